Source: an optimization exercise on an open RTL-to-GDS flow (aim: a short achievable clock period). Production flows keep margins and buffers that such runs may drop.
RTL that was checked went through simulation tests only; none was proved equivalent to the original.
Order is by start time. A run may have started before the one above it ended, and the first run may already hold edits.
The series may have gaps, and a smaller design here may also do less where the tests do not look.
The RTL of runs 1 to 3 was laid out without a check of its function.
In runs 4 and 6 to 14 the design's own scripts or RTL, not TritonCTS, make the clock network.
The clock port is modelled as an ideal driver, which makes a skipped or thinned clock tree look cheaper than it is; a real chip needs a root buffer or a tree.
No activity file was given, so power comes from the tool's default toggle rates.

`design/flow/design.v`:
```
module FIFO
  #(
    parameter ADDR_W=5,      
    parameter DATA_W=8,      
    parameter DEPTH=32)      
   (
    input               clk,     
    input               rst,     
    input               we,      
    input               re,      
    input  [DATA_W-1:0] datai,   
    output [DATA_W-1:0] datao,   
    output              full,    
    output              avail,   
    output              empty,   
    output [ADDR_W:0]   used);   
localparam [ADDR_W-1:0] ADDR_LIMIT=DEPTH-1;
reg  [ADDR_W-1:0] addr_re;  
reg  [ADDR_W-1:0] addr_wr;  
reg  [ADDR_W:0]   diff;       
wire avail_now;
reg  avail_ff;
reg [DATA_W-1:0] ram[DEPTH-1:0];
reg [ADDR_W-1:0] read_addr_r;
always @(posedge clk)
begin : the_ram
  if (we)
     ram[addr_wr] <= datai;
  read_addr_r <= addr_re;
end  
assign datao=ram[read_addr_r];
always @(posedge clk or posedge rst)
begin : avail_ff_proc
   if (rst)
      avail_ff <= 1'b0;
   else
      avail_ff <= avail_now;
end  
assign avail_now=diff!=0;
assign avail=avail_now & avail_ff;
assign full=diff==DEPTH;
assign used=diff;
always @(posedge clk or posedge rst)
begin : FIFO_work
  if (rst)
     begin
     addr_wr <= 0;
     addr_re <= 0;
     diff    <= 0;
     end
  else
     begin
     if (we)  
        begin
        if (addr_wr==ADDR_LIMIT)
           addr_wr <= 0;
        else
           addr_wr <= addr_wr+1;
        diff <= diff+1;
        end
     if (re)  
        begin
        if (addr_re==ADDR_LIMIT)
           addr_re <= 0;
        else
           addr_re <= addr_re+1;
        diff <= diff-1;
        end
     if (re && we)
        diff <= diff;
     end
end  
assign empty=~avail_now;
endmodule  
module LA_1_Base
  #(
    parameter N_CH=8,
    parameter N_FIFO=9,
    parameter N_TX=10,
    parameter C_TX=1000,
    parameter CLK_DIV=1,
    parameter F_CLK=60)
   (
    input             clk_i,
    input             rst_i,
    output [N_CH-1:0] tx_data_o, 
    output            tx_wr_o,
    input             tx_full_i,     
    input             tx_ft_full_i,  
    input             rx_rd_i,
    input [7:0]       rx_data_i,
    input [N_CH-1:0]  chn_i,
    output            wr_o,
    output [3:0]      dbg_o);
reg             start_r;
reg             start_acq_r;
reg             was_full;
wire            next_data;
wire            tx_wr;
wire [N_CH-1:0] acq_data;
reg  [N_CH-1:0] acq_data_r;
reg  [N_CH-1:0] trg_mask;
reg  [N_CH-1:0] trg_value;
reg  [N_CH-1:0] trg_edge;
wire [N_CH-1:0] acq_edge;
wire            trigger;
reg  [1:0]      cnt_rx;
reg  [N_TX-1:0] cnt_tx;
wire [1:0]      cnt_tx_sel;
reg  [7:0]      cnt_cdiv;
reg             cfg_src_r;  
wire [N_CH-1:0] cfg_data;  
assign tx_data_o=cfg_src_r ? cfg_data : acq_data_r;
assign acq_data=chn_i;
generate
if (N_CH==8)
   begin : cfg_8
   assign cnt_tx_sel=cnt_tx[1:0];
   assign cfg_data=cnt_tx_sel==2'd0 ? 8'h08 : (   
                   cnt_tx_sel==2'd1 ? N_FIFO[7:0] : (  
                   cnt_tx_sel==2'd2 ? CLK_DIV[7:0] : ( 
                                      F_CLK[7:0])));   
   end  
else if (N_CH==16)
   begin : cfg_16
   assign cfg_data=cnt_tx[0]==1'b0 ? {N_FIFO[7:0], 8'h10} :       
                                     {F_CLK[7:0], CLK_DIV[7:0]};  
   end  
else if (N_CH==32)
   begin : cfg_32
   assign cfg_data={F_CLK[7:0], CLK_DIV[7:0], N_FIFO[7:0], 8'h20};
   end  
endgenerate
assign tx_wr=!tx_full_i && (start_acq_r || (start_r && trigger)) && cnt_cdiv==0;
assign tx_wr_o=tx_wr;
assign next_data=!tx_full_i && start_r && cnt_cdiv==0 && !cfg_src_r;
assign wr_o=next_data;
always @(posedge clk_i)
begin : do_clk_div
  if (rst_i || (rx_rd_i && rx_data_i[0]))
     cnt_cdiv <= 0;
  else
     begin
     cnt_cdiv <= cnt_cdiv+1;
     if (cnt_cdiv==CLK_DIV-1)
        cnt_cdiv <= 0;
     end
end  
always @(posedge clk_i)
begin : do_regs
  if (rst_i)
     begin
     start_r     <= 1'b0;
     start_acq_r <= 1'b0;
     cfg_src_r   <= 1'b0;
     was_full    <= 1'b0;
     cnt_tx      <= {N_TX{1'b0}};
     cnt_rx      <= 2'b0;
     trg_mask    <= 8'b0;
     trg_value   <= 8'b0;
     trg_edge    <= 8'b0;
     end
  else
     begin
     if (tx_ft_full_i && start_r)
         was_full <= 1'b1;
     if (start_r && (trigger || cfg_src_r))
        start_acq_r <= 1'b1;
     if (tx_wr)
        begin
        cnt_tx <= cnt_tx+1;
        if (cnt_tx==C_TX-1 ||
           (cfg_src_r && cnt_tx[1:0]==2'b11 && N_CH==8)  ||
           (cfg_src_r && cnt_tx[0:0]==1'b1  && N_CH==16) ||
           (cfg_src_r && N_CH==32))
           begin
           start_r     <= 1'b0;
           start_acq_r <= 1'b0;
           end
        end
     if (rx_rd_i)
        begin
        cnt_rx <= cnt_rx+1;
        case (cnt_rx)
             2'd0: trg_mask  <= rx_data_i;
             2'd1: trg_value <= rx_data_i;
             2'd2: trg_edge  <= rx_data_i;
             2'd3:
                begin
                start_r   <= rx_data_i[0];
                cfg_src_r <= rx_data_i[1];
                if (!start_r && rx_data_i[0])
                   begin
                   was_full <= 1'b0;
                   cnt_tx <= {N_TX{1'b0}};
                   if (trg_mask==8'b0)
                      start_acq_r <= 1'b1;
                   end
                if (!rx_data_i[0])
                   start_acq_r <= 1'b0;
                end
        endcase
        end
     if (!rx_rd_i)
        cnt_rx <= 2'b0;
     end
end  
assign dbg_o=4'b0;
always @(posedge clk_i)
begin : do_acq_data_r
  if (rst_i)
     acq_data_r <= {N_CH{1'b0}};
  else if (next_data)
     acq_data_r <= acq_data;
end  
assign acq_edge=(acq_data_r ^ acq_data) &&
                trg_edge;  
assign trigger=trg_mask==8'b0 ||  
               ((trg_value ~^ acq_data_r) &  
                (trg_edge  ~^ acq_edge) &    
                 trg_mask)==trg_mask;  
endmodule  
module Reducer_32_8
   (
    input         clk,
    input         rst,
    input  [31:0] in_d,
    input         in_wr,
    input         out_empty,
    output        in_full,
    output [7:0]  out_d,
    output        out_wr);
localparam N_IN=32;
localparam N_OUT=8;
localparam integer STEPS=N_IN/N_OUT;
localparam integer CNT_BITS=$clog2(STEPS);
reg busy_r;
reg [CNT_BITS-1:0] cnt_r;
reg [N_IN-1:0] in_d_r;
wire last;
wire in_full_aux;
always @(posedge clk)
begin : do_fsm
  if (rst)
     begin
     cnt_r  <= 0;
     busy_r <= 0;
     end
  else  
     begin
     if (busy_r && out_empty)
        begin
        if (last)
           begin
           busy_r <= 0;
           cnt_r  <= 0;
           end
        else
           cnt_r  <= cnt_r+1;
        end
     if (in_wr)
        begin
        in_d_r <= in_d;
        busy_r <= 1;
        cnt_r  <= 0;
        end
     end
end  
assign last=cnt_r==STEPS-1 && out_empty;
assign in_full_aux=busy_r && !last;
assign out_wr=out_empty && busy_r;
assign in_full=in_full_aux;
integer i;
reg [N_OUT-1:0] out_d_aux;
always @ (*)
begin : do_mux
  for (i=0; i<N_OUT; i=i+1)
      out_d_aux[i]=in_d_r[cnt_r*N_OUT+i];
end  
assign out_d=out_d_aux;
endmodule  
module ft245_sync_if
  #(
    parameter DEBUG=0,             
    parameter EXTRA_READ_GUARD=0,  
    parameter FAST_WRITE_OLD=0,    
    parameter USE_STATE_RESET=0)   
   (
    input  [7:0] adbus_i,
    output [7:0] adbus_o,
    output adbus_oe,
    input  rxf_n_i,
    input  txe_n_i,
    output rd_n_o,
    output wr_n_o,
    input  clk_i,
    output oe_n_o,
    output siwu_o, 
    input rst_i, 
    input [7:0] tx_data_i, 
    input tx_empty_i, 
    output tx_read_o, 
    output [7:0] rx_data_o, 
    output rx_valid_o, 
    input rx_full_i);
localparam  
  ST_RESET=0,
  ST_IDLE=1,
  ST_WAIT_READ1=2,
  ST_WAIT_READ2=3,
  ST_READ=4,
  ST_READ_OLD=5,
  ST_AFTER_READ1=6,
  ST_AFTER_READ2=7,
  ST_WRITE=8,
  ST_WRITE_OLD=9;
reg  [3:0] state_r;
reg  [3:0] next_state;  
wire ft_oe;
wire ft_wr;
wire ft_rd;
reg  ft_txe_r;
reg  ft_rxf_r;
reg  [7:0] rx_data_old_0;
reg  [7:0] rx_data_old_1;
reg  [1:0] rx_valid_old;
reg  [7:0] rx_data_r;
wire oe;
wire rx_valid;
wire ft_read_ok;
wire fpga_read_ok;
reg  [1:0] ft_rd_old;
wire rx_pending;
reg  [7:0] tx_data_old_0;
reg  [7:0] tx_data_old_1;
reg  [7:0] tx_data_old_2;
reg  [2:0] tx_valid_old;
reg  [1:0] ft_wr_old;
reg  write_failed;
reg  [1:0] old_counter;
wire tx_read_int;
reg  tx_read_old;
reg  [7:0] tx_data_r;
reg rd_n;
reg wr_n;
reg oe_n;
assign rd_n_o=rd_n;
assign wr_n_o=wr_n;
assign oe_n_o=oe_n;
assign siwu_o=1'b1;
assign adbus_o=tx_data_r;
assign adbus_oe=oe;
wire [7:0] adbus_io=oe ? tx_data_r : adbus_i;
always @(posedge clk_i or posedge rst_i)
begin : in_sync
  if (rst_i)
     begin
     rx_data_r <= 8'b0;
     ft_txe_r  <= 1'b0;
     ft_rxf_r  <= 1'b0;
     end
  else
     begin
     rx_data_r <= adbus_io;
     ft_txe_r  <= ~txe_n_i;
     ft_rxf_r  <= ~rxf_n_i;
     end
end  
always @(posedge clk_i or posedge rst_i)
begin : out_sync
  if (rst_i)
     begin
     tx_data_r <= 8'b0;
     rd_n      <= 1'b1;
     wr_n      <= 1'b1;
     oe_n      <= 1'b1;
     end
  else
     begin
     rd_n    <= ~ft_rd;
     wr_n    <= ~ft_wr;
     oe_n    <= ~ft_oe;
     if (state_r==ST_WRITE_OLD)
        tx_data_r <= tx_data_old_2;
     else
        tx_data_r <= tx_data_i;
     end
end  
always @(posedge clk_i or posedge rst_i)
begin : state_machine
  if (rst_i)
     begin
     if (USE_STATE_RESET)
        state_r <= ST_RESET;
     else
        state_r <= ST_IDLE;
     end
  else
     state_r <= next_state;
end  
always @*
begin : state_machine_next
  next_state <= state_r;
  case (state_r)
       ST_RESET: next_state <= ST_IDLE;
       ST_IDLE:
         begin
         if (ft_txe_r)
            begin
            if (write_failed)
               next_state <= ST_WRITE_OLD;
            else if (!tx_empty_i)
               next_state <= ST_WRITE;
            end
         if (!rx_full_i)
            begin
            if (rx_pending)
               next_state <= ST_READ_OLD;
            else if (ft_rxf_r)
               next_state <= ST_WAIT_READ1;
            end
         end  
       ST_WAIT_READ1:
         next_state <= ST_WAIT_READ2;
       ST_WAIT_READ2:
         next_state <= ST_READ;
       ST_READ:
         if (!ft_rxf_r || rx_full_i)
            next_state <= ST_AFTER_READ1;
       ST_AFTER_READ1:
         if (EXTRA_READ_GUARD)
            next_state <= ST_AFTER_READ2;
         else
            next_state <= ST_IDLE;
       ST_AFTER_READ2: next_state <= ST_IDLE;
       ST_WRITE:
         if (!ft_txe_r || tx_empty_i)
            next_state <= ST_IDLE;
       ST_WRITE_OLD:
         if (old_counter==2)
            begin
            next_state <= ST_IDLE;
            if (FAST_WRITE_OLD && ft_txe_r && !tx_empty_i)
               next_state <= ST_WRITE;
            end
       ST_READ_OLD:
         if (!rx_pending || rx_full_i)
            next_state <= ST_IDLE;
  endcase
end  
assign ft_oe=state_r==ST_WAIT_READ1 || state_r==ST_WAIT_READ2 || state_r==ST_READ;
assign oe=~(state_r==ST_WAIT_READ1  || state_r==ST_WAIT_READ2 || state_r==ST_READ ||
            state_r==ST_AFTER_READ1 || state_r==ST_AFTER_READ2);
assign ft_rd=state_r==ST_WAIT_READ2 || state_r==ST_READ ? ~rx_full_i : 1'b0;
always @(posedge clk_i or posedge rst_i)
begin : old_rx
  if (rst_i)
     ft_rd_old <= 2'b0;
  else
     ft_rd_old <= { ft_rd_old[0], ft_rd };
end  
assign ft_read_ok=ft_rd_old[1] & ft_rxf_r;
always @(posedge clk_i or posedge rst_i)
begin : do_rx_pipe
  if (rst_i)
     begin
     {rx_data_old_1, rx_data_old_0} <= {2{8'b0}};
     rx_valid_old   <= {2{1'b0}};
     end
  else
     if ((ft_read_ok && !fpga_read_ok) ||  
         (state_r==ST_READ_OLD && !rx_full_i))  
        begin
        {rx_data_old_1, rx_data_old_0} <= { rx_data_old_0, rx_data_r };
        rx_valid_old   <= { rx_valid_old[0], ft_read_ok };
        end
end  
assign rx_pending=rx_valid_old!=0;
assign rx_valid= state_r==ST_READ ? ft_read_ok :   
                (state_r==ST_READ_OLD ? rx_valid_old[1] : 1'b0);  
assign fpga_read_ok=rx_valid & ~rx_full_i;
assign rx_valid_o=fpga_read_ok;
assign rx_data_o=state_r==ST_READ_OLD ? rx_data_old_1 : rx_data_r;
assign tx_read_int=next_state==ST_WRITE ? ft_txe_r : 1'b0;
assign tx_read_o=tx_read_int;
always @(posedge clk_i or posedge rst_i)
begin : old_tx
  if (rst_i)
     ft_wr_old <= 2'b0;
  else
     ft_wr_old <= { ft_wr_old[0], ft_wr };
end  
always @(posedge clk_i or posedge rst_i)
begin : tx_read_old_proc
  if (rst_i)
     tx_read_old <= 1'b0;
  else
     tx_read_old <= tx_read_int;
end  
always @(posedge clk_i or posedge rst_i)
begin : do_tx_fifo
  if (rst_i)
     begin
     {tx_data_old_2, tx_data_old_1, tx_data_old_0} <= {2{8'b0}};
     tx_valid_old   <= {2{1'b0}};
     old_counter    <= 2'b0;
     write_failed   <= 1'b0;
     end
  else
     begin
     if (!write_failed)
        begin
        {tx_data_old_2, tx_data_old_1, tx_data_old_0} <= { tx_data_old_1, tx_data_old_0, tx_data_i };
        tx_valid_old   <= { tx_valid_old[1:0], tx_read_old };
        end
     if (ft_wr_old[1] && !ft_txe_r)
        write_failed <= 1'b1;
     if (tx_read_old && !ft_txe_r)
        write_failed <= 1'b1;
     if (state_r==ST_WRITE_OLD)
        begin
        old_counter  <= old_counter+1;
        tx_valid_old <= { tx_valid_old[1:0], 1'b0 };
        {tx_data_old_2, tx_data_old_1, tx_data_old_0} <= { tx_data_old_1, tx_data_old_0, 8'b0 };
        if (old_counter==2)
           begin
           old_counter  <= 2'b0;
           write_failed <= 1'b0;
           end
        end  
     end  
end  
assign ft_wr= state_r==ST_WRITE     ? ft_txe_r :
             (state_r==ST_WRITE_OLD ? tx_valid_old[2] : 0);
endmodule  
module la_1_32_sync_ft245
   (
    input         clk,
    input         rst,
    input  [7:0]  ft_data_i,
    output [7:0]  ft_data_o,
    output        ft_data_oe,
    input         ft_rxf_n,
    input         ft_txe_n,
    output        ft_rd_n,
    output        ft_wr_n,
    output        ft_oe_n,
    output        ft_siwu,
    input  [31:0] chn,
    output        wr,
    output [3:0]  dbg);
localparam CLK_DIV=2;
localparam N_FIFO=7;    
localparam N_TX=8;
localparam C_TX=250;
localparam F_CLK=60;
wire [31:0] la_tx_data;
wire        la_tx_wr;
wire        red_in_full;
wire [7:0]  red_out_d;
wire        red_out_wr;
wire [7:0]  fifo_datao;
wire        fifo_full;
wire        fifo_avail;
wire        fifo_empty;
wire [N_FIFO:0] fifo_used;
wire        ft_tx_read;
wire [7:0]  ft_rx_data;
wire        ft_rx_valid;
LA_1_Base
  #(.N_CH(32), .N_FIFO(N_FIFO), .N_TX(N_TX), .C_TX(C_TX), .CLK_DIV(CLK_DIV),
    .F_CLK(F_CLK))
  la
   (.clk_i(clk), .rst_i(rst),
    .tx_data_o(la_tx_data), .tx_wr_o(la_tx_wr), .tx_full_i(red_in_full),
    .tx_ft_full_i(fifo_full),
    .rx_rd_i(ft_rx_valid), .rx_data_i(ft_rx_data),
    .chn_i(chn), .wr_o(wr), .dbg_o(dbg));
Reducer_32_8 red
   (.clk(clk), .rst(rst),
    .in_d(la_tx_data), .in_wr(la_tx_wr), .out_empty(~fifo_full),
    .in_full(red_in_full), .out_d(red_out_d), .out_wr(red_out_wr));
FIFO #(.ADDR_W(N_FIFO), .DATA_W(8), .DEPTH(2**N_FIFO)) fifo
   (.clk(clk), .rst(rst), .we(red_out_wr), .re(ft_tx_read),
    .datai(red_out_d), .datao(fifo_datao), .full(fifo_full),
    .avail(fifo_avail), .empty(fifo_empty), .used(fifo_used));
ft245_sync_if ft
   (.adbus_i(ft_data_i), .adbus_o(ft_data_o), .adbus_oe(ft_data_oe),
    .rxf_n_i(ft_rxf_n), .txe_n_i(ft_txe_n), .rd_n_o(ft_rd_n),
    .wr_n_o(ft_wr_n), .clk_i(clk), .oe_n_o(ft_oe_n), .siwu_o(ft_siwu),
    .rst_i(rst),
    .tx_data_i(fifo_datao), .tx_empty_i(fifo_empty), .tx_read_o(ft_tx_read),
    .rx_data_o(ft_rx_data), .rx_valid_o(ft_rx_valid), .rx_full_i(1'b0));
endmodule  
```
`design/flow/run.sh`:
```
#!/bin/bash
# synth_recipe.tcl (not shown) runs the flow's synth.tcl, then flattens the netlist and writes it again
# the make line also repeats each setting of config.mk as NAME=value (left out here)
make -C /OpenROAD-flow-scripts/flow DESIGN_CONFIG=/design/flow/config.mk WORK_HOME=/design/flow/orfs CLKGATE_MAP_FILE= SYNTH_SCRIPT=/design/flow/synth_recipe.tcl finish
```
`design/flow/config.mk`:
```
export PLATFORM = sky130hd
export DESIGN_NAME = la_1_32_sync_ft245
export DESIGN_NICKNAME = la_1_32_sync_ft245
export VERILOG_FILES = /design/flow/design.v
export SDC_FILE = /design/flow/constraint.sdc
export NUM_CORES = 4
export LEC_CHECK = 0
export CAP_MARGIN = 20
export CORE_MARGIN = 2
export CORE_UTILIZATION = 40
export SLEW_MARGIN = 20
```
`design/flow/constraint.sdc`:
```
create_clock -name core_clock -period 4.0 [get_ports {clk}]
set_input_delay 0.8000 -clock core_clock [delete_from_list [all_inputs] [get_ports {clk}]]
set_output_delay 0.8000 -clock core_clock [all_outputs]
set_load 0.01 [all_outputs]
```
==> results of run 1 <==
path summary, 6_finish.rpt:
kind	depth (start not counted)	from	to	slack [ps]
worst max-delay path	5	la.cnt_cdiv[3]	wr	210
worst min-delay path	2	rst	ft.rx_data_old_1[5]	300
worst max register to register	14	ft.state_r[0]	fifo.diff[7]	330
worst min register to register	0	ft.ft_rd_old[0]	ft.ft_rd_old[1]	350
max in group asynchronous	3	rst	ft.wr_n	2880
min in group core_clock	0	ft.ft_rd_old[0]	ft.ft_rd_old[1]	350
Yosys cell counts, drive strengths merged (8+ instances only):
cell type	instances
clkbuf	66
nor3	10
ha	18
xor2	54
a211oi	44
xnor2	10
buf	86
o21ai	50
mux4	234
mux2i	126
o41ai	9
mux2	80
a31oi	11
nand3	52
nand4	14
nor2	254
inv	21
and2	10
a22oi	45
nor4	11
and3	12
o2bb2ai	8
o211ai	25
or2	12
nand2	84
dfxtp	87
a22o	8
dfrtp	96
nor2b	48
edfxtp	1056
a21oi	40
area by class of cell:
| cell class | instances | area, um2 | area share |
|---|---|---|---|
| Inverter | 21 | 86.3 | 0.00154 |
| Timing Repair Buffer | 142 | 1400 | 0.0250 |
| Sequential cell | 1243 | 36000 | 0.640 |
| Multi-Input combinational cell | 1333 | 12700 | 0.226 |
| Tap cell | 1637 | 2050 | 0.0365 |
| Clock buffer | 156 | 3270 | 0.0582 |
| Clock inverter | 69 | 719 | 0.0128 |
per-layer routing:
metal / global-route usage / vias to the layer above
met3: 0.0279 / 162
li1: - / 11082
met2: 0.290 / 768
met5: 0 / -
met4: 0.0565 / 0
met1: 0.250 / 13243
metrics by stage:
stage	util	cell area, um2	total power, mW
final	0.456	56200	31.8
after global routing	0.456	56200	33.0
after CTS	0.455	56100	32.1
after detailed placement	0.423	52100	20.7
after global placement	0.423	52100	20.5
after floorplan	-	49500	19.1
placed cells by master (no fill, tap or decap), types with 18 or more instances in the layout:
master and instances:
o21ai_0 43, clkinv_1 18, mux2i_1 126, inv_1 19
mux4_2 226, buf_4 71, a22oi_1 45, clkinv_2 24
o211ai_1 25, xor2_1 54, nor2b_1 48, clkbuf_1 26
edfxtp_1 1056, nor2_1 250, mux2_2 68, clkdlybuf4s50_1 55
nand2_1 84, dfrtp_1 96, nand3_1 51, dfxtp_1 83
ha_1 18, a21oi_1 39, a211oi_1 43, clkbuf_16 124
what timing repair did:
action,4_1_cts,5_1_grt
setup buffers,0,0
gates resized for setup,0,5
hold endpoints to repair,0,0
endpoints found under the setup margin,0,1
power groups by stage:
stage	clock (mW)	combinational, mW	sequential [mW]
2_1_floorplan	0	4.33	14.8
3_3_place_gp	0	5.49	15.1
3_5_place_dp	0	5.58	15.1
4_1_cts	11.7	5.59	14.8
5_1_grt	12.2	5.94	14.9
6_report	11.4	5.54	14.8
worst register-to-register path: cells and delay by family (launching register included):
family / cells / cell delay, ps
adders and majority gates: 1 / 250
and+or+nand+nor: 4 / 840
DFF: 1 / 680
buffers and inverters: 1 / 190
AOI/OAI and AO/OA: 7 / 1480
xor gates and xnor gates: 1 / 160
cell families (layout without fill, tap and decap cells):
group | Yosys count | count (layout) | share of synthesized area
AOI/OAI and AO/OA | 264 | 264 | 0.0368
xor gates and xnor gates | 64 | 64 | 0.0117
adders and majority gates | 19 | 19 | 0.00495
buffers and inverters | 173 | 388 | 0.0189
DFF | 1243 | 1243 | 0.726
muxes | 440 | 440 | 0.150
other | 2 | 5 | 0.000152
and+or+nand+nor | 541 | 541 | 0.0507
==> impl_metrics.ini, run 1 <==
[cts]
cts_buffers = 121
clkLatencyLatePin_ps = 700
cts.sinks = 1243
h-tree-depth = 3
clock_path_buffers = 3
postCtsHoldBufs = 0
clk_pin_slew_worst_paths_ps = 60
root_buffer = clkbuf_16
cts_tree = built

[floorplan]
die_h_um = 356
die_area_um2 = 127000
pin_count = 62
rows = 129
die_x_um = 356
core_um2 = 123000
initial_core_util = 0.401

[power]
p_clk_frac = 0.360
swShare = 0.251
power_frac_comb = 0.174
cellPowerDensity_nw_per_um2 = 566
internal_power_mw = 23.8
vdd_drop_max_mv = 0.399
p_switching_mw = 7.98
power_leakage_nw = 18.3
p_seq_frac = 0.466

[logic_synthesis]
synth_seq_area_share = 0.726
synth_top_cell_area_share = 0.641
yosys_most_used_dff = edfxtp_1
avgSynthCellArea_um2 = 18.0
async_flop_share = 0.0805
syn-cell-area_um2 = 49500
yosys_warnings = 4
synth_edf_count = 1056
ys_ff_latch = 1243
syn_inst = 2746
synth_cell_type_count = 74
synth_top_area_cell = edfxtp_1
netlist_top_cells_area = edfxtp_1 (64%), mux4_2 (11%), dfrtp_1 (4.9%), dfxtp_1 (3.5%), mux2i_1 (2.5%)

[cells_and_area]
fin_cells = 4601
drive_above_1_share = 0.208
top_regs = fifo.ram x1024, la.acq_data_r x32, red.in_d_r x32
syn_to_final_growth_pct = 13.5
largest_reg_flops = 1024
top_register = fifo.ram
n_fill_cell = 10402
nNetsFinal = 2925
diodes = 0

[critical_path]
end_kind = output pin
cp.arrival_ps = 2990
path_class = flop to output pin
crit_fanout = 4
cp.required_ps = 3200
cpPeakStageDelay_ps = 570
cp_top_family = simple AND/OR/NAND/NOR gates
cp-start-kind = flop
path_cells = or4_1 -> nor3_1 -> and3_1 -> and3b_2 -> clkdlybuf4s50_1
path_buf_inv = 1
critPathSlowestCell = clkdlybuf4s50_1

[timing]
grt_setup_unrepaired = false
fin_skew_ps = 24.1
setup_viol = 0
holdWs_ps = 303
slew_violations = 0
tightest_slew_ps = 1110
finalCritPeriodShare = 0.948
fin_ws_ps = 208
slew_headroom = 0.262
final.setup.tns_ps = 0
hold_violations = 0
timing.fmax_mhz = 264
fin_crit_ps = 3790

[global_route]
grt_max_degree = 98
grt_pass1_vias = 26274
antenna_found_initial = 1
grt_pass1_wl_um = 171000
overflow = 0
grt_use_total = 0.179

[route]
firstDrtPassIters = 5
route.met3.wl_um = 6560
antenna_left = 0
vias = 25255
drc = 0
top_layer = met4
viasPerCell = 5.49
drtIter0Drc = 2432
wl_per_cell_um = 24.6
routedLengthMet1_um = 48800
met2_length_um = 55000
drt_wl_total_um = 113000

[job]
max_cap_violations = 0

[place]
gp_congestion = 0.845
place_inst = 4375
hpwl_um = 70800
numPortBuffers = 56
dpl_worst_slack_ps = 197

[min_path]
min_path_type = primary input to asynchronous set/reset pin

[outcome]
status = timing/DRC/antenna clean
==> run 2, diff against run 1 <==
==> design/flow/design.v (replaced) <==
module la_1_32_sync_ft245
   (
    input         clk,
    input         rst,
    input  [7:0]  ft_data_i,
    output [7:0]  ft_data_o,
    output        ft_data_oe,
    input         ft_rxf_n,
    input         ft_txe_n,
    output        ft_rd_n,
    output        ft_wr_n,
    output        ft_oe_n,
    output        ft_siwu,
    input  [31:0] chn,
    output        wr,
    output [3:0]  dbg);
localparam [31:0] CFG_WORD=32'h3C020720;  
localparam [7:0]  C_TX_LAST=8'd249;       
integer i;
reg  s_nidle, s_wr1, s_wr2, s_read, s_rold, s_ar1, s_write, s_wold;
wire s_idle=~s_nidle;
reg        ft_txe_r, ft_rxf_r;
reg  [7:0] rx_data_r;
reg  [7:0] rx_old0, rx_old1;
reg  [1:0] rx_valid_old;
reg  [1:0] ft_rd_old;
reg  [7:0] tx_old0, tx_old1, tx_old2;
reg  [2:0] tx_valid_old;
reg  [1:0] ft_wr_old;
reg        write_failed;
reg  [1:0] old_counter;
reg        tx_read_old;
reg  [7:0] tx_data_r;
reg        rd_n_r, wr_n_r, oe_n_r, oe_r, wr_r;
reg  [127:0] oh_wr, oh_re, oh_rd;
reg  [7:0]   ram[0:127];
reg  [7:0]   diff;
reg          avail_r, full_r;
reg          busy_r;
reg  [1:0]   cnt_r;
reg  [31:0]  in_d_r;
reg          start_r, start_acq_r, cfg_src_r;
reg  [7:0]   cnt_tx;
reg  [1:0]   cnt_rx;
reg  [7:0]   trg_mask, trg_value, trg_edge;
reg  [31:0]  acq_data_r;
reg          cdiv;
wire rx_pending=|rx_valid_old;
wire ft_read_ok=ft_rd_old[1] & ft_rxf_r;
wire rx_valid=(s_read & ft_read_ok) | (s_rold & rx_valid_old[1]);
wire [7:0] rx_data=s_rold ? rx_old1 : rx_data_r;
wire rx_shift=(ft_read_ok & ~rx_valid) | s_rold;
wire old_end=old_counter==2'd2;
wire idle_tx=s_idle & ~rx_pending & ~ft_rxf_r & ft_txe_r;
wire go_rold=s_idle & rx_pending;
wire go_wr1=s_idle & ~rx_pending & ft_rxf_r;
wire go_wold=idle_tx & write_failed;
wire go_write=idle_tx & ~write_failed & avail_r;
wire n_wr1=go_wr1;
wire n_wr2=s_wr1;
wire n_read=s_wr2 | (s_read & ft_rxf_r);
wire n_ar1=s_read & ~ft_rxf_r;
wire n_write=go_write | (s_write & ft_txe_r & avail_r);
wire n_wold=go_wold | (s_wold & ~old_end);
wire n_rold=go_rold | (s_rold & rx_pending);
wire n_nidle=n_wr1 | n_wr2 | n_read | n_ar1 | n_write | n_wold | n_rold;
wire ft_rd=s_wr2 | s_read;
wire ft_oe=s_wr1 | s_wr2 | s_read;
wire ft_wr=(s_write & ft_txe_r) | (s_wold & tx_valid_old[2]);
wire tx_read=n_write;  
wire we=busy_r & ~full_r;
wire re=tx_read;
wire inc=we & ~re;
wire dec=re & ~we;
reg  [7:0] datai;
always @*
begin
  case (cnt_r)
    2'd0: datai=in_d_r[7:0];
    2'd1: datai=in_d_r[15:8];
    2'd2: datai=in_d_r[23:16];
    default: datai=in_d_r[31:24];
  endcase
end
reg [7:0] dout;
always @*
begin
  dout=8'b0;
  for (i=0; i<128; i=i+1)
      dout=dout | (ram[i] & {8{oh_rd[i]}});
end
always @(posedge clk)
begin
  for (i=0; i<128; i=i+1)
      if (we && oh_wr[i])
         ram[i] <= datai;
  oh_rd <= oh_re;
end
always @(posedge clk or posedge rst)
begin
  if (rst)
     begin
     oh_wr   <= 128'b1;
     oh_re   <= 128'b1;
     diff    <= 8'b0;
     avail_r <= 1'b0;
     full_r  <= 1'b0;
     end
  else
     begin
     if (we)
        oh_wr <= {oh_wr[126:0], oh_wr[127]};
     if (re)
        oh_re <= {oh_re[126:0], oh_re[127]};
     if (inc)
        begin
        diff    <= diff+8'd1;
        avail_r <= 1'b1;
        full_r  <= diff==8'd127;
        end
     else if (dec)
        begin
        diff    <= diff-8'd1;
        avail_r <= diff!=8'd1;
        full_r  <= 1'b0;
        end
     end
end
wire last=(cnt_r==2'd3) & ~full_r;
wire tx_full=busy_r & ~last;
wire cdiv0=~cdiv;
wire [31:0] tx_data_o=cfg_src_r ? CFG_WORD : acq_data_r;
wire any_edge=|trg_edge;
wire any_change=|(acq_data_r ^ chn);
wire edge0=any_change & any_edge;
wire [7:0] trg_ok;
assign trg_ok[0]=~trg_mask[0] | ((trg_value[0] ~^ acq_data_r[0]) & (trg_edge[0] ~^ edge0));
genvar g;
generate
for (g=1; g<8; g=g+1)
   begin : trg_bits
   assign trg_ok[g]=~trg_mask[g] | ((trg_value[g] ~^ acq_data_r[g]) & ~trg_edge[g]);
   end
endgenerate
wire trigger=(trg_mask==8'b0) | (&trg_ok);
wire tx_wr=~tx_full & cdiv0 & (start_acq_r | (start_r & trigger));
wire next_data=~tx_full & start_r & cdiv0 & ~cfg_src_r;
wire rx_cmd=rx_valid & (cnt_rx==2'd3);
reg       nx_start, nx_start_acq, nx_cfg_src, nx_busy, nx_cdiv;
reg [1:0] nx_cnt;
reg [7:0] nx_cnt_tx;
always @*
begin
  nx_start=start_r;
  nx_start_acq=start_acq_r;
  nx_cfg_src=cfg_src_r;
  nx_cnt_tx=cnt_tx;
  if (start_r && (trigger || cfg_src_r))
     nx_start_acq=1'b1;
  if (tx_wr)
     begin
     nx_cnt_tx=cnt_tx+8'd1;
     if (cnt_tx==C_TX_LAST || cfg_src_r)
        begin
        nx_start=1'b0;
        nx_start_acq=1'b0;
        end
     end
  if (rx_cmd)
     begin
     nx_start=rx_data[0];
     nx_cfg_src=rx_data[1];
     if (!start_r && rx_data[0])
        begin
        nx_cnt_tx=8'b0;
        if (trg_mask==8'b0)
           nx_start_acq=1'b1;
        end
     if (!rx_data[0])
        nx_start_acq=1'b0;
     end
  nx_cdiv=(rx_valid && rx_data[0]) ? 1'b0 : ~cdiv;
  nx_busy=busy_r;
  nx_cnt=cnt_r;
  if (busy_r && !full_r)
     begin
     if (last)
        begin
        nx_busy=1'b0;
        nx_cnt=2'd0;
        end
     else
        nx_cnt=cnt_r+2'd1;
     end
  if (tx_wr)
     begin
     nx_busy=1'b1;
     nx_cnt=2'd0;
     end
end
wire nx_full=inc ? diff==8'd127 : (dec ? 1'b0 : full_r);
wire nx_tx_full=nx_busy & ~((nx_cnt==2'd3) & ~nx_full);
wire nx_next_data=~nx_tx_full & nx_start & ~nx_cdiv & ~nx_cfg_src;
always @(posedge clk or posedge rst)
begin
  if (rst)
     begin
     start_r     <= 1'b0;
     start_acq_r <= 1'b0;
     cfg_src_r   <= 1'b0;
     cnt_tx      <= 8'b0;
     cnt_rx      <= 2'b0;
     trg_mask    <= 8'b0;
     trg_value   <= 8'b0;
     trg_edge    <= 8'b0;
     cdiv        <= 1'b0;
     busy_r      <= 1'b0;
     cnt_r       <= 2'b0;
     acq_data_r  <= 32'b0;
     end
  else
     begin
     start_r     <= nx_start;
     start_acq_r <= nx_start_acq;
     cfg_src_r   <= nx_cfg_src;
     cnt_tx      <= nx_cnt_tx;
     cdiv        <= nx_cdiv;
     busy_r      <= nx_busy;
     cnt_r       <= nx_cnt;
     if (rx_valid)
        begin
        cnt_rx <= cnt_rx+2'd1;
        case (cnt_rx)
          2'd0: trg_mask  <= rx_data;
          2'd1: trg_value <= rx_data;
          2'd2: trg_edge  <= rx_data;
          default: ;
        endcase
        end
     else
        cnt_rx <= 2'b0;
     if (next_data)
        acq_data_r <= chn;
     end
end
always @(posedge clk)
begin
  if (tx_wr)
     in_d_r <= tx_data_o;
end
always @(posedge clk or posedge rst)
begin
  if (rst)
     begin
     s_nidle      <= 1'b0;
     s_wr1        <= 1'b0;
     s_wr2        <= 1'b0;
     s_read       <= 1'b0;
     s_rold       <= 1'b0;
     s_ar1        <= 1'b0;
     s_write      <= 1'b0;
     s_wold       <= 1'b0;
     ft_txe_r     <= 1'b0;
     ft_rxf_r     <= 1'b0;
     rx_data_r    <= 8'b0;
     rx_old0      <= 8'b0;
     rx_old1      <= 8'b0;
     rx_valid_old <= 2'b0;
     ft_rd_old    <= 2'b0;
     ft_wr_old    <= 2'b0;
     tx_read_old  <= 1'b0;
     tx_old0      <= 8'b0;
     tx_old1      <= 8'b0;
     tx_old2      <= 8'b0;
     tx_valid_old <= 3'b0;
     old_counter  <= 2'b0;
     write_failed <= 1'b0;
     end
  else
     begin
     s_nidle <= n_nidle;
     s_wr1   <= n_wr1;
     s_wr2   <= n_wr2;
     s_read  <= n_read;
     s_rold  <= n_rold;
     s_ar1   <= n_ar1;
     s_write <= n_write;
     s_wold  <= n_wold;
     ft_txe_r  <= ~ft_txe_n;
     ft_rxf_r  <= ~ft_rxf_n;
     rx_data_r <= oe_r ? tx_data_r : ft_data_i;
     if (rx_shift)
        begin
        rx_old1      <= rx_old0;
        rx_old0      <= rx_data_r;
        rx_valid_old <= {rx_valid_old[0], ft_read_ok};
        end
     ft_rd_old   <= {ft_rd_old[0], ft_rd};
     ft_wr_old   <= {ft_wr_old[0], ft_wr};
     tx_read_old <= tx_read;
     if (!write_failed)
        begin
        tx_old2      <= tx_old1;
        tx_old1      <= tx_old0;
        tx_old0      <= dout;
        tx_valid_old <= {tx_valid_old[1:0], tx_read_old};
        end
     if (ft_wr_old[1] && !ft_txe_r)
        write_failed <= 1'b1;
     if (tx_read_old && !ft_txe_r)
        write_failed <= 1'b1;
     if (s_wold)
        begin
        old_counter  <= old_counter+2'd1;
        tx_valid_old <= {tx_valid_old[1:0], 1'b0};
        tx_old2      <= tx_old1;
        tx_old1      <= tx_old0;
        tx_old0      <= 8'b0;
        if (old_end)
           begin
           old_counter  <= 2'b0;
           write_failed <= 1'b0;
           end
        end
     end
end
always @(posedge clk)
begin
  if (rst)
     begin
     rd_n_r <= 1'b1;
     wr_n_r <= 1'b1;
     oe_n_r <= 1'b1;
     oe_r   <= 1'b1;
     wr_r   <= 1'b0;
     end
  else
     begin
     rd_n_r <= ~ft_rd;
     wr_n_r <= ~ft_wr;
     oe_n_r <= ~ft_oe;
     oe_r   <= ~(n_wr1 | n_wr2 | n_read | n_ar1);
     wr_r   <= nx_next_data;
     end
  tx_data_r <= s_wold ? tx_old2 : dout;
end
assign ft_data_o=tx_data_r;
assign ft_data_oe=oe_r;
assign ft_rd_n=rd_n_r;
assign ft_wr_n=wr_n_r;
assign ft_oe_n=oe_n_r;
assign ft_siwu=1'b1;
assign wr=wr_r;
assign dbg=4'b0;
endmodule  
==> run 2 against run 1 <==
  * Core utilization grew 1.0 points
  * Highest routed layer is now met5
  * Still clean
  * Synthesized cell count grew 31%
  * Largest cell class unchanged
  * Critical path type is now flop to flop
  * Synthesized area grew 16%
==> impl_metrics.ini, run 2 <==
[power]
internal_power_mw = 31.2
p_clk_frac = 0.341
p_seq_frac = 0.511
swShare = 0.278
power_frac_comb = 0.148
power_mw = 43.2
power_leakage_nw = 25.5
p_switching_mw = 12.0
cellPowerDensity_nw_per_um2 = 655
vdd_drop_max_mv = 0.579

[cells_and_area]
final_cell_mix = edfxtp_1 (1056), nand2_1 (446), dfrtp_1 (406)
syn_to_final_growth_pct = 15.5
design_area_um2 = 66000
top_register = ram
largest_reg_flops = 1024
fin_cells = 5789
nNetsFinal = 3821
drive_above_1_share = 0.130
final_common_cell = edfxtp_1
n_fill_cell = 12119

[floorplan]
pin_count = 62
die_h_um = 382
die_area_um2 = 146000
rows = 138
initial_core_util = 0.404
die_x_um = 382
core_um2 = 142000

[cts]
cts_setup_buffers = 0
cts_buffers = 156
post_cts_resized = 0
postCtsHoldBufs = 0
root_buffer = clkbuf_16
cts.sinks = 1605
clock_path_buffers = 3
h-tree-depth = 4
clk_pin_slew_worst_paths_ps = 60
clkLatencyLatePin_ps = 810
cts_tree = built

[timing]
hold_violations = 0
grt_setup_unrepaired = false
setup_viol = 0
fin_skew_ps = 32.6
slew_headroom = 0.144
slew_violations = 0
tightest_slew_ps = 1280
fin_ws_ps = 498
fin_crit_ps = 3500
timing.fmax_mhz = 286
finalCritPeriodShare = 0.875

[critical_path]
path_cells = a22o_1 -> a221oi_1 -> nand3_1 -> nor4_1 -> buf_4 -> and3_1 -> o21a_1 -> nor2_1
critPathLaunch = oh_rd[0]
cp-start-kind = flop
path_class = flop to flop
end_kind = flop
r2r_slack_ps = 500
crit_fanout = 6
cpPeakStageDelay_ps = 800
cp.required_ps = 4660
critPathSlowestCell = a221oi_1
r2r_end = tx_old0[3]
rr_worst_depth = 8
r2r_start = oh_rd[0]
cp.arrival_ps = 4160

[logic_synthesis]
avgSynthCellArea_um2 = 16.0
async_flop_share = 0.254
synth_cell_type_count = 53
synth_edf_count = 1056
synth_most_common_cell = edfxtp_1
syn-cell-area_um2 = 57200
synth_seq_area_share = 0.782
synth-simple-area-share = 0.0684
yosys-top-cells-count = edfxtp_1 (1056), nand2_1 (446), dfrtp_1 (406)
syn_inst = 3584
yosys_warnings = 2
synth_adder_area_share = 0.00328
netlist_top_cells_area = edfxtp_1 (55%), dfrtp_1 (18%), dfxtp_1 (4.9%), nand2_1 (2.9%), a221oi_1 (2.7%)
synth_top_area_cell = edfxtp_1
synthMuxAreaShare = 0.0178
ys_ff_latch = 1605
synth_top_cell_area_share = 0.554
synth_top_family_by_area = compound AO/OA/AOI/OAI gates
synth_xor_area_frac = 0.00766
yosys_most_used_dff = edfxtp_1
synth_compound_area_frac = 0.104

[global_route]
grt_use_total = 0.294
grt_pass1_wl_um = 291000
antenna_found_initial = 8
overflow = 0
grt_pass1_vias = 33631
grt_max_degree = 129

[route]
drt_wl_total_um = 217000
drtIter0Drc = 6538
viasPerCell = 6.25
drc = 0
wl_per_cell_um = 37.4
vias = 36165
firstDrtPassIters = 5
antenna_left = 0

[outcome]
status = timing/DRC/antenna clean

[place]
postPlaceCellArea_um2 = 60900
hpwl_um = 143000
gp_congestion = 1.03
dpl_worst_slack_ps = 410
numPortBuffers = 56
place_inst = 5493

[job]
max_cap_violations = 0

[min_path]
whs_endpoint = ft_wr_old[1]
hold_depth = 0
hold_start = ft_wr_old[0]
min_path_type = flop to flop
[run 2: worst max path at each step]
stage                 endpoint  slack (ps)
global route        tx_old0[3]         670
floorplan               oe_n_r       -2950
detailed placement   cnt_tx[1]         410
global placement     cnt_tx[5]         430
finish              tx_old0[3]         500
CTS                 tx_old0[3]         900
[run 2: power groups by stage]
stage,clock network (mW),logic [mW],registers [mW]
finish,14.7,6.41,22.1
global route,15.5,6.78,22.2
CTS,14.8,6.34,22.1
detailed placement,0,6.31,22.4
global placement,0,6.20,22.4
floorplan,0,3.37,22.3
[run 2: cell families (layout without fill, tap and decap cells)]
family	Yosys count	count (layout)
other cells	2	11
compound gates	748	748
simple gates	820	820
buf+inv	251	557
mux	93	93
flops	1605	1605
xor+xnor	50	50
fa+ha+maj	15	15
[run 2: layout make-up]
class                   instances  area [um2]  share of cell area
flip-flops and latches       1605       44700               0.677
multi-input cells            1731       11600               0.176
clock buffers                 221        4370              0.0662
well taps                    1890        2360              0.0358
repair buffers                235        2100              0.0318
clock inverters                68         702              0.0106
inverters                      33         133             0.00201
diodes                          6        15.0            0.000227
[run 2: metrics by stage]
step	setup TNS, ps	hold slack, ps	util
after floorplan	-952790	331	-
after global placement	0	333	0.430
after detailed placement	0	335	0.430
after CTS	0	347	0.466
after global routing	0	361	0.466
final	0	347	0.466
[run 2: routing by layer]
metal / global-route usage / part of all wire / vias up
li1: - / - / 14068
met4: 0.172 / 0.071 / 6
met3: 0.105 / 0.15 / 600
met1: 0.387 / 0.36 / 18518
met2: 0.419 / 0.42 / 2973
met5: 0.000331 / 0.00070 / -
[run 2: worst max-delay path, delay by kind of cell, from the launching register on]
kind	cells	cell delay (ps)
buffers and inverters	1	250
AOI/OAI and AO/OA	3	1270
and+or+nand+nor	4	1300
DFF	1	550
==> run 3, diff against run 2 <==
--- a/design/flow/config.mk
+++ b/design/flow/config.mk
@@ -6,6 +6,10 @@
 export NUM_CORES = 4
 export LEC_CHECK = 0
+export ABC_CLOCK_PERIOD_IN_PS = 1500
 export CAP_MARGIN = 20
 export CORE_MARGIN = 2
-export CORE_UTILIZATION = 40
+export CORE_UTILIZATION = 60
+export PLACE_DENSITY = 0.75
+export SETUP_SLACK_MARGIN = 2.3
 export SLEW_MARGIN = 20
+export TNS_END_PERCENT = 100
==> run 3 against run 2 <==
  * The flow now stops in 5_1_grt
  * Synthesized area unchanged
  * Synthesized cell count unchanged
==> impl_metrics.ini, run 3 <==
[outcome]
status = did not finish
lastStage = 5_1_grt
tool.error = [ERROR GRT-0232] Routing congestion too high. Check the congestion heatmap in the GUI.

[cts]
cts.sinks = 1605
h-tree-depth = 4
cts_buffers = 153
root_buffer = clkbuf_16
postCtsHoldBufs = 0
clock_path_buffers = 3

[logic_synthesis]
yosys-top-cells-count = edfxtp_1 (1056), nand2_1 (446), dfrtp_1 (406)
synth_cell_type_count = 53
syn_inst = 3584
ys_ff_latch = 1605
synthMuxAreaShare = 0.0178
synth_top_area_cell = edfxtp_1
yosys_warnings = 2
syn-cell-area_um2 = 57200
synth_seq_area_share = 0.782
synth_top_cell_area_share = 0.554
synth_edf_count = 1056
synth_top_family_by_area = compound AO/OA/AOI/OAI gates
netlist_top_cells_area = edfxtp_1 (55%), dfrtp_1 (18%), dfxtp_1 (4.9%), nand2_1 (2.9%), a221oi_1 (2.7%)
avgSynthCellArea_um2 = 16.0
synth_most_common_cell = edfxtp_1
synth_xor_area_frac = 0.00766
synth_adder_area_share = 0.00328
async_flop_share = 0.254
synth-simple-area-share = 0.0684
yosys_most_used_dff = edfxtp_1
synth_compound_area_frac = 0.104

[floorplan]
pin_count = 62
initial_core_util = 0.604
die_h_um = 313
die_x_um = 313
rows = 113

[global_route]
grt_max_degree = 103
overflow = 364
grt_use_total = 0.776

[place]
numPortBuffers = 56
dpl_worst_slack_ps = 496
postPlaceCellArea_um2 = 59600
gp_congestion = 1.08
hpwl_um = 128000
==> run 3: cell counts after synthesis <==
No cell type changed its count.
==> run 3: worst max path at each step <==
stage                    from  slack (ps)  cells after the start         to
3_3_place_gp          chn[26]         470                      9  cnt_tx[7]
3_5_place_dp          chn[26]         500                      8  cnt_tx[1]
4_1_cts        acq_data_r[21]        1610                     10  cnt_tx[0]
2_1_floorplan             rst       -2950                      2     oe_n_r
==> run 3: cells by family after synthesis <==
| group | Yosys count |
|---|---|
| buffers and inverters | 251 |
| AND/OR/NAND/NOR | 820 |
| XOR/XNOR | 50 |
| flip-flops | 1605 |
| AO/OA/AOI/OAI | 748 |
| adder cells (fa/ha/maj) | 15 |
| other | 2 |
| multiplexers | 93 |
==> run 3: repair_timing <==
action,4_1_cts
cloned,194
resized for setup,1271
pin swaps,306
buffers inserted,206
endpoints found under the setup margin,2466
==> run 3: stage by stage <==
stage | instances | power (mW)
floorplan | 3587 | 25.7
global placement | 4795 | 28.2
detailed placement | 4797 | 28.4
CTS | 5480 | 57.8
==> run 3: routing by layer <==
metal / GRT overflow / GRT usage
met1: 21 / 0.776
met2: 158 / 0.887
met3: 22 / 0.705
met4: 159 / 0.730
met5: 4 / 0.440
==> run 3: power by group through the flow <==
stage / clock network [mW] / registers, mW / logic, mW
after CTS: 14.8 / 21.9 / 21.0
after detailed placement: 0 / 22.4 / 5.99
after global placement: 0 / 22.4 / 5.80
after floorplan: 0 / 22.3 / 3.39
==> run 4, diff against run 3 <==
--- a/design/flow/design.v
+++ b/design/flow/design.v
@@ -17,4 +17,5 @@
 localparam [31:0] CFG_WORD=32'h3C020720;  
 localparam [7:0]  C_TX_LAST=8'd249;       
+localparam        DEPTH=128;
 integer i;
 reg  s_nidle, s_wr1, s_wr2, s_read, s_rold, s_ar1, s_write, s_wold;
@@ -33,8 +34,15 @@
 reg  [7:0] tx_data_r;
 reg        rd_n_r, wr_n_r, oe_n_r, oe_r, wr_r;
-reg  [127:0] oh_wr, oh_re, oh_rd;
-reg  [7:0]   ram[0:127];
-reg  [7:0]   diff;
-reg          avail_r, full_r;
+reg        oe_i;
+reg  [7:0] tx_data_i;
+reg  [7:0]       fifo[0:DEPTH-1];
+reg  [7:0]       diff;      
+reg              avail_r;   
+reg              full_r;    
+reg  [DEPTH/8-1:0] shift_g;  
+reg              re_r;      
+reg              we_r;      
+reg  [7:0]       datai_r;   
+reg  [7:0]       dpop;      
 reg          busy_r;
 reg  [1:0]   cnt_r;
@@ -46,4 +54,5 @@
 reg  [31:0]  acq_data_r;
 reg          cdiv;
+reg          np_r;      
 wire rx_pending=|rx_valid_old;
 wire ft_read_ok=ft_rd_old[1] & ft_rxf_r;
@@ -68,32 +77,38 @@
 wire ft_oe=s_wr1 | s_wr2 | s_read;
 wire ft_wr=(s_write & ft_txe_r) | (s_wold & tx_valid_old[2]);
-wire tx_read=n_write;  
-wire we=busy_r & ~full_r;
-wire re=tx_read;
+wire [1:0] nx_rx_valid_old=rx_shift ? {rx_valid_old[0], ft_read_ok} : rx_valid_old;
+wire nx_write_failed=(s_wold & old_end) ? 1'b0 :
+                     (write_failed | (ft_wr_old[1] & ~ft_txe_r) | (tx_read_old & ~ft_txe_r));
+wire re=re_r;
+wire we=we_r;
 wire inc=we & ~re;
 wire dec=re & ~we;
-reg  [7:0] datai;
+wire nx_avail=inc ? 1'b1 : (dec ? diff!=8'd1 : avail_r);
+wire nx_re=~ft_txe_n & nx_avail &
+           (n_write | (~n_nidle & ~(|nx_rx_valid_old) & ft_rxf_n & ~nx_write_failed));
+wire nx_full=inc ? diff==DEPTH-1 : (dec ? 1'b0 : full_r);
+wire [7:0] nx_diff=inc ? diff+8'd1 : (dec ? diff-8'd1 : diff);
+reg [DEPTH/8-1:0] nx_gt;
 always @*
 begin
-  case (cnt_r)
-    2'd0: datai=in_d_r[7:0];
-    2'd1: datai=in_d_r[15:8];
-    2'd2: datai=in_d_r[23:16];
-    default: datai=in_d_r[31:24];
-  endcase
-end
-reg [7:0] dout;
-always @*
-begin
-  dout=8'b0;
-  for (i=0; i<128; i=i+1)
-      dout=dout | (ram[i] & {8{oh_rd[i]}});
+  for (i=0; i<DEPTH/8; i=i+1)
+      nx_gt[i]=inc ? diff>=8*i : (dec ? diff>=8*i+2 : diff>=8*i+1);
 end
 always @(posedge clk)
 begin
-  for (i=0; i<128; i=i+1)
-      if (we && oh_wr[i])
-         ram[i] <= datai;
-  oh_rd <= oh_re;
+  for (i=0; i<DEPTH; i=i+1)
+      if (shift_g[i/8])
+         begin
+         if (diff==i+1)
+            fifo[i] <= datai_r;
+         else if (i<DEPTH-1)
+            fifo[i] <= fifo[(i+1)%DEPTH];
+         end
+      else
+         begin
+         if (diff==i)
+            fifo[i] <= datai_r;
+         end
+  dpop <= fifo[0];
 end
 always @(posedge clk or posedge rst)
@@ -101,7 +116,5 @@
   if (rst)
      begin
-     oh_wr   <= 128'b1;
-     oh_re   <= 128'b1;
-     diff    <= 8'b0;
+     diff    <= 8'd0;
      avail_r <= 1'b0;
      full_r  <= 1'b0;
@@ -109,97 +122,116 @@
   else
      begin
-     if (we)
-        oh_wr <= {oh_wr[126:0], oh_wr[127]};
-     if (re)
-        oh_re <= {oh_re[126:0], oh_re[127]};
-     if (inc)
-        begin
-        diff    <= diff+8'd1;
-        avail_r <= 1'b1;
-        full_r  <= diff==8'd127;
-        end
-     else if (dec)
-        begin
-        diff    <= diff-8'd1;
-        avail_r <= diff!=8'd1;
-        full_r  <= 1'b0;
-        end
+     diff    <= nx_diff;
+     avail_r <= nx_avail;
+     full_r  <= nx_full;
      end
 end
 wire last=(cnt_r==2'd3) & ~full_r;
-wire tx_full=busy_r & ~last;
-wire cdiv0=~cdiv;
 wire [31:0] tx_data_o=cfg_src_r ? CFG_WORD : acq_data_r;
 wire any_edge=|trg_edge;
 wire any_change=|(acq_data_r ^ chn);
-wire edge0=any_change & any_edge;
-wire [7:0] trg_ok;
-assign trg_ok[0]=~trg_mask[0] | ((trg_value[0] ~^ acq_data_r[0]) & (trg_edge[0] ~^ edge0));
+wire [7:0] lvl_ok;
+assign lvl_ok[0]=~trg_mask[0] | (trg_value[0] ~^ acq_data_r[0]);
 genvar g;
 generate
 for (g=1; g<8; g=g+1)
    begin : trg_bits
-   assign trg_ok[g]=~trg_mask[g] | ((trg_value[g] ~^ acq_data_r[g]) & ~trg_edge[g]);
+   assign lvl_ok[g]=~trg_mask[g] | ((trg_value[g] ~^ acq_data_r[g]) & ~trg_edge[g]);
    end
 endgenerate
-wire trigger=(trg_mask==8'b0) | (&trg_ok);
-wire tx_wr=~tx_full & cdiv0 & (start_acq_r | (start_r & trigger));
-wire next_data=~tx_full & start_r & cdiv0 & ~cfg_src_r;
+wire mask0=trg_mask==8'b0;
+wire trig_nochg=mask0 | ((&lvl_ok) & (~trg_mask[0] | ~trg_edge[0]));
+wire trig_chg  =mask0 | ((&lvl_ok) & (~trg_mask[0] | (trg_edge[0] ~^ any_edge)));
+wire p_r=~np_r;
+wire next_data=p_r & start_r & ~cfg_src_r;
 wire rx_cmd=rx_valid & (cnt_rx==2'd3);
-reg       nx_start, nx_start_acq, nx_cfg_src, nx_busy, nx_cdiv;
-reg [1:0] nx_cnt;
-reg [7:0] nx_cnt_tx;
+wire cnt_tx_last=cnt_tx==C_TX_LAST;
+wire nx_cdiv=(rx_valid && rx_data[0]) ? 1'b0 : ~cdiv;
+wire nx_cfg_src=rx_cmd ? rx_data[1] : cfg_src_r;
+reg       busy0;
+reg [1:0] cnt0;
 always @*
 begin
-  nx_start=start_r;
-  nx_start_acq=start_acq_r;
-  nx_cfg_src=cfg_src_r;
-  nx_cnt_tx=cnt_tx;
-  if (start_r && (trigger || cfg_src_r))
-     nx_start_acq=1'b1;
-  if (tx_wr)
+  busy0=busy_r;
+  cnt0=cnt_r;
+  if (busy_r && !full_r)
      begin
-     nx_cnt_tx=cnt_tx+8'd1;
-     if (cnt_tx==C_TX_LAST || cfg_src_r)
+     if (last)
         begin
-        nx_start=1'b0;
-        nx_start_acq=1'b0;
+        busy0=1'b0;
+        cnt0=2'd0;
         end
+     else
+        cnt0=cnt_r+2'd1;
      end
-  if (rx_cmd)
+end
+wire tx_full0=busy0 & ~((cnt0==2'd3) & ~nx_full);
+wire start0=rx_cmd ? rx_data[0] : start_r;
+wire p0=~tx_full0 & ~nx_cdiv;
+wire wr0=p0 & start0 & ~nx_cfg_src;
+reg [7:0] byte0;
+always @*
+begin
+  case (cnt0)
+    2'd0: byte0=in_d_r[7:0];
+    2'd1: byte0=in_d_r[15:8];
+    2'd2: byte0=in_d_r[23:16];
+    default: byte0=in_d_r[31:24];
+  endcase
+end
+function [24:0] la_next;
+  input trg;
+  reg       t_wr, n_start, n_start_acq, n_busy;
+  reg [7:0] n_cnt_tx;
+  begin
+  t_wr=p_r & (start_acq_r | (start_r & trg));
+  n_start=start_r;
+  n_start_acq=start_acq_r;
+  n_cnt_tx=cnt_tx;
+  if (start_r && (trg || cfg_src_r))
+     n_start_acq=1'b1;
+  if (t_wr)
      begin
-     nx_start=rx_data[0];
-     nx_cfg_src=rx_data[1];
-     if (!start_r && rx_data[0])
+     n_cnt_tx=cnt_tx+8'd1;
+     if (cnt_tx_last || cfg_src_r)
         begin
-        nx_cnt_tx=8'b0;
-        if (trg_mask==8'b0)
-           nx_start_acq=1'b1;
+        n_start=1'b0;
+        n_start_acq=1'b0;
         end
-     if (!rx_data[0])
-        nx_start_acq=1'b0;
      end
-  nx_cdiv=(rx_valid && rx_data[0]) ? 1'b0 : ~cdiv;
-  nx_busy=busy_r;
-  nx_cnt=cnt_r;
-  if (busy_r && !full_r)
+  if (rx_cmd)
      begin
-     if (last)
+     n_start=rx_data[0];
+     if (!start_r && rx_data[0])
         begin
-        nx_busy=1'b0;
-        nx_cnt=2'd0;
+        n_cnt_tx=8'b0;
+        if (mask0)
+           n_start_acq=1'b1;
         end
-     else
-        nx_cnt=cnt_r+2'd1;
-     end
-  if (tx_wr)
-     begin
-     nx_busy=1'b1;
-     nx_cnt=2'd0;
+     if (!rx_data[0])
+        n_start_acq=1'b0;
      end
-end
-wire nx_full=inc ? diff==8'd127 : (dec ? 1'b0 : full_r);
-wire nx_tx_full=nx_busy & ~((nx_cnt==2'd3) & ~nx_full);
-wire nx_next_data=~nx_tx_full & nx_start & ~nx_cdiv & ~nx_cfg_src;
+  n_busy=t_wr | busy0;
+  la_next={t_wr, n_start, n_start_acq, n_cnt_tx, n_busy,
+           t_wr ? 2'd0 : cnt0,
+           t_wr | ~p0,
+           n_busy & ~nx_full,
+           ~t_wr & wr0,
+           t_wr ? tx_data_o[7:0] : byte0};
+  end
+endfunction
+wire [24:0] la_nx_c1=la_next(trig_chg);
+wire [24:0] la_nx_c0=la_next(trig_nochg);
+wire [24:0] la_nx=any_change ? la_nx_c1 : la_nx_c0;
+wire       tx_wr=la_nx[24];
+wire       nx_start=la_nx[23];
+wire       nx_start_acq=la_nx[22];
+wire [7:0] nx_cnt_tx=la_nx[21:14];
+wire       nx_busy=la_nx[13];
+wire [1:0] nx_cnt=la_nx[12:11];
+wire       nx_np=la_nx[10];
+wire       nx_we=la_nx[9];
+wire       nx_wr=la_nx[8];
+wire [7:0] nx_datai=la_nx[7:0];
 always @(posedge clk or posedge rst)
 begin
@@ -215,7 +247,9 @@
      trg_edge    <= 8'b0;
      cdiv        <= 1'b0;
+     np_r        <= 1'b0;
      busy_r      <= 1'b0;
      cnt_r       <= 2'b0;
      acq_data_r  <= 32'b0;
+     we_r        <= 1'b0;
      end
   else
@@ -226,6 +260,8 @@
      cnt_tx      <= nx_cnt_tx;
      cdiv        <= nx_cdiv;
+     np_r        <= nx_np;
      busy_r      <= nx_busy;
      cnt_r       <= nx_cnt;
+     we_r        <= nx_we;
      if (rx_valid)
         begin
@@ -248,4 +284,5 @@
   if (tx_wr)
      in_d_r <= tx_data_o;
+  datai_r <= nx_datai;
 end
 always @(posedge clk or posedge rst)
@@ -262,4 +299,6 @@
      s_wold       <= 1'b0;
      ft_txe_r     <= 1'b0;
+     oe_i         <= 1'b1;
+     tx_data_i    <= 8'b0;
      ft_rxf_r     <= 1'b0;
      rx_data_r    <= 8'b0;
@@ -270,4 +309,6 @@
      ft_wr_old    <= 2'b0;
      tx_read_old  <= 1'b0;
+     re_r         <= 1'b0;
+     shift_g      <= {DEPTH/8{1'b0}};
      tx_old0      <= 8'b0;
      tx_old1      <= 8'b0;
@@ -288,6 +329,8 @@
      s_wold  <= n_wold;
      ft_txe_r  <= ~ft_txe_n;
+     oe_i      <= ~(n_wr1 | n_wr2 | n_read | n_ar1);
+     tx_data_i <= s_wold ? tx_old2 : dpop;
      ft_rxf_r  <= ~ft_rxf_n;
-     rx_data_r <= oe_r ? tx_data_r : ft_data_i;
+     rx_data_r <= oe_i ? tx_data_i : ft_data_i;
      if (rx_shift)
         begin
@@ -298,10 +341,12 @@
      ft_rd_old   <= {ft_rd_old[0], ft_rd};
      ft_wr_old   <= {ft_wr_old[0], ft_wr};
-     tx_read_old <= tx_read;
+     tx_read_old <= re;
+     re_r    <= nx_re;
+     shift_g <= {DEPTH/8{nx_re}} & nx_gt;
      if (!write_failed)
         begin
         tx_old2      <= tx_old1;
         tx_old1      <= tx_old0;
-        tx_old0      <= dout;
+        tx_old0      <= dpop;
         tx_valid_old <= {tx_valid_old[1:0], tx_read_old};
         end
@@ -341,7 +386,7 @@
      oe_n_r <= ~ft_oe;
      oe_r   <= ~(n_wr1 | n_wr2 | n_read | n_ar1);
-     wr_r   <= nx_next_data;
+     wr_r   <= nx_wr;
      end
-  tx_data_r <= s_wold ? tx_old2 : dout;
+  tx_data_r <= s_wold ? tx_old2 : dpop;
 end
 assign ft_data_o=tx_data_r;
==> design/flow/flow/run.sh (new file) <==
#!/bin/bash
# Standard layout (standard.sh), with two changes:
#  * the port buffers that placement inserts are buf_4 cells (ORFS picks a
#    slow delay buffer, clkdlybuf4s50_1, by default);
#  * the clock tree: ORFS's cts.tcl sources flow/pre_cts.tcl (PRE_CTS_TCL),
#    which replaces clock_tree_synthesis by a two-level balanced tree.
# standard.sh's output is in standard.log; each ORFS step keeps its own log
# under orfs/logs.
set -euo pipefail
export PRE_CTS_TCL="$(pwd)/flow/pre_cts.tcl"
export BUFFER_PORTS_ARGS="-buffer_cell sky130_fd_sc_hd__buf_4"
bash standard.sh > standard.log 2>&1
==> design/flow/flow/pre_cts.tcl (new file) <==
# Own clock tree for the CTS step of the standard flow (sourced through
# PRE_CTS_TCL by ORFS's cts.tcl, just before it calls clock_tree_synthesis).
# TritonCTS builds a three-buffer-deep H-tree here; this builds a two-level
# balanced tree instead: the clock port drives 4 root buffers (one per
# quadrant), each root drives the leaf buffers of its quadrant, and each
# leaf buffer drives a cluster of nearby flip-flops (the sinks split into
# equal-count columns by x, then equal-count rows by y). All flip-flops are
# two buffers from the port, with the same buffer type at each level.
proc manual_cts_build {ncol nrow nroot} {
  set db [ord::get_db]
  set block [ord::get_db_block]
  set bufm [$db findMaster sky130_fd_sc_hd__clkbuf_16]
  set clk_net [$block findNet clk]
  set sinks {}
  foreach it [$clk_net getITerms] {
    set inst [$it getInst]
    set bb [$inst getBBox]
    set x [expr {([$bb xMin] + [$bb xMax]) / 2}]
    set y [expr {([$bb yMin] + [$bb yMax]) / 2}]
    lappend sinks [list $x $y $it]
  }
  set n [llength $sinks]
  puts "manual_cts: $n sinks, $ncol x $nrow leaf clusters, $nroot roots"
  # columns of equal count by x, then rows of equal count by y
  set sinks [lsort -integer -index 0 $sinks]
  set leaves {}
  for {set c 0} {$c < $ncol} {incr c} {
    set a [expr {$c * $n / $ncol}]
    set b [expr {($c + 1) * $n / $ncol - 1}]
    set col [lsort -integer -index 1 [lrange $sinks $a $b]]
    set m [llength $col]
    for {set r 0} {$r < $nrow} {incr r} {
      set a2 [expr {$r * $m / $nrow}]
      set b2 [expr {($r + 1) * $m / $nrow - 1}]
      lappend leaves [list $c $r [lrange $col $a2 $b2]]
    }
  }
  # root buffers: split the columns among the roots
  set roots {}
  set rootnets {}
  for {set k 0} {$k < $nroot} {incr k} {
    set rinst [odb::dbInst_create $block $bufm "cts_root_$k"]
    set rnet [odb::dbNet_create $block "clknet_root_$k"]
    $rnet setSigType CLOCK
    [$rinst findITerm X] connect $rnet
    lappend roots $rinst
    lappend rootnets $rnet
    set rsx($k) 0; set rsy($k) 0; set rcnt($k) 0
  }
  set li 0
  foreach leaf $leaves {
    lassign $leaf c r members
    set sx 0; set sy 0
    foreach s $members { incr sx [lindex $s 0]; incr sy [lindex $s 1] }
    set cnt [llength $members]
    set cx [expr {$sx / $cnt}]
    set cy [expr {$sy / $cnt}]
    set linst [odb::dbInst_create $block $bufm "cts_leaf_$li"]
    set lnet [odb::dbNet_create $block "clknet_leaf_$li"]
    $lnet setSigType CLOCK
    foreach s $members {
      set it [lindex $s 2]
      $it disconnect
      $it connect $lnet
    }
    [$linst findITerm X] connect $lnet
    # root index: by quadrant of columns/rows
    if {$nroot == 1} {
      set k 0
    } elseif {$nroot == 2} {
      set k [expr {$c < $ncol / 2 ? 0 : 1}]
    } else {
      set k [expr {($c < $ncol / 2 ? 0 : 1) + ($r < $nrow / 2 ? 0 : 2)}]
    }
    [$linst findITerm A] connect [lindex $rootnets $k]
    $linst setLocation [expr {$cx - 2000}] [expr {$cy - 1360}]
    $linst setPlacementStatus PLACED
    incr rsx($k) $cx; incr rsy($k) $cy; incr rcnt($k)
    incr li
  }
  for {set k 0} {$k < $nroot} {incr k} {
    set rinst [lindex $roots $k]
    [$rinst findITerm A] connect $clk_net
    $rinst setLocation [expr {$rsx($k) / $rcnt($k) - 2000}] [expr {$rsy($k) / $rcnt($k) - 1360}]
    $rinst setPlacementStatus PLACED
  }
  $clk_net setSigType CLOCK
  puts "manual_cts: $li leaf buffers"
}

rename clock_tree_synthesis orfs_clock_tree_synthesis
proc clock_tree_synthesis {args} {
  manual_cts_build 8 8 4
  set_propagated_clock [all_clocks]
}
==> design/flow/standard.sh (new file) <==
#!/bin/bash
# synth_recipe.tcl (not shown) runs the flow's synth.tcl, then flattens the netlist and writes it again
# the make line also repeats each setting of config.mk as NAME=value (left out here)
make -C /OpenROAD-flow-scripts/flow DESIGN_CONFIG=/design/flow/config.mk WORK_HOME=/design/flow/orfs CLKGATE_MAP_FILE= SYNTH_SCRIPT=/design/flow/synth_recipe.tcl "${@:-finish}"
--- a/design/flow/config.mk
+++ b/design/flow/config.mk
@@ -9,6 +9,5 @@
 export CAP_MARGIN = 20
 export CORE_MARGIN = 2
-export CORE_UTILIZATION = 60
-export PLACE_DENSITY = 0.75
+export CORE_UTILIZATION = 40
 export SETUP_SLACK_MARGIN = 2.3
 export SLEW_MARGIN = 20
removed: design/flow/run.sh
==> run 4 against run 3 <==
  * The run now finishes clean
  * Synthesized area down 5.2%
  * Synthesized cell count up 71%
==> impl_metrics.ini, run 4 <==
[outcome]
status = timing/DRC/antenna clean

[cts]
postCtsHoldBufs = 0
clk_pin_slew_worst_paths_ps = 100
clkLatencyLatePin_ps = 520

[route]
antenna_left = 0
viasPerCell = 6.02
vias = 51906
drc = 0
drt_wl_total_um = 198000
drtIter0Drc = 5006
wl_per_cell_um = 23.0
firstDrtPassIters = 8

[floorplan]
core_um2 = 135000
die_h_um = 372
die_area_um2 = 138000
initial_core_util = 0.402
rows = 135
die_x_um = 372
pin_count = 62

[timing]
setup_viol = 0
fin_ws_ps = 1040
fin_skew_ps = 43.8
slew_headroom = 0.216
finalCritPeriodShare = 0.740
hold_violations = 0
tightest_slew_ps = 1180
holdWs_ps = 345
grt_setup_unrepaired = true
slew_violations = 0
timing.fmax_mhz = 338
final.setup.tns_ps = 0
fin_crit_ps = 2960

[critical_path]
r2r_start = diff[7]
critPathSlowestCell = a211oi_1
r2r_end = fifo[49][3]
end_kind = flop
cpPeakStageDelay_ps = 710
cp.required_ps = 4340
path_class = flop to flop
cp_top_family = compound AO/OA/AOI/OAI gates
path_cells = buf_6 -> nor2_4 -> buf_12 -> buf_12 -> nand3_4 -> buf_6 -> buf_6 -> nor2_4 -> buf_12 -> a21oi_4 -> nor2_1 -> a211oi_1
path_buf_inv = 6
cp.arrival_ps = 3300
rr_worst_depth = 12
crit_fanout = 7
r2r_slack_ps = 1040
cp-start-kind = flop

[logic_synthesis]
async_flop_share = 0.143
syn-cell-area_um2 = 54200
ys_ff_latch = 1266
avgSynthCellArea_um2 = 8.82
synth_seq_area_share = 0.493
synth_edf_count = 48
yosys-top-cells-count = nor2_1 (1211), dfxtp_1 (1037), nor3_1 (587)
yosys_most_used_dff = dfxtp_1
yosys_warnings = 2
netlist_top_cells_area = dfxtp_1 (38%), nor2_1 (8.4%), dfrtp_1 (8.3%), mux2i_1 (7.1%), a211oi_1 (6.8%)
syn_inst = 6146
synth_cell_type_count = 68
synth_most_common_cell = nor2_1
synth_top_area_cell = dfxtp_1
synth_top_cell_area_share = 0.383

[place]
hpwl_um = 86900
numPortBuffers = 56
dpl_worst_slack_ps = 819
postPlaceCellArea_um2 = 57100
gp_congestion = 0.827

[power]
cellPowerDensity_nw_per_um2 = 733
p_seq_frac = 0.398
power_leakage_nw = 28.8
swShare = 0.406
p_switching_mw = 24.2
p_clk_frac = 0.120
power_frac_comb = 0.482
vdd_drop_max_mv = 0.442
internal_power_mw = 35.4

[cells_and_area]
diodes = 0
final_cell_mix = dfxtp_1 (1016), nor2_1 (612), buf_6 (485)
largest_reg_flops = 1024
top_register = fifo
n_fill_cell = 9916
ff_latch_area_um2 = 26900
drive_above_1_share = 0.457
syn_to_final_growth_pct = 50.0
final_common_cell = dfxtp_1
top_regs = fifo x1024, acq_data_r x32, in_d_r x32
multi_input_area_um2 = 36600
design_area_um2 = 81300
nNetsFinal = 6908

[global_route]
grt_use_total = 0.240
grt_max_degree = 79
overflow = 0
grt_pass1_wl_um = 272000
grt_pass1_vias = 47919
antenna_found_initial = 4

[min_path]
hold_depth = 0
min_path_type = flop to flop
hold_start = fifo[0][4]
whs_endpoint = dpop[4]

[job]
max_cap_violations = 0
## run 4: cell types whose count changed after synthesis, moves of 233 or more
cell	before	now
dfxtp_1	141	1037
nor2_1	30	1211
nand2_1	446	213
o21a_1	10	252
clkbuf_1	204	458
edfxtp_1	1056	48
mux2i_1	25	384
a211oi_1	0	488
o21ai_0	50	585
nor3_1	17	587
## run 4: timing repair
action	in CTS	in global routing
gates resized for setup	1967	1530
endpoints found under the hold margin	0	0
pin swaps	542	594
endpoints found under the setup margin	1203	1199
gates cloned	73	15
setup buffers	626	219
## run 4: worst reg2reg max path, delay by kind of cell (launching register included)
kind / cells / cell delay, ps
simple gates: 4 / 330
buf+inv: 6 / 910
flops: 1 / 580
compound gates: 2 / 970
## run 4: area by class of cell
type / instances / share of cell area
plain buffers: 68 / 0.0209
inverters: 29 / 0.00181
multi-input cells: 4359 / 0.450
flip-flops and latches: 1266 / 0.330
well taps: 1781 / 0.0274
repair buffers: 1125 / 0.170
repair inverters: 1 / 0.0000615
## run 4: power groups by stage
stage	Sequential (mW)	Clock (mW)	Combinational, mW
2_1_floorplan	20.5	0	13.3
5_1_grt	24.3	7.65	30.3
3_5_place_dp	22.7	0	15.7
4_1_cts	22.7	7.19	22.8
6_report	23.7	7.15	28.7
3_3_place_gp	22.6	0	15.3
## run 4: metrics by stage
stage,utilization,cells,power [mW]
final,0.603,8629,59.6
after CTS,0.542,8395,52.7
after global placement,0.423,7628,37.9
after detailed placement,0.423,7628,38.4
after floorplan,-,6149,33.8
after global routing,0.603,8629,62.2
## run 4: worst max path at each step
stage | from | endpoint | slack [ps] | cells after the start
after global routing | diff[2] | fifo[49][3] | 1120 | 9
after global placement | chn[29] | cnt_tx[0] | 860 | 10
after detailed placement | chn[29] | cnt_tx[5] | 820 | 8
after CTS | acq_data_r[8] | cnt_tx[5] | 1460 | 7
after floorplan | rst | oe_n_r | 290 | 2
final | diff[7] | fifo[49][3] | 1040 | 12
## run 4: cell families after synthesis
group           synth area share
compound gates             0.190
xor+xnor                 0.00792
fa+ha+maj                0.00323
buf+inv                   0.0382
flops                      0.493
mux                       0.0929
other cells             0.000139
simple gates               0.175
## run 4: routing by layer
metal	up-vias	global-route usage	routed length, um
met3	884	0.0295	15600
met4	6	0.0886	13000
met1	25366	0.314	76900
met5	-	0	35
li1	23246	-	-
met2	2404	0.403	93000
==> run 5, diff against run 4 <==
--- a/design/flow/design.v
+++ b/design/flow/design.v
@@ -37,8 +37,5 @@
 reg  [7:0] tx_data_i;
 reg  [7:0]       fifo[0:DEPTH-1];
-reg  [7:0]       diff;      
-reg              avail_r;   
-reg              full_r;    
-reg  [DEPTH/8-1:0] shift_g;  
+reg  [DEPTH-1:0] occ;       
 reg              re_r;      
 reg              we_r;      
@@ -55,4 +52,6 @@
 reg          cdiv;
 reg          np_r;      
+wire avail_r=occ[0];
+wire full_r=occ[DEPTH-1];
 wire rx_pending=|rx_valid_old;
 wire ft_read_ok=ft_rd_old[1] & ft_rxf_r;
@@ -84,21 +83,12 @@
 wire inc=we & ~re;
 wire dec=re & ~we;
-wire nx_avail=inc ? 1'b1 : (dec ? diff!=8'd1 : avail_r);
-wire nx_re=~ft_txe_n & nx_avail &
-           (n_write | (~n_nidle & ~(|nx_rx_valid_old) & ft_rxf_n & ~nx_write_failed));
-wire nx_full=inc ? diff==DEPTH-1 : (dec ? 1'b0 : full_r);
-wire [7:0] nx_diff=inc ? diff+8'd1 : (dec ? diff-8'd1 : diff);
-reg [DEPTH/8-1:0] nx_gt;
-always @*
-begin
-  for (i=0; i<DEPTH/8; i=i+1)
-      nx_gt[i]=inc ? diff>=8*i : (dec ? diff>=8*i+2 : diff>=8*i+1);
-end
+wire nx_avail=inc ? 1'b1 : (dec ? occ[1] : occ[0]);
+wire nx_full=inc ? occ[DEPTH-2] : (dec ? 1'b0 : occ[DEPTH-1]);
 always @(posedge clk)
 begin
   for (i=0; i<DEPTH; i=i+1)
-      if (shift_g[i/8])
+      if (re)
          begin
-         if (diff==i+1)
+         if (we && occ[i] && (i==DEPTH-1 || !occ[(i+1)%DEPTH]))
             fifo[i] <= datai_r;
          else if (i<DEPTH-1)
@@ -107,5 +97,5 @@
       else
          begin
-         if (diff==i)
+         if (we && (i==0 || occ[(i+DEPTH-1)%DEPTH]) && !occ[i])
             fifo[i] <= datai_r;
          end
@@ -115,15 +105,9 @@
 begin
   if (rst)
-     begin
-     diff    <= 8'd0;
-     avail_r <= 1'b0;
-     full_r  <= 1'b0;
-     end
-  else
-     begin
-     diff    <= nx_diff;
-     avail_r <= nx_avail;
-     full_r  <= nx_full;
-     end
+     occ <= {DEPTH{1'b0}};
+  else if (inc)
+     occ <= {occ[DEPTH-2:0], 1'b1};
+  else if (dec)
+     occ <= {1'b0, occ[DEPTH-1:1]};
 end
 wire last=(cnt_r==2'd3) & ~full_r;
@@ -310,5 +294,4 @@
      tx_read_old  <= 1'b0;
      re_r         <= 1'b0;
-     shift_g      <= {DEPTH/8{1'b0}};
      tx_old0      <= 8'b0;
      tx_old1      <= 8'b0;
@@ -342,6 +325,6 @@
      ft_wr_old   <= {ft_wr_old[0], ft_wr};
      tx_read_old <= re;
-     re_r    <= nx_re;
-     shift_g <= {DEPTH/8{nx_re}} & nx_gt;
+     re_r <= ~ft_txe_n & nx_avail &
+             (n_write | (~n_nidle & ~(|nx_rx_valid_old) & ft_rxf_n & ~nx_write_failed));
      if (!write_failed)
         begin
==> design/flow/run.sh (new file) <==
#!/bin/bash
# synth_recipe.tcl (not shown) runs the flow's synth.tcl, then flattens the netlist and writes it again
# the make line also repeats each setting of config.mk as NAME=value (left out here)
make -C /OpenROAD-flow-scripts/flow DESIGN_CONFIG=/design/flow/config.mk WORK_HOME=/design/flow/orfs CLKGATE_MAP_FILE= SYNTH_SCRIPT=/design/flow/synth_recipe.tcl finish
removed: design/flow/flow/run.sh
removed: design/flow/flow/pre_cts.tcl
removed: design/flow/standard.sh
==> run 5 against run 4 <==
  * Still clean
  * Maximum frequency up 24%
  * Total power down 11%
  * Die area rose by 8.9%
  * Combinational power decreased by 28%
  * Clock skew shrank 18 ps
  * Critical path depth shrank 5
  * Critical path type unchanged
  * Largest cell class unchanged
  * Largest power group unchanged
  * Highest routed layer is now met4
==> impl_metrics.ini, run 5 <==
[outcome]
status = timing/DRC/antenna clean

[logic_synthesis]
async_flop_share = 0.207
syn-cell-area_um2 = 59100
synth_top_cell_area_share = 0.351
synth_seq_area_share = 0.496
avgSynthCellArea_um2 = 11.0
synth_most_common_cell = mux2i_1
yosys_most_used_dff = dfxtp_1
ys_ff_latch = 1368
yosys-top-cells-count = mux2i_1 (1909), dfxtp_1 (1037), nand3_1 (384)
synth_cell_type_count = 49
synth_edf_count = 48
syn_inst = 5349
synth_top_area_cell = dfxtp_1
netlist_top_cells_area = dfxtp_1 (35%), mux2i_1 (32%), dfrtp_1 (12%), nand3_1 (3.3%), o21ai_0 (2.6%)
yosys_warnings = 2

[floorplan]
core_um2 = 147000
die_x_um = 388
pin_count = 62
initial_core_util = 0.402
die_area_um2 = 151000
rows = 141
die_h_um = 388

[cells_and_area]
largest_reg_flops = 1024
final_cell_mix = mux2i_1 (1172), dfxtp_1 (1026), mux2i_4 (559)
final_common_cell = mux2i_1
drive_above_1_share = 0.326
diodes = 0
fin_cells = 7713
n_fill_cell = 11520
nNetsFinal = 5712
top_register = fifo
top_regs = fifo x1024, occ x128
syn_to_final_growth_pct = 41.0
fin_util = 0.566

[cts]
clk_pin_slew_worst_paths_ps = 60
cts.sinks = 1368
clock_path_buffers = 3
h-tree-depth = 4
clkLatencyLatePin_ps = 770
cts_tree = built
cts_buffers = 151
root_buffer = clkbuf_16

[timing]
slew_violations = 0
tightest_slew_ps = 901
final.setup.tns_ps = 0
timing.fmax_mhz = 418
fin_skew_ps = 26.1
setup_viol = 0
finalCritPeriodShare = 0.598
slew_headroom = 0.400
hold_violations = 0
grt_setup_unrepaired = true
fin_crit_ps = 2390

[global_route]
grt_max_degree = 106
overflow = 0
grt_use_total = 0.202
antenna_found_initial = 0
grt_pass1_wl_um = 244000
grt_pass1_vias = 42673

[critical_path]
cp.required_ps = 4680
r2r_end = cnt_tx[6]
crit_fanout = 5
cp-start-kind = flop
r2r_slack_ps = 1610
cpPeakStageDelay_ps = 510
critPathSlowestCell = or4_4
critPathLaunch = acq_data_r[15]
path_cells = xnor2_2 -> nand4_1 -> nor4_4 -> a221o_2 -> nand4b_4 -> or4_4 -> a21oi_2
rr_worst_depth = 7
end_kind = flop
cp.arrival_ps = 3070
path_class = flop to flop
r2r_start = acq_data_r[15]

[power]
cellPowerDensity_nw_per_um2 = 639
power_leakage_nw = 32.6
vdd_drop_max_mv = 0.541

[place]
hpwl_um = 69300
place_inst = 6900
gp_congestion = 0.744
numPortBuffers = 56

[route]
viasPerCell = 5.46
firstDrtPassIters = 7
antenna_left = 0
drtIter0Drc = 2467
wl_per_cell_um = 21.0
vias = 42120
drc = 0
drt_wl_total_um = 162000

[min_path]
min_path_type = primary input to flop
hold_depth = 2
whs_endpoint = acq_data_r[29]
hold_start = chn[29]

[job]
max_cap_violations = 0
## run 5: timing repair
item                       4_1_cts  5_1_grt
pin swaps                       99      140
hold buffers                     0        0
buffers inserted               325       81
setup endpoints to repair     1333     1388
gates resized for setup       1059     1022
gates cloned                    93       37
## run 5: where the power goes
| part | switching [mW] | internal [mW] |
|---|---|---|
| clock network | 5.76 | 8.35 |
| logic | 11.1 | 9.61 |
| registers | 2.04 | 16.3 |
## run 5: how the worst max path moves through the flow
stage / to / slack (ps) / depth (start not counted)
after global placement: cnt_tx[4] / 470 / 8
after CTS: cnt_tx[6] / 1610 / 7
after floorplan: oe_n_r / -1170 / 2
after detailed placement: cnt_tx[6] / 470 / 8
final: cnt_tx[6] / 1610 / 7
after global routing: cnt_tx[6] / 1500 / 7
## run 5: area by class of cell
class                           count  area (um2)  area share
Clock inverter                     34         362     0.00434
Inverter                           20        98.8     0.00119
Sequential cell                  1368       29300       0.352
Tap cell                         1930        2410      0.0290
Clock buffer                      243        4680      0.0562
Multi-Input combinational cell   3485       36600       0.439
Timing Repair inverter              5        50.0    0.000601
Timing Repair Buffer              628        9780       0.117
## run 5: metal layers
metal	track usage	share of wire	up-vias
li1	-	-	19808
met1	0.264	0.44	21206
met2	0.341	0.49	804
met3	0.0318	0.042	302
met4	0.0656	0.031	0
met5	0	0	-
## run 5: cell families (layout without fill, tap and decap cells)
logic type | count (synthesis) | count (layout) | share of synthesized area
other cells | 2 | 5 | 0.000127
flops | 1368 | 1368 | 0.496
mux | 2024 | 2025 | 0.345
simple gates | 1053 | 1055 | 0.0873
fa+ha+maj | 9 | 9 | 0.00191
buf+inv | 502 | 930 | 0.0325
compound gates | 350 | 350 | 0.0310
xor+xnor | 41 | 41 | 0.00608
## run 5: critical path, delay by kind of cell (launching register included)
kind             cells  cell delay, ps
flip-flops           1             410
AO/OA/AOI/OAI        2             460
XOR/XNOR             1             160
AND/OR/NAND/NOR      4            1270
## run 5: metrics by stage
stage               total power, mW  instance area (um2)  hold WS, ps  setup slack, ps
CTS                            50.6                76800          339             1610
floorplan                      26.9                59700          323            -1170
detailed placement             29.4                61000          327              468
finish                         53.2                83300          336             1610
global placement               29.2                61000          325              467
global route                   55.4                83300          326             1500
==> run 6, diff against run 5 <==
--- a/design/flow/design.v
+++ b/design/flow/design.v
@@ -1,2 +1,16 @@
+module LA_Trigger_Select
+  #(parameter N=1)
+   (
+    input  [31:0]  chn_i,        
+    input  [31:0]  acq_i,        
+    input          trg_chg_i,    
+    input          trg_nochg_i,  
+    input  [N-1:0] nx_t1_i,      
+    input  [N-1:0] nx_t0_i,      
+    output [N-1:0] nx_o);
+wire any_change=|(acq_i ^ chn_i);
+wire trigger=any_change ? trg_chg_i : trg_nochg_i;
+assign nx_o=trigger ? nx_t1_i : nx_t0_i;
+endmodule  
 module la_1_32_sync_ft245
    (
@@ -37,5 +51,9 @@
 reg  [7:0] tx_data_i;
 reg  [7:0]       fifo[0:DEPTH-1];
-reg  [DEPTH-1:0] occ;       
+reg  [7:0]       diff;      
+reg  [DEPTH:0]   pos;       
+reg              avail_r;   
+reg              full_r;    
+reg  [DEPTH/8-1:0] shift_g;  
 reg              re_r;      
 reg              we_r;      
@@ -44,14 +62,16 @@
 reg          busy_r;
 reg  [1:0]   cnt_r;
-reg  [31:0]  in_d_r;
+reg          tw_r;
+reg  [31:0]  txd_r, in_d_hold;
+wire [31:0]  in_d_r=tw_r ? txd_r : in_d_hold;
 reg          start_r, start_acq_r, cfg_src_r;
 reg  [7:0]   cnt_tx;
 reg  [1:0]   cnt_rx;
 reg  [7:0]   trg_mask, trg_value, trg_edge;
+reg  [7:0]   n_okif1, n_okif0;
+reg          n_mask0, n_k_nochg, n_k_chg;
 reg  [31:0]  acq_data_r;
 reg          cdiv;
 reg          np_r;      
-wire avail_r=occ[0];
-wire full_r=occ[DEPTH-1];
 wire rx_pending=|rx_valid_old;
 wire ft_read_ok=ft_rd_old[1] & ft_rxf_r;
@@ -83,12 +103,21 @@
 wire inc=we & ~re;
 wire dec=re & ~we;
-wire nx_avail=inc ? 1'b1 : (dec ? occ[1] : occ[0]);
-wire nx_full=inc ? occ[DEPTH-2] : (dec ? 1'b0 : occ[DEPTH-1]);
+wire nx_avail=inc ? 1'b1 : (dec ? ~pos[1] : avail_r);
+wire nx_re=~ft_txe_n & nx_avail &
+           (n_write | (~n_nidle & ~(|nx_rx_valid_old) & ft_rxf_n & ~nx_write_failed));
+wire nx_full=inc ? pos[DEPTH-1] : (dec ? 1'b0 : full_r);
+wire [7:0] nx_diff=inc ? diff+8'd1 : (dec ? diff-8'd1 : diff);
+reg [DEPTH/8-1:0] nx_gt;
+always @*
+begin
+  for (i=0; i<DEPTH/8; i=i+1)
+      nx_gt[i]=inc ? diff>=8*i : (dec ? diff>=8*i+2 : diff>=8*i+1);
+end
 always @(posedge clk)
 begin
   for (i=0; i<DEPTH; i=i+1)
-      if (re)
+      if (shift_g[i/8])
          begin
-         if (we && occ[i] && (i==DEPTH-1 || !occ[(i+1)%DEPTH]))
+         if (pos[i+1])
             fifo[i] <= datai_r;
          else if (i<DEPTH-1)
@@ -97,5 +126,5 @@
       else
          begin
-         if (we && (i==0 || occ[(i+DEPTH-1)%DEPTH]) && !occ[i])
+         if (pos[i])
             fifo[i] <= datai_r;
          end
@@ -105,26 +134,37 @@
 begin
   if (rst)
-     occ <= {DEPTH{1'b0}};
-  else if (inc)
-     occ <= {occ[DEPTH-2:0], 1'b1};
-  else if (dec)
-     occ <= {1'b0, occ[DEPTH-1:1]};
+     begin
+     diff    <= 8'd0;
+     pos     <= {{DEPTH{1'b0}}, 1'b1};
+     avail_r <= 1'b0;
+     full_r  <= 1'b0;
+     end
+  else
+     begin
+     diff    <= nx_diff;
+     if (inc)
+        pos <= {pos[DEPTH-1:0], 1'b0};
+     else if (dec)
+        pos <= {1'b0, pos[DEPTH:1]};
+     avail_r <= nx_avail;
+     full_r  <= nx_full;
+     end
 end
 wire last=(cnt_r==2'd3) & ~full_r;
 wire [31:0] tx_data_o=cfg_src_r ? CFG_WORD : acq_data_r;
-wire any_edge=|trg_edge;
-wire any_change=|(acq_data_r ^ chn);
 wire [7:0] lvl_ok;
-assign lvl_ok[0]=~trg_mask[0] | (trg_value[0] ~^ acq_data_r[0]);
 genvar g;
 generate
-for (g=1; g<8; g=g+1)
+for (g=0; g<8; g=g+1)
    begin : trg_bits
-   assign lvl_ok[g]=~trg_mask[g] | ((trg_value[g] ~^ acq_data_r[g]) & ~trg_edge[g]);
+   assign lvl_ok[g]=~(acq_data_r[g] ? n_okif1[g] : n_okif0[g]);
    end
 endgenerate
-wire mask0=trg_mask==8'b0;
-wire trig_nochg=mask0 | ((&lvl_ok) & (~trg_mask[0] | ~trg_edge[0]));
-wire trig_chg  =mask0 | ((&lvl_ok) & (~trg_mask[0] | (trg_edge[0] ~^ any_edge)));
+wire mask0=~n_mask0;
+wire trig_nochg=mask0 | ((&lvl_ok) & ~n_k_nochg);
+wire trig_chg  =mask0 | ((&lvl_ok) & ~n_k_chg);
+wire [7:0] nx_mask =(rx_valid && cnt_rx==2'd0) ? rx_data : trg_mask;
+wire [7:0] nx_value=(rx_valid && cnt_rx==2'd1) ? rx_data : trg_value;
+wire [7:0] nx_edge =(rx_valid && cnt_rx==2'd2) ? rx_data : trg_edge;
 wire p_r=~np_r;
 wire next_data=p_r & start_r & ~cfg_src_r;
@@ -205,7 +245,11 @@
   end
 endfunction
-wire [24:0] la_nx_c1=la_next(trig_chg);
-wire [24:0] la_nx_c0=la_next(trig_nochg);
-wire [24:0] la_nx=any_change ? la_nx_c1 : la_nx_c0;
+wire [24:0] la_nx_t1=la_next(1'b1);
+wire [24:0] la_nx_t0=la_next(1'b0);
+wire [24:0] la_nx;
+LA_Trigger_Select #(.N(25)) trg_sel
+   (.chn_i(chn), .acq_i(acq_data_r), .trg_chg_i(trig_chg),
+    .trg_nochg_i(trig_nochg), .nx_t1_i(la_nx_t1), .nx_t0_i(la_nx_t0),
+    .nx_o(la_nx));
 wire       tx_wr=la_nx[24];
 wire       nx_start=la_nx[23];
@@ -230,4 +274,10 @@
      trg_value   <= 8'b0;
      trg_edge    <= 8'b0;
+     n_okif1     <= 8'h00;
+     n_okif0     <= 8'h00;
+     n_mask0     <= 1'b0;
+     n_k_nochg   <= 1'b0;
+     n_k_chg     <= 1'b0;
+     tw_r        <= 1'b0;
      cdiv        <= 1'b0;
      np_r        <= 1'b0;
@@ -248,16 +298,14 @@
      cnt_r       <= nx_cnt;
      we_r        <= nx_we;
-     if (rx_valid)
-        begin
-        cnt_rx <= cnt_rx+2'd1;
-        case (cnt_rx)
-          2'd0: trg_mask  <= rx_data;
-          2'd1: trg_value <= rx_data;
-          2'd2: trg_edge  <= rx_data;
-          default: ;
-        endcase
-        end
-     else
-        cnt_rx <= 2'b0;
+     cnt_rx    <= rx_valid ? cnt_rx+2'd1 : 2'b0;
+     trg_mask  <= nx_mask;
+     trg_value <= nx_value;
+     trg_edge  <= nx_edge;
+     n_okif1   <= nx_mask & ~{nx_value[7:1] & ~nx_edge[7:1], nx_value[0]};
+     n_okif0   <= nx_mask & ~{~nx_value[7:1] & ~nx_edge[7:1], ~nx_value[0]};
+     n_mask0   <= nx_mask!=8'b0;
+     n_k_nochg <= nx_mask[0] & nx_edge[0];
+     n_k_chg   <= nx_mask[0] & (nx_edge[0] ^ (|nx_edge));
+     tw_r      <= tx_wr;
      if (next_data)
         acq_data_r <= chn;
@@ -266,6 +314,6 @@
 always @(posedge clk)
 begin
-  if (tx_wr)
-     in_d_r <= tx_data_o;
+  txd_r     <= tx_data_o;
+  in_d_hold <= in_d_r;
   datai_r <= nx_datai;
 end
@@ -294,4 +342,5 @@
      tx_read_old  <= 1'b0;
      re_r         <= 1'b0;
+     shift_g      <= {DEPTH/8{1'b0}};
      tx_old0      <= 8'b0;
      tx_old1      <= 8'b0;
@@ -325,6 +374,6 @@
      ft_wr_old   <= {ft_wr_old[0], ft_wr};
      tx_read_old <= re;
-     re_r <= ~ft_txe_n & nx_avail &
-             (n_write | (~n_nidle & ~(|nx_rx_valid_old) & ft_rxf_n & ~nx_write_failed));
+     re_r    <= nx_re;
+     shift_g <= {DEPTH/8{nx_re}} & nx_gt;
      if (!write_failed)
         begin
==> design/flow/flow/run.sh (new file) <==
#!/bin/bash
# Standard layout (standard.sh), with two changes:
#  * the port buffers that placement inserts are buf_4 cells (ORFS picks a
#    slow delay buffer, clkdlybuf4s50_1, by default);
#  * the clock tree: ORFS's cts.tcl sources flow/pre_cts.tcl (PRE_CTS_TCL),
#    which replaces clock_tree_synthesis by a two-level balanced tree.
# standard.sh's output is in standard.log; each ORFS step keeps its own log
# under orfs/logs.
set -euo pipefail
export PRE_CTS_TCL="$(pwd)/flow/pre_cts.tcl"
export BUFFER_PORTS_ARGS="-buffer_cell sky130_fd_sc_hd__buf_4"
bash standard.sh > standard.log 2>&1
==> design/flow/flow/pre_cts.tcl: back to that of run 4 <==
==> design/flow/standard.sh (new file) <==
#!/bin/bash
# synth_recipe.tcl (not shown) runs the flow's synth.tcl, then flattens the netlist and writes it again
# the make line also repeats each setting of config.mk as NAME=value (left out here)
make -C /OpenROAD-flow-scripts/flow DESIGN_CONFIG=/design/flow/config.mk WORK_HOME=/design/flow/orfs CLKGATE_MAP_FILE= SYNTH_SCRIPT=/design/flow/synth_recipe.tcl "${@:-finish}"
--- a/design/flow/config.mk
+++ b/design/flow/config.mk
@@ -12,3 +12,4 @@
 export SETUP_SLACK_MARGIN = 2.3
 export SLEW_MARGIN = 20
+export SYNTH_HIERARCHICAL = 1
 export TNS_END_PERCENT = 100
removed: design/flow/run.sh
==> run 6 against run 5 <==
  * Total power shrank 1.9%
  * Core utilization shrank 12 points
  * Critical endpoint is now datai_r[4]
  * Global-route usage shrank 0.83 points
==> impl_metrics.ini, run 6 <==
[outcome]
status = timing/DRC/antenna clean

[place]
place_inst = 8137
hpwl_um = 85800
numPortBuffers = 56
gp_congestion = 0.754

[timing]
holdWs_ps = 348
tightest_slew_ps = 1100
setup_viol = 0
hold_violations = 0
final.setup.tns_ps = 0
timing.fmax_mhz = 417
finalCritPeriodShare = 0.599
slew_violations = 0
slew_headroom = 0.268
grt_setup_unrepaired = true
fin_crit_ps = 2400
fin_skew_ps = 27.8

[critical_path]
path_class = flop to flop
r2r_slack_ps = 1600
r2r_end = datai_r[4]
rr_worst_depth = 10
end_kind = flop
cp.required_ps = 4450
cpPeakStageDelay_ps = 440
critPathSlowestCell = dfrtp_1
path_cells = nor2b_4 -> buf_4 -> mux2i_1 -> buf_6 -> clkbuf_4 -> mux2_4 -> a21oi_2 -> or2b_1 -> a211oi_2 -> or2_1
crit_fanout = 4
cp_top_family = simple AND/OR/NAND/NOR gates
path_buf_inv = 3
cp-start-kind = flop
cp.arrival_ps = 2850
r2r_start = full_r

[route]
vias = 46793
antenna_left = 0
drc = 0
viasPerCell = 5.58
firstDrtPassIters = 6
drt_wl_total_um = 163000
wl_per_cell_um = 19.5
drtIter0Drc = 3720

[job]
max_cap_violations = 0

[min_path]
hold_depth = 0
min_path_type = flop to flop
hold_start = fifo[0][6]
whs_endpoint = dpop[6]

[floorplan]
initial_core_util = 0.402
core_um2 = 154000
rows = 144
pin_count = 62
die_h_um = 397
die_area_um2 = 158000
die_x_um = 397

[global_route]
grt_max_degree = 113
overflow = 0
antenna_found_initial = 5
grt_pass1_vias = 45488
grt_use_total = 0.194
grt_pass1_wl_um = 255000

[logic_synthesis]
synth_top_cell_area_share = 0.356
yosys_most_used_dff = dfxtp_1
synth_seq_area_share = 0.497
synth_most_common_cell = dfxtp_1
yosys_warnings = 8
yosys-top-cells-count = dfxtp_1 (1101), nor2_1 (1030), mux2i_1 (610)
synth_cell_type_count = 75
ys_ff_latch = 1447
syn_inst = 6571
netlist_top_cells_area = dfxtp_1 (36%), dfrtp_1 (13%), mux2i_1 (9.9%), nor2_1 (6.2%), o21ai_0 (4.7%)
avgSynthCellArea_um2 = 9.42
syn-cell-area_um2 = 61900
async_flop_share = 0.228
synth_top_area_cell = dfxtp_1
synth_edf_count = 16

[cells_and_area]
final_common_cell = dfxtp_1
final_cell_mix = dfxtp_1 (1080), nor2_1 (1022), o21ai_0 (563)
fin_util = 0.449
ff_latch_area_um2 = 30900
diodes = 0
drive_above_1_share = 0.154
top_regs = fifo x1024, pos x129
syn_to_final_growth_pct = 11.6
largest_reg_flops = 1024
n_fill_cell = 14544
fin_cells = 8384
multi_input_area_um2 = 29800
nNetsFinal = 6399
top_register = fifo

[cts]
postCtsHoldBufs = 0
clk_pin_slew_worst_paths_ps = 100
clkLatencyLatePin_ps = 520

[power]
power_leakage_nw = 25.8
cellPowerDensity_nw_per_um2 = 756
power_mw = 52.2
vdd_drop_max_mv = 0.694
## run 6: worst max path at each step
stage            start          to  slack, ps  cells after the start
5_1_grt         full_r  datai_r[5]       1580                      9
2_1_floorplan      rst      oe_n_r      -1850                      2
6_report        full_r  datai_r[4]       1600                     10
3_5_place_dp   chn[20]  datai_r[3]        950                      7
3_3_place_gp   chn[20]  datai_r[2]        980                      7
4_1_cts         full_r  datai_r[5]       1740                      9
## run 6: stage by stage
step / setup WS, ps / cell area [um2]
final: 1600 / 69100
after floorplan: -1850 / 62100
after CTS: 1740 / 68000
after global routing: 1580 / 69100
after detailed placement: 945 / 63400
after global placement: 978 / 63400
## run 6: power by group
part | internal (mW) | switching (mW)
clock | 3.01 | 4.46
sequential | 19.9 | 3.35
combinational | 10.0 | 11.4
total | 33.0 | 19.3
## run 6: layout make-up
cell class | count | share of cell area
Timing Repair Buffer | 301 | 0.0562
Sequential cell | 1447 | 0.448
Buffer | 68 | 0.0246
Timing Repair inverter | 1 | 0.0000725
Inverter | 48 | 0.00284
Multi-Input combinational cell | 4475 | 0.431
Tap cell | 2044 | 0.0370
## run 6: kinds of logic after synthesis
family	share of synthesized area
compound gates	0.175
xor+xnor	0.00708
fa+ha+maj	0.00263
buf+inv	0.0423
flops	0.497
mux	0.128
other cells	0.000121
simple gates	0.147
## run 6: layer usage
layer,routed length (um),track usage,up-vias
met2,77000,0.325,756
met4,3410,0.0390,2
met3,5540,0.0169,182
met5,19,0,-
met1,77500,0.272,23131
li1,-,-,22722
## run 6: repair_timing
| action | CTS | global route |
|---|---|---|
| resized for setup | 259 | 135 |
| buffers inserted | 111 | 41 |
| hold endpoints to repair | 0 | 0 |
| gates cloned | 18 | 9 |
| setup endpoints to repair | 1239 | 580 |
| pin swaps | 53 | 28 |
==> run 7, diff against run 6 <==
--- a/design/flow/design.v
+++ b/design/flow/design.v
@@ -53,4 +53,5 @@
 reg  [7:0]       diff;      
 reg  [DEPTH:0]   pos;       
+reg  [DEPTH/8-1:0] grp;     
 reg              avail_r;   
 reg              full_r;    
@@ -112,5 +113,5 @@
 begin
   for (i=0; i<DEPTH/8; i=i+1)
-      nx_gt[i]=inc ? diff>=8*i : (dec ? diff>=8*i+2 : diff>=8*i+1);
+      nx_gt[i]=inc ? grp[i] | pos[8*i] : (dec ? grp[i] & ~pos[8*i+1] : grp[i]);
 end
 always @(posedge clk)
@@ -137,4 +138,5 @@
      diff    <= 8'd0;
      pos     <= {{DEPTH{1'b0}}, 1'b1};
+     grp     <= {DEPTH/8{1'b0}};
      avail_r <= 1'b0;
      full_r  <= 1'b0;
@@ -143,4 +145,5 @@
      begin
      diff    <= nx_diff;
+     grp     <= nx_gt;
      if (inc)
         pos <= {pos[DEPTH-1:0], 1'b0};
@@ -190,18 +193,25 @@
      end
 end
-wire tx_full0=busy0 & ~((cnt0==2'd3) & ~nx_full);
+wire tx_full0=busy_r & (full_r ? ~((cnt_r==2'd3) & re) :
+                                 ((cnt_r!=2'd3) & ((cnt_r!=2'd2) | (~re & pos[DEPTH-1]))));
 wire start0=rx_cmd ? rx_data[0] : start_r;
 wire p0=~tx_full0 & ~nx_cdiv;
 wire wr0=p0 & start0 & ~nx_cfg_src;
-reg [7:0] byte0;
+reg [7:0] byte_hold, byte_adv;
 always @*
 begin
-  case (cnt0)
-    2'd0: byte0=in_d_r[7:0];
-    2'd1: byte0=in_d_r[15:8];
-    2'd2: byte0=in_d_r[23:16];
-    default: byte0=in_d_r[31:24];
+  case (cnt_r)
+    2'd0: begin byte_hold=in_d_hold[7:0];   byte_adv=in_d_hold[15:8];  end
+    2'd1: begin byte_hold=in_d_hold[15:8];  byte_adv=in_d_hold[23:16]; end
+    2'd2: begin byte_hold=in_d_hold[23:16]; byte_adv=in_d_hold[31:24]; end
+    default: begin byte_hold=in_d_hold[31:24]; byte_adv=in_d_hold[7:0]; end
   endcase
+  if (tw_r)
+     begin
+     byte_hold=txd_r[7:0];
+     byte_adv=txd_r[15:8];
+     end
 end
+wire [7:0] byte0=(busy_r & ~full_r) ? byte_adv : byte_hold;
 function [24:0] la_next;
   input trg;
@@ -410,5 +420,4 @@
      oe_n_r <= 1'b1;
      oe_r   <= 1'b1;
-     wr_r   <= 1'b0;
      end
   else
@@ -418,7 +427,7 @@
      oe_n_r <= ~ft_oe;
      oe_r   <= ~(n_wr1 | n_wr2 | n_read | n_ar1);
-     wr_r   <= nx_wr;
      end
   tx_data_r <= s_wold ? tx_old2 : dpop;
+  wr_r      <= nx_wr;
 end
 assign ft_data_o=tx_data_r;
--- a/design/flow/flow/pre_cts.tcl
+++ b/design/flow/flow/pre_cts.tcl
@@ -91,5 +91,5 @@
 rename clock_tree_synthesis orfs_clock_tree_synthesis
 proc clock_tree_synthesis {args} {
-  manual_cts_build 8 8 4
+  manual_cts_build 8 10 4
   set_propagated_clock [all_clocks]
 }
==> run 7 against run 6 <==
  * Critical path type unchanged
  * Worst setup slack better by 75 ps
  * Critical path depth up 2
  * Total power decreased by 26%
  * Clock skew up 22 ps
  * Hold slack worse by 58 ps
==> impl_metrics.ini, run 7 <==
[outcome]
status = timing/DRC/antenna clean

[logic_synthesis]
synth_edf_count = 48
async_flop_share = 0.232
synth_most_common_cell = dfxtp_1
synth_top_cell_area_share = 0.344
synth_cell_type_count = 70
yosys-top-cells-count = dfxtp_1 (1069), nor2_1 (1008), o21ai_0 (600)
avgSynthCellArea_um2 = 9.43
ys_ff_latch = 1455
synth_top_area_cell = dfxtp_1
syn-cell-area_um2 = 62300
yosys_warnings = 8
netlist_top_cells_area = dfxtp_1 (34%), dfrtp_1 (14%), mux2i_1 (9.5%), nor2_1 (6.1%), o21ai_0 (4.8%)
synth_seq_area_share = 0.503
yosys_most_used_dff = dfxtp_1
syn_inst = 6604

[global_route]
overflow = 0
antenna_found_initial = 3
grt_max_degree = 130
grt_pass1_vias = 44839
grt_pass1_wl_um = 249000
grt_use_total = 0.186

[cells_and_area]
final_cell_mix = dfxtp_1 (1049), nor2_1 (1004), mux2i_1 (527)
design_area_um2 = 70000
syn_to_final_growth_pct = 12.5
drive_above_1_share = 0.147
n_fill_cell = 14501
multi_input_area_um2 = 29300
top_regs = fifo x1024, pos x129
largest_reg_flops = 1024
final_common_cell = dfxtp_1
ff_latch_area_um2 = 31400
nNetsFinal = 6468
top_register = fifo

[critical_path]
cp.required_ps = 4500
cp-start-kind = flop
path_class = flop to flop
r2r_start = cnt_r[1]
end_kind = flop
rr_worst_depth = 12
crit_fanout = 7
r2r_slack_ps = 1680
r2r_end = datai_r[1]
cp.arrival_ps = 2820

[timing]
fin_crit_ps = 2320
setup_viol = 0
slew_violations = 0
fin_ws_ps = 1680
fin_skew_ps = 49.4
slew_headroom = 0.432
tightest_slew_ps = 851
timing.fmax_mhz = 431
finalCritPeriodShare = 0.580
grt_setup_unrepaired = true
final.setup.tns_ps = 0
hold_violations = 0

[route]
wl_per_cell_um = 18.6
vias = 46701
drtIter0Drc = 3590
firstDrtPassIters = 5
antenna_left = 0
viasPerCell = 5.52
drc = 0
drt_wl_total_um = 157000

[power]
power_mw = 38.5
power_leakage_nw = 25.6
p_clk_frac = 0.215
vdd_drop_max_mv = 0.568
p_seq_frac = 0.444
cellPowerDensity_nw_per_um2 = 550
swShare = 0.346
p_switching_mw = 13.3
power_frac_comb = 0.342
internal_power_mw = 25.2

[floorplan]
initial_core_util = 0.403
die_x_um = 399
rows = 144
die_h_um = 399
core_um2 = 154000
pin_count = 62
die_area_um2 = 159000

[place]
gp_congestion = 0.776
postPlaceCellArea_um2 = 63800
hpwl_um = 84500
numPortBuffers = 56
dpl_worst_slack_ps = 1100

[job]
max_cap_violations = 0

[cts]
clk_pin_slew_worst_paths_ps = 90
clkLatencyLatePin_ps = 560

[min_path]
min_path_type = primary input to asynchronous set/reset pin
[run 7: what timing repair did]
item,4_1_cts,5_1_grt
hold buffers,0,0
setup buffers,98,48
endpoints found under the setup margin,1185,545
pin swaps,35,54
resized for setup,242,238
gates cloned,19,20
[run 7: worst max-delay path by stage]
stage | startpoint | endpoint | cells past startpoint
3_3_place_gp | cnt_r[0] | wr_r | 10
4_1_cts | cnt_r[1] | datai_r[5] | 11
3_5_place_dp | cnt_r[0] | wr_r | 10
2_1_floorplan | rst | oe_n_r | 2
5_1_grt | cnt_r[1] | datai_r[4] | 11
6_report | cnt_r[1] | datai_r[1] | 12
[run 7: area by class of cell]
cell class	instances	share of cell area
inverters	62	0.00365
diodes	1	0.0000357
plain buffers	84	0.0300
well taps	2044	0.0365
repair inverters	2	0.000214
multi-input cells	4479	0.419
repair buffers	328	0.0617
flip-flops and latches	1455	0.449
[run 7: cell families after synthesis]
family | synth area share
compound gates | 0.179
xor+xnor | 0.00605
fa+ha+maj | 0.00241
buf+inv | 0.0439
flops | 0.503
mux | 0.117
other cells | 0.000121
simple gates | 0.149
[run 7: per-layer routing]
layer	track usage	vias to the layer above	routed length, um
li1	-	22917	-
met1	0.269	22831	76100
met2	0.308	760	72300
met3	0.0104	191	5100
met5	0	-	12
met4	0.0365	2	3560
[run 7: critical path, cell delays in order, from the launching register on]
cell	delay, ps
dfrtp_2	470
inv_4	100
ha_4	200
buf_6	150
buf_4	110
a22oi_1	50
a221oi_1	270
a21oi_1	70
a22o_1	280
o21ai_2	160
nand2b_1	80
a211oi_1	180
or2_2	130
[run 7: metrics by stage]
stage	std cells	hold slack, ps	util
after CTS	8386	273	0.443
after global routing	8455	308	0.453
after global placement	8185	326	0.413
final	8455	290	0.453
after detailed placement	8185	327	0.413
after floorplan	6607	323	-
[run 7: power groups by stage]
stage | clock network [mW] | registers (mW) | logic, mW
finish | 8.26 | 17.1 | 13.2
global route | 9.00 | 17.2 | 13.8
CTS | 8.50 | 17.1 | 11.2
detailed placement | 0 | 17.5 | 7.92
global placement | 0 | 17.5 | 7.77
floorplan | 0 | 16.5 | 6.02
==> run 8, diff against run 7 <==
--- a/design/flow/design.v
+++ b/design/flow/design.v
@@ -1,15 +1,17 @@
-module LA_Trigger_Select
-  #(parameter N=1)
+module LA_Change
    (
     input  [31:0]  chn_i,        
     input  [31:0]  acq_i,        
-    input          trg_chg_i,    
-    input          trg_nochg_i,  
-    input  [N-1:0] nx_t1_i,      
-    input  [N-1:0] nx_t0_i,      
+    output         change_o);    
+assign change_o=|(acq_i ^ chn_i);
+endmodule  
+module LA_Select
+  #(parameter N=1)
+   (
+    input          change_i,
+    input  [N-1:0] nx_chg_i,     
+    input  [N-1:0] nx_nochg_i,   
     output [N-1:0] nx_o);
-wire any_change=|(acq_i ^ chn_i);
-wire trigger=any_change ? trg_chg_i : trg_nochg_i;
-assign nx_o=trigger ? nx_t1_i : nx_t0_i;
+assign nx_o=change_i ? nx_chg_i : nx_nochg_i;
 endmodule  
 module la_1_32_sync_ft245
@@ -62,5 +64,7 @@
 reg  [7:0]       dpop;      
 reg          busy_r;
-reg  [1:0]   cnt_r;
+reg  [3:1]   cnt_oh;    
+reg          cnt_nz;    
+wire [3:0]   cnt_c={cnt_oh, ~cnt_nz};
 reg          tw_r;
 reg  [31:0]  txd_r, in_d_hold;
@@ -154,5 +158,5 @@
      end
 end
-wire last=(cnt_r==2'd3) & ~full_r;
+wire last=cnt_c[3] & ~full_r;
 wire [31:0] tx_data_o=cfg_src_r ? CFG_WORD : acq_data_r;
 wire [7:0] lvl_ok;
@@ -176,23 +180,9 @@
 wire nx_cdiv=(rx_valid && rx_data[0]) ? 1'b0 : ~cdiv;
 wire nx_cfg_src=rx_cmd ? rx_data[1] : cfg_src_r;
-reg       busy0;
-reg [1:0] cnt0;
-always @*
-begin
-  busy0=busy_r;
-  cnt0=cnt_r;
-  if (busy_r && !full_r)
-     begin
-     if (last)
-        begin
-        busy0=1'b0;
-        cnt0=2'd0;
-        end
-     else
-        cnt0=cnt_r+2'd1;
-     end
-end
-wire tx_full0=busy_r & (full_r ? ~((cnt_r==2'd3) & re) :
-                                 ((cnt_r!=2'd3) & ((cnt_r!=2'd2) | (~re & pos[DEPTH-1]))));
+wire       adv=busy_r & ~full_r;
+wire       busy0=busy_r & ~last;
+wire [3:0] cnt0=adv ? {cnt_c[2:0], cnt_c[3]} : cnt_c;
+wire tx_full0=busy_r & (full_r ? ~(cnt_c[3] & re) :
+                                 (~cnt_c[3] & (~cnt_c[2] | (~re & pos[DEPTH-1]))));
 wire start0=rx_cmd ? rx_data[0] : start_r;
 wire p0=~tx_full0 & ~nx_cdiv;
@@ -201,10 +191,8 @@
 always @*
 begin
-  case (cnt_r)
-    2'd0: begin byte_hold=in_d_hold[7:0];   byte_adv=in_d_hold[15:8];  end
-    2'd1: begin byte_hold=in_d_hold[15:8];  byte_adv=in_d_hold[23:16]; end
-    2'd2: begin byte_hold=in_d_hold[23:16]; byte_adv=in_d_hold[31:24]; end
-    default: begin byte_hold=in_d_hold[31:24]; byte_adv=in_d_hold[7:0]; end
-  endcase
+  byte_hold=({8{cnt_c[0]}} & in_d_hold[7:0])   | ({8{cnt_c[1]}} & in_d_hold[15:8]) |
+            ({8{cnt_c[2]}} & in_d_hold[23:16]) | ({8{cnt_c[3]}} & in_d_hold[31:24]);
+  byte_adv =({8{cnt_c[3]}} & in_d_hold[7:0])   | ({8{cnt_c[0]}} & in_d_hold[15:8]) |
+            ({8{cnt_c[1]}} & in_d_hold[23:16]) | ({8{cnt_c[2]}} & in_d_hold[31:24]);
   if (tw_r)
      begin
@@ -214,5 +202,5 @@
 end
 wire [7:0] byte0=(busy_r & ~full_r) ? byte_adv : byte_hold;
-function [24:0] la_next;
+function [26:0] la_next;
   input trg;
   reg       t_wr, n_start, n_start_acq, n_busy;
@@ -248,5 +236,5 @@
   n_busy=t_wr | busy0;
   la_next={t_wr, n_start, n_start_acq, n_cnt_tx, n_busy,
-           t_wr ? 2'd0 : cnt0,
+           t_wr ? 4'b0001 : cnt0,
            t_wr | ~p0,
            n_busy & ~nx_full,
@@ -255,17 +243,21 @@
   end
 endfunction
-wire [24:0] la_nx_t1=la_next(1'b1);
-wire [24:0] la_nx_t0=la_next(1'b0);
-wire [24:0] la_nx;
-LA_Trigger_Select #(.N(25)) trg_sel
-   (.chn_i(chn), .acq_i(acq_data_r), .trg_chg_i(trig_chg),
-    .trg_nochg_i(trig_nochg), .nx_t1_i(la_nx_t1), .nx_t0_i(la_nx_t0),
+wire [26:0] la_nx_t1=la_next(1'b1);
+wire [26:0] la_nx_t0=la_next(1'b0);
+wire [26:0] la_nx;
+wire any_change;
+LA_Change chg
+   (.chn_i(chn), .acq_i(acq_data_r), .change_o(any_change));
+wire [26:0] la_nx_chg=trig_chg ? la_nx_t1 : la_nx_t0;
+wire [26:0] la_nx_nochg=trig_nochg ? la_nx_t1 : la_nx_t0;
+LA_Select #(.N(27)) trg_sel
+   (.change_i(any_change), .nx_chg_i(la_nx_chg), .nx_nochg_i(la_nx_nochg),
     .nx_o(la_nx));
-wire       tx_wr=la_nx[24];
-wire       nx_start=la_nx[23];
-wire       nx_start_acq=la_nx[22];
-wire [7:0] nx_cnt_tx=la_nx[21:14];
-wire       nx_busy=la_nx[13];
-wire [1:0] nx_cnt=la_nx[12:11];
+wire       tx_wr=la_nx[26];
+wire       nx_start=la_nx[25];
+wire       nx_start_acq=la_nx[24];
+wire [7:0] nx_cnt_tx=la_nx[23:16];
+wire       nx_busy=la_nx[15];
+wire [3:0] nx_cnt=la_nx[14:11];
 wire       nx_np=la_nx[10];
 wire       nx_we=la_nx[9];
@@ -293,5 +285,6 @@
      np_r        <= 1'b0;
      busy_r      <= 1'b0;
-     cnt_r       <= 2'b0;
+     cnt_oh      <= 3'b0;
+     cnt_nz      <= 1'b0;
      acq_data_r  <= 32'b0;
      we_r        <= 1'b0;
@@ -306,5 +299,6 @@
      np_r        <= nx_np;
      busy_r      <= nx_busy;
-     cnt_r       <= nx_cnt;
+     cnt_oh      <= nx_cnt[3:1];
+     cnt_nz      <= ~nx_cnt[0];
      we_r        <= nx_we;
      cnt_rx    <= rx_valid ? cnt_rx+2'd1 : 2'b0;
==> run 8 against run 7 <==
  * Highest routed layer unchanged
  * Sequential share of layout area grew 1.3 points
  * Critical path depth shrank 4
  * Synthesized area shrank 1.8%
  * Global-route usage shrank 0.37 points
  * Core utilization shrank 0.54 points
  * Critical endpoint is now cnt_tx[7]
==> impl_metrics.ini, run 8 <==
[global_route]
antenna_found_initial = 2
grt_pass1_vias = 43899
grt_pass1_wl_um = 240000
grt_use_total = 0.182
grt_max_degree = 117
overflow = 0

[route]
drc = 0
firstDrtPassIters = 7
antenna_left = 0
drtIter0Drc = 3388
drt_wl_total_um = 152000
wl_per_cell_um = 18.5
vias = 45184
viasPerCell = 5.50

[floorplan]
core_um2 = 152000
die_h_um = 395
die_x_um = 395
rows = 143
initial_core_util = 0.402
pin_count = 62
die_area_um2 = 156000

[logic_synthesis]
synth_adder_area_share = 0.00164
synth_top_area_cell = dfxtp_1
yosys_most_used_dff = dfxtp_1
async_flop_share = 0.233
synth_edf_count = 48
yosys_warnings = 8
synth_seq_area_share = 0.513
synth_top_family_by_area = compound AO/OA/AOI/OAI gates
synth_top_cell_area_share = 0.350
synth_xor_area_frac = 0.00516
ys_ff_latch = 1457
synth_most_common_cell = nor2_1
synth_compound_area_frac = 0.162
yosys-top-cells-count = nor2_1 (1181), dfxtp_1 (1069), mux2i_1 (611)
synth_cell_type_count = 72
synthMuxAreaShare = 0.131
synth-simple-area-share = 0.146
syn_inst = 6437
avgSynthCellArea_um2 = 9.50
syn-cell-area_um2 = 61100
netlist_top_cells_area = dfxtp_1 (35%), dfrtp_1 (14%), mux2i_1 (10%), nor2_1 (7.3%), o21ai_0 (4.0%)

[critical_path]
critPathLaunch = acq_data_r[4]
cp.arrival_ps = 2800
critPathSlowestCell = or4_4
end_kind = flop
r2r_slack_ps = 1680
cp-start-kind = flop
r2r_end = cnt_tx[7]
path_cells = mux2i_1 -> nand2_1 -> or4_4 -> buf_12 -> o31a_1 -> o32ai_2 -> a21o_1 -> mux2_4
r2r_start = acq_data_r[4]
crit_fanout = 7
crit_end = cnt_tx[7]
path_class = flop to flop
cp.required_ps = 4480
cpPeakStageDelay_ps = 610
rr_worst_depth = 8

[place]
gp_congestion = 0.777
dpl_worst_slack_ps = 993
numPortBuffers = 56
hpwl_um = 82500

[cells_and_area]
nNetsFinal = 6242
final_common_cell = nor2_1
drive_above_1_share = 0.148
diodes = 0
fin_util = 0.448
top_register = fifo
final_cell_mix = nor2_1 (1165), dfxtp_1 (1048), mux2i_1 (551)
largest_reg_flops = 1024
syn_to_final_growth_pct = 11.3
top_regs = fifo x1024, pos x129

[timing]
holdWs_ps = 342
fin_skew_ps = 18.5
fin_ws_ps = 1680
grt_setup_unrepaired = true
fin_crit_ps = 2320
final.setup.tns_ps = 0
slew_violations = 0
setup_viol = 0
hold_violations = 0
finalCritPeriodShare = 0.580
slew_headroom = 0.495
tightest_slew_ps = 758
timing.fmax_mhz = 431

[power]
vdd_drop_max_mv = 0.443
cellPowerDensity_nw_per_um2 = 519
power_leakage_nw = 26.0

[cts]
clkLatencyLatePin_ps = 540
postCtsHoldBufs = 0
clk_pin_slew_worst_paths_ps = 80

[outcome]
status = timing/DRC/antenna clean

[min_path]
min_path_type = flop to flop

[job]
max_cap_violations = 0
## run 8: cell types whose count changed after synthesis, sizes merged, moves of 49 or more
cell	previous run	this run
o22ai	107	266
buf	155	100
o21ai	603	496
nor3	330	260
nor2	1008	1181
clkbuf	453	502
nand2	393	316
a211oi	336	250
## run 8: worst min-delay path by stage
stage / from / endpoint / slack (ps) / depth (start not counted)
final: fifo[0][0] / dpop[0] / 340 / 0
after global routing: fifo[0][1] / dpop[1] / 350 / 0
after CTS: rst / pos[3] / 350 / 2
after detailed placement: fifo[0][6] / dpop[6] / 330 / 0
after global placement: fifo[0][6] / dpop[6] / 330 / 0
after floorplan: fifo[0][0] / dpop[0] / 320 / 0
## run 8: per-stage QoR
step,cells,power (mW),instance area [um2]
2_1_floorplan,6440,21.9,61400
3_3_place_gp,7993,24.4,62800
3_5_place_dp,7993,24.5,62800
4_1_cts,8169,34.7,66800
5_1_grt,8218,36.7,68100
6_report,8218,35.3,68100
## run 8: final cells by class
type	count	area [um2]
Buffer	84	2100
Fill cell	14220	83800
Inverter	38	180
Multi-Input combinational cell	4347	28600
Sequential cell	1457	31500
Tap cell	2030	2540
Timing Repair Buffer	262	3220
## run 8: cells by family after synthesis
kind of cell,after synthesis
AO/OA/AOI/OAI,1472
multiplexers,771
flip-flops,1457
adder cells (fa/ha/maj),8
XOR/XNOR,36
other,2
AND/OR/NAND/NOR,2051
buffers and inverters,640
## run 8: per-module statistics from Yosys, one instance, submodules excluded, a selection
module	cells inside	times used	flops+latches	area [um2]
la_1_32_sync_ft245	6364	1	1457	60400
LA_Change	43	1	0	347
## run 8: power by group
group / internal (mW) / switching [mW]
logic: 4.01 / 5.89
registers: 15.7 / 1.40
clock network: 3.67 / 4.60
total: 23.4 / 11.9
## run 8: worst max-delay path: cells and delay by family, from the launching register on
kind                   cells  cell delay (ps)
muxes                      2              300
AOI/OAI and AO/OA          3              670
DFF                        1              420
and+or+nand+nor            2              680
buffers and inverters      1              180
## run 8: per-layer routing
layer,routed length [um],vias up,GRT usage,share of wire
li1,-,22117,-,-
met1,73300,22227,0.261,0.48
met3,4030,175,0.00853,0.027
met2,71000,661,0.304,0.47
met4,3400,4,0.0400,0.022
met5,27,-,0,0.00018
## run 8: what timing repair did
action,in CTS,in global routing
cloned,11,9
setup endpoints to repair,1119,522
pin swaps,32,28
resized for setup,212,151
endpoints found under the hold margin,0,0
setup buffers,81,40
==> run 9, diff against run 8 <==
--- a/design/flow/design.v
+++ b/design/flow/design.v
@@ -74,5 +74,5 @@
 reg  [1:0]   cnt_rx;
 reg  [7:0]   trg_mask, trg_value, trg_edge;
-reg  [7:0]   n_okif1, n_okif0;
+reg          n_lvl;
 reg          n_mask0, n_k_nochg, n_k_chg;
 reg  [31:0]  acq_data_r;
@@ -160,15 +160,7 @@
 wire last=cnt_c[3] & ~full_r;
 wire [31:0] tx_data_o=cfg_src_r ? CFG_WORD : acq_data_r;
-wire [7:0] lvl_ok;
-genvar g;
-generate
-for (g=0; g<8; g=g+1)
-   begin : trg_bits
-   assign lvl_ok[g]=~(acq_data_r[g] ? n_okif1[g] : n_okif0[g]);
-   end
-endgenerate
 wire mask0=~n_mask0;
-wire trig_nochg=mask0 | ((&lvl_ok) & ~n_k_nochg);
-wire trig_chg  =mask0 | ((&lvl_ok) & ~n_k_chg);
+wire trig_nochg=mask0 | (~n_lvl & ~n_k_nochg);
+wire trig_chg  =mask0 | (~n_lvl & ~n_k_chg);
 wire [7:0] nx_mask =(rx_valid && cnt_rx==2'd0) ? rx_data : trg_mask;
 wire [7:0] nx_value=(rx_valid && cnt_rx==2'd1) ? rx_data : trg_value;
@@ -177,4 +169,10 @@
 wire next_data=p_r & start_r & ~cfg_src_r;
 wire rx_cmd=rx_valid & (cnt_rx==2'd3);
+wire [7:0] nx_lvl_new=~nx_mask |
+                      ({nx_value[7:1] ~^ chn[7:1], nx_value[0] ~^ chn[0]} &
+                       ~{nx_edge[7:1], 1'b0});
+wire [7:0] nx_lvl_old=~nx_mask |
+                      ({nx_value[7:1] ~^ acq_data_r[7:1], nx_value[0] ~^ acq_data_r[0]} &
+                       ~{nx_edge[7:1], 1'b0});
 wire cnt_tx_last=cnt_tx==C_TX_LAST;
 wire nx_cdiv=(rx_valid && rx_data[0]) ? 1'b0 : ~cdiv;
@@ -276,6 +274,5 @@
      trg_value   <= 8'b0;
      trg_edge    <= 8'b0;
-     n_okif1     <= 8'h00;
-     n_okif0     <= 8'h00;
+     n_lvl       <= 1'b0;
      n_mask0     <= 1'b0;
      n_k_nochg   <= 1'b0;
@@ -306,6 +303,5 @@
      trg_value <= nx_value;
      trg_edge  <= nx_edge;
-     n_okif1   <= nx_mask & ~{nx_value[7:1] & ~nx_edge[7:1], nx_value[0]};
-     n_okif0   <= nx_mask & ~{~nx_value[7:1] & ~nx_edge[7:1], ~nx_value[0]};
+     n_lvl     <= next_data ? ~(&nx_lvl_new) : ~(&nx_lvl_old);
      n_mask0   <= nx_mask!=8'b0;
      n_k_nochg <= nx_mask[0] & nx_edge[0];
==> run 9 against run 8 <==
  * Cell count about the same
  * Die area decreased by 1.1%
  * Sequential power decreased by 3%
  * Routed wire length decreased by 2.0%
  * Clock power decreased by 0.8%
  * Global-route usage increased by 0.091 points
  * Critical path type unchanged
  * Highest routed layer unchanged
==> impl_metrics.ini, run 9 <==
[logic_synthesis]
synth_top_cell_area_share = 0.354
yosys_warnings = 8
async_flop_share = 0.225
synth_xor_area_frac = 0.00565
synth_compound_area_frac = 0.157
synth_top_family_by_area = compound AO/OA/AOI/OAI gates
synth-simple-area-share = 0.149
synth_adder_area_share = 0.00166
synth_seq_area_share = 0.512
netlist_top_cells_area = dfxtp_1 (35%), dfrtp_1 (13%), mux2i_1 (9.9%), nor2_1 (7.7%), o21ai_0 (4.1%)
synth_cell_type_count = 64
syn_inst = 6433
yosys_most_used_dff = dfxtp_1
synthMuxAreaShare = 0.132
avgSynthCellArea_um2 = 9.40
synth_edf_count = 48
ys_ff_latch = 1442
synth_top_area_cell = dfxtp_1
synth_most_common_cell = nor2_1
syn-cell-area_um2 = 60500
yosys-top-cells-count = nor2_1 (1234), dfxtp_1 (1069), mux2i_1 (599)

[timing]
timing.fmax_mhz = 449
hold_violations = 0
finalCritPeriodShare = 0.557
final.setup.tns_ps = 0
slew_violations = 0
setup_viol = 0
slew_headroom = 0.378
grt_setup_unrepaired = true
fin_ws_ps = 1770
fin_crit_ps = 2230
fin_skew_ps = 27.8
holdWs_ps = 204
tightest_slew_ps = 932

[power]
vdd_drop_max_mv = 0.465
cellPowerDensity_nw_per_um2 = 492
power_mw = 33.3
power_leakage_nw = 25.6

[cts]
clkLatencyLatePin_ps = 540
postCtsHoldBufs = 0
clk_pin_slew_worst_paths_ps = 80

[critical_path]
rr_worst_depth = 7
cp.required_ps = 4420
critPathSlowestCell = or4_1
crit_fanout = 6
cpPeakStageDelay_ps = 480
critPathLaunch = s_read
crit_end = n_mask0
path_common_cell = buf_12
end_kind = flop
path_buf_inv = 2
path_depth = 7
path_cells = buf_12 -> a32o_4 -> nand2_8 -> buf_12 -> mux2i_4 -> nand2_1 -> or4_1
cp_top_family = simple AND/OR/NAND/NOR gates
cp.arrival_ps = 2640
r2r_slack_ps = 1770
cp-start-kind = flop
path_class = flop to flop
r2r_start = s_read
r2r_end = n_mask0

[cells_and_area]
fin_cells = 8211
design_area_um2 = 67600
fin_util = 0.451
final_common_cell = nor2_1
syn_to_final_growth_pct = 11.7
top_regs = fifo x1024, pos x129
drive_above_1_share = 0.150
final_cell_mix = nor2_1 (1226), dfxtp_1 (1048), mux2i_1 (520)
n_fill_cell = 14157
largest_reg_flops = 1024
top_register = fifo
nNetsFinal = 6247

[place]
gp_congestion = 0.777
postPlaceCellArea_um2 = 62000
dpl_worst_slack_ps = 939
place_inst = 7978
hpwl_um = 83100
numPortBuffers = 56

[floorplan]
die_area_um2 = 154000
die_h_um = 393
die_x_um = 393
pin_count = 62
rows = 142
initial_core_util = 0.403
core_um2 = 150000

[global_route]
grt_pass1_wl_um = 237000
antenna_found_initial = 7
grt_pass1_vias = 43376
grt_max_degree = 147
overflow = 0
grt_use_total = 0.183

[route]
antenna_left = 0
drc = 0
wl_per_cell_um = 18.1
vias = 44583
viasPerCell = 5.43
drtIter0Drc = 3265
firstDrtPassIters = 5
drt_wl_total_um = 149000

[min_path]
min_path_type = primary input to asynchronous set/reset pin

[job]
max_cap_violations = 0

[outcome]
status = timing/DRC/antenna clean
## run 9: report_power, final
part	leakage, nW	internal [mW]	switching (mW)
Combinational	11.2	3.41	5.05
Clock	1.04	3.67	4.53
Sequential	13.3	15.4	1.21
## run 9: layer usage
layer	GRT usage	part of all wire
met5	0	0.00010
met3	0.0153	0.031
met2	0.307	0.47
met4	0.0403	0.026
met1	0.256	0.48
## run 9: final cells by class
class	instances	area, um2	share of cell area
diodes	2	5.00	0.0000741
repair inverters	1	7.51	0.000111
multi-input cells	4334	28300	0.419
inverters	64	259	0.00383
repair buffers	268	3230	0.0477
plain buffers	84	2100	0.0311
flip-flops and latches	1442	31100	0.460
well taps	2016	2520	0.0373
## run 9: logic make-up after synthesis
group,count (synthesis)
compound gates,1429
xor+xnor,39
fa+ha+maj,8
buf+inv,662
flops,1442
mux,758
other cells,2
simple gates,2093
## run 9: Yosys stat by module (local to each module, per instance), a selection
module              cells inside  cell area [um2]
LA_Change                     43              347
la_1_32_sync_ft245          6360            59700
## run 9: how the worst min path moves through the flow
stage	to	from	slack (ps)	depth (start not counted)
floorplan	dpop[0]	fifo[0][0]	320	0
global placement	dpop[3]	fifo[0][3]	330	0
detailed placement	dpop[6]	fifo[0][6]	330	0
CTS	s_wold	rst	180	2
global route	s_wold	rst	180	2
finish	s_wold	rst	200	2
## run 9: timing repair
item                                    in CTS  in global routing
gates cloned                                15                  4
gates resized for setup                    281                147
endpoints found under the setup margin    1098                528
pin swaps                                   29                 35
buffers inserted                            90                 38
==> run 10, diff against run 9 <==
--- a/design/flow/design.v
+++ b/design/flow/design.v
@@ -3,15 +3,52 @@
     input  [31:0]  chn_i,        
     input  [31:0]  acq_i,        
-    output         change_o);    
-assign change_o=|(acq_i ^ chn_i);
+    output         nochange_o);  
+wire [31:0] d;
+wire [15:0] n1;
+wire [7:0]  o2;
+wire [3:0]  n3;
+wire [1:0]  o4;
+genvar i;
+generate
+for (i=0; i<32; i=i+1)
+   begin : l1
+   LA_Xor2 g (.a_i(chn_i[i]), .b_i(acq_i[i]), .y_o(d[i]));
+   end
+for (i=0; i<16; i=i+1)
+   begin : l2
+   LA_Nor2 g (.a_i(d[2*i]), .b_i(d[2*i+1]), .y_o(n1[i]));
+   end
+for (i=0; i<8; i=i+1)
+   begin : l3
+   LA_Nand2 g (.a_i(n1[2*i]), .b_i(n1[2*i+1]), .y_o(o2[i]));
+   end
+for (i=0; i<4; i=i+1)
+   begin : l4
+   LA_Nor2 g (.a_i(o2[2*i]), .b_i(o2[2*i+1]), .y_o(n3[i]));
+   end
+for (i=0; i<2; i=i+1)
+   begin : l5
+   LA_Nand2 g (.a_i(n3[2*i]), .b_i(n3[2*i+1]), .y_o(o4[i]));
+   end
+endgenerate
+LA_Nor2 l6 (.a_i(o4[0]), .b_i(o4[1]), .y_o(nochange_o));
+endmodule  
+module LA_Xor2 (input a_i, input b_i, output y_o);
+assign y_o=a_i ^ b_i;
+endmodule  
+module LA_Nor2 (input a_i, input b_i, output y_o);
+assign y_o=~(a_i | b_i);
+endmodule  
+module LA_Nand2 (input a_i, input b_i, output y_o);
+assign y_o=~(a_i & b_i);
 endmodule  
 module LA_Select
   #(parameter N=1)
    (
-    input          change_i,
+    input          nochange_i,
     input  [N-1:0] nx_chg_i,     
     input  [N-1:0] nx_nochg_i,   
     output [N-1:0] nx_o);
-assign nx_o=change_i ? nx_chg_i : nx_nochg_i;
+assign nx_o=nochange_i ? nx_nochg_i : nx_chg_i;
 endmodule  
 module la_1_32_sync_ft245
@@ -41,4 +78,7 @@
 reg  [7:0] rx_old0, rx_old1;
 reg  [1:0] rx_valid_old;
+reg        rx_valid;
+reg  [7:0] rx_data;
+reg        ld_mask, ld_value, ld_edge, rx_cmd;
 reg  [1:0] ft_rd_old;
 reg  [7:0] tx_old0, tx_old1, tx_old2;
@@ -81,7 +121,6 @@
 wire rx_pending=|rx_valid_old;
 wire ft_read_ok=ft_rd_old[1] & ft_rxf_r;
-wire rx_valid=(s_read & ft_read_ok) | (s_rold & rx_valid_old[1]);
-wire [7:0] rx_data=s_rold ? rx_old1 : rx_data_r;
-wire rx_shift=(ft_read_ok & ~rx_valid) | s_rold;
+wire rx_valid_c=(s_read & ft_read_ok) | (s_rold & rx_valid_old[1]);
+wire rx_shift=(ft_read_ok & ~rx_valid_c) | s_rold;
 wire old_end=old_counter==2'd2;
 wire idle_tx=s_idle & ~rx_pending & ~ft_rxf_r & ft_txe_r;
@@ -102,4 +141,5 @@
 wire ft_wr=(s_write & ft_txe_r) | (s_wold & tx_valid_old[2]);
 wire [1:0] nx_rx_valid_old=rx_shift ? {rx_valid_old[0], ft_read_ok} : rx_valid_old;
+wire       nx_rx_valid=(n_read & ft_rd_old[0] & ~ft_rxf_n) | (n_rold & nx_rx_valid_old[1]);
 wire nx_write_failed=(s_wold & old_end) ? 1'b0 :
                      (write_failed | (ft_wr_old[1] & ~ft_txe_r) | (tx_read_old & ~ft_txe_r));
@@ -163,10 +203,9 @@
 wire trig_nochg=mask0 | (~n_lvl & ~n_k_nochg);
 wire trig_chg  =mask0 | (~n_lvl & ~n_k_chg);
-wire [7:0] nx_mask =(rx_valid && cnt_rx==2'd0) ? rx_data : trg_mask;
-wire [7:0] nx_value=(rx_valid && cnt_rx==2'd1) ? rx_data : trg_value;
-wire [7:0] nx_edge =(rx_valid && cnt_rx==2'd2) ? rx_data : trg_edge;
+wire [7:0] nx_mask =ld_mask  ? rx_data : trg_mask;
+wire [7:0] nx_value=ld_value ? rx_data : trg_value;
+wire [7:0] nx_edge =ld_edge  ? rx_data : trg_edge;
 wire p_r=~np_r;
 wire next_data=p_r & start_r & ~cfg_src_r;
-wire rx_cmd=rx_valid & (cnt_rx==2'd3);
 wire [7:0] nx_lvl_new=~nx_mask |
                       ({nx_value[7:1] ~^ chn[7:1], nx_value[0] ~^ chn[0]} &
@@ -244,11 +283,11 @@
 wire [26:0] la_nx_t0=la_next(1'b0);
 wire [26:0] la_nx;
-wire any_change;
+wire no_change;
 LA_Change chg
-   (.chn_i(chn), .acq_i(acq_data_r), .change_o(any_change));
+   (.chn_i(chn), .acq_i(acq_data_r), .nochange_o(no_change));
 wire [26:0] la_nx_chg=trig_chg ? la_nx_t1 : la_nx_t0;
 wire [26:0] la_nx_nochg=trig_nochg ? la_nx_t1 : la_nx_t0;
 LA_Select #(.N(27)) trg_sel
-   (.change_i(any_change), .nx_chg_i(la_nx_chg), .nx_nochg_i(la_nx_nochg),
+   (.nochange_i(no_change), .nx_chg_i(la_nx_chg), .nx_nochg_i(la_nx_nochg),
     .nx_o(la_nx));
 wire       tx_wr=la_nx[26];
@@ -284,5 +323,4 @@
      cnt_oh      <= 3'b0;
      cnt_nz      <= 1'b0;
-     acq_data_r  <= 32'b0;
      we_r        <= 1'b0;
      end
@@ -308,10 +346,15 @@
      n_k_chg   <= nx_mask[0] & (nx_edge[0] ^ (|nx_edge));
      tw_r      <= tx_wr;
-     if (next_data)
-        acq_data_r <= chn;
      end
 end
 always @(posedge clk)
 begin
+  if (rst)
+     acq_data_r <= 32'b0;
+  else if (next_data)
+     acq_data_r <= chn;
+end
+always @(posedge clk)
+begin
   txd_r     <= tx_data_o;
   in_d_hold <= in_d_r;
@@ -338,4 +381,10 @@
      rx_old1      <= 8'b0;
      rx_valid_old <= 2'b0;
+     rx_valid     <= 1'b0;
+     rx_data      <= 8'b0;
+     ld_mask      <= 1'b0;
+     ld_value     <= 1'b0;
+     ld_edge      <= 1'b0;
+     rx_cmd       <= 1'b0;
      ft_rd_old    <= 2'b0;
      ft_wr_old    <= 2'b0;
@@ -365,4 +414,11 @@
      ft_rxf_r  <= ~ft_rxf_n;
      rx_data_r <= oe_i ? tx_data_i : ft_data_i;
+     rx_valid  <= nx_rx_valid;
+     rx_data   <= n_rold ? (rx_shift ? rx_old0 : rx_old1) :
+                           (oe_i ? tx_data_i : ft_data_i);
+     ld_mask   <= nx_rx_valid & (~rx_valid | cnt_rx==2'd3);
+     ld_value  <= nx_rx_valid & rx_valid & cnt_rx==2'd0;
+     ld_edge   <= nx_rx_valid & rx_valid & cnt_rx==2'd1;
+     rx_cmd    <= nx_rx_valid & rx_valid & cnt_rx==2'd2;
      if (rx_shift)
         begin
==> run 10 against run 9 <==
  * Still clean on timing, DRC and antenna
  * Clock power rose by 0.6%
  * Clock skew down 4.1 ps
  * Critical path depth unchanged
  * Die area rose by 0.10%
  * Synthesized area up 0.10%
  * Register-to-register slack improved by 70 ps
  * Worst setup slack improved by 68 ps
  * Global-route usage decreased by 0.31 points
  * Sequential share of layout area rose by 0.84 points
  * First-iteration DRC count shrank 5.6%
  * Maximum frequency increased by 3.1%
  * Largest power group unchanged
==> impl_metrics.ini, run 10 <==
[logic_synthesis]
yosys_most_used_dff = dfxtp_1
netlist_top_cells_area = dfxtp_1 (36%), dfrtp_1 (13%), mux2i_1 (9.9%), nor2_1 (8.2%), o22ai_1 (4.1%)
async_flop_share = 0.210
synth_top_area_cell = dfxtp_1
synth_cell_type_count = 70
syn_inst = 6471
syn-cell-area_um2 = 60500
ys_ff_latch = 1455
yosys-top-cells-count = nor2_1 (1322), dfxtp_1 (1101), mux2i_1 (596)
yosys_warnings = 8
avgSynthCellArea_um2 = 9.36
synth_seq_area_share = 0.514
synth_top_cell_area_share = 0.364
synth_most_common_cell = nor2_1
synth_edf_count = 48

[route]
viasPerCell = 5.41
drt_wl_total_um = 147000
antenna_left = 0
wl_per_cell_um = 17.8
vias = 44519
drtIter0Drc = 3081
drc = 0
firstDrtPassIters = 5

[floorplan]
die_area_um2 = 154000
pin_count = 62
core_um2 = 150000
initial_core_util = 0.403
die_h_um = 393
die_x_um = 393
rows = 142

[power]
p_switching_mw = 10.8
swShare = 0.323
cellPowerDensity_nw_per_um2 = 502
internal_power_mw = 22.7
p_clk_frac = 0.246
power_leakage_nw = 25.9
power_mw = 33.5
p_seq_frac = 0.497
power_frac_comb = 0.257
vdd_drop_max_mv = 0.539

[global_route]
grt_pass1_wl_um = 233000
grt_pass1_vias = 42630
grt_use_total = 0.180
antenna_found_initial = 3
overflow = 0
grt_max_degree = 123

[critical_path]
path_class = flop to flop
r2r_end = datai_r[0]
r2r_start = cnt_oh[1]
critPathLaunch = cnt_oh[1]
cp-start-kind = flop
cp.arrival_ps = 2590
r2r_slack_ps = 1840
cpPeakStageDelay_ps = 520
crit_fanout = 6
rr_worst_depth = 7
cp.required_ps = 4430
critPathSlowestCell = dfrtp_4
end_kind = flop
path_cells = buf_6 -> a22o_1 -> a221o_1 -> mux4_2 -> nand2_1 -> o21ai_1 -> mux2_2

[cells_and_area]
fin_util = 0.445
fin_cells = 8233
top_regs = fifo x1024, pos x129
syn_to_final_growth_pct = 10.3
largest_reg_flops = 1024
design_area_um2 = 66700
nNetsFinal = 6268
final_common_cell = nor2_1
drive_above_1_share = 0.135
top_register = fifo
final_cell_mix = nor2_1 (1313), dfxtp_1 (1072), mux2i_1 (528)

[cts]
postCtsHoldBufs = 0
clk_pin_slew_worst_paths_ps = 80
clkLatencyLatePin_ps = 540

[timing]
setup_viol = 0
grt_setup_unrepaired = true
fin_skew_ps = 23.7
tightest_slew_ps = 781
timing.fmax_mhz = 463
finalCritPeriodShare = 0.540
slew_violations = 0
fin_crit_ps = 2160
slew_headroom = 0.480
hold_violations = 0

[min_path]
min_path_type = flop to flop
hold_start = fifo[0][3]
hold_depth = 0
whs_endpoint = dpop[3]

[job]
max_cap_violations = 0

[place]
postPlaceCellArea_um2 = 61700
gp_congestion = 0.783
hpwl_um = 83900
numPortBuffers = 56
place_inst = 8002

[outcome]
status = timing/DRC/antenna clean
==> run 10: metal layers <==
layer	wire (um)	GRT usage
met2	68100	0.299
met3	4770	0.0126
met5	27	0
met4	3910	0.0452
met1	69900	0.254
==> run 10: power by group through the flow <==
stage | combinational, mW | sequential (mW) | clock (mW)
2_1_floorplan | 4.79 | 16.1 | 0
3_3_place_gp | 5.90 | 17.1 | 0
3_5_place_dp | 5.99 | 17.2 | 0
4_1_cts | 7.85 | 16.7 | 8.49
5_1_grt | 9.12 | 16.8 | 8.95
6_report | 8.61 | 16.7 | 8.24
==> run 10: final cells by class <==
class,count,area [um2]
buffer,84,2100
timing repair buffer,258,3050
multi-input combinational,4376,27600
inverter,41,170
tap,2016,2520
sequential,1455,31300
fill,14186,83400
antenna,3,7.51
==> run 10: how the worst max path moves through the flow <==
stage	endpoint	cells past startpoint
2_1_floorplan	oe_n_r	3
3_3_place_gp	cnt_tx[6]	9
3_5_place_dp	start_acq_r	9
4_1_cts	datai_r[3]	7
5_1_grt	datai_r[0]	7
6_report	datai_r[0]	7
==> run 10: logic make-up after synthesis <==
family	Yosys count	synth area share
AOI/OAI and AO/OA	1400	0.152
xor gates and xnor gates	56	0.00810
adders and majority gates	8	0.00165
buffers and inverters	648	0.0433
DFF	1455	0.514
muxes	734	0.127
other	2	0.000124
and+or+nand+nor	2168	0.153
==> run 10: per-stage QoR <==
stage | setup WS (ps) | hold slack, ps | setup TNS, ps
after floorplan | -1690 | 323 | -324200
after global placement | 1010 | 324 | 0
after detailed placement | 999 | 329 | 0
after CTS | 1880 | 347 | 0
after global routing | 1790 | 349 | 0
final | 1840 | 342 | 0
==> run 10: timing repair <==
item                       CTS  global route
setup endpoints to repair  967           553
setup buffers               75            51
cloned                      13             5
pin swaps                   20            24
resized for setup          183           154
==> run 10: per-module statistics from Yosys (local to each module, per instance), a selection <==
module | times used | cells inside | area [um2] | flip-flops and latches
la_1_32_sync_ft245 | 1 | 6378 | 59700 | 1455
LA_Nor2 | 21 | 1 | 3.75 | 0
LA_Nand2 | 10 | 1 | 3.75 | 0
LA_Xor2 | 32 | 1 | 8.76 | 0
==> run 10: critical path: cells and delay by family (launching register included) <==
kind	cells	cell delay (ps)
mux	2	760
flops	1	520
buf+inv	1	150
simple gates	1	90
compound gates	3	530
==> run 11, diff against run 10 <==
--- a/design/flow/design.v
+++ b/design/flow/design.v
@@ -109,5 +109,5 @@
 reg          tw_r;
 reg  [31:0]  txd_r, in_d_hold;
-wire [31:0]  in_d_r=tw_r ? txd_r : in_d_hold;
+wire [31:0]  in_d_sh=tw_r ? txd_r : in_d_hold;
 reg          start_r, start_acq_r, cfg_src_r;
 reg  [7:0]   cnt_tx;
@@ -225,18 +225,5 @@
 wire p0=~tx_full0 & ~nx_cdiv;
 wire wr0=p0 & start0 & ~nx_cfg_src;
-reg [7:0] byte_hold, byte_adv;
-always @*
-begin
-  byte_hold=({8{cnt_c[0]}} & in_d_hold[7:0])   | ({8{cnt_c[1]}} & in_d_hold[15:8]) |
-            ({8{cnt_c[2]}} & in_d_hold[23:16]) | ({8{cnt_c[3]}} & in_d_hold[31:24]);
-  byte_adv =({8{cnt_c[3]}} & in_d_hold[7:0])   | ({8{cnt_c[0]}} & in_d_hold[15:8]) |
-            ({8{cnt_c[1]}} & in_d_hold[23:16]) | ({8{cnt_c[2]}} & in_d_hold[31:24]);
-  if (tw_r)
-     begin
-     byte_hold=txd_r[7:0];
-     byte_adv=txd_r[15:8];
-     end
-end
-wire [7:0] byte0=(busy_r & ~full_r) ? byte_adv : byte_hold;
+wire [7:0] byte0=adv ? in_d_sh[15:8] : in_d_sh[7:0];
 function [26:0] la_next;
   input trg;
@@ -358,5 +345,5 @@
 begin
   txd_r     <= tx_data_o;
-  in_d_hold <= in_d_r;
+  in_d_hold <= adv ? {8'b0, in_d_sh[31:8]} : in_d_sh;
   datai_r <= nx_datai;
 end
==> run 11 against run 10 <==
  * Still clean
  * Clock skew shrank 9.4 ps
  * Cell count is 0.21% higher
  * Critical path depth up 3
  * First-iteration DRC count decreased by 9.3%
  * Routed wire length is 2.5% higher
==> impl_metrics.ini, run 11 <==
[cells_and_area]
top_register = fifo
drive_above_1_share = 0.131
final_cell_mix = nor2_1 (1196), dfxtp_1 (1102), o21ai_0 (534)
multi_input_area_um2 = 28200
largest_reg_flops = 1024
fin_cells = 8250
ff_latch_area_um2 = 31000
top_regs = fifo x1024, pos x129
syn_to_final_growth_pct = 9.83
n_fill_cell = 14355
fin_util = 0.441
final_common_cell = nor2_1
nNetsFinal = 6273

[logic_synthesis]
avgSynthCellArea_um2 = 9.37
netlist_top_cells_area = dfxtp_1 (37%), dfrtp_1 (12%), mux2i_1 (9.6%), nor2_1 (7.4%), o21ai_0 (4.4%)
syn_inst = 6499
ys_ff_latch = 1455
yosys-top-cells-count = nor2_1 (1203), dfxtp_1 (1133), mux2i_1 (582)
synth_seq_area_share = 0.506
async_flop_share = 0.210
synth_edf_count = 16
synth_cell_type_count = 67
syn-cell-area_um2 = 60900
yosys_warnings = 8
synth_top_cell_area_share = 0.373
synth_most_common_cell = nor2_1
yosys_most_used_dff = dfxtp_1
synth_top_area_cell = dfxtp_1

[floorplan]
initial_core_util = 0.402
die_area_um2 = 155000
pin_count = 62
core_um2 = 152000
die_h_um = 394
rows = 143
die_x_um = 394

[global_route]
grt_use_total = 0.181
grt_pass1_wl_um = 239000
grt_max_degree = 110
antenna_found_initial = 1
overflow = 0
grt_pass1_vias = 43467

[critical_path]
cp-start-kind = primary input
crit_fanout = 7
cp.arrival_ps = 2320
path_class = primary input to flop
rr_worst_depth = 9
cp.required_ps = 4420
end_kind = flop

[power]
power_mw = 30.0
vdd_drop_max_mv = 0.522
cellPowerDensity_nw_per_um2 = 448
power_leakage_nw = 25.9

[route]
antenna_left = 0
firstDrtPassIters = 6
drtIter0Drc = 2793
wl_per_cell_um = 18.2
viasPerCell = 5.45
drc = 0
drt_wl_total_um = 150000
vias = 44968

[min_path]
hold_depth = 0
min_path_type = flop to flop

[place]
numPortBuffers = 56
hpwl_um = 83100
gp_congestion = 0.787
place_inst = 8050

[timing]
slew_headroom = 0.496
fin_skew_ps = 14.3
grt_setup_unrepaired = true
fin_crit_ps = 1900
hold_violations = 0
tightest_slew_ps = 757
slew_violations = 0
setup_viol = 0
finalCritPeriodShare = 0.474
timing.fmax_mhz = 527

[cts]
postCtsHoldBufs = 0
clkLatencyLatePin_ps = 540
clk_pin_slew_worst_paths_ps = 80

[outcome]
status = timing/DRC/antenna clean

[job]
max_cap_violations = 0
[run 11: cell types whose count changed in the layout (fill, tap and decap cells not counted), moves of 30 or more]
cell      delta
nor3_1      +75
nor2_1     -117
o21ai_1     -30
o22ai_1    -147
a211oi_1    +71
edfxtp_1    -32
dfxtp_1     +30
o21ai_0    +117
o21a_1      +46
[run 11: path summary, 6_finish.rpt]
path	start	to	slack [ps]
max	chn[28]	cnt_tx[2]	2100
min	fifo[0][6]	dpop[6]	330
max reg2reg	acq_data_r[3]	cnt_tx[2]	2110
min reg2reg	fifo[0][6]	dpop[6]	330
max in group asynchronous	rst	shift_g[6]	2500
min in group asynchronous	rst	cnt_oh[2]	470
[run 11: cell families after synthesis]
family | synth area share
AND/OR/NAND/NOR | 0.150
AO/OA/AOI/OAI | 0.161
flip-flops | 0.506
multiplexers | 0.131
other | 0.000123
XOR/XNOR | 0.00820
buffers and inverters | 0.0422
adder cells (fa/ha/maj) | 0.00164
[run 11: final cells by class]
type                       instances  share of cell area
antenna                            1           0.0000374
buffer                            84              0.0314
inverter                          41             0.00249
multi-input combinational       4403               0.422
sequential                      1455               0.463
tap                             2030              0.0380
timing repair buffer             236              0.0426
[run 11: report_power, final]
group | switching, mW | total (mW) | leakage [nW] | internal (mW)
sequential | 0.610 | 15.9 | 13.3 | 15.3
clock | 4.59 | 8.25 | 1.04 | 3.67
combinational | 3.33 | 5.85 | 11.5 | 2.52
[run 11: stage by stage]
stage / worst slack (ps) / hold WS, ps / setup TNS (ps) / instance area (um2)
finish: 2100 / 334 / 0 / 66800
global route: 2020 / 336 / 0 / 66800
CTS: 2090 / 335 / 0 / 66000
detailed placement: 1410 / 327 / 0 / 62200
global placement: 1430 / 327 / 0 / 62200
floorplan: -1690 / 323 / -324200 / 61000
[run 11: modules after synthesis, one instance, submodules excluded, excerpt]
| module | flops+latches | times used | cell area (um2) |
|---|---|---|---|
| LA_Xor2 | 0 | 32 | 8.76 |
| la_1_32_sync_ft245 | 1455 | 1 | 60000 |
| LA_Nand2 | 0 | 10 | 3.75 |
| LA_Nor2 | 0 | 21 | 3.75 |
[run 11: per-layer routing]
| metal | vias to the layer above | track usage | routed length, um |
|---|---|---|---|
| met3 | 170 | 0.0102 | 4840 |
| met4 | 0 | 0.0350 | 3180 |
| met1 | 22004 | 0.262 | 73100 |
| met2 | 644 | 0.299 | 69200 |
| met5 | - | 0 | 0 |
| li1 | 22150 | - | - |
[run 11: critical path: stages]
cell     delay [ps]
buf_4           120
xor2_1          130
nor2_1          130
nand2_1          80
nor2_2          120
nand2_1         120
nor2_4          230
buf_6           150
buf_12          130
mux2_4          300
[run 11: repair_timing]
action                      CTS  global route
cloned                       10             5
setup buffers                68            32
setup endpoints to repair  1127           532
resized for setup           161           110
pin swaps                     5            14
==> run 12, diff against run 11 <==
--- a/design/flow/design.v
+++ b/design/flow/design.v
@@ -98,5 +98,5 @@
 reg              avail_r;   
 reg              full_r;    
-reg  [DEPTH/8-1:0] shift_g;  
+reg  [DEPTH/16-1:0] shift_g;  
 reg              re_r;      
 reg              we_r;      
@@ -162,5 +162,5 @@
 begin
   for (i=0; i<DEPTH; i=i+1)
-      if (shift_g[i/8])
+      if (shift_g[i/16])
          begin
          if (pos[i+1])
@@ -214,5 +214,5 @@
                       ({nx_value[7:1] ~^ acq_data_r[7:1], nx_value[0] ~^ acq_data_r[0]} &
                        ~{nx_edge[7:1], 1'b0});
-wire cnt_tx_last=cnt_tx==C_TX_LAST;
+reg  cnt_tx_last;
 wire nx_cdiv=(rx_valid && rx_data[0]) ? 1'b0 : ~cdiv;
 wire nx_cfg_src=rx_cmd ? rx_data[1] : cfg_src_r;
@@ -226,5 +226,5 @@
 wire wr0=p0 & start0 & ~nx_cfg_src;
 wire [7:0] byte0=adv ? in_d_sh[15:8] : in_d_sh[7:0];
-function [26:0] la_next;
+function [27:0] la_next;
   input trg;
   reg       t_wr, n_start, n_start_acq, n_busy;
@@ -259,5 +259,7 @@
      end
   n_busy=t_wr | busy0;
-  la_next={t_wr, n_start, n_start_acq, n_cnt_tx, n_busy,
+  la_next={(rx_cmd && !start_r && rx_data[0]) ? 1'b0 :
+           (t_wr ? cnt_tx==C_TX_LAST-8'd1 : cnt_tx_last),
+           t_wr, n_start, n_start_acq, n_cnt_tx, n_busy,
            t_wr ? 4'b0001 : cnt0,
            t_wr | ~p0,
@@ -267,15 +269,16 @@
   end
 endfunction
-wire [26:0] la_nx_t1=la_next(1'b1);
-wire [26:0] la_nx_t0=la_next(1'b0);
-wire [26:0] la_nx;
+wire [27:0] la_nx_t1=la_next(1'b1);
+wire [27:0] la_nx_t0=la_next(1'b0);
+wire [27:0] la_nx;
 wire no_change;
 LA_Change chg
    (.chn_i(chn), .acq_i(acq_data_r), .nochange_o(no_change));
-wire [26:0] la_nx_chg=trig_chg ? la_nx_t1 : la_nx_t0;
-wire [26:0] la_nx_nochg=trig_nochg ? la_nx_t1 : la_nx_t0;
-LA_Select #(.N(27)) trg_sel
+wire [27:0] la_nx_chg=trig_chg ? la_nx_t1 : la_nx_t0;
+wire [27:0] la_nx_nochg=trig_nochg ? la_nx_t1 : la_nx_t0;
+LA_Select #(.N(28)) trg_sel
    (.nochange_i(no_change), .nx_chg_i(la_nx_chg), .nx_nochg_i(la_nx_nochg),
     .nx_o(la_nx));
+wire       nx_cnt_tx_last=la_nx[27];
 wire       tx_wr=la_nx[26];
 wire       nx_start=la_nx[25];
@@ -296,4 +299,5 @@
      cfg_src_r   <= 1'b0;
      cnt_tx      <= 8'b0;
+     cnt_tx_last <= 1'b0;
      cnt_rx      <= 2'b0;
      trg_mask    <= 8'b0;
@@ -318,4 +322,5 @@
      cfg_src_r   <= nx_cfg_src;
      cnt_tx      <= nx_cnt_tx;
+     cnt_tx_last <= nx_cnt_tx_last;
      cdiv        <= nx_cdiv;
      np_r        <= nx_np;
@@ -378,5 +383,5 @@
      tx_read_old  <= 1'b0;
      re_r         <= 1'b0;
-     shift_g      <= {DEPTH/8{1'b0}};
+     shift_g      <= {DEPTH/16{1'b0}};
      tx_old0      <= 8'b0;
      tx_old1      <= 8'b0;
@@ -418,5 +423,6 @@
      tx_read_old <= re;
      re_r    <= nx_re;
-     shift_g <= {DEPTH/8{nx_re}} & nx_gt;
+     for (i=0; i<DEPTH/16; i=i+1)
+        shift_g[i] <= nx_re & nx_gt[2*i];
      if (!write_failed)
         begin
==> run 12 against run 11 <==
  * Maximum frequency rose by 4.1%
  * Sequential power barely moved
  * Sequential cell count decreased by 15
  * Synthesized area is 0.62% lower
  * Synthesized cell count decreased by 0.23%
  * Critical path depth unchanged
  * Critical path type unchanged
  * Critical endpoint is now wr_r
  * Largest cell class unchanged
==> impl_metrics.ini, run 12 <==
[outcome]
status = timing/DRC/antenna clean

[logic_synthesis]
synth_top_cell_area_share = 0.375
yosys-top-cells-count = nor2_1 (1196), dfxtp_1 (1133), mux2i_1 (669)
ys_ff_latch = 1440
syn_inst = 6484
synth_seq_area_share = 0.503
synth_top_area_cell = dfxtp_1
yosys_warnings = 8
synth_most_common_cell = nor2_1
yosys_most_used_dff = dfxtp_1
async_flop_share = 0.202
syn-cell-area_um2 = 60500
synth_edf_count = 16
avgSynthCellArea_um2 = 9.33
netlist_top_cells_area = dfxtp_1 (37%), dfrtp_1 (12%), mux2i_1 (11%), nor2_1 (7.4%), o21ai_0 (5.0%)
synth_cell_type_count = 68

[power]
power_leakage_nw = 25.2
power_mw = 28.7
cellPowerDensity_nw_per_um2 = 432
vdd_drop_max_mv = 0.427

[floorplan]
die_h_um = 393
pin_count = 62
die_area_um2 = 154000
rows = 142
die_x_um = 393
core_um2 = 150000
initial_core_util = 0.403

[cells_and_area]
top_register = fifo
fin_util = 0.443
largest_reg_flops = 1024
syn_to_final_growth_pct = 9.90
final_cell_mix = nor2_1 (1189), dfxtp_1 (1096), mux2i_1 (603)
final_common_cell = nor2_1
drive_above_1_share = 0.125
top_regs = fifo x1024, pos x129
diodes = 0
nNetsFinal = 6256

[route]
vias = 44384
wl_per_cell_um = 18.3
drtIter0Drc = 3030
antenna_left = 0
viasPerCell = 5.40
firstDrtPassIters = 7
drt_wl_total_um = 150000
drc = 0

[critical_path]
path_class = primary input to flop
path_buf_inv = 3
cp.required_ps = 4430
critPathSlowestCell = mux2_4
rr_worst_depth = 9
crit_end = wr_r
critPathLaunch = chn[1]
r2r_end = wr_r
crit_fanout = 4
cp-start-kind = primary input
path_depth = 10
r2r_start = acq_data_r[1]
path_cells = buf_4 -> xor2_1 -> nor2_1 -> nand2_1 -> nor2_4 -> nand2_2 -> nor2_4 -> buf_6 -> clkbuf_16 -> mux2_4
end_kind = flop
cpPeakStageDelay_ps = 290
r2r_slack_ps = 2200
cp.arrival_ps = 2250
cp_top_family = simple AND/OR/NAND/NOR gates
path_common_cell = nor2_4

[job]
max_cap_violations = 0

[cts]
clk_pin_slew_worst_paths_ps = 80
postCtsHoldBufs = 0
clkLatencyLatePin_ps = 540

[global_route]
grt_max_degree = 107
grt_pass1_wl_um = 236000
grt_pass1_vias = 42449
grt_use_total = 0.183
overflow = 0
antenna_found_initial = 3

[place]
hpwl_um = 84700
numPortBuffers = 56
gp_congestion = 0.800

[timing]
timing.fmax_mhz = 549
finalCritPeriodShare = 0.456
setup_viol = 0
hold_violations = 0
slew_headroom = 0.455
fin_crit_ps = 1820
fin_skew_ps = 19.1
slew_violations = 0
tightest_slew_ps = 817
grt_setup_unrepaired = true

[min_path]
min_path_type = flop to flop
==> run 12: cell type report <==
cell class | count | area, um2
Timing Repair inverter | 1 | 5.00
Multi-Input combinational cell | 4381 | 28000
Inverter | 43 | 165
Sequential cell | 1440 | 30600
Tap cell | 2016 | 2520
Fill cell | 14196 | 83500
Buffer | 84 | 2100
Timing Repair Buffer | 253 | 3120
==> run 12: Yosys stat by module, one instance, submodules excluded, a selection <==
module              flops+latches  cells inside  times used
LA_Nand2                        0             1          10
LA_Xor2                         0             1          32
la_1_32_sync_ft245           1440          6390           1
LA_Nor2                         0             1          21
==> run 12: kinds of logic after synthesis <==
| group | synth area share |
|---|---|
| AND/OR/NAND/NOR | 0.140 |
| other | 0.000124 |
| flip-flops | 0.503 |
| XOR/XNOR | 0.00825 |
| buffers and inverters | 0.0457 |
| adder cells (fa/ha/maj) | 0.00165 |
| multiplexers | 0.145 |
| AO/OA/AOI/OAI | 0.156 |
==> run 12: worst min-delay path by stage <==
stage / end / depth (start not counted) / from / slack [ps]
after global placement: dpop[1] / 0 / fifo[0][1] / 330
after global routing: dpop[1] / 0 / fifo[0][1] / 350
after detailed placement: dpop[2] / 0 / fifo[0][2] / 330
after CTS: dpop[2] / 0 / fifo[0][2] / 350
after floorplan: dpop[0] / 0 / fifo[0][0] / 320
final: dpop[2] / 0 / fifo[0][2] / 340
==> run 12: where the power goes <==
| group | switching [mW] | leakage [nW] | internal (mW) | total, mW |
|---|---|---|---|---|
| Clock | 4.56 | 1.04 | 3.67 | 8.23 |
| Combinational | 2.67 | 11.1 | 2.07 | 4.74 |
| Sequential | 0.609 | 13.1 | 15.1 | 15.7 |
| Total | 7.84 | 25.2 | 20.9 | 28.7 |
==> run 12: metal layers <==
layer	global-route usage	up-vias	share of wire
met5	0	-	0
met4	0.0343	0	0.022
met3	0.0122	161	0.031
met2	0.308	651	0.47
met1	0.260	21603	0.48
li1	-	21969	-
==> run 12: timing repair <==
item / 4_1_cts / 5_1_grt
pin swaps: 14 / 20
endpoints found under the hold margin: 0 / 0
buffers inserted: 75 / 41
gates resized for setup: 152 / 120
setup endpoints to repair: 1099 / 498
gates cloned: 3 / 13
==> run 12: through the flow <==
stage | instance area [um2] | TNS, ps | hold WS, ps | cells | setup WS, ps
final | 66500 | 0 | 345 | 8218 | 2180
after global routing | 66500 | 0 | 350 | 8218 | 2130
after CTS | 65300 | 0 | 346 | 8164 | 2150
after detailed placement | 61700 | 0 | 327 | 8002 | 1260
after global placement | 61700 | 0 | 329 | 8002 | 1240
after floorplan | 60600 | -247100 | 323 | 6487 | -1470
==> run 13, diff against run 12 <==
--- a/design/flow/design.v
+++ b/design/flow/design.v
@@ -272,12 +272,28 @@
 wire [27:0] la_nx_t0=la_next(1'b0);
 wire [27:0] la_nx;
-wire no_change;
-LA_Change chg
-   (.chn_i(chn), .acq_i(acq_data_r), .nochange_o(no_change));
+wire no_change_a, no_change_b;
+wire [31:0] chn_p, acq_p;    
+genvar g;
+generate
+for (g=0; g<16; g=g+1)
+   begin : perm
+   assign chn_p[2*g]=chn[g];
+   assign chn_p[2*g+1]=chn[g+16];
+   assign acq_p[2*g]=acq_data_r[g];
+   assign acq_p[2*g+1]=acq_data_r[g+16];
+   end
+endgenerate
+LA_Change chg_a
+   (.chn_i(chn), .acq_i(acq_data_r), .nochange_o(no_change_a));
+LA_Change chg_b
+   (.chn_i(chn_p), .acq_i(acq_p), .nochange_o(no_change_b));
 wire [27:0] la_nx_chg=trig_chg ? la_nx_t1 : la_nx_t0;
 wire [27:0] la_nx_nochg=trig_nochg ? la_nx_t1 : la_nx_t0;
-LA_Select #(.N(28)) trg_sel
-   (.nochange_i(no_change), .nx_chg_i(la_nx_chg), .nx_nochg_i(la_nx_nochg),
-    .nx_o(la_nx));
+LA_Select #(.N(14)) trg_sel_a
+   (.nochange_i(no_change_a), .nx_chg_i(la_nx_chg[13:0]),
+    .nx_nochg_i(la_nx_nochg[13:0]), .nx_o(la_nx[13:0]));
+LA_Select #(.N(14)) trg_sel_b
+   (.nochange_i(no_change_b), .nx_chg_i(la_nx_chg[27:14]),
+    .nx_nochg_i(la_nx_nochg[27:14]), .nx_o(la_nx[27:14]));
 wire       nx_cnt_tx_last=la_nx[27];
 wire       tx_wr=la_nx[26];
==> run 13 against run 12 <==
  * Clock power barely moved
  * Cell count rose by 1.2%
  * Routed wire length fell by 0.13%
  * Hold slack got worse by 7.5 ps
  * Via count rose by 1.6%
  * Critical endpoint is now we_r
  * Synthesized cell count rose by 0.96%
  * First-iteration DRC count rose by 8.0%
  * Global-route usage fell by 0.23 points
  * Critical path depth did not move
==> impl_metrics.ini, run 13 <==
[outcome]
status = timing/DRC/antenna clean

[min_path]
hold_start = fifo[0][6]
whs_endpoint = dpop[6]
min_path_type = flop to flop
hold_depth = 0

[cells_and_area]
fin_util = 0.444
top_regs = fifo x1024, pos x129
nNetsFinal = 6338
largest_reg_flops = 1024
drive_above_1_share = 0.127
final_common_cell = nor2_1
top_register = fifo
fin_cells = 8316
final_cell_mix = nor2_1 (1210), dfxtp_1 (1095), mux2i_1 (600)
syn_to_final_growth_pct = 10.6

[logic_synthesis]
synth_edf_count = 16
synth_most_common_cell = nor2_1
synth_top_cell_area_share = 0.373
synth_cell_type_count = 68
syn-cell-area_um2 = 60800
netlist_top_cells_area = dfxtp_1 (37%), dfrtp_1 (12%), mux2i_1 (11%), nor2_1 (7.5%), o21ai_0 (5.0%)
yosys-top-cells-count = nor2_1 (1217), dfxtp_1 (1133), mux2i_1 (669)
ys_ff_latch = 1440
synth_seq_area_share = 0.501
syn_inst = 6546
yosys_warnings = 8
yosys_most_used_dff = dfxtp_1
avgSynthCellArea_um2 = 9.29
synth_top_area_cell = dfxtp_1
async_flop_share = 0.202

[critical_path]
rr_worst_depth = 6
path_class = primary input to flop
cp-start-kind = primary input
end_kind = flop
r2r_end = we_r
crit_fanout = 14
cp.required_ps = 4410
cp.arrival_ps = 2260
r2r_start = re_r
r2r_slack_ps = 2210

[floorplan]
initial_core_util = 0.402
rows = 143
pin_count = 62
die_x_um = 394
core_um2 = 151000
die_h_um = 394
die_area_um2 = 155000

[route]
wl_per_cell_um = 18.0
drt_wl_total_um = 150000
firstDrtPassIters = 7
viasPerCell = 5.42
antenna_left = 0
drc = 0
drtIter0Drc = 3271
vias = 45073

[cts]
postCtsHoldBufs = 0
clkLatencyLatePin_ps = 530
clk_pin_slew_worst_paths_ps = 80

[timing]
fin_crit_ps = 1840
timing.fmax_mhz = 542
setup_viol = 0
finalCritPeriodShare = 0.461
fin_skew_ps = 14.8
fin_ws_ps = 2160
grt_setup_unrepaired = true
slew_headroom = 0.499
tightest_slew_ps = 751
slew_violations = 0
hold_violations = 0

[place]
gp_congestion = 0.791
dpl_worst_slack_ps = 1390
hpwl_um = 84300
numPortBuffers = 56
place_inst = 8072

[power]
power_leakage_nw = 25.6
vdd_drop_max_mv = 0.456
cellPowerDensity_nw_per_um2 = 428

[global_route]
overflow = 0
grt_use_total = 0.181
grt_pass1_vias = 43394
antenna_found_initial = 3
grt_max_degree = 81
grt_pass1_wl_um = 238000

[job]
max_cap_violations = 0
-- run 13: cell type report --
| type | count | area [um2] |
|---|---|---|
| diodes | 2 | 5.00 |
| flip-flops and latches | 1440 | 30600 |
| well taps | 2030 | 2540 |
| plain buffers | 84 | 2100 |
| inverters | 43 | 169 |
| repair buffers | 272 | 3310 |
| fillers | 14354 | 84100 |
| multi-input cells | 4445 | 28500 |
-- run 13: kinds of logic after synthesis --
| kind of cell | count (synthesis) | synth area share |
|---|---|---|
| and+or+nand+nor | 2024 | 0.141 |
| buffers and inverters | 666 | 0.0450 |
| DFF | 1440 | 0.501 |
| AOI/OAI and AO/OA | 1496 | 0.155 |
| adders and majority gates | 8 | 0.00165 |
| other | 2 | 0.000124 |
| xor gates and xnor gates | 89 | 0.0128 |
| muxes | 821 | 0.143 |
-- run 13: stage by stage --
stage	area [um2]	hold WS (ps)	TNS, ps	total power, mW
3_3_place_gp	62100	328	0	19.8
4_1_cts	66200	341	0	28.8
5_1_grt	67200	350	0	30.0
2_1_floorplan	61000	323	-247100	18.7
6_report	67300	337	0	28.8
3_5_place_dp	62100	330	0	19.9
-- run 13: Yosys stat by module, one instance, submodules excluded, a selection --
module,flops+latches,cells inside,cell area [um2],copies in the design
LA_Nand2,0,1,3.75,20
LA_Nor2,0,1,3.75,42
LA_Xor2,0,1,8.76,64
la_1_32_sync_ft245,1440,6390,59700,1
-- run 13: power by group --
group | total, mW | internal, mW | switching [mW]
registers | 15.8 | 15.1 | 0.636
logic | 4.80 | 2.12 | 2.68
clock network | 8.21 | 3.67 | 4.54
-- run 13: layer usage --
metal / GRT usage / part of all wire / wire (um)
met5: 0 / 0 / 0
met1: 0.258 / 0.47 / 70900
met3: 0.0159 / 0.040 / 6030
met2: 0.299 / 0.46 / 69500
met4: 0.0374 / 0.023 / 3440
-- run 13: worst max path at each step --
stage	from	to	slack [ps]	depth (start not counted)
final	chn[13]	we_r	2160	10
after global placement	chn[30]	cnt_tx[4]	1400	8
after global routing	chn[13]	we_r	2110	10
after floorplan	rst	oe_n_r	-1470	3
after detailed placement	chn[12]	we_r	1390	8
after CTS	chn[13]	we_r	2180	10
-- run 13: worst max-delay path: stages --
cell     delay [ps]
buf_8           100
buf_4           120
xor2_1          130
nor2_1          140
nand2_1         130
nor2_1          120
nand2_1         100
nor2_4          110
buf_12          170
mux2_4          310
-- run 13: timing repair --
item                                     CTS  global route
pin swaps                                 21            12
gates cloned                               7             6
endpoints found under the setup margin  1180           469
resized for setup                        186            97
buffers inserted                          95            50
==> run 14, diff against run 13 <==
--- a/design/flow/design.v
+++ b/design/flow/design.v
@@ -50,5 +50,19 @@
     input  [N-1:0] nx_nochg_i,   
     output [N-1:0] nx_o);
-assign nx_o=nochange_i ? nx_nochg_i : nx_chg_i;
+wire change;
+wire [N-1:0] t_nochg, t_chg;
+LA_Inv inv (.a_i(nochange_i), .y_o(change));
+genvar i;
+generate
+for (i=0; i<N; i=i+1)
+   begin : sel
+   LA_Nand2 g_n (.a_i(nochange_i), .b_i(nx_nochg_i[i]), .y_o(t_nochg[i]));
+   LA_Nand2 g_c (.a_i(change), .b_i(nx_chg_i[i]), .y_o(t_chg[i]));
+   LA_Nand2 g_o (.a_i(t_nochg[i]), .b_i(t_chg[i]), .y_o(nx_o[i]));
+   end
+endgenerate
+endmodule  
+module LA_Inv (input a_i, output y_o);
+assign y_o=~a_i;
 endmodule  
 module la_1_32_sync_ft245
@@ -272,28 +286,12 @@
 wire [27:0] la_nx_t0=la_next(1'b0);
 wire [27:0] la_nx;
-wire no_change_a, no_change_b;
-wire [31:0] chn_p, acq_p;    
-genvar g;
-generate
-for (g=0; g<16; g=g+1)
-   begin : perm
-   assign chn_p[2*g]=chn[g];
-   assign chn_p[2*g+1]=chn[g+16];
-   assign acq_p[2*g]=acq_data_r[g];
-   assign acq_p[2*g+1]=acq_data_r[g+16];
-   end
-endgenerate
-LA_Change chg_a
-   (.chn_i(chn), .acq_i(acq_data_r), .nochange_o(no_change_a));
-LA_Change chg_b
-   (.chn_i(chn_p), .acq_i(acq_p), .nochange_o(no_change_b));
+wire no_change;
+LA_Change chg
+   (.chn_i(chn), .acq_i(acq_data_r), .nochange_o(no_change));
 wire [27:0] la_nx_chg=trig_chg ? la_nx_t1 : la_nx_t0;
 wire [27:0] la_nx_nochg=trig_nochg ? la_nx_t1 : la_nx_t0;
-LA_Select #(.N(14)) trg_sel_a
-   (.nochange_i(no_change_a), .nx_chg_i(la_nx_chg[13:0]),
-    .nx_nochg_i(la_nx_nochg[13:0]), .nx_o(la_nx[13:0]));
-LA_Select #(.N(14)) trg_sel_b
-   (.nochange_i(no_change_b), .nx_chg_i(la_nx_chg[27:14]),
-    .nx_nochg_i(la_nx_nochg[27:14]), .nx_o(la_nx[27:14]));
+LA_Select #(.N(28)) trg_sel
+   (.nochange_i(no_change), .nx_chg_i(la_nx_chg), .nx_nochg_i(la_nx_nochg),
+    .nx_o(la_nx));
 wire       nx_cnt_tx_last=la_nx[27];
 wire       tx_wr=la_nx[26];
==> run 14 against run 13 <==
  * Still clean
  * Clock skew shrank 2.0 ps
  * Synthesized area decreased by 0.68%
  * Sequential share of layout area grew 0.39 points
  * Synthesized cell count is 0.12% lower
  * Critical path depth down 9
==> impl_metrics.ini, run 14 <==
[logic_synthesis]
syn_inst = 6538
synth_seq_area_share = 0.504
synth_top_cell_area_share = 0.376
synth_most_common_cell = nor2_1
synth_top_area_cell = dfxtp_1
yosys_most_used_dff = dfxtp_1
netlist_top_cells_area = dfxtp_1 (38%), dfrtp_1 (12%), mux2i_1 (11%), nor2_1 (7.4%), o21ai_0 (5.0%)
syn-cell-area_um2 = 60400
synth_cell_type_count = 68
ys_ff_latch = 1440
yosys_warnings = 8
synth_edf_count = 16
async_flop_share = 0.202
yosys-top-cells-count = nor2_1 (1196), dfxtp_1 (1133), mux2i_1 (669)
avgSynthCellArea_um2 = 9.23

[timing]
finalCritPeriodShare = 0.454
tightest_slew_ps = 779
fin_crit_ps = 1820
fin_skew_ps = 12.8
hold_violations = 0
timing.fmax_mhz = 550
slew_headroom = 0.481
slew_violations = 0
setup_viol = 0
grt_setup_unrepaired = true
fin_ws_ps = 2180

[critical_path]
path_class = flop to output pin
cp_top_family = flip-flops
path_buf_inv = 1
crit_fanout = 1
r2r_start = n_lvl
path_cells = buf_6
rr_worst_depth = 8
r2r_end = cnt_tx[6]
path_depth = 1
cp.required_ps = 3200
critPathSlowestCell = dfxtp_4
end_kind = output pin
cp.arrival_ps = 1020
cp-start-kind = flop
r2r_slack_ps = 2240
cpPeakStageDelay_ps = 370

[outcome]
status = timing/DRC/antenna clean

[floorplan]
die_x_um = 392
pin_count = 62
initial_core_util = 0.403
die_h_um = 392
core_um2 = 150000
die_area_um2 = 154000
rows = 142

[place]
gp_congestion = 0.800
numPortBuffers = 56
postPlaceCellArea_um2 = 61600
dpl_worst_slack_ps = 1080
hpwl_um = 82200

[cells_and_area]
fin_util = 0.445
n_fill_cell = 14135
final_common_cell = nor2_1
final_cell_mix = nor2_1 (1190), dfxtp_1 (1102), o21ai_0 (601)
drive_above_1_share = 0.122
largest_reg_flops = 1024
top_register = fifo
diodes = 0
top_regs = fifo x1024, pos x129
syn_to_final_growth_pct = 10.4
nNetsFinal = 6315
design_area_um2 = 66600

[global_route]
overflow = 0
grt_use_total = 0.183
grt_pass1_vias = 43271
antenna_found_initial = 4
grt_max_degree = 113
grt_pass1_wl_um = 236000

[route]
viasPerCell = 5.43
drt_wl_total_um = 150000
vias = 44912
drc = 0
firstDrtPassIters = 5
drtIter0Drc = 3188
antenna_left = 0
wl_per_cell_um = 18.1

[job]
max_cap_violations = 0

[power]
power_frac_comb = 0.167
swShare = 0.276
vdd_drop_max_mv = 0.420
p_seq_frac = 0.548
cellPowerDensity_nw_per_um2 = 433
power_leakage_nw = 25.3
p_clk_frac = 0.285
p_switching_mw = 7.96
internal_power_mw = 20.9

[cts]
clk_pin_slew_worst_paths_ps = 80
clkLatencyLatePin_ps = 540

[min_path]
hold_depth = 0
min_path_type = flop to flop
whs_endpoint = dpop[4]
hold_start = fifo[0][4]
==> run 14: cell types whose count changed in the layout (fill, tap and decap cells not counted), moves of 5 or more <==
cell       change
mux2_4        -28
nor2_1        -20
dfxtp_1        +7
nand2_1       +56
buf_12        -11
xor2_1        -31
nand2_2       +19
buf_4         -13
mux2i_1        -5
clkbuf_16      +6
or2_4          -6
mux2i_4        +6
or2_2          +5
==> run 14: timing repair <==
item | CTS | global route
endpoints found under the setup margin | 1166 | 560
hold buffers | 0 | 0
resized for setup | 193 | 94
cloned | 10 | 12
buffers inserted | 74 | 38
pin swaps | 23 | 7
==> run 14: area by class of cell <==
cell class                      count  area [um2]  share of cell area
Inverter                           44         176             0.00265
Tap cell                         2016        2520              0.0379
Buffer                             84        2100              0.0315
Timing Repair inverter              1        7.51            0.000113
Multi-Input combinational cell   4437       28100               0.421
Sequential cell                  1440       30600               0.459
Timing Repair Buffer              255        3190              0.0479
==> run 14: power groups by stage <==
stage | logic [mW] | registers, mW | clock network (mW)
after floorplan | 2.88 | 15.7 | 0
after global placement | 3.62 | 16.1 | 0
after detailed placement | 3.65 | 16.2 | 0
after CTS | 4.47 | 15.8 | 8.47
after global routing | 5.17 | 15.9 | 8.98
final | 4.82 | 15.8 | 8.24
==> run 14: cell families (layout without fill, tap and decap cells) <==
family          after synthesis  count (layout)  share of synthesized area
simple gates               2077            2078                      0.145
compound gates             1496            1496                      0.156
flops                      1440            1440                      0.504
mux                         793             793                      0.139
buf+inv                     665             384                     0.0450
xor+xnor                     57              57                    0.00827
fa+ha+maj                     8               8                    0.00166
other cells                   2               5                   0.000124
==> run 14: worst max path at each step <==
stage / endpoint / startpoint / slack, ps
floorplan: oe_n_r / rst / -1470
global placement: cnt_nz / chn[13] / 1060
detailed placement: cnt_tx[7] / chn[13] / 1080
CTS: wr / wr_r / 2150
global route: cnt_tx[6] / cnt_tx[0] / 2130
finish: wr / wr_r / 2180
==> run 14: stage by stage <==
stage / hold slack [ps] / cells / total power [mW] / TNS (ps)
floorplan: 323 / 6541 / 18.6 / -247100
global placement: 329 / 8059 / 19.8 / 0
detailed placement: 332 / 8059 / 19.8 / 0
CTS: 351 / 8227 / 28.7 / 0
global route: 358 / 8277 / 30.1 / 0
finish: 349 / 8277 / 28.9 / 0
==> run 14: metal layers <==
layer,wire length (um),vias up,share of wire,GRT usage
met5,12,-,0.000080,0
met4,3650,2,0.024,0.0385
met3,5040,192,0.034,0.0118
met2,68600,680,0.46,0.300
met1,72900,21919,0.49,0.265
li1,-,22119,-,-
==> run 14: modules after synthesis, one instance, submodules excluded, a selection <==
module,cell area (um2),flops+latches,cells inside
la_1_32_sync_ft245,59700,1440,6390
LA_Nand2,3.75,0,1
LA_Inv,3.75,0,1
LA_Nor2,3.75,0,1
LA_Xor2,8.76,0,1

==> what the ideal ports hide <==
No port has a modelled driver above. Below, the same layouts with a new extraction and two added sets of constraints. Step 1: set_driving_cell puts a clkbuf_16 on clk and a buf_2 on each other input, an assumption about the parent block. Step 2 adds t to the input delays and takes it off the output delays; t is the mean of the earliest and latest rising clock arrival at the registers after step 1. Input paths then give back, and output paths get back, about the clock's delay inside the block. a / b / c = ideal / step 1 / step 2; a / b = the first two.
| run | t (ns) | setup WS [ns] | worst slew at a driven data input, ns |
|---|---|---|---|
| run 1 | 0.763 | 0.208 / 0.134 / 0.334 | 0.04 |
| run 2 | 0.865 | 0.498 / 0.498 / 0.416 | 0.07 |
| run 4 | 0.678 | 1.038 / 1.038 / 0.969 | 0.04 |
| run 5 | 0.834 | 1.610 / 1.610 / 0.830 | 0.04 |
| run 6 | 0.655 | 1.604 / 1.604 / 1.347 | 0.12 |
| run 7 | 0.695 | 1.679 / 1.679 / 1.454 | 0.07 |
| run 8 | 0.692 | 1.678 / 1.678 / 1.427 | 0.04 |
| run 9 | 0.691 | 1.773 / 1.773 / 1.471 | 0.04 |
| run 10 | 0.684 | 1.840 / 1.840 / 1.616 | 0.07 |
| run 11 | 0.686 | 2.102 / 2.038 / 1.548 | 0.04 |
| run 12 | 0.698 | 2.177 / 2.032 / 1.606 | 0.07 |
| run 13 | 0.686 | 2.156 / 2.056 / 1.591 | 0.07 |
| run 14 | 0.693 | 2.183 / 2.023 / 1.670 | 0.07 |
After both steps setup and hold are still met in every run listed. The setup slack of run 5, which loses most, moves by 0.000 ns with the drivers and by -0.780 ns with both steps.
